Source: an optimization exercise on an open RTL-to-GDS flow (aim: small area and a short achievable clock period). Production flows keep margins and buffers that such runs may drop. Function was checked by simulation only, so behaviour that the tests miss may differ from the original. The runs stand in the order in which they began. Some may have run side by side, so a run need not build on the results above it, and the first need not be the original design. Some runs may be left out. An edit can pass the tests and still lose a function that they never use. Power is estimated from default activity; no workload was simulated.

==> design.v <==
module Control(OPCode, Reg2Loc, Branch, UncondBranch, MemRead, MemToReg, ALUOP, MemWrite, ALUSrc, RegWrite);
input [10:0] OPCode;                         
output [1:0] ALUOP;                          
reg    [1:0] ALUOP;
output Reg2Loc;
output Branch;
output UncondBranch;
output MemRead;
output MemToReg;
output MemWrite;
output ALUSrc;
output RegWrite;
reg Reg2Loc, Branch, UncondBranch, MemRead, MemToReg, MemWrite, ALUSrc, RegWrite;
always @ (*)
begin
    Reg2Loc      =  1'b0;
    ALUSrc       =  1'b0;
    MemToReg     =  1'b0;
    RegWrite     =  1'b0;
    MemRead      =  1'b0;
    MemWrite     =  1'b0;
    Branch       =  1'b0;
    UncondBranch =  1'b0;
    ALUOP        =  2'b00;
    casez(OPCode)
        11'b11111000010:                     
            begin
                ALUSrc      =  1'b1;
                MemToReg    =  1'b1;
                RegWrite    =  1'b1;
                MemRead     =  1'b1;
                ALUOP       =  2'b00;
            end
        11'b11111000000:                     
            begin
                Reg2Loc     =  1'b1;
                ALUSrc      =  1'b1;
                MemWrite    =  1'b1;
                ALUOP       =  2'b00;
            end
        11'b10110100???:                     
            begin
                Reg2Loc     =  1'b1;
                Branch      =  1'b1;
                ALUOP       =  2'b01;
            end
        11'b000101?????:                     
            begin
                UncondBranch =  1'b1;
            end
        11'b10001011000,                     
        11'b11001011000,                     
        11'b10001010000,                     
        11'b10101010000:                     
            begin
                RegWrite    =  1'b1;
                ALUOP       =  2'b10;
            end
        11'b11010011011,                     
        11'b11010011010:                     
            begin
                ALUSrc      =  1'b1;
                RegWrite    =  1'b1;
                ALUOP       =  2'b10;
            end
        11'b1011001000?:                     
            begin
                ALUSrc      =  1'b1;
                RegWrite    =  1'b1;
                ALUOP       =  2'b11;
            end
        default: ;
    endcase
end
endmodule
module ALUControl(Operation, ALUOP, OPCode);
input [1:0] ALUOP;                           
input [10:0] OPCode;                         
output reg [3:0] Operation;                  
always @ (*)
begin
	Operation = 4'b0111;                     
	if (ALUOP == 2'b00)                      
		Operation =  4'b0010;
	if (ALUOP == 2'b01)                      
		Operation =  4'b0111;
	if (ALUOP == 2'b11)                      
		Operation =  4'b0001;
	if (ALUOP == 2'b10)                      
	begin
		if (OPCode == 11'b10001011000)       
			Operation =  4'b0010;
		if (OPCode == 11'b11001011000)       
			Operation =  4'b0110;
		if (OPCode == 11'b10001010000)       
			Operation =  4'b0000;
		if (OPCode == 11'b10101010000)       
			Operation =  4'b0001;
		if (OPCode == 11'b11010011011)       
			Operation =  4'b0011;
		if (OPCode == 11'b11010011010)       
			Operation =  4'b0100;
	end
end
endmodule
 module ALU(Out, R1, R2, Mode, Zero);
    localparam [3:0] OP_ADD   = 4'b0010;
    localparam [3:0] OP_SUB   = 4'b0110;
    localparam [3:0] OP_AND   = 4'b0000;
    localparam [3:0] OP_OR    = 4'b0001;
    localparam [3:0] OP_LSL   = 4'b0011;
    localparam [3:0] OP_LSR   = 4'b0100;
    localparam [3:0] OP_PassB = 4'b0111;
    input   [63:0] R1, R2;   
    input   [3:0] Mode;      
    output  [63:0] Out;      
    reg     [63:0] Out;
    output  wire Zero;
    always @(*)
        begin
        case(Mode)
            OP_AND:   Out = R1 & R2;
            OP_OR:    Out = R1 | R2;
            OP_ADD:   Out = R1 + R2;
            OP_LSL:   Out = R1 << R2;
            OP_LSR:   Out = R1 >> R2;
            OP_SUB:   Out = R1 - R2;
            OP_PassB: Out = R2;
            default:  Out = 64'b0;
        endcase
    end
    assign Zero = (Out == 64'b0);
endmodule
module SignExtend(Instruction, extended);
input [31:0] Instruction;
output reg [63:0] extended;
always @ (*)
begin
if (Instruction[31:26] == 6'b000101)                                      
	extended = {{38{Instruction[25]}}, Instruction[25:0]};
else if(Instruction[31:24] == 8'b10110100)                                
	extended = {{45{Instruction[23]}}, Instruction[23:5]};
else if(Instruction[31:21] == 11'b11111000010 || Instruction[31:21] == 11'b11111000000)    
	extended = {{55{Instruction[20]}}, Instruction[20:12]};
else if(Instruction[31:21] == 11'b11010011011 || Instruction[31:21] == 11'b11010011010)    
	extended = {{58{1'b0}}, Instruction[15:10]};
else if(Instruction[31:22] == 10'b1011001000)                             
	extended = {{52{1'b0}}, Instruction[21:10]};
else
	extended = {{32{Instruction[31]}},Instruction};
end
endmodule
module RegisterFile(R1, R2, WReg, Data, WE, Out1, Out2, Clk, Rst);
	input Clk;						 
	input Rst;
	input [4:0] R1, R2;				 
	input [4:0] WReg;				 
	input [63:0] Data;				 
	input WE;						 
	output [63:0] Out1, Out2;		 
	reg [63:0] registers [30:0]; 	 
	integer i;
	assign Out1 = (R1 == 5'b11111) ? 64'b0 : registers[R1];
	assign Out2 = (R2 == 5'b11111) ? 64'b0 : registers[R2];
	always @ (posedge Clk)
	begin
		if(Rst)
		begin
			for(i = 0; i < 31; i=i+1)
				registers[i] <= 64'b0;
		end
		else
		begin
			if(WE && WReg != 5'b11111)
				registers[WReg] <= Data;
		end
	end
endmodule
module ProgramCounter (NextPC, CurrentPC, SignExt, Branch, UncondBranch, ALUZero);
input [63:0] CurrentPC;
input [63:0] SignExt;
input Branch;
input UncondBranch;
input ALUZero;
output reg [63:0] NextPC;
always @ (*)
begin
    if (UncondBranch || (Branch && ALUZero))   
        NextPC = CurrentPC + (SignExt << 2);
    else
        NextPC = CurrentPC + 4;
end
endmodule
module SingleCycle(Clk, Rst, startPC, currentPC, instruction,
                   dMemAddr, dMemWData, dMemRead, dMemWrite, dMemRData);
   input Clk;
   input Rst;
   input [63:0] startPC;
   output [63:0] currentPC;
   input [31:0] instruction;
   output [63:0] dMemAddr;
   output [63:0] dMemWData;
   output dMemRead;
   output dMemWrite;
   input [63:0] dMemRData;
   wire [63:0] 	 nextPC;
   reg [63:0] 	 currentPC;
   wire [31:0] 	 currentInstruction;
   wire [10:0] 	 OPCode;
   wire [4:0] 	 rm,rn,rd;
   wire [5:0] 	 shamt;
   assign currentInstruction = instruction;
   assign {OPCode, rm, shamt, rn, rd} = currentInstruction;
   wire [63:0] 	 Out1;
   wire [63:0] 	 Out2;
   wire [63:0] 	 Data;
   wire [4:0]	 Rb;
   wire Reg2Loc, Branch, UncondBranch, MemRead, MemToReg, MemWrite, ALUSrc, RegWrite;
   wire [1:0] 	 ALUOP;
   wire [3:0] 	 Operation;
   wire [63:0] 	 ALUIn1, ALUIn2;
   wire [63:0] 	 OutALU;
   wire 	 Zero;
   wire [63:0]    signextended;
   ProgramCounter next(
      .NextPC(nextPC),
      .CurrentPC(currentPC),
      .SignExt(signextended),
      .Branch(Branch),
      .UncondBranch(UncondBranch),
      .ALUZero(Zero)
   );
   always @ (posedge Clk)
   begin
      if(Rst)
         currentPC <= startPC;
      else
         currentPC <= nextPC;
   end
   Control control(
      .OPCode(OPCode),
      .Reg2Loc(Reg2Loc),
      .Branch(Branch),
      .UncondBranch(UncondBranch),
      .MemRead(MemRead),
      .MemToReg(MemToReg),
      .ALUOP(ALUOP),
      .MemWrite(MemWrite),
      .ALUSrc(ALUSrc),
      .RegWrite(RegWrite)
   );
   assign Rb = Reg2Loc ? rd : rm;
   RegisterFile registers(
      .R1(rn),
      .R2(Rb),
      .WReg(rd),
      .Data(Data),
      .WE(RegWrite),
      .Out1(Out1),
      .Out2(Out2),
      .Clk(Clk),
      .Rst(Rst)
   );
   SignExtend SignExt(
      .Instruction(currentInstruction),
      .extended(signextended)
   );
   ALUControl ALUCont(
      .Operation(Operation),
      .ALUOP(ALUOP),
      .OPCode(OPCode)
   );
   assign ALUIn2 = ALUSrc ? signextended : Out2;
   assign ALUIn1 = Out1;
   ALU mainALU(
      .Out(OutALU),
      .R1(ALUIn1),
      .R2(ALUIn2),
      .Mode(Operation),
      .Zero(Zero)
   );
   assign dMemAddr  = OutALU;
   assign dMemWData = Out2;
   assign dMemRead  = MemRead;
   assign dMemWrite = MemWrite;
   assign Data = MemToReg == 1 ? dMemRData : OutALU;
endmodule
==> run.sh <==
#!/bin/bash
# synth_recipe.tcl (not shown) runs the flow's synth.tcl, then flattens the netlist and writes it again
# the make line also repeats each setting of config.mk as NAME=value (left out here)
make -C /OpenROAD-flow-scripts/flow DESIGN_CONFIG=/design/flow/config.mk WORK_HOME=/design/flow/orfs CLKGATE_MAP_FILE= SYNTH_SCRIPT=/design/flow/synth_recipe.tcl finish
==> config.mk <==
export PLATFORM = sky130hd
export DESIGN_NAME = SingleCycle
export DESIGN_NICKNAME = SingleCycle
export VERILOG_FILES = /design/flow/design.v
export SDC_FILE = /design/flow/constraint.sdc
export NUM_CORES = 4
export LEC_CHECK = 0
export CAP_MARGIN = 30
export CORE_MARGIN = 2
export CORE_UTILIZATION = 40
export PLACE_DENSITY = 0.6
export SETUP_SLACK_MARGIN = 0.3
export SLEW_MARGIN = 30
==> constraint.sdc <==
create_clock -name core_clock -period 18.0 [get_ports {Clk}]
set_input_delay 3.6000 -clock core_clock [delete_from_list [all_inputs] [get_ports {Clk}]]
set_output_delay 3.6000 -clock core_clock [all_outputs]
set_load 0.01 [all_outputs]
==> results of run 1 <==
power breakdown:
group          switching, mW  total, mW  internal [mW]
registers              0.136       5.76           5.63
clock network           2.12       4.98           2.86
logic                   4.31       6.40           2.09
total                   6.57       17.1           10.6
state kept, by name, indices dropped and copies added (netlist names):
signal               flops
currentPC               64
registers.registers   2048
critical path, delay by kind of cell:
kind / cells / cell delay [ns]
buffers and inverters: 15 / 2.68
XOR/XNOR: 2 / 0.33
AO/OA/AOI/OAI: 30 / 5.71
AND/OR/NAND/NOR: 20 / 5.26
adder cells (fa/ha/maj): 2 / 0.56
metal layers:
layer | vias up | GRT usage | part of all wire
li1 | 49250 | - | -
met1 | 61780 | 0.5089 | 0.34
met2 | 11780 | 0.5925 | 0.41
met3 | 3110 | 0.1754 | 0.16
met4 | 69 | 0.3172 | 0.092
met5 | - | 0 | 0.00072
worst max path at each step:
stage | startpoint | to | slack [ns]
after CTS | instruction[23] | currentPC[60] | 0.32
after global routing | instruction[24] | currentPC[63] | 0.20
after detailed placement | instruction[30] | currentPC[60] | -2.02
after global placement | instruction[30] | currentPC[60] | -1.98
final | instruction[24] | currentPC[59] | 0.62
after floorplan | instruction[24] | currentPC[63] | 0.34
final cells by class:
| type | count | share of cell area |
|---|---|---|
| diodes | 38 | 0.0005867 |
| clock buffers | 260 | 0.03581 |
| well taps | 4346 | 0.03355 |
| repair buffers | 2307 | 0.1244 |
| flip-flops and latches | 2112 | 0.3875 |
| multi-input cells | 9047 | 0.4025 |
| inverters | 194 | 0.004500 |
| clock inverters | 157 | 0.01120 |
cells in the final DEF, fill, tap and decap left out, drive strengths merged, types with 185 or more instances in the layout:
master         count
nor2            2492
edfxtp          2050
buf             1953
nand2           1452
mux2i            661
mux4             640
nand3            433
o21ai            418
a21oi            387
clkdlybuf4s50    347
clkbuf           264
inv              198
mux2             185
repair_timing:
item	4_1_cts	5_1_grt
endpoints found under the setup margin	30	16
setup buffers	13	22
pin swaps	12	52
gates resized for setup	41	118
gates cloned	1	4
logic make-up after synthesis:
family | share of synthesized area
AOI/OAI and AO/OA | 0.1125
xor gates and xnor gates | 0.01063
adders and majority gates | 0.01719
buffers and inverters | 0.04824
DFF | 0.4762
muxes | 0.1753
other | 0.00002844
and+or+nand+nor | 0.1599
==> metrics.md, run 1 <==
| Metric | Value |
|---|---|
| Cell mode on critical path | buf_4 |
| CTS tree | built |
| Ys Warns | 7 |
| Critical Path Slowest Stage Cell | or4b_4 |
| First-pass DRT Iterations | 7 |
| Netlist Area Pre-Place | 131900 µm² |
| Max-Cap Viols | 0 |
| TritonCTS buffer count | 226 |
| FF-to-FF path depth | 63 |
| Post-Syn Instances | 12510 |
| Most area-hungry cell type in the Yosys netlist | edfxtp_1 |
| # IOs | 356 |
| Syn avg cell area | 10.54 µm² |
| Combined area of the multi-input logic cells | 65230 µm² |
| Worst skew pair latency | 1.00 ns |
| FF-to-FF End | currentPC[59] |
| Area grow syn2layout | 22.91% |
| Initial core utilization | 0.4025 |
| Number of synthesized flops with an enable pin | 2050 |
| Root Buffer | clkbuf_16 |
| Rows | 210 |
| Worst Hold Path Cells | 2 |
| Unrepaired setup endpoints after global routing | no |
| Total GRT Usage | 0.4198 |
| Seq. cell area | 62800 µm² |
| Critical Path Fanout Max | 7 |
| Cell with the most instances after synthesis | nor2_1 |
| Post-synth top cells | 2489 x nor2_1, 2050 x edfxtp_1, 1451 x nand2_1 |
| Reg-to-reg startpoint | registers.registers[16][8] |
| Crit Path Class | in -> reg |
| Hold EP | currentPC[2] |
| Core area | 327700 µm² |
| Fin Setup TNS | 0 ns |
| Reg2reg setup slack | 5.20 ns |
| Worst Path Arrival | 18.24 ns |
| Layout Nets | 14180 |
| CP peak stage delay | 0.66 ns |
| Total gr overflow | 0 |
| VDD IR max | 0.09604 mV |
| Finish-stage setup viols | 0 |
| Tmin final | 17.38 ns |
| CTS clock-pin slew for the worst setup and hold paths | 0.06 ns |
| Die area | 334300 µm² |
| Pins over their slew limit | 0 |
| Clock Sinks | 2112 |
| Crit start category | input pin |
| Min-delay worst type | reg -> reg |
| Final hold vios | 0 |
| Global-route wire length before repair | 972.2 mm |
| Clk buf depth | 4 |
| P per Cell Area | 105.8 nW/µm² |
| Post-route non-filler standard cell count | 18460 |
| Post-CTS Hold Buffers | 0 |
| DP Area | 153200 µm² |
| Fin Clk Skew | 0.1427 ns |
| Wirelength, routed | 723.7 mm |
| Largest net degree at the start of global routing | 117 |
| Post-Place Worst Slack | -2.025 ns |
| Detailed Place HPWL | 503.4 mm |
| Setup ws final | 0.6214 ns |
| Final instance area | 162100 µm² |
| Total power | 17.14 mW |
| CP endpoint kind | flop |
| DRC | 0 |
| Peak Freq | 0.05754 GHz |
| Least-Margin Pin Slew | 1.154 ns |
| Number of global-route vias before repair | 117100 |
| Area fraction of the dominant cell type after synthesis | 0.4668 |
| Static Leak | 63.95 nW |
| Via Count | 126000 |
| Fillers | 29650 |
| Hold_ws | 0.6839 ns |
| Async SR Flop Fraction | 0 |
| Number of routed nets with antenna violations | 0 |
| Dpl cells | 17970 |
| Cell variety after synth | 120 |
| Routed len/inst | 39.20 µm |
| Critical path required time | 18.86 ns |
| Die Height | 578.2 µm |
| Ys flop type | edfxtp_1 |
| RePlAce Congestion | 1.096 |
| Max-slew headroom | 0.2085 |
| Synth area leaders | edfxtp_1 47%, mux4_2 11%, nor2_1 7.1% |
| Min-delay src | currentPC[2] |
| DIE WIDTH | 578.2 µm |
| Final Util | 0.4947 |
| FF+latch count, synth | 2112 |
| Vias per std cell | 6.825 |
| Share of cells above drive strength 1 | 0.2473 |
| Initial antenna violation count | 75 |
| Port-buffer cells | 355 |
| Sequential fraction of the synthesis area | 0.4762 |
| Final period util | 0.9655 |
| Status | finished clean |
| H-Tree Depth | 4 |
| Iter 0 DRT Violations | 23340 |
==> inputs of run 2 (changes only) <==
==> design.v (replaced) <==
module Control(OPCode, IsLDUR, IsSTUR, IsCBZ, IsB, RegWrite);
input  [10:0] OPCode;
output IsLDUR, IsSTUR, IsCBZ, IsB, RegWrite;
wire IsADD  = (OPCode == 11'b10001011000);
wire IsSUB  = (OPCode == 11'b11001011000);
wire IsAND  = (OPCode == 11'b10001010000);
wire IsORR  = (OPCode == 11'b10101010000);
wire IsLSL  = (OPCode == 11'b11010011011);
wire IsLSR  = (OPCode == 11'b11010011010);
wire IsORRI = (OPCode[10:1] == 10'b1011001000);
assign IsLDUR = (OPCode == 11'b11111000010);
assign IsSTUR = (OPCode == 11'b11111000000);
assign IsCBZ  = (OPCode[10:3] == 8'b10110100);
assign IsB    = (OPCode[10:5] == 6'b000101);
assign RegWrite = IsLDUR | IsADD | IsSUB | IsAND | IsORR | IsLSL | IsLSR | IsORRI;
endmodule
module ALUControl(Instr, SelMem, SelShift, SelOr, SelAnd, SelAdd, Sub, ShLeft, OrImm);
input  [31:0] Instr;
output SelMem, SelShift, SelOr, SelAnd, SelAdd, Sub, ShLeft, OrImm;
wire i30 = Instr[30], i29 = Instr[29], i28 = Instr[28], i27 = Instr[27], i24 = Instr[24];
assign SelMem   =  i28 &  i27;
assign SelShift =  i28 & ~i27 &  i30;
assign OrImm    =  i28 & ~i27 & ~i30;
assign SelOr    =  OrImm | (~i28 & ~i24 & i29);
assign SelAnd   = ~i28 & ~i24 & ~i29;
assign SelAdd   = ~i28 &  i24;
assign Sub      =  i30;
assign ShLeft   =  Instr[21];
endmodule
module ALU(Out, R1, R2, Instr, MemData, SelMem, SelShift, SelOr, SelAnd, SelAdd, Sub, ShLeft, OrImm);
input  [63:0] R1, R2, MemData;
input  [31:0] Instr;
input  SelMem, SelShift, SelOr, SelAnd, SelAdd, Sub, ShLeft, OrImm;
output [63:0] Out;
wire [63:0] b = R2 ^ {64{Sub}};
wire [63:0] sum;
BKAdd add(.A(R1), .B(b), .Ci(Sub), .S(sum));
wire [63:0] orb = OrImm ? {52'b0, Instr[21:10]} : R2;
function [63:0] rev;
	input [63:0] x;
	integer k;
	begin
		for (k = 0; k < 64; k = k + 1) rev[k] = x[63-k];
	end
endfunction
wire [63:0] shin  = ShLeft ? rev(R1) : R1;
wire [63:0] shout = shin >> Instr[15:10];
wire [63:0] shres = ShLeft ? rev(shout) : shout;
assign Out = ({64{SelMem}}   & MemData)
           | ({64{SelAdd}}   & sum)
           | ({64{SelAnd}}   & (R1 & R2))
           | ({64{SelOr}}    & (R1 | orb))
           | ({64{SelShift}} & shres);
endmodule
module BKAdd(A, B, Ci, S);
input  [63:0] A, B;
input  Ci;
output [63:0] S;
wire [63:0] g0 = A & B;
wire [63:0] p0 = A ^ B;
wire [63:0] g [0:12];
wire [63:0] p [0:12];
assign g[0] = {g0[63:1], g0[0] | (p0[0] & Ci)};
assign p[0] = p0;
genvar k, j;
generate
   for (k = 0; k < 6; k = k + 1) begin : up
      for (j = 0; j < 64; j = j + 1) begin : b
         if ((j % (1 << (k+1))) == ((1 << (k+1)) - 1)) begin
            assign g[k+1][j] = g[k][j] | (p[k][j] & g[k][j - (1 << k)]);
            assign p[k+1][j] = p[k][j] & p[k][j - (1 << k)];
         end else begin
            assign g[k+1][j] = g[k][j];
            assign p[k+1][j] = p[k][j];
         end
      end
   end
   for (k = 0; k < 5; k = k + 1) begin : dn
      for (j = 0; j < 64; j = j + 1) begin : b
         if ((j % (1 << (5-k))) == ((1 << (4-k)) - 1) && j >= (1 << (5-k))) begin
            assign g[7+k][j] = g[6+k][j] | (p[6+k][j] & g[6+k][j - (1 << (4-k))]);
            assign p[7+k][j] = p[6+k][j] & p[6+k][j - (1 << (4-k))];
         end else begin
            assign g[7+k][j] = g[6+k][j];
            assign p[7+k][j] = p[6+k][j];
         end
      end
   end
endgenerate
wire [63:0] c = {g[11][62:0], Ci};
assign S = p0 ^ c;
endmodule
module SignExtend(A, B, S);
parameter W = 64;
parameter N = 9;
localparam H = W - N;
input  [W-1:0] A;
input  [N-1:0] B;
output [W-1:0] S;
wire [N-1:0] lo;
wire c;
SkAdd #(.N(N)) low(.A(A[N-1:0]), .B(B), .Ci(1'b0), .S(lo), .Co(c));
wire s = B[N-1];
wire inc = c & ~s;
wire dec = ~c & s;
wire [H-1:0] hi = A[W-1:N];
wire [H-1:0] po, pz;
PrefixAnd #(.H(H)) pao(.X(hi),  .P(po));
PrefixAnd #(.H(H)) paz(.X(~hi), .P(pz));
wire [H-1:0] eo = {po[H-2:0], 1'b1};
wire [H-1:0] ez = {pz[H-2:0], 1'b1};
assign S = {hi ^ (({H{inc}} & eo) | ({H{dec}} & ez)), lo};
endmodule
module PrefixAnd(X, P);
parameter H = 55;
localparam L = 6;    
input  [H-1:0] X;
output [H-1:0] P;
wire [H-1:0] lv [0:L];
assign lv[0] = X;
genvar k, j;
generate
   for (k = 0; k < L; k = k + 1) begin : lvl
      for (j = 0; j < H; j = j + 1) begin : b
         if (((j >> k) & 1) == 1)
            assign lv[k+1][j] = lv[k][j] & lv[k][((j >> k) << k) - 1];
         else
            assign lv[k+1][j] = lv[k][j];
      end
   end
endgenerate
assign P = lv[L];
endmodule
module SkAdd(A, B, Ci, S, Co);
parameter N = 9;
localparam L = 6;    
input  [N-1:0] A, B;
input  Ci;
output [N-1:0] S;
output Co;
wire [N-1:0] p0 = A ^ B;
wire [N-1:0] g [0:L];
wire [N-1:0] p [0:L];
assign g[0] = {A[N-1:1] & B[N-1:1], (A[0] & B[0]) | (p0[0] & Ci)};
assign p[0] = p0;
genvar k, j;
generate
   for (k = 0; k < L; k = k + 1) begin : lvl
      for (j = 0; j < N; j = j + 1) begin : b
         if (((j >> k) & 1) == 1) begin
            assign g[k+1][j] = g[k][j] | (p[k][j] & g[k][((j >> k) << k) - 1]);
            assign p[k+1][j] = p[k][j] & p[k][((j >> k) << k) - 1];
         end else begin
            assign g[k+1][j] = g[k][j];
            assign p[k+1][j] = p[k][j];
         end
      end
   end
endgenerate
assign S  = p0 ^ {g[L][N-2:0], Ci};
assign Co = g[L][N-1];
endmodule
module RegisterFile(SelA, SelB, WE, Data, Out1, Out2, Clk, Rst);
	input Clk;
	input Rst;
	input [30:0] SelA, SelB;	 
	input [30:0] WE;		 
	input [63:0] Data;
	output reg [63:0] Out1, Out2;
	reg [64*31-1:0] rf;
	integer i;
	always @(*)
	begin
		Out1 = 64'b0;
		Out2 = 64'b0;
		for (i = 0; i < 31; i = i + 1)
		begin
			Out1 = Out1 | ({64{SelA[i]}} & rf[64*i +: 64]);
			Out2 = Out2 | ({64{SelB[i]}} & rf[64*i +: 64]);
		end
	end
	wire [63:0] wd = Data & {64{~Rst}};
	always @(posedge Clk)
	begin
		for (i = 0; i < 31; i = i + 1)
			if (Rst | WE[i])
				rf[64*i +: 64] <= wd;
	end
endmodule
module ProgramCounter (NextPC, CurrentPC, Instr, IsCBZ, IsB, Zero);
input  [63:0] CurrentPC;
input  [31:0] Instr;
input  IsCBZ, IsB, Zero;
output [63:0] NextPC;
wire [25:0] boff = IsB ? Instr[25:0] : {{7{Instr[23]}}, Instr[23:5]};
wire taken = IsB | (IsCBZ & Zero);
wire [25:0] off = taken ? boff : 26'd1;
wire [61:0] npc;
SignExtend #(.W(62), .N(26)) add(.A(CurrentPC[63:2]), .B(off), .S(npc));
assign NextPC = {npc, CurrentPC[1:0]};
endmodule
module SingleCycle(Clk, Rst, startPC, currentPC, instruction,
                   dMemAddr, dMemWData, dMemRead, dMemWrite, dMemRData);
   input Clk;
   input Rst;
   input [63:0] startPC;
   output [63:0] currentPC;
   input [31:0] instruction;
   output [63:0] dMemAddr;
   output [63:0] dMemWData;
   output dMemRead;
   output dMemWrite;
   input [63:0] dMemRData;
   reg [63:0] currentPC;
   wire [63:0] nextPC;
   wire [4:0] rd = instruction[4:0];
   wire [4:0] rn = instruction[9:5];
   wire [4:0] rm = instruction[20:16];
   wire IsLDUR, IsSTUR, IsCBZ, IsB, RegWrite;
   Control control(
      .OPCode(instruction[31:21]),
      .IsLDUR(IsLDUR), .IsSTUR(IsSTUR), .IsCBZ(IsCBZ), .IsB(IsB),
      .RegWrite(RegWrite)
   );
   wire SelMem, SelShift, SelOr, SelAnd, SelAdd, Sub, ShLeft, OrImm;
   ALUControl aluctl(
      .Instr(instruction),
      .SelMem(SelMem), .SelShift(SelShift), .SelOr(SelOr), .SelAnd(SelAnd),
      .SelAdd(SelAdd), .Sub(Sub), .ShLeft(ShLeft), .OrImm(OrImm)
   );
   wire [30:0] selA, selB, we;
   genvar r;
   generate
      for (r = 0; r < 31; r = r + 1) begin : dec
         assign selA[r] = (rn == r);
         assign selB[r] = instruction[28] ? (rd == r) : (rm == r);
         assign we[r]   = RegWrite & (rd == r);
      end
   endgenerate
   wire [63:0] Out1, Out2, Data;
   RegisterFile registers(
      .SelA(selA), .SelB(selB), .WE(we), .Data(Data),
      .Out1(Out1), .Out2(Out2), .Clk(Clk), .Rst(Rst)
   );
   ALU mainALU(
      .Out(Data), .R1(Out1), .R2(Out2), .Instr(instruction), .MemData(dMemRData),
      .SelMem(SelMem), .SelShift(SelShift), .SelOr(SelOr), .SelAnd(SelAnd),
      .SelAdd(SelAdd), .Sub(Sub), .ShLeft(ShLeft), .OrImm(OrImm)
   );
   SignExtend #(.W(64), .N(9)) addr(.A(Out1), .B(instruction[20:12]), .S(dMemAddr));
   wire Zero = ~|Out2;
   ProgramCounter next(
      .NextPC(nextPC), .CurrentPC(currentPC), .Instr(instruction),
      .IsCBZ(IsCBZ), .IsB(IsB), .Zero(Zero)
   );
   always @ (posedge Clk)
   begin
      if (Rst)
         currentPC <= startPC;
      else
         currentPC <= nextPC;
   end
   assign dMemWData = Out2;
   assign dMemRead  = IsLDUR;
   assign dMemWrite = IsSTUR;
endmodule
--- a/config.mk
+++ b/config.mk
@@ -9,5 +9,6 @@
 export CORE_MARGIN = 2
-export CORE_UTILIZATION = 40
-export PLACE_DENSITY = 0.6
-export SETUP_SLACK_MARGIN = 0.3
+export CORE_UTILIZATION = 55
+export PLACE_DENSITY = 0.7
+export SETUP_SLACK_MARGIN = 5
 export SLEW_MARGIN = 30
+export SYNTH_HIERARCHICAL = 1
==> metrics.md, run 2 <==
| Metric | Value |
|---|---|
| Port-buffer cells | 355 |
| Layout Nets | 8323 |
| Root Buffer | clkbuf_16 |
| Worst skew pair latency | 0.92 ns |
| Max FFs per register | 1984 |
| Wirelength, routed | 457.6 mm |
| Power Internal | 9.667 mW |
| # IOs | 356 |
| Tmin final | 13.02 ns |
| Total gr overflow | 0 |
| Cell mode on critical path | buf_4 |
| Clock power frac | 0.315 |
| Static Leak | 41.05 nW |
| Final period util | 0.7233 |
| Critical Path Fanout Max | 39 |
| Max-slew headroom | 0.2035 |
| Share of cells above drive strength 1 | 0.1597 |
| Sw frac | 0.3174 |
| Most common cell after layout, fill and taps aside | edfxtp_1 |
| Peak Freq | 0.07681 GHz |
| Status | finished clean |
| Clk buf depth | 3 |
| Fillers | 13630 |
| Ordered list of cells on the worst path | buf_2 > nand2b_4 > buf_4 > nor2_4 > buf_4 > a222oi_1 > nand3_1 > or4_1 > buf_4 > nand4_2 > nor4_1 > nand4_1 > nor2_1 > a22oi_2 > xnor2_1 > clkdlybuf4s50_1 |
| Initial antenna violation count | 49 |
| Via Count | 85690 |
| Routed met3 length | 81.44 mm |
| Hold_ws | 0.4849 ns |
| Sw Pwr | 4.495 mW |
| Number of global-route vias before repair | 80540 |
| CTS clock-pin slew for the worst setup and hold paths | 0.06 ns |
| Fin Clk Skew | 0.1234 ns |
| Number of routed nets with antenna violations | 0 |
| Critical path required time | 14.40 ns |
| Crit Path Class | in -> out |
| Worst Path Arrival | 9.42 ns |
| Min-delay worst type | reg -> reg |
| Netlist Area Pre-Place | 102900 µm² |
| Total power | 14.16 mW |
| Kind of cell adding the most delay to the critical path | simple AND/OR/NAND/NOR gates |
| Iter 0 DRT Violations | 17880 |
| M1 wire length | 148.9 mm |
| P per Cell Area | 120.5 nW/µm² |
| Final hold vios | 0 |
| Global-route wire length before repair | 623.4 mm |
| Initial core utilization | 0.5543 |
| H-Tree Depth | 4 |
| CP peak stage delay | 0.73 ns |
| Largest net degree at the start of global routing | 65 |
| Pins over their slew limit | 0 |
| Max-Cap Viols | 0 |
| Vias per std cell | 8.007 |
| Routed len/inst | 42.76 µm |
| First-pass DRT Iterations | 13 |
| Metal2 WL | 187.6 mm |
| Top flop regs | registers.rf (1984), currentPC (64) |
| Area grow syn2layout | 14.23% |
| Die area | 190600 µm² |
| Core area | 185600 µm² |
| Most frequent cells in the layout | 1984 x edfxtp_1, 1591 x a22oi_1, 353 x nand3_1 |
| TritonCTS buffer count | 201 |
| Least-Margin Pin Slew | 1.184 ns |
| Seq pwr share | 0.459 |
| Rows | 158 |
| RePlAce Congestion | 1.052 |
| Post-Syn Instances | 7745 |
| DR top layer | met5 |
| Critical Path Slowest Stage Cell | nor2_4 |
| Die Height | 436.5 µm |
| CP endpoint kind | output pin |
| Combinational Power Share | 0.226 |
| Ys Warns | 14 |
| Largest register by flop count | registers.rf |
| Unrepaired setup endpoints after global routing | no |
| Detailed Place HPWL | 292.6 mm |
| Total GRT Usage | 0.4641 |
| Crit start category | input pin |
| Fin Setup TNS | 0 ns |
| CTS tree | built |
| Syn avg cell area | 13.29 µm² |
| VDD IR max | 0.09046 mV |
| DRC | 0 |
| Bufs and invs on worst path | 5 |
| Finish-stage setup viols | 0 |
| DIE WIDTH | 436.5 µm |
| Clock Sinks | 2048 |
run 2: layer usage:
metal | global-route usage | vias to the layer above
met5 | 0.01411 | -
met4 | 0.3040 | 40
met3 | 0.2258 | 2117
met2 | 0.6554 | 8777
met1 | 0.5615 | 41860
li1 | - | 32900
run 2: final cells by class:
type,count,area [µm²],share of cell area
well taps,2480,3103,0.02640
repair buffers,703,6515,0.05543
flip-flops and latches,2048,60860,0.5177
diodes,23,57.56,0.0004896
inverters,232,870.8,0.007409
clock inverters,138,1702,0.01448
multi-input cells,4837,39230,0.3338
clock buffers,240,5207,0.04430
run 2: per-stage QoR:
stage	cells	util	instance area [µm²]	worst slack, ns
6_report	10700	0.6332	117500	4.981
5_1_grt	10680	0.6330	117500	5.011
4_1_cts	10670	0.6317	117300	5.035
3_5_place_dp	10270	0.5927	110000	3.280
3_3_place_gp	10260	0.5917	109800	3.391
2_1_floorplan	7745	-	102900	6.756
run 2: worst paths after layout:
path	from	endpoint	slack, ns	depth (start not counted)
worst max-delay path	instruction[8]	dMemAddr[59]	4.98	16
worst min-delay path	currentPC[1]	currentPC[1]	0.48	1
worst max register to register	registers.rf[931]	currentPC[30]	9.92	23
worst min register to register	currentPC[1]	currentPC[1]	0.48	1
run 2: power groups by stage:
| stage | combinational (mW) | clock (mW) | sequential, mW |
|---|---|---|---|
| global route | 3.23 | 4.61 | 6.55 |
| CTS | 3.00 | 4.45 | 6.47 |
| detailed placement | 2.97 | 0 | 6.57 |
| global placement | 2.92 | 0 | 6.53 |
| finish | 3.20 | 4.46 | 6.50 |
| floorplan | 1.53 | 0 | 6.48 |
run 2: timing repair:
action | CTS | global route
resized for setup | 49 | 14
pin swaps | 10 | 2
endpoints found under the setup margin | 57 | 49
setup buffers | 19 | 4
gates cloned | 3 | 0
hold buffers | 0 | 0
==> inputs of run 3 (changes only) <==
--- a/design.v
+++ b/design.v
@@ -38,2 +38,6 @@
 wire [63:0] orb = OrImm ? {52'b0, Instr[21:10]} : R2;
+wire [63:0] shout;
+ShiftUnit shu(.X(R1), .Sh(Instr[15:10]), .Left(ShLeft), .Y(shout));
+wire SelShL = SelShift &  ShLeft;
+wire SelShR = SelShift & ~ShLeft;
 function [63:0] rev;
@@ -45,5 +49,2 @@
 endfunction
-wire [63:0] shin  = ShLeft ? rev(R1) : R1;
-wire [63:0] shout = shin >> Instr[15:10];
-wire [63:0] shres = ShLeft ? rev(shout) : shout;
 assign Out = ({64{SelMem}}   & MemData)
@@ -52,3 +53,34 @@
            | ({64{SelOr}}    & (R1 | orb))
-           | ({64{SelShift}} & shres);
+           | ({64{SelShR}}   & shout)
+           | ({64{SelShL}}   & rev(shout));
+endmodule
+module ShiftUnit(X, Sh, Left, Y);
+input  [63:0] X;
+input  [5:0] Sh;
+input  Left;
+output [63:0] Y;
+wire [63:0] st [0:6];
+genvar k, i;
+generate
+	for (i = 0; i < 64; i = i + 1) begin : rv
+		assign st[0][i] = Left ? X[63-i] : X[i];
+	end
+	for (k = 0; k < 6; k = k + 1) begin : stg
+		for (i = 0; i < 64; i = i + 1) begin : b
+			if (i + (1 << k) < 64) begin : m
+				MUX2I u(.A0(st[k][i]), .A1(st[k][i + (1 << k)]), .S(Sh[k]), .Y(st[k+1][i]));
+			end else if (k % 2 == 0) begin : z0
+				assign st[k+1][i] = ~(~Sh[k] & st[k][i]);
+			end else begin : z1
+				assign st[k+1][i] = ~(Sh[k] | st[k][i]);
+			end
+		end
+	end
+endgenerate
+assign Y = st[6];
+endmodule
+module MUX2I(A0, A1, S, Y);
+input A0, A1, S;
+output Y;
+assign Y = ~(S ? A1 : A0);
 endmodule
@@ -58,8 +90,21 @@
 output [63:0] S;
-wire [63:0] g0 = A & B;
-wire [63:0] p0 = A ^ B;
-wire [63:0] g [0:12];
-wire [63:0] p [0:12];
-assign g[0] = {g0[63:1], g0[0] | (p0[0] & Ci)};
-assign p[0] = p0;
+wire [63:0] p;
+wire [64:0] c;
+genvar j;
+generate
+   for (j = 0; j < 64; j = j + 1) begin : px
+      XOR2 up(.A(A[j]), .B(B[j]), .Y(p[j]));
+      XOR2 us(.A(p[j]), .B(c[j]), .Y(S[j]));
+   end
+endgenerate
+BKCarry cy(.G(A & B), .P(p), .Ci(Ci), .C(c));
+endmodule
+module BKCarry(G, P, Ci, C);
+input  [63:0] G, P;
+input  Ci;
+output [64:0] C;
+wire [63:0] g [0:11];
+wire [63:0] p [0:11];
+assign g[0] = {G[63:1], G[0] | (P[0] & Ci)};
+assign p[0] = P;
 genvar k, j;
@@ -89,4 +134,3 @@
 endgenerate
-wire [63:0] c = {g[11][62:0], Ci};
-assign S = p0 ^ c;
+assign C = {g[11], Ci};
 endmodule
@@ -111,3 +155,11 @@
 wire [H-1:0] ez = {pz[H-2:0], 1'b1};
-assign S = {hi ^ (({H{inc}} & eo) | ({H{dec}} & ez)), lo};
+wire [H-1:0] t = ({H{inc}} & eo) | ({H{dec}} & ez);
+wire [H-1:0] sh;
+genvar x;
+generate
+   for (x = 0; x < H; x = x + 1) begin : hx
+      XOR2 u(.A(hi[x]), .B(t[x]), .Y(sh[x]));
+   end
+endgenerate
+assign S = {sh, lo};
 endmodule
@@ -124,4 +176,4 @@
       for (j = 0; j < H; j = j + 1) begin : b
-         if (((j >> k) & 1) == 1)
-            assign lv[k+1][j] = lv[k][j] & lv[k][((j >> k) << k) - 1];
+         if (j >= (1 << k))
+            assign lv[k+1][j] = lv[k][j] & lv[k][j - (1 << k)];
          else
@@ -135,3 +187,2 @@
 parameter N = 9;
-localparam L = 6;    
 input  [N-1:0] A, B;
@@ -140,7 +191,24 @@
 output Co;
-wire [N-1:0] p0 = A ^ B;
+wire [N-1:0] p;
+wire [N:0] c;
+genvar j;
+generate
+   for (j = 0; j < N; j = j + 1) begin : px
+      XOR2 up(.A(A[j]), .B(B[j]), .Y(p[j]));
+      XOR2 us(.A(p[j]), .B(c[j]), .Y(S[j]));
+   end
+endgenerate
+SkCarry #(.N(N)) cy(.G(A & B), .P(p), .Ci(Ci), .C(c));
+assign Co = c[N];
+endmodule
+module SkCarry(G, P, Ci, C);
+parameter N = 9;
+localparam L = 6;    
+input  [N-1:0] G, P;
+input  Ci;
+output [N:0] C;
 wire [N-1:0] g [0:L];
 wire [N-1:0] p [0:L];
-assign g[0] = {A[N-1:1] & B[N-1:1], (A[0] & B[0]) | (p0[0] & Ci)};
-assign p[0] = p0;
+assign g[0] = {G[N-1:1], G[0] | (P[0] & Ci)};
+assign p[0] = P;
 genvar k, j;
@@ -159,24 +227,1477 @@
 endgenerate
-assign S  = p0 ^ {g[L][N-2:0], Ci};
-assign Co = g[L][N-1];
+assign C = {g[L], Ci};
+endmodule
+module XOR2(A, B, Y);
+input A, B;
+output Y;
+assign Y = A ^ B;
+endmodule
+module AddrAdd(A, An, B, S);
+input  [63:0] A, An;
+input  [8:0] B;
+output [63:0] S;
+wire n1;
+NAND2 u2(.A(A[0]), .B(B[0]), .Y(n1));
+wire n3;
+NOR2 u4(.A(A[0]), .B(B[0]), .Y(n3));
+wire n5;
+NAND2 u6(.A(A[1]), .B(B[1]), .Y(n5));
+wire n7;
+NOR2 u8(.A(A[1]), .B(B[1]), .Y(n7));
+wire n9;
+NAND2 u10(.A(A[2]), .B(B[2]), .Y(n9));
+wire n11;
+NOR2 u12(.A(A[2]), .B(B[2]), .Y(n11));
+wire n13;
+NAND2 u14(.A(A[3]), .B(B[3]), .Y(n13));
+wire n15;
+NOR2 u16(.A(A[3]), .B(B[3]), .Y(n15));
+wire n17;
+NAND2 u18(.A(A[4]), .B(B[4]), .Y(n17));
+wire n19;
+NOR2 u20(.A(A[4]), .B(B[4]), .Y(n19));
+wire n21;
+NAND2 u22(.A(A[5]), .B(B[5]), .Y(n21));
+wire n23;
+NOR2 u24(.A(A[5]), .B(B[5]), .Y(n23));
+wire n25;
+NAND2 u26(.A(A[6]), .B(B[6]), .Y(n25));
+wire n27;
+NOR2 u28(.A(A[6]), .B(B[6]), .Y(n27));
+wire n29;
+NAND2 u30(.A(A[7]), .B(B[7]), .Y(n29));
+wire n31;
+NOR2 u32(.A(A[7]), .B(B[7]), .Y(n31));
+wire n33;
+NAND2 u34(.A(A[8]), .B(B[8]), .Y(n33));
+wire n35;
+NOR2 u36(.A(A[8]), .B(B[8]), .Y(n35));
+wire n37;
+OAI21 u38(.A1(n7), .A2(n1), .B1(n5), .Y(n37));
+wire n39;
+OAI21 u40(.A1(n15), .A2(n9), .B1(n13), .Y(n39));
+wire n41;
+NOR2 u42(.A(n15), .B(n11), .Y(n41));
+wire n43;
+OAI21 u44(.A1(n23), .A2(n17), .B1(n21), .Y(n43));
+wire n45;
+NOR2 u46(.A(n23), .B(n19), .Y(n45));
+wire n47;
+OAI21 u48(.A1(n31), .A2(n25), .B1(n29), .Y(n47));
+wire n49;
+NOR2 u50(.A(n31), .B(n27), .Y(n49));
+wire n51;
+INV u52(.A(n37), .Y(n51));
+wire n53;
+OAI21 u54(.A1(n11), .A2(n51), .B1(n9), .Y(n53));
+wire n55;
+AOI21 u56(.A1(n41), .A2(n37), .B1(n39), .Y(n55));
+wire n57;
+INV u58(.A(n43), .Y(n57));
+wire n59;
+OAI21 u60(.A1(n27), .A2(n57), .B1(n25), .Y(n59));
+wire n61;
+INV u62(.A(n45), .Y(n61));
+wire n63;
+NOR2 u64(.A(n27), .B(n61), .Y(n63));
+wire n65;
+AOI21 u66(.A1(n49), .A2(n43), .B1(n47), .Y(n65));
+wire n67;
+NAND2 u68(.A(n49), .B(n45), .Y(n67));
+wire n69;
+OAI21 u70(.A1(n19), .A2(n55), .B1(n17), .Y(n69));
+wire n71;
+INV u72(.A(n55), .Y(n71));
+wire n73;
+AOI21 u74(.A1(n45), .A2(n71), .B1(n43), .Y(n73));
+wire n75;
+AOI21 u76(.A1(n63), .A2(n71), .B1(n59), .Y(n75));
+wire n77;
+OAI21 u78(.A1(n67), .A2(n55), .B1(n65), .Y(n77));
+wire n79;
+INV u80(.A(n77), .Y(n79));
+wire n81;
+OAI21 u82(.A1(n35), .A2(n79), .B1(n33), .Y(n81));
+wire n83;
+XOR2 u84(.A(A[0]), .B(B[0]), .Y(n83));
+assign S[0] = n83;
+wire n85;
+XOR2 u86(.A(A[1]), .B(B[1]), .Y(n85));
+XNOR2 u87(.A(n85), .B(n1), .Y(S[1]));
+wire n88;
+XOR2 u89(.A(A[2]), .B(B[2]), .Y(n88));
+XOR2 u90(.A(n88), .B(n37), .Y(S[2]));
+wire n91;
+XOR2 u92(.A(A[3]), .B(B[3]), .Y(n91));
+XOR2 u93(.A(n91), .B(n53), .Y(S[3]));
+wire n94;
+XOR2 u95(.A(A[4]), .B(B[4]), .Y(n94));
+XNOR2 u96(.A(n94), .B(n55), .Y(S[4]));
+wire n97;
+XOR2 u98(.A(A[5]), .B(B[5]), .Y(n97));
+XOR2 u99(.A(n97), .B(n69), .Y(S[5]));
+wire n100;
+XOR2 u101(.A(A[6]), .B(B[6]), .Y(n100));
+XNOR2 u102(.A(n100), .B(n73), .Y(S[6]));
+wire n103;
+XOR2 u104(.A(A[7]), .B(B[7]), .Y(n103));
+XNOR2 u105(.A(n103), .B(n75), .Y(S[7]));
+wire n106;
+XOR2 u107(.A(A[8]), .B(B[8]), .Y(n106));
+XOR2 u108(.A(n106), .B(n77), .Y(S[8]));
+wire n109;
+INV u110(.A(B[8]), .Y(n109));
+wire n111;
+INV u112(.A(n81), .Y(n111));
+wire n113;
+NAND2 u114(.A(n81), .B(n109), .Y(n113));
+wire n115;
+NAND2 u116(.A(n111), .B(B[8]), .Y(n115));
+wire n117;
+INV u118(.A(n113), .Y(n117));
+wire n119;
+INV u120(.A(n115), .Y(n119));
+wire n121;
+NAND2 u122(.A(A[10]), .B(A[9]), .Y(n121));
+wire n123;
+NAND2 u124(.A(A[11]), .B(A[10]), .Y(n123));
+wire n125;
+NAND2 u126(.A(A[12]), .B(A[11]), .Y(n125));
+wire n127;
+NAND2 u128(.A(A[13]), .B(A[12]), .Y(n127));
+wire n129;
+NAND2 u130(.A(A[14]), .B(A[13]), .Y(n129));
+wire n131;
+NAND2 u132(.A(A[15]), .B(A[14]), .Y(n131));
+wire n133;
+NAND2 u134(.A(A[16]), .B(A[15]), .Y(n133));
+wire n135;
+NAND2 u136(.A(A[17]), .B(A[16]), .Y(n135));
+wire n137;
+NAND2 u138(.A(A[18]), .B(A[17]), .Y(n137));
+wire n139;
+NAND2 u140(.A(A[19]), .B(A[18]), .Y(n139));
+wire n141;
+NAND2 u142(.A(A[20]), .B(A[19]), .Y(n141));
+wire n143;
+NAND2 u144(.A(A[21]), .B(A[20]), .Y(n143));
+wire n145;
+NAND2 u146(.A(A[22]), .B(A[21]), .Y(n145));
+wire n147;
+NAND2 u148(.A(A[23]), .B(A[22]), .Y(n147));
+wire n149;
+NAND2 u150(.A(A[24]), .B(A[23]), .Y(n149));
+wire n151;
+NAND2 u152(.A(A[25]), .B(A[24]), .Y(n151));
+wire n153;
+NAND2 u154(.A(A[26]), .B(A[25]), .Y(n153));
+wire n155;
+NAND2 u156(.A(A[27]), .B(A[26]), .Y(n155));
+wire n157;
+NAND2 u158(.A(A[28]), .B(A[27]), .Y(n157));
+wire n159;
+NAND2 u160(.A(A[29]), .B(A[28]), .Y(n159));
+wire n161;
+NAND2 u162(.A(A[30]), .B(A[29]), .Y(n161));
+wire n163;
+NAND2 u164(.A(A[31]), .B(A[30]), .Y(n163));
+wire n165;
+NAND2 u166(.A(A[32]), .B(A[31]), .Y(n165));
+wire n167;
+NAND2 u168(.A(A[33]), .B(A[32]), .Y(n167));
+wire n169;
+NAND2 u170(.A(A[34]), .B(A[33]), .Y(n169));
+wire n171;
+NAND2 u172(.A(A[35]), .B(A[34]), .Y(n171));
+wire n173;
+NAND2 u174(.A(A[36]), .B(A[35]), .Y(n173));
+wire n175;
+NAND2 u176(.A(A[37]), .B(A[36]), .Y(n175));
+wire n177;
+NAND2 u178(.A(A[38]), .B(A[37]), .Y(n177));
+wire n179;
+NAND2 u180(.A(A[39]), .B(A[38]), .Y(n179));
+wire n181;
+NAND2 u182(.A(A[40]), .B(A[39]), .Y(n181));
+wire n183;
+NAND2 u184(.A(A[41]), .B(A[40]), .Y(n183));
+wire n185;
+NAND2 u186(.A(A[42]), .B(A[41]), .Y(n185));
+wire n187;
+NAND2 u188(.A(A[43]), .B(A[42]), .Y(n187));
+wire n189;
+NAND2 u190(.A(A[44]), .B(A[43]), .Y(n189));
+wire n191;
+NAND2 u192(.A(A[45]), .B(A[44]), .Y(n191));
+wire n193;
+NAND2 u194(.A(A[46]), .B(A[45]), .Y(n193));
+wire n195;
+NAND2 u196(.A(A[47]), .B(A[46]), .Y(n195));
+wire n197;
+NAND2 u198(.A(A[48]), .B(A[47]), .Y(n197));
+wire n199;
+NAND2 u200(.A(A[49]), .B(A[48]), .Y(n199));
+wire n201;
+NAND2 u202(.A(A[50]), .B(A[49]), .Y(n201));
+wire n203;
+NAND2 u204(.A(A[51]), .B(A[50]), .Y(n203));
+wire n205;
+NAND2 u206(.A(A[52]), .B(A[51]), .Y(n205));
+wire n207;
+NAND2 u208(.A(A[53]), .B(A[52]), .Y(n207));
+wire n209;
+NAND2 u210(.A(A[54]), .B(A[53]), .Y(n209));
+wire n211;
+NAND2 u212(.A(A[55]), .B(A[54]), .Y(n211));
+wire n213;
+NAND2 u214(.A(A[56]), .B(A[55]), .Y(n213));
+wire n215;
+NAND2 u216(.A(A[57]), .B(A[56]), .Y(n215));
+wire n217;
+NAND2 u218(.A(A[58]), .B(A[57]), .Y(n217));
+wire n219;
+NAND2 u220(.A(A[59]), .B(A[58]), .Y(n219));
+wire n221;
+NAND2 u222(.A(A[60]), .B(A[59]), .Y(n221));
+wire n223;
+NAND2 u224(.A(A[61]), .B(A[60]), .Y(n223));
+wire n225;
+NAND2 u226(.A(A[62]), .B(A[61]), .Y(n225));
+wire n227;
+INV u228(.A(A[9]), .Y(n227));
+wire n229;
+NOR2 u230(.A(n123), .B(n227), .Y(n229));
+wire n231;
+NOR2 u232(.A(n125), .B(n121), .Y(n231));
+wire n233;
+NOR2 u234(.A(n127), .B(n123), .Y(n233));
+wire n235;
+NOR2 u236(.A(n129), .B(n125), .Y(n235));
+wire n237;
+NOR2 u238(.A(n131), .B(n127), .Y(n237));
+wire n239;
+NOR2 u240(.A(n133), .B(n129), .Y(n239));
+wire n241;
+NOR2 u242(.A(n135), .B(n131), .Y(n241));
+wire n243;
+NOR2 u244(.A(n137), .B(n133), .Y(n243));
+wire n245;
+NOR2 u246(.A(n139), .B(n135), .Y(n245));
+wire n247;
+NOR2 u248(.A(n141), .B(n137), .Y(n247));
+wire n249;
+NOR2 u250(.A(n143), .B(n139), .Y(n249));
+wire n251;
+NOR2 u252(.A(n145), .B(n141), .Y(n251));
+wire n253;
+NOR2 u254(.A(n147), .B(n143), .Y(n253));
+wire n255;
+NOR2 u256(.A(n149), .B(n145), .Y(n255));
+wire n257;
+NOR2 u258(.A(n151), .B(n147), .Y(n257));
+wire n259;
+NOR2 u260(.A(n153), .B(n149), .Y(n259));
+wire n261;
+NOR2 u262(.A(n155), .B(n151), .Y(n261));
+wire n263;
+NOR2 u264(.A(n157), .B(n153), .Y(n263));
+wire n265;
+NOR2 u266(.A(n159), .B(n155), .Y(n265));
+wire n267;
+NOR2 u268(.A(n161), .B(n157), .Y(n267));
+wire n269;
+NOR2 u270(.A(n163), .B(n159), .Y(n269));
+wire n271;
+NOR2 u272(.A(n165), .B(n161), .Y(n271));
+wire n273;
+NOR2 u274(.A(n167), .B(n163), .Y(n273));
+wire n275;
+NOR2 u276(.A(n169), .B(n165), .Y(n275));
+wire n277;
+NOR2 u278(.A(n171), .B(n167), .Y(n277));
+wire n279;
+NOR2 u280(.A(n173), .B(n169), .Y(n279));
+wire n281;
+NOR2 u282(.A(n175), .B(n171), .Y(n281));
+wire n283;
+NOR2 u284(.A(n177), .B(n173), .Y(n283));
+wire n285;
+NOR2 u286(.A(n179), .B(n175), .Y(n285));
+wire n287;
+NOR2 u288(.A(n181), .B(n177), .Y(n287));
+wire n289;
+NOR2 u290(.A(n183), .B(n179), .Y(n289));
+wire n291;
+NOR2 u292(.A(n185), .B(n181), .Y(n291));
+wire n293;
+NOR2 u294(.A(n187), .B(n183), .Y(n293));
+wire n295;
+NOR2 u296(.A(n189), .B(n185), .Y(n295));
+wire n297;
+NOR2 u298(.A(n191), .B(n187), .Y(n297));
+wire n299;
+NOR2 u300(.A(n193), .B(n189), .Y(n299));
+wire n301;
+NOR2 u302(.A(n195), .B(n191), .Y(n301));
+wire n303;
+NOR2 u304(.A(n197), .B(n193), .Y(n303));
+wire n305;
+NOR2 u306(.A(n199), .B(n195), .Y(n305));
+wire n307;
+NOR2 u308(.A(n201), .B(n197), .Y(n307));
+wire n309;
+NOR2 u310(.A(n203), .B(n199), .Y(n309));
+wire n311;
+NOR2 u312(.A(n205), .B(n201), .Y(n311));
+wire n313;
+NOR2 u314(.A(n207), .B(n203), .Y(n313));
+wire n315;
+NOR2 u316(.A(n209), .B(n205), .Y(n315));
+wire n317;
+NOR2 u318(.A(n211), .B(n207), .Y(n317));
+wire n319;
+NOR2 u320(.A(n213), .B(n209), .Y(n319));
+wire n321;
+NOR2 u322(.A(n215), .B(n211), .Y(n321));
+wire n323;
+NOR2 u324(.A(n217), .B(n213), .Y(n323));
+wire n325;
+NOR2 u326(.A(n219), .B(n215), .Y(n325));
+wire n327;
+NOR2 u328(.A(n221), .B(n217), .Y(n327));
+wire n329;
+NOR2 u330(.A(n223), .B(n219), .Y(n329));
+wire n331;
+NOR2 u332(.A(n225), .B(n221), .Y(n331));
+wire n333;
+NAND2 u334(.A(n233), .B(A[9]), .Y(n333));
+wire n335;
+INV u336(.A(n121), .Y(n335));
+wire n337;
+NAND2 u338(.A(n235), .B(n335), .Y(n337));
+wire n339;
+NAND2 u340(.A(n237), .B(n229), .Y(n339));
+wire n341;
+NAND2 u342(.A(n239), .B(n231), .Y(n341));
+wire n343;
+NAND2 u344(.A(n241), .B(n233), .Y(n343));
+wire n345;
+NAND2 u346(.A(n243), .B(n235), .Y(n345));
+wire n347;
+NAND2 u348(.A(n245), .B(n237), .Y(n347));
+wire n349;
+NAND2 u350(.A(n247), .B(n239), .Y(n349));
+wire n351;
+NAND2 u352(.A(n249), .B(n241), .Y(n351));
+wire n353;
+NAND2 u354(.A(n251), .B(n243), .Y(n353));
+wire n355;
+NAND2 u356(.A(n253), .B(n245), .Y(n355));
+wire n357;
+NAND2 u358(.A(n255), .B(n247), .Y(n357));
+wire n359;
+NAND2 u360(.A(n257), .B(n249), .Y(n359));
+wire n361;
+NAND2 u362(.A(n259), .B(n251), .Y(n361));
+wire n363;
+NAND2 u364(.A(n261), .B(n253), .Y(n363));
+wire n365;
+NAND2 u366(.A(n263), .B(n255), .Y(n365));
+wire n367;
+NAND2 u368(.A(n265), .B(n257), .Y(n367));
+wire n369;
+NAND2 u370(.A(n267), .B(n259), .Y(n369));
+wire n371;
+NAND2 u372(.A(n269), .B(n261), .Y(n371));
+wire n373;
+NAND2 u374(.A(n271), .B(n263), .Y(n373));
+wire n375;
+NAND2 u376(.A(n273), .B(n265), .Y(n375));
+wire n377;
+NAND2 u378(.A(n275), .B(n267), .Y(n377));
+wire n379;
+NAND2 u380(.A(n277), .B(n269), .Y(n379));
+wire n381;
+NAND2 u382(.A(n279), .B(n271), .Y(n381));
+wire n383;
+NAND2 u384(.A(n281), .B(n273), .Y(n383));
+wire n385;
+NAND2 u386(.A(n283), .B(n275), .Y(n385));
+wire n387;
+NAND2 u388(.A(n285), .B(n277), .Y(n387));
+wire n389;
+NAND2 u390(.A(n287), .B(n279), .Y(n389));
+wire n391;
+NAND2 u392(.A(n289), .B(n281), .Y(n391));
+wire n393;
+NAND2 u394(.A(n291), .B(n283), .Y(n393));
+wire n395;
+NAND2 u396(.A(n293), .B(n285), .Y(n395));
+wire n397;
+NAND2 u398(.A(n295), .B(n287), .Y(n397));
+wire n399;
+NAND2 u400(.A(n297), .B(n289), .Y(n399));
+wire n401;
+NAND2 u402(.A(n299), .B(n291), .Y(n401));
+wire n403;
+NAND2 u404(.A(n301), .B(n293), .Y(n403));
+wire n405;
+NAND2 u406(.A(n303), .B(n295), .Y(n405));
+wire n407;
+NAND2 u408(.A(n305), .B(n297), .Y(n407));
+wire n409;
+NAND2 u410(.A(n307), .B(n299), .Y(n409));
+wire n411;
+NAND2 u412(.A(n309), .B(n301), .Y(n411));
+wire n413;
+NAND2 u414(.A(n311), .B(n303), .Y(n413));
+wire n415;
+NAND2 u416(.A(n313), .B(n305), .Y(n415));
+wire n417;
+NAND2 u418(.A(n315), .B(n307), .Y(n417));
+wire n419;
+NAND2 u420(.A(n317), .B(n309), .Y(n419));
+wire n421;
+NAND2 u422(.A(n319), .B(n311), .Y(n421));
+wire n423;
+NAND2 u424(.A(n321), .B(n313), .Y(n423));
+wire n425;
+NAND2 u426(.A(n323), .B(n315), .Y(n425));
+wire n427;
+NAND2 u428(.A(n325), .B(n317), .Y(n427));
+wire n429;
+NAND2 u430(.A(n327), .B(n319), .Y(n429));
+wire n431;
+NAND2 u432(.A(n329), .B(n321), .Y(n431));
+wire n433;
+NAND2 u434(.A(n331), .B(n323), .Y(n433));
+wire n435;
+NOR2 u436(.A(n343), .B(n227), .Y(n435));
+wire n437;
+NOR2 u438(.A(n345), .B(n121), .Y(n437));
+wire n439;
+INV u440(.A(n229), .Y(n439));
+wire n441;
+NOR2 u442(.A(n347), .B(n439), .Y(n441));
+wire n443;
+INV u444(.A(n231), .Y(n443));
+wire n445;
+NOR2 u446(.A(n349), .B(n443), .Y(n445));
+wire n447;
+NOR2 u448(.A(n351), .B(n333), .Y(n447));
+wire n449;
+NOR2 u450(.A(n353), .B(n337), .Y(n449));
+wire n451;
+NOR2 u452(.A(n355), .B(n339), .Y(n451));
+wire n453;
+NOR2 u454(.A(n357), .B(n341), .Y(n453));
+wire n455;
+NOR2 u456(.A(n359), .B(n343), .Y(n455));
+wire n457;
+NOR2 u458(.A(n361), .B(n345), .Y(n457));
+wire n459;
+NOR2 u460(.A(n363), .B(n347), .Y(n459));
+wire n461;
+NOR2 u462(.A(n365), .B(n349), .Y(n461));
+wire n463;
+NOR2 u464(.A(n367), .B(n351), .Y(n463));
+wire n465;
+NOR2 u466(.A(n369), .B(n353), .Y(n465));
+wire n467;
+NOR2 u468(.A(n371), .B(n355), .Y(n467));
+wire n469;
+NOR2 u470(.A(n373), .B(n357), .Y(n469));
+wire n471;
+NOR2 u472(.A(n375), .B(n359), .Y(n471));
+wire n473;
+NOR2 u474(.A(n377), .B(n361), .Y(n473));
+wire n475;
+NOR2 u476(.A(n379), .B(n363), .Y(n475));
+wire n477;
+NOR2 u478(.A(n381), .B(n365), .Y(n477));
+wire n479;
+NOR2 u480(.A(n383), .B(n367), .Y(n479));
+wire n481;
+NOR2 u482(.A(n385), .B(n369), .Y(n481));
+wire n483;
+NOR2 u484(.A(n387), .B(n371), .Y(n483));
+wire n485;
+NOR2 u486(.A(n389), .B(n373), .Y(n485));
+wire n487;
+NOR2 u488(.A(n391), .B(n375), .Y(n487));
+wire n489;
+NOR2 u490(.A(n393), .B(n377), .Y(n489));
+wire n491;
+NOR2 u492(.A(n395), .B(n379), .Y(n491));
+wire n493;
+NOR2 u494(.A(n397), .B(n381), .Y(n493));
+wire n495;
+NOR2 u496(.A(n399), .B(n383), .Y(n495));
+wire n497;
+NOR2 u498(.A(n401), .B(n385), .Y(n497));
+wire n499;
+NOR2 u500(.A(n403), .B(n387), .Y(n499));
+wire n501;
+NOR2 u502(.A(n405), .B(n389), .Y(n501));
+wire n503;
+NOR2 u504(.A(n407), .B(n391), .Y(n503));
+wire n505;
+NOR2 u506(.A(n409), .B(n393), .Y(n505));
+wire n507;
+NOR2 u508(.A(n411), .B(n395), .Y(n507));
+wire n509;
+NOR2 u510(.A(n413), .B(n397), .Y(n509));
+wire n511;
+NOR2 u512(.A(n415), .B(n399), .Y(n511));
+wire n513;
+NOR2 u514(.A(n417), .B(n401), .Y(n513));
+wire n515;
+NOR2 u516(.A(n419), .B(n403), .Y(n515));
+wire n517;
+NOR2 u518(.A(n421), .B(n405), .Y(n517));
+wire n519;
+NOR2 u520(.A(n423), .B(n407), .Y(n519));
+wire n521;
+NOR2 u522(.A(n425), .B(n409), .Y(n521));
+wire n523;
+NOR2 u524(.A(n427), .B(n411), .Y(n523));
+wire n525;
+NOR2 u526(.A(n429), .B(n413), .Y(n525));
+wire n527;
+NOR2 u528(.A(n431), .B(n415), .Y(n527));
+wire n529;
+NOR2 u530(.A(n433), .B(n417), .Y(n529));
+wire n531;
+NAND2 u532(.A(n455), .B(A[9]), .Y(n531));
+wire n533;
+NAND2 u534(.A(n457), .B(n335), .Y(n533));
+wire n535;
+NAND2 u536(.A(n459), .B(n229), .Y(n535));
+wire n537;
+NAND2 u538(.A(n461), .B(n231), .Y(n537));
+wire n539;
+INV u540(.A(n333), .Y(n539));
+wire n541;
+NAND2 u542(.A(n463), .B(n539), .Y(n541));
+wire n543;
+INV u544(.A(n337), .Y(n543));
+wire n545;
+NAND2 u546(.A(n465), .B(n543), .Y(n545));
+wire n547;
+INV u548(.A(n339), .Y(n547));
+wire n549;
+NAND2 u550(.A(n467), .B(n547), .Y(n549));
+wire n551;
+INV u552(.A(n341), .Y(n551));
+wire n553;
+NAND2 u554(.A(n469), .B(n551), .Y(n553));
+wire n555;
+NAND2 u556(.A(n471), .B(n435), .Y(n555));
+wire n557;
+NAND2 u558(.A(n473), .B(n437), .Y(n557));
+wire n559;
+NAND2 u560(.A(n475), .B(n441), .Y(n559));
+wire n561;
+NAND2 u562(.A(n477), .B(n445), .Y(n561));
+wire n563;
+NAND2 u564(.A(n479), .B(n447), .Y(n563));
+wire n565;
+NAND2 u566(.A(n481), .B(n449), .Y(n565));
+wire n567;
+NAND2 u568(.A(n483), .B(n451), .Y(n567));
+wire n569;
+NAND2 u570(.A(n485), .B(n453), .Y(n569));
+wire n571;
+NAND2 u572(.A(n487), .B(n455), .Y(n571));
+wire n573;
+NAND2 u574(.A(n489), .B(n457), .Y(n573));
+wire n575;
+NAND2 u576(.A(n491), .B(n459), .Y(n575));
+wire n577;
+NAND2 u578(.A(n493), .B(n461), .Y(n577));
+wire n579;
+NAND2 u580(.A(n495), .B(n463), .Y(n579));
+wire n581;
+NAND2 u582(.A(n497), .B(n465), .Y(n581));
+wire n583;
+NAND2 u584(.A(n499), .B(n467), .Y(n583));
+wire n585;
+NAND2 u586(.A(n501), .B(n469), .Y(n585));
+wire n587;
+NAND2 u588(.A(n503), .B(n471), .Y(n587));
+wire n589;
+NAND2 u590(.A(n505), .B(n473), .Y(n589));
+wire n591;
+NAND2 u592(.A(n507), .B(n475), .Y(n591));
+wire n593;
+NAND2 u594(.A(n509), .B(n477), .Y(n593));
+wire n595;
+NAND2 u596(.A(n511), .B(n479), .Y(n595));
+wire n597;
+NAND2 u598(.A(n513), .B(n481), .Y(n597));
+wire n599;
+NAND2 u600(.A(n515), .B(n483), .Y(n599));
+wire n601;
+NAND2 u602(.A(n517), .B(n485), .Y(n601));
+wire n603;
+NAND2 u604(.A(n519), .B(n487), .Y(n603));
+wire n605;
+NAND2 u606(.A(n521), .B(n489), .Y(n605));
+wire n607;
+NAND2 u608(.A(n523), .B(n491), .Y(n607));
+wire n609;
+NAND2 u610(.A(n525), .B(n493), .Y(n609));
+wire n611;
+NAND2 u612(.A(n527), .B(n495), .Y(n611));
+wire n613;
+NAND2 u614(.A(n529), .B(n497), .Y(n613));
+wire n615;
+NOR2 u616(.A(n571), .B(n227), .Y(n615));
+wire n617;
+NOR2 u618(.A(n573), .B(n121), .Y(n617));
+wire n619;
+NOR2 u620(.A(n575), .B(n439), .Y(n619));
+wire n621;
+NOR2 u622(.A(n577), .B(n443), .Y(n621));
+wire n623;
+NOR2 u624(.A(n579), .B(n333), .Y(n623));
+wire n625;
+NOR2 u626(.A(n581), .B(n337), .Y(n625));
+wire n627;
+NOR2 u628(.A(n583), .B(n339), .Y(n627));
+wire n629;
+NOR2 u630(.A(n585), .B(n341), .Y(n629));
+wire n631;
+INV u632(.A(n435), .Y(n631));
+wire n633;
+NOR2 u634(.A(n587), .B(n631), .Y(n633));
+wire n635;
+INV u636(.A(n437), .Y(n635));
+wire n637;
+NOR2 u638(.A(n589), .B(n635), .Y(n637));
+wire n639;
+INV u640(.A(n441), .Y(n639));
+wire n641;
+NOR2 u642(.A(n591), .B(n639), .Y(n641));
+wire n643;
+INV u644(.A(n445), .Y(n643));
+wire n645;
+NOR2 u646(.A(n593), .B(n643), .Y(n645));
+wire n647;
+INV u648(.A(n447), .Y(n647));
+wire n649;
+NOR2 u650(.A(n595), .B(n647), .Y(n649));
+wire n651;
+INV u652(.A(n449), .Y(n651));
+wire n653;
+NOR2 u654(.A(n597), .B(n651), .Y(n653));
+wire n655;
+INV u656(.A(n451), .Y(n655));
+wire n657;
+NOR2 u658(.A(n599), .B(n655), .Y(n657));
+wire n659;
+INV u660(.A(n453), .Y(n659));
+wire n661;
+NOR2 u662(.A(n601), .B(n659), .Y(n661));
+wire n663;
+NOR2 u664(.A(n603), .B(n531), .Y(n663));
+wire n665;
+NOR2 u666(.A(n605), .B(n533), .Y(n665));
+wire n667;
+NOR2 u668(.A(n607), .B(n535), .Y(n667));
+wire n669;
+NOR2 u670(.A(n609), .B(n537), .Y(n669));
+wire n671;
+NOR2 u672(.A(n611), .B(n541), .Y(n671));
+wire n673;
+NOR2 u674(.A(n613), .B(n545), .Y(n673));
+wire n675;
+NAND2 u676(.A(An[10]), .B(An[9]), .Y(n675));
+wire n677;
+NAND2 u678(.A(An[11]), .B(An[10]), .Y(n677));
+wire n679;
+NAND2 u680(.A(An[12]), .B(An[11]), .Y(n679));
+wire n681;
+NAND2 u682(.A(An[13]), .B(An[12]), .Y(n681));
+wire n683;
+NAND2 u684(.A(An[14]), .B(An[13]), .Y(n683));
+wire n685;
+NAND2 u686(.A(An[15]), .B(An[14]), .Y(n685));
+wire n687;
+NAND2 u688(.A(An[16]), .B(An[15]), .Y(n687));
+wire n689;
+NAND2 u690(.A(An[17]), .B(An[16]), .Y(n689));
+wire n691;
+NAND2 u692(.A(An[18]), .B(An[17]), .Y(n691));
+wire n693;
+NAND2 u694(.A(An[19]), .B(An[18]), .Y(n693));
+wire n695;
+NAND2 u696(.A(An[20]), .B(An[19]), .Y(n695));
+wire n697;
+NAND2 u698(.A(An[21]), .B(An[20]), .Y(n697));
+wire n699;
+NAND2 u700(.A(An[22]), .B(An[21]), .Y(n699));
+wire n701;
+NAND2 u702(.A(An[23]), .B(An[22]), .Y(n701));
+wire n703;
+NAND2 u704(.A(An[24]), .B(An[23]), .Y(n703));
+wire n705;
+NAND2 u706(.A(An[25]), .B(An[24]), .Y(n705));
+wire n707;
+NAND2 u708(.A(An[26]), .B(An[25]), .Y(n707));
+wire n709;
+NAND2 u710(.A(An[27]), .B(An[26]), .Y(n709));
+wire n711;
+NAND2 u712(.A(An[28]), .B(An[27]), .Y(n711));
+wire n713;
+NAND2 u714(.A(An[29]), .B(An[28]), .Y(n713));
+wire n715;
+NAND2 u716(.A(An[30]), .B(An[29]), .Y(n715));
+wire n717;
+NAND2 u718(.A(An[31]), .B(An[30]), .Y(n717));
+wire n719;
+NAND2 u720(.A(An[32]), .B(An[31]), .Y(n719));
+wire n721;
+NAND2 u722(.A(An[33]), .B(An[32]), .Y(n721));
+wire n723;
+NAND2 u724(.A(An[34]), .B(An[33]), .Y(n723));
+wire n725;
+NAND2 u726(.A(An[35]), .B(An[34]), .Y(n725));
+wire n727;
+NAND2 u728(.A(An[36]), .B(An[35]), .Y(n727));
+wire n729;
+NAND2 u730(.A(An[37]), .B(An[36]), .Y(n729));
+wire n731;
+NAND2 u732(.A(An[38]), .B(An[37]), .Y(n731));
+wire n733;
+NAND2 u734(.A(An[39]), .B(An[38]), .Y(n733));
+wire n735;
+NAND2 u736(.A(An[40]), .B(An[39]), .Y(n735));
+wire n737;
+NAND2 u738(.A(An[41]), .B(An[40]), .Y(n737));
+wire n739;
+NAND2 u740(.A(An[42]), .B(An[41]), .Y(n739));
+wire n741;
+NAND2 u742(.A(An[43]), .B(An[42]), .Y(n741));
+wire n743;
+NAND2 u744(.A(An[44]), .B(An[43]), .Y(n743));
+wire n745;
+NAND2 u746(.A(An[45]), .B(An[44]), .Y(n745));
+wire n747;
+NAND2 u748(.A(An[46]), .B(An[45]), .Y(n747));
+wire n749;
+NAND2 u750(.A(An[47]), .B(An[46]), .Y(n749));
+wire n751;
+NAND2 u752(.A(An[48]), .B(An[47]), .Y(n751));
+wire n753;
+NAND2 u754(.A(An[49]), .B(An[48]), .Y(n753));
+wire n755;
+NAND2 u756(.A(An[50]), .B(An[49]), .Y(n755));
+wire n757;
+NAND2 u758(.A(An[51]), .B(An[50]), .Y(n757));
+wire n759;
+NAND2 u760(.A(An[52]), .B(An[51]), .Y(n759));
+wire n761;
+NAND2 u762(.A(An[53]), .B(An[52]), .Y(n761));
+wire n763;
+NAND2 u764(.A(An[54]), .B(An[53]), .Y(n763));
+wire n765;
+NAND2 u766(.A(An[55]), .B(An[54]), .Y(n765));
+wire n767;
+NAND2 u768(.A(An[56]), .B(An[55]), .Y(n767));
+wire n769;
+NAND2 u770(.A(An[57]), .B(An[56]), .Y(n769));
+wire n771;
+NAND2 u772(.A(An[58]), .B(An[57]), .Y(n771));
+wire n773;
+NAND2 u774(.A(An[59]), .B(An[58]), .Y(n773));
+wire n775;
+NAND2 u776(.A(An[60]), .B(An[59]), .Y(n775));
+wire n777;
+NAND2 u778(.A(An[61]), .B(An[60]), .Y(n777));
+wire n779;
+NAND2 u780(.A(An[62]), .B(An[61]), .Y(n779));
+wire n781;
+INV u782(.A(An[9]), .Y(n781));
+wire n783;
+NOR2 u784(.A(n677), .B(n781), .Y(n783));
+wire n785;
+NOR2 u786(.A(n679), .B(n675), .Y(n785));
+wire n787;
+NOR2 u788(.A(n681), .B(n677), .Y(n787));
+wire n789;
+NOR2 u790(.A(n683), .B(n679), .Y(n789));
+wire n791;
+NOR2 u792(.A(n685), .B(n681), .Y(n791));
+wire n793;
+NOR2 u794(.A(n687), .B(n683), .Y(n793));
+wire n795;
+NOR2 u796(.A(n689), .B(n685), .Y(n795));
+wire n797;
+NOR2 u798(.A(n691), .B(n687), .Y(n797));
+wire n799;
+NOR2 u800(.A(n693), .B(n689), .Y(n799));
+wire n801;
+NOR2 u802(.A(n695), .B(n691), .Y(n801));
+wire n803;
+NOR2 u804(.A(n697), .B(n693), .Y(n803));
+wire n805;
+NOR2 u806(.A(n699), .B(n695), .Y(n805));
+wire n807;
+NOR2 u808(.A(n701), .B(n697), .Y(n807));
+wire n809;
+NOR2 u810(.A(n703), .B(n699), .Y(n809));
+wire n811;
+NOR2 u812(.A(n705), .B(n701), .Y(n811));
+wire n813;
+NOR2 u814(.A(n707), .B(n703), .Y(n813));
+wire n815;
+NOR2 u816(.A(n709), .B(n705), .Y(n815));
+wire n817;
+NOR2 u818(.A(n711), .B(n707), .Y(n817));
+wire n819;
+NOR2 u820(.A(n713), .B(n709), .Y(n819));
+wire n821;
+NOR2 u822(.A(n715), .B(n711), .Y(n821));
+wire n823;
+NOR2 u824(.A(n717), .B(n713), .Y(n823));
+wire n825;
+NOR2 u826(.A(n719), .B(n715), .Y(n825));
+wire n827;
+NOR2 u828(.A(n721), .B(n717), .Y(n827));
+wire n829;
+NOR2 u830(.A(n723), .B(n719), .Y(n829));
+wire n831;
+NOR2 u832(.A(n725), .B(n721), .Y(n831));
+wire n833;
+NOR2 u834(.A(n727), .B(n723), .Y(n833));
+wire n835;
+NOR2 u836(.A(n729), .B(n725), .Y(n835));
+wire n837;
+NOR2 u838(.A(n731), .B(n727), .Y(n837));
+wire n839;
+NOR2 u840(.A(n733), .B(n729), .Y(n839));
+wire n841;
+NOR2 u842(.A(n735), .B(n731), .Y(n841));
+wire n843;
+NOR2 u844(.A(n737), .B(n733), .Y(n843));
+wire n845;
+NOR2 u846(.A(n739), .B(n735), .Y(n845));
+wire n847;
+NOR2 u848(.A(n741), .B(n737), .Y(n847));
+wire n849;
+NOR2 u850(.A(n743), .B(n739), .Y(n849));
+wire n851;
+NOR2 u852(.A(n745), .B(n741), .Y(n851));
+wire n853;
+NOR2 u854(.A(n747), .B(n743), .Y(n853));
+wire n855;
+NOR2 u856(.A(n749), .B(n745), .Y(n855));
+wire n857;
+NOR2 u858(.A(n751), .B(n747), .Y(n857));
+wire n859;
+NOR2 u860(.A(n753), .B(n749), .Y(n859));
+wire n861;
+NOR2 u862(.A(n755), .B(n751), .Y(n861));
+wire n863;
+NOR2 u864(.A(n757), .B(n753), .Y(n863));
+wire n865;
+NOR2 u866(.A(n759), .B(n755), .Y(n865));
+wire n867;
+NOR2 u868(.A(n761), .B(n757), .Y(n867));
+wire n869;
+NOR2 u870(.A(n763), .B(n759), .Y(n869));
+wire n871;
+NOR2 u872(.A(n765), .B(n761), .Y(n871));
+wire n873;
+NOR2 u874(.A(n767), .B(n763), .Y(n873));
+wire n875;
+NOR2 u876(.A(n769), .B(n765), .Y(n875));
+wire n877;
+NOR2 u878(.A(n771), .B(n767), .Y(n877));
+wire n879;
+NOR2 u880(.A(n773), .B(n769), .Y(n879));
+wire n881;
+NOR2 u882(.A(n775), .B(n771), .Y(n881));
+wire n883;
+NOR2 u884(.A(n777), .B(n773), .Y(n883));
+wire n885;
+NOR2 u886(.A(n779), .B(n775), .Y(n885));
+wire n887;
+NAND2 u888(.A(n787), .B(An[9]), .Y(n887));
+wire n889;
+INV u890(.A(n675), .Y(n889));
+wire n891;
+NAND2 u892(.A(n789), .B(n889), .Y(n891));
+wire n893;
+NAND2 u894(.A(n791), .B(n783), .Y(n893));
+wire n895;
+NAND2 u896(.A(n793), .B(n785), .Y(n895));
+wire n897;
+NAND2 u898(.A(n795), .B(n787), .Y(n897));
+wire n899;
+NAND2 u900(.A(n797), .B(n789), .Y(n899));
+wire n901;
+NAND2 u902(.A(n799), .B(n791), .Y(n901));
+wire n903;
+NAND2 u904(.A(n801), .B(n793), .Y(n903));
+wire n905;
+NAND2 u906(.A(n803), .B(n795), .Y(n905));
+wire n907;
+NAND2 u908(.A(n805), .B(n797), .Y(n907));
+wire n909;
+NAND2 u910(.A(n807), .B(n799), .Y(n909));
+wire n911;
+NAND2 u912(.A(n809), .B(n801), .Y(n911));
+wire n913;
+NAND2 u914(.A(n811), .B(n803), .Y(n913));
+wire n915;
+NAND2 u916(.A(n813), .B(n805), .Y(n915));
+wire n917;
+NAND2 u918(.A(n815), .B(n807), .Y(n917));
+wire n919;
+NAND2 u920(.A(n817), .B(n809), .Y(n919));
+wire n921;
+NAND2 u922(.A(n819), .B(n811), .Y(n921));
+wire n923;
+NAND2 u924(.A(n821), .B(n813), .Y(n923));
+wire n925;
+NAND2 u926(.A(n823), .B(n815), .Y(n925));
+wire n927;
+NAND2 u928(.A(n825), .B(n817), .Y(n927));
+wire n929;
+NAND2 u930(.A(n827), .B(n819), .Y(n929));
+wire n931;
+NAND2 u932(.A(n829), .B(n821), .Y(n931));
+wire n933;
+NAND2 u934(.A(n831), .B(n823), .Y(n933));
+wire n935;
+NAND2 u936(.A(n833), .B(n825), .Y(n935));
+wire n937;
+NAND2 u938(.A(n835), .B(n827), .Y(n937));
+wire n939;
+NAND2 u940(.A(n837), .B(n829), .Y(n939));
+wire n941;
+NAND2 u942(.A(n839), .B(n831), .Y(n941));
+wire n943;
+NAND2 u944(.A(n841), .B(n833), .Y(n943));
+wire n945;
+NAND2 u946(.A(n843), .B(n835), .Y(n945));
+wire n947;
+NAND2 u948(.A(n845), .B(n837), .Y(n947));
+wire n949;
+NAND2 u950(.A(n847), .B(n839), .Y(n949));
+wire n951;
+NAND2 u952(.A(n849), .B(n841), .Y(n951));
+wire n953;
+NAND2 u954(.A(n851), .B(n843), .Y(n953));
+wire n955;
+NAND2 u956(.A(n853), .B(n845), .Y(n955));
+wire n957;
+NAND2 u958(.A(n855), .B(n847), .Y(n957));
+wire n959;
+NAND2 u960(.A(n857), .B(n849), .Y(n959));
+wire n961;
+NAND2 u962(.A(n859), .B(n851), .Y(n961));
+wire n963;
+NAND2 u964(.A(n861), .B(n853), .Y(n963));
+wire n965;
+NAND2 u966(.A(n863), .B(n855), .Y(n965));
+wire n967;
+NAND2 u968(.A(n865), .B(n857), .Y(n967));
+wire n969;
+NAND2 u970(.A(n867), .B(n859), .Y(n969));
+wire n971;
+NAND2 u972(.A(n869), .B(n861), .Y(n971));
+wire n973;
+NAND2 u974(.A(n871), .B(n863), .Y(n973));
+wire n975;
+NAND2 u976(.A(n873), .B(n865), .Y(n975));
+wire n977;
+NAND2 u978(.A(n875), .B(n867), .Y(n977));
+wire n979;
+NAND2 u980(.A(n877), .B(n869), .Y(n979));
+wire n981;
+NAND2 u982(.A(n879), .B(n871), .Y(n981));
+wire n983;
+NAND2 u984(.A(n881), .B(n873), .Y(n983));
+wire n985;
+NAND2 u986(.A(n883), .B(n875), .Y(n985));
+wire n987;
+NAND2 u988(.A(n885), .B(n877), .Y(n987));
+wire n989;
+NOR2 u990(.A(n897), .B(n781), .Y(n989));
+wire n991;
+NOR2 u992(.A(n899), .B(n675), .Y(n991));
+wire n993;
+INV u994(.A(n783), .Y(n993));
+wire n995;
+NOR2 u996(.A(n901), .B(n993), .Y(n995));
+wire n997;
+INV u998(.A(n785), .Y(n997));
+wire n999;
+NOR2 u1000(.A(n903), .B(n997), .Y(n999));
+wire n1001;
+NOR2 u1002(.A(n905), .B(n887), .Y(n1001));
+wire n1003;
+NOR2 u1004(.A(n907), .B(n891), .Y(n1003));
+wire n1005;
+NOR2 u1006(.A(n909), .B(n893), .Y(n1005));
+wire n1007;
+NOR2 u1008(.A(n911), .B(n895), .Y(n1007));
+wire n1009;
+NOR2 u1010(.A(n913), .B(n897), .Y(n1009));
+wire n1011;
+NOR2 u1012(.A(n915), .B(n899), .Y(n1011));
+wire n1013;
+NOR2 u1014(.A(n917), .B(n901), .Y(n1013));
+wire n1015;
+NOR2 u1016(.A(n919), .B(n903), .Y(n1015));
+wire n1017;
+NOR2 u1018(.A(n921), .B(n905), .Y(n1017));
+wire n1019;
+NOR2 u1020(.A(n923), .B(n907), .Y(n1019));
+wire n1021;
+NOR2 u1022(.A(n925), .B(n909), .Y(n1021));
+wire n1023;
+NOR2 u1024(.A(n927), .B(n911), .Y(n1023));
+wire n1025;
+NOR2 u1026(.A(n929), .B(n913), .Y(n1025));
+wire n1027;
+NOR2 u1028(.A(n931), .B(n915), .Y(n1027));
+wire n1029;
+NOR2 u1030(.A(n933), .B(n917), .Y(n1029));
+wire n1031;
+NOR2 u1032(.A(n935), .B(n919), .Y(n1031));
+wire n1033;
+NOR2 u1034(.A(n937), .B(n921), .Y(n1033));
+wire n1035;
+NOR2 u1036(.A(n939), .B(n923), .Y(n1035));
+wire n1037;
+NOR2 u1038(.A(n941), .B(n925), .Y(n1037));
+wire n1039;
+NOR2 u1040(.A(n943), .B(n927), .Y(n1039));
+wire n1041;
+NOR2 u1042(.A(n945), .B(n929), .Y(n1041));
+wire n1043;
+NOR2 u1044(.A(n947), .B(n931), .Y(n1043));
+wire n1045;
+NOR2 u1046(.A(n949), .B(n933), .Y(n1045));
+wire n1047;
+NOR2 u1048(.A(n951), .B(n935), .Y(n1047));
+wire n1049;
+NOR2 u1050(.A(n953), .B(n937), .Y(n1049));
+wire n1051;
+NOR2 u1052(.A(n955), .B(n939), .Y(n1051));
+wire n1053;
+NOR2 u1054(.A(n957), .B(n941), .Y(n1053));
+wire n1055;
+NOR2 u1056(.A(n959), .B(n943), .Y(n1055));
+wire n1057;
+NOR2 u1058(.A(n961), .B(n945), .Y(n1057));
+wire n1059;
+NOR2 u1060(.A(n963), .B(n947), .Y(n1059));
+wire n1061;
+NOR2 u1062(.A(n965), .B(n949), .Y(n1061));
+wire n1063;
+NOR2 u1064(.A(n967), .B(n951), .Y(n1063));
+wire n1065;
+NOR2 u1066(.A(n969), .B(n953), .Y(n1065));
+wire n1067;
+NOR2 u1068(.A(n971), .B(n955), .Y(n1067));
+wire n1069;
+NOR2 u1070(.A(n973), .B(n957), .Y(n1069));
+wire n1071;
+NOR2 u1072(.A(n975), .B(n959), .Y(n1071));
+wire n1073;
+NOR2 u1074(.A(n977), .B(n961), .Y(n1073));
+wire n1075;
+NOR2 u1076(.A(n979), .B(n963), .Y(n1075));
+wire n1077;
+NOR2 u1078(.A(n981), .B(n965), .Y(n1077));
+wire n1079;
+NOR2 u1080(.A(n983), .B(n967), .Y(n1079));
+wire n1081;
+NOR2 u1082(.A(n985), .B(n969), .Y(n1081));
+wire n1083;
+NOR2 u1084(.A(n987), .B(n971), .Y(n1083));
+wire n1085;
+NAND2 u1086(.A(n1009), .B(An[9]), .Y(n1085));
+wire n1087;
+NAND2 u1088(.A(n1011), .B(n889), .Y(n1087));
+wire n1089;
+NAND2 u1090(.A(n1013), .B(n783), .Y(n1089));
+wire n1091;
+NAND2 u1092(.A(n1015), .B(n785), .Y(n1091));
+wire n1093;
+INV u1094(.A(n887), .Y(n1093));
+wire n1095;
+NAND2 u1096(.A(n1017), .B(n1093), .Y(n1095));
+wire n1097;
+INV u1098(.A(n891), .Y(n1097));
+wire n1099;
+NAND2 u1100(.A(n1019), .B(n1097), .Y(n1099));
+wire n1101;
+INV u1102(.A(n893), .Y(n1101));
+wire n1103;
+NAND2 u1104(.A(n1021), .B(n1101), .Y(n1103));
+wire n1105;
+INV u1106(.A(n895), .Y(n1105));
+wire n1107;
+NAND2 u1108(.A(n1023), .B(n1105), .Y(n1107));
+wire n1109;
+NAND2 u1110(.A(n1025), .B(n989), .Y(n1109));
+wire n1111;
+NAND2 u1112(.A(n1027), .B(n991), .Y(n1111));
+wire n1113;
+NAND2 u1114(.A(n1029), .B(n995), .Y(n1113));
+wire n1115;
+NAND2 u1116(.A(n1031), .B(n999), .Y(n1115));
+wire n1117;
+NAND2 u1118(.A(n1033), .B(n1001), .Y(n1117));
+wire n1119;
+NAND2 u1120(.A(n1035), .B(n1003), .Y(n1119));
+wire n1121;
+NAND2 u1122(.A(n1037), .B(n1005), .Y(n1121));
+wire n1123;
+NAND2 u1124(.A(n1039), .B(n1007), .Y(n1123));
+wire n1125;
+NAND2 u1126(.A(n1041), .B(n1009), .Y(n1125));
+wire n1127;
+NAND2 u1128(.A(n1043), .B(n1011), .Y(n1127));
+wire n1129;
+NAND2 u1130(.A(n1045), .B(n1013), .Y(n1129));
+wire n1131;
+NAND2 u1132(.A(n1047), .B(n1015), .Y(n1131));
+wire n1133;
+NAND2 u1134(.A(n1049), .B(n1017), .Y(n1133));
+wire n1135;
+NAND2 u1136(.A(n1051), .B(n1019), .Y(n1135));
+wire n1137;
+NAND2 u1138(.A(n1053), .B(n1021), .Y(n1137));
+wire n1139;
+NAND2 u1140(.A(n1055), .B(n1023), .Y(n1139));
+wire n1141;
+NAND2 u1142(.A(n1057), .B(n1025), .Y(n1141));
+wire n1143;
+NAND2 u1144(.A(n1059), .B(n1027), .Y(n1143));
+wire n1145;
+NAND2 u1146(.A(n1061), .B(n1029), .Y(n1145));
+wire n1147;
+NAND2 u1148(.A(n1063), .B(n1031), .Y(n1147));
+wire n1149;
+NAND2 u1150(.A(n1065), .B(n1033), .Y(n1149));
+wire n1151;
+NAND2 u1152(.A(n1067), .B(n1035), .Y(n1151));
+wire n1153;
+NAND2 u1154(.A(n1069), .B(n1037), .Y(n1153));
+wire n1155;
+NAND2 u1156(.A(n1071), .B(n1039), .Y(n1155));
+wire n1157;
+NAND2 u1158(.A(n1073), .B(n1041), .Y(n1157));
+wire n1159;
+NAND2 u1160(.A(n1075), .B(n1043), .Y(n1159));
+wire n1161;
+NAND2 u1162(.A(n1077), .B(n1045), .Y(n1161));
+wire n1163;
+NAND2 u1164(.A(n1079), .B(n1047), .Y(n1163));
+wire n1165;
+NAND2 u1166(.A(n1081), .B(n1049), .Y(n1165));
+wire n1167;
+NAND2 u1168(.A(n1083), .B(n1051), .Y(n1167));
+wire n1169;
+NOR2 u1170(.A(n1125), .B(n781), .Y(n1169));
+wire n1171;
+NOR2 u1172(.A(n1127), .B(n675), .Y(n1171));
+wire n1173;
+NOR2 u1174(.A(n1129), .B(n993), .Y(n1173));
+wire n1175;
+NOR2 u1176(.A(n1131), .B(n997), .Y(n1175));
+wire n1177;
+NOR2 u1178(.A(n1133), .B(n887), .Y(n1177));
+wire n1179;
+NOR2 u1180(.A(n1135), .B(n891), .Y(n1179));
+wire n1181;
+NOR2 u1182(.A(n1137), .B(n893), .Y(n1181));
+wire n1183;
+NOR2 u1184(.A(n1139), .B(n895), .Y(n1183));
+wire n1185;
+INV u1186(.A(n989), .Y(n1185));
+wire n1187;
+NOR2 u1188(.A(n1141), .B(n1185), .Y(n1187));
+wire n1189;
+INV u1190(.A(n991), .Y(n1189));
+wire n1191;
+NOR2 u1192(.A(n1143), .B(n1189), .Y(n1191));
+wire n1193;
+INV u1194(.A(n995), .Y(n1193));
+wire n1195;
+NOR2 u1196(.A(n1145), .B(n1193), .Y(n1195));
+wire n1197;
+INV u1198(.A(n999), .Y(n1197));
+wire n1199;
+NOR2 u1200(.A(n1147), .B(n1197), .Y(n1199));
+wire n1201;
+INV u1202(.A(n1001), .Y(n1201));
+wire n1203;
+NOR2 u1204(.A(n1149), .B(n1201), .Y(n1203));
+wire n1205;
+INV u1206(.A(n1003), .Y(n1205));
+wire n1207;
+NOR2 u1208(.A(n1151), .B(n1205), .Y(n1207));
+wire n1209;
+INV u1210(.A(n1005), .Y(n1209));
+wire n1211;
+NOR2 u1212(.A(n1153), .B(n1209), .Y(n1211));
+wire n1213;
+INV u1214(.A(n1007), .Y(n1213));
+wire n1215;
+NOR2 u1216(.A(n1155), .B(n1213), .Y(n1215));
+wire n1217;
+NOR2 u1218(.A(n1157), .B(n1085), .Y(n1217));
+wire n1219;
+NOR2 u1220(.A(n1159), .B(n1087), .Y(n1219));
+wire n1221;
+NOR2 u1222(.A(n1161), .B(n1089), .Y(n1221));
+wire n1223;
+NOR2 u1224(.A(n1163), .B(n1091), .Y(n1223));
+wire n1225;
+NOR2 u1226(.A(n1165), .B(n1095), .Y(n1225));
+wire n1227;
+NOR2 u1228(.A(n1167), .B(n1099), .Y(n1227));
+wire n1229;
+NAND2 u1230(.A(n113), .B(n115), .Y(n1229));
+XOR2 u1231(.A(A[9]), .B(n1229), .Y(S[9]));
+wire n1232;
+AOI22 u1233(.A1(n117), .A2(A[9]), .B1(n119), .B2(An[9]), .Y(n1232));
+XNOR2 u1234(.A(A[10]), .B(n1232), .Y(S[10]));
+wire n1235;
+OAI22 u1236(.A1(n113), .A2(n121), .B1(n115), .B2(n675), .Y(n1235));
+XOR2 u1237(.A(A[11]), .B(n1235), .Y(S[11]));
+wire n1238;
+AOI22 u1239(.A1(n117), .A2(n229), .B1(n119), .B2(n783), .Y(n1238));
+XNOR2 u1240(.A(A[12]), .B(n1238), .Y(S[12]));
+wire n1241;
+AOI22 u1242(.A1(n117), .A2(n231), .B1(n119), .B2(n785), .Y(n1241));
+XNOR2 u1243(.A(A[13]), .B(n1241), .Y(S[13]));
+wire n1244;
+OAI22 u1245(.A1(n113), .A2(n333), .B1(n115), .B2(n887), .Y(n1244));
+XOR2 u1246(.A(A[14]), .B(n1244), .Y(S[14]));
+wire n1247;
+OAI22 u1248(.A1(n113), .A2(n337), .B1(n115), .B2(n891), .Y(n1247));
+XOR2 u1249(.A(A[15]), .B(n1247), .Y(S[15]));
+wire n1250;
+OAI22 u1251(.A1(n113), .A2(n339), .B1(n115), .B2(n893), .Y(n1250));
+XOR2 u1252(.A(A[16]), .B(n1250), .Y(S[16]));
+wire n1253;
+OAI22 u1254(.A1(n113), .A2(n341), .B1(n115), .B2(n895), .Y(n1253));
+XOR2 u1255(.A(A[17]), .B(n1253), .Y(S[17]));
+wire n1256;
+AOI22 u1257(.A1(n117), .A2(n435), .B1(n119), .B2(n989), .Y(n1256));
+XNOR2 u1258(.A(A[18]), .B(n1256), .Y(S[18]));
+wire n1259;
+AOI22 u1260(.A1(n117), .A2(n437), .B1(n119), .B2(n991), .Y(n1259));
+XNOR2 u1261(.A(A[19]), .B(n1259), .Y(S[19]));
+wire n1262;
+AOI22 u1263(.A1(n117), .A2(n441), .B1(n119), .B2(n995), .Y(n1262));
+XNOR2 u1264(.A(A[20]), .B(n1262), .Y(S[20]));
+wire n1265;
+AOI22 u1266(.A1(n117), .A2(n445), .B1(n119), .B2(n999), .Y(n1265));
+XNOR2 u1267(.A(A[21]), .B(n1265), .Y(S[21]));
+wire n1268;
+AOI22 u1269(.A1(n117), .A2(n447), .B1(n119), .B2(n1001), .Y(n1268));
+XNOR2 u1270(.A(A[22]), .B(n1268), .Y(S[22]));
+wire n1271;
+AOI22 u1272(.A1(n117), .A2(n449), .B1(n119), .B2(n1003), .Y(n1271));
+XNOR2 u1273(.A(A[23]), .B(n1271), .Y(S[23]));
+wire n1274;
+AOI22 u1275(.A1(n117), .A2(n451), .B1(n119), .B2(n1005), .Y(n1274));
+XNOR2 u1276(.A(A[24]), .B(n1274), .Y(S[24]));
+wire n1277;
+AOI22 u1278(.A1(n117), .A2(n453), .B1(n119), .B2(n1007), .Y(n1277));
+XNOR2 u1279(.A(A[25]), .B(n1277), .Y(S[25]));
+wire n1280;
+OAI22 u1281(.A1(n113), .A2(n531), .B1(n115), .B2(n1085), .Y(n1280));
+XOR2 u1282(.A(A[26]), .B(n1280), .Y(S[26]));
+wire n1283;
+OAI22 u1284(.A1(n113), .A2(n533), .B1(n115), .B2(n1087), .Y(n1283));
+XOR2 u1285(.A(A[27]), .B(n1283), .Y(S[27]));
+wire n1286;
+OAI22 u1287(.A1(n113), .A2(n535), .B1(n115), .B2(n1089), .Y(n1286));
+XOR2 u1288(.A(A[28]), .B(n1286), .Y(S[28]));
+wire n1289;
+OAI22 u1290(.A1(n113), .A2(n537), .B1(n115), .B2(n1091), .Y(n1289));
+XOR2 u1291(.A(A[29]), .B(n1289), .Y(S[29]));
+wire n1292;
+OAI22 u1293(.A1(n113), .A2(n541), .B1(n115), .B2(n1095), .Y(n1292));
+XOR2 u1294(.A(A[30]), .B(n1292), .Y(S[30]));
+wire n1295;
+OAI22 u1296(.A1(n113), .A2(n545), .B1(n115), .B2(n1099), .Y(n1295));
+XOR2 u1297(.A(A[31]), .B(n1295), .Y(S[31]));
+wire n1298;
+OAI22 u1299(.A1(n113), .A2(n549), .B1(n115), .B2(n1103), .Y(n1298));
+XOR2 u1300(.A(A[32]), .B(n1298), .Y(S[32]));
+wire n1301;
+OAI22 u1302(.A1(n113), .A2(n553), .B1(n115), .B2(n1107), .Y(n1301));
+XOR2 u1303(.A(A[33]), .B(n1301), .Y(S[33]));
+wire n1304;
+OAI22 u1305(.A1(n113), .A2(n555), .B1(n115), .B2(n1109), .Y(n1304));
+XOR2 u1306(.A(A[34]), .B(n1304), .Y(S[34]));
+wire n1307;
+OAI22 u1308(.A1(n113), .A2(n557), .B1(n115), .B2(n1111), .Y(n1307));
+XOR2 u1309(.A(A[35]), .B(n1307), .Y(S[35]));
+wire n1310;
+OAI22 u1311(.A1(n113), .A2(n559), .B1(n115), .B2(n1113), .Y(n1310));
+XOR2 u1312(.A(A[36]), .B(n1310), .Y(S[36]));
+wire n1313;
+OAI22 u1314(.A1(n113), .A2(n561), .B1(n115), .B2(n1115), .Y(n1313));
+XOR2 u1315(.A(A[37]), .B(n1313), .Y(S[37]));
+wire n1316;
+OAI22 u1317(.A1(n113), .A2(n563), .B1(n115), .B2(n1117), .Y(n1316));
+XOR2 u1318(.A(A[38]), .B(n1316), .Y(S[38]));
+wire n1319;
+OAI22 u1320(.A1(n113), .A2(n565), .B1(n115), .B2(n1119), .Y(n1319));
+XOR2 u1321(.A(A[39]), .B(n1319), .Y(S[39]));
+wire n1322;
+OAI22 u1323(.A1(n113), .A2(n567), .B1(n115), .B2(n1121), .Y(n1322));
+XOR2 u1324(.A(A[40]), .B(n1322), .Y(S[40]));
+wire n1325;
+OAI22 u1326(.A1(n113), .A2(n569), .B1(n115), .B2(n1123), .Y(n1325));
+XOR2 u1327(.A(A[41]), .B(n1325), .Y(S[41]));
+wire n1328;
+AOI22 u1329(.A1(n117), .A2(n615), .B1(n119), .B2(n1169), .Y(n1328));
+XNOR2 u1330(.A(A[42]), .B(n1328), .Y(S[42]));
+wire n1331;
+AOI22 u1332(.A1(n117), .A2(n617), .B1(n119), .B2(n1171), .Y(n1331));
+XNOR2 u1333(.A(A[43]), .B(n1331), .Y(S[43]));
+wire n1334;
+AOI22 u1335(.A1(n117), .A2(n619), .B1(n119), .B2(n1173), .Y(n1334));
+XNOR2 u1336(.A(A[44]), .B(n1334), .Y(S[44]));
+wire n1337;
+AOI22 u1338(.A1(n117), .A2(n621), .B1(n119), .B2(n1175), .Y(n1337));
+XNOR2 u1339(.A(A[45]), .B(n1337), .Y(S[45]));
+wire n1340;
+AOI22 u1341(.A1(n117), .A2(n623), .B1(n119), .B2(n1177), .Y(n1340));
+XNOR2 u1342(.A(A[46]), .B(n1340), .Y(S[46]));
+wire n1343;
+AOI22 u1344(.A1(n117), .A2(n625), .B1(n119), .B2(n1179), .Y(n1343));
+XNOR2 u1345(.A(A[47]), .B(n1343), .Y(S[47]));
+wire n1346;
+AOI22 u1347(.A1(n117), .A2(n627), .B1(n119), .B2(n1181), .Y(n1346));
+XNOR2 u1348(.A(A[48]), .B(n1346), .Y(S[48]));
+wire n1349;
+AOI22 u1350(.A1(n117), .A2(n629), .B1(n119), .B2(n1183), .Y(n1349));
+XNOR2 u1351(.A(A[49]), .B(n1349), .Y(S[49]));
+wire n1352;
+AOI22 u1353(.A1(n117), .A2(n633), .B1(n119), .B2(n1187), .Y(n1352));
+XNOR2 u1354(.A(A[50]), .B(n1352), .Y(S[50]));
+wire n1355;
+AOI22 u1356(.A1(n117), .A2(n637), .B1(n119), .B2(n1191), .Y(n1355));
+XNOR2 u1357(.A(A[51]), .B(n1355), .Y(S[51]));
+wire n1358;
+AOI22 u1359(.A1(n117), .A2(n641), .B1(n119), .B2(n1195), .Y(n1358));
+XNOR2 u1360(.A(A[52]), .B(n1358), .Y(S[52]));
+wire n1361;
+AOI22 u1362(.A1(n117), .A2(n645), .B1(n119), .B2(n1199), .Y(n1361));
+XNOR2 u1363(.A(A[53]), .B(n1361), .Y(S[53]));
+wire n1364;
+AOI22 u1365(.A1(n117), .A2(n649), .B1(n119), .B2(n1203), .Y(n1364));
+XNOR2 u1366(.A(A[54]), .B(n1364), .Y(S[54]));
+wire n1367;
+AOI22 u1368(.A1(n117), .A2(n653), .B1(n119), .B2(n1207), .Y(n1367));
+XNOR2 u1369(.A(A[55]), .B(n1367), .Y(S[55]));
+wire n1370;
+AOI22 u1371(.A1(n117), .A2(n657), .B1(n119), .B2(n1211), .Y(n1370));
+XNOR2 u1372(.A(A[56]), .B(n1370), .Y(S[56]));
+wire n1373;
+AOI22 u1374(.A1(n117), .A2(n661), .B1(n119), .B2(n1215), .Y(n1373));
+XNOR2 u1375(.A(A[57]), .B(n1373), .Y(S[57]));
+wire n1376;
+AOI22 u1377(.A1(n117), .A2(n663), .B1(n119), .B2(n1217), .Y(n1376));
+XNOR2 u1378(.A(A[58]), .B(n1376), .Y(S[58]));
+wire n1379;
+AOI22 u1380(.A1(n117), .A2(n665), .B1(n119), .B2(n1219), .Y(n1379));
+XNOR2 u1381(.A(A[59]), .B(n1379), .Y(S[59]));
+wire n1382;
+AOI22 u1383(.A1(n117), .A2(n667), .B1(n119), .B2(n1221), .Y(n1382));
+XNOR2 u1384(.A(A[60]), .B(n1382), .Y(S[60]));
+wire n1385;
+AOI22 u1386(.A1(n117), .A2(n669), .B1(n119), .B2(n1223), .Y(n1385));
+XNOR2 u1387(.A(A[61]), .B(n1385), .Y(S[61]));
+wire n1388;
+AOI22 u1389(.A1(n117), .A2(n671), .B1(n119), .B2(n1225), .Y(n1388));
+XNOR2 u1390(.A(A[62]), .B(n1388), .Y(S[62]));
+wire n1391;
+AOI22 u1392(.A1(n117), .A2(n673), .B1(n119), .B2(n1227), .Y(n1391));
+XNOR2 u1393(.A(A[63]), .B(n1391), .Y(S[63]));
 endmodule
-module RegisterFile(SelA, SelB, WE, Data, Out1, Out2, Clk, Rst);
+module INV(A, Y);
+input A;
+output Y;
+assign Y = ~A;
+endmodule
+module NAND2(A, B, Y);
+input A, B;
+output Y;
+assign Y = ~(A & B);
+endmodule
+module NOR2(A, B, Y);
+input A, B;
+output Y;
+assign Y = ~(A | B);
+endmodule
+module XNOR2(A, B, Y);
+input A, B;
+output Y;
+assign Y = ~(A ^ B);
+endmodule
+module AOI21(A1, A2, B1, Y);
+input A1, A2, B1;
+output Y;
+assign Y = ~((A1 & A2) | B1);
+endmodule
+module OAI21(A1, A2, B1, Y);
+input A1, A2, B1;
+output Y;
+assign Y = ~((A1 | A2) & B1);
+endmodule
+module AOI22(A1, A2, B1, B2, Y);
+input A1, A2, B1, B2;
+output Y;
+assign Y = ~((A1 & A2) | (B1 & B2));
+endmodule
+module OAI22(A1, A2, B1, B2, Y);
+input A1, A2, B1, B2;
+output Y;
+assign Y = ~((A1 | A2) & (B1 | B2));
+endmodule
+module RegisterFile(SelA, SelB, WE, Data, Out1, Out1A, Out1An, Out2, Clk, Rst);
 	input Clk;
 	input Rst;
-	input [30:0] SelA, SelB;	 
+	input [4*31-1:0] SelA;	 
+	input [2*31-1:0] SelB;	 
 	input [30:0] WE;		 
 	input [63:0] Data;
-	output reg [63:0] Out1, Out2;
+	output [63:0] Out1, Out1A, Out1An, Out2;	 
 	reg [64*31-1:0] rf;
 	integer i;
-	always @(*)
-	begin
-		Out1 = 64'b0;
-		Out2 = 64'b0;
-		for (i = 0; i < 31; i = i + 1)
-		begin
-			Out1 = Out1 | ({64{SelA[i]}} & rf[64*i +: 64]);
-			Out2 = Out2 | ({64{SelB[i]}} & rf[64*i +: 64]);
+	genvar b, r;
+	generate
+		for (b = 0; b < 64; b = b + 1) begin : col
+			wire [30:0] d;
+			for (r = 0; r < 31; r = r + 1) begin : row
+				assign d[r] = rf[64*r + b];
+			end
+			wire [10:0] ya, yb;
+			wire [2:0] za, zb;
+			ReadAOI ra(.D(d), .S(SelA[(b / 16) * 31 +: 31]), .Y(ya));
+			ReadAOI rb(.D(d), .S(SelB[(b / 32) * 31 +: 31]), .Y(yb));
+			NAND11P na(.A(ya), .Z(za));
+			NAND11P nb(.A(yb), .Z(zb));
+			OR3 oa(.A(za), .Y(Out1[b]));
+			OR3 ob(.A(za), .Y(Out1A[b]));
+			NOR3 obn(.A(za), .Y(Out1An[b]));
+			OR3 o2(.A(zb), .Y(Out2[b]));
 		end
-	end
+	endgenerate
 	wire [63:0] wd = Data & {64{~Rst}};
@@ -189,2 +1710,34 @@
 endmodule
+module ReadAOI(D, S, Y);
+	input [30:0] D, S;
+	output [10:0] Y;
+	genvar i;
+	generate
+		for (i = 0; i < 10; i = i + 1) begin : g
+			AOI222 u(.A(D[3*i]), .B(S[3*i]), .C(D[3*i+1]), .D(S[3*i+1]),
+			         .E(D[3*i+2]), .F(S[3*i+2]), .Y(Y[i]));
+		end
+	endgenerate
+	assign Y[10] = ~(D[30] & S[30]);
+endmodule
+module NAND11P(A, Z);
+	input [10:0] A;
+	output [2:0] Z;
+	assign Z = {~&A[10:8], ~&A[7:4], ~&A[3:0]};
+endmodule
+module NOR3(A, Y);
+	input [2:0] A;
+	output Y;
+	assign Y = ~|A;
+endmodule
+module OR3(A, Y);
+	input [2:0] A;
+	output Y;
+	assign Y = |A;
+endmodule
+module AOI222(A, B, C, D, E, F, Y);
+	input A, B, C, D, E, F;
+	output Y;
+	assign Y = ~((A & B) | (C & D) | (E & F));
+endmodule
 module ProgramCounter (NextPC, CurrentPC, Instr, IsCBZ, IsB, Zero);
@@ -230,8 +1783,14 @@
    );
-   wire [30:0] selA, selB, we;
+   wire [4*31-1:0] selA;
+   wire [2*31-1:0] selB;
+   wire [30:0] we;
    genvar r;
    generate
-      for (r = 0; r < 31; r = r + 1) begin : dec
-         assign selA[r] = (rn == r);
-         assign selB[r] = instruction[28] ? (rd == r) : (rm == r);
+      for (r = 0; r < 4; r = r + 1) begin : deca
+         Dec5 d(.A(rn), .Y(selA[31*r +: 31]));
+      end
+      for (r = 0; r < 2; r = r + 1) begin : decb
+         DecB d(.Rd(rd), .Rm(rm), .UseRd(instruction[28]), .Y(selB[31*r +: 31]));
+      end
+      for (r = 0; r < 31; r = r + 1) begin : decw
          assign we[r]   = RegWrite & (rd == r);
@@ -239,6 +1798,6 @@
    endgenerate
-   wire [63:0] Out1, Out2, Data;
+   wire [63:0] Out1, Out1A, Out1An, Out2, Data;
    RegisterFile registers(
       .SelA(selA), .SelB(selB), .WE(we), .Data(Data),
-      .Out1(Out1), .Out2(Out2), .Clk(Clk), .Rst(Rst)
+      .Out1(Out1), .Out1A(Out1A), .Out1An(Out1An), .Out2(Out2), .Clk(Clk), .Rst(Rst)
    );
@@ -249,3 +1808,3 @@
    );
-   SignExtend #(.W(64), .N(9)) addr(.A(Out1), .B(instruction[20:12]), .S(dMemAddr));
+   AddrAdd addr(.A(Out1A), .An(Out1An), .B(instruction[20:12]), .S(dMemAddr));
    wire Zero = ~|Out2;
@@ -266 +1825,17 @@
 endmodule
+module Dec5(A, Y);
+   input [4:0] A;
+   output [30:0] Y;
+   genvar r;
+   generate
+      for (r = 0; r < 31; r = r + 1) begin : d
+         assign Y[r] = (A == r);
+      end
+   endgenerate
+endmodule
+module DecB(Rd, Rm, UseRd, Y);
+   input [4:0] Rd, Rm;
+   input UseRd;
+   output [30:0] Y;
+   Dec5 d(.A(UseRd ? Rd : Rm), .Y(Y));
+endmodule
==> flow/run.sh (new file) <==
#!/bin/bash
# Own flow: the standard layout (standard.sh: unchanged synthesis and
# steps, the standard flow's SDC and clock period) with two changes to how the layout is
# optimised:
#  - timing repair aims for a larger setup margin, so it keeps improving the
#    paths past the design's clock period;
#  - the port buffers are buf_2 instead of the delay cell buffer_ports picks
#    by default (every port still gets its buffer).
# The make output goes to layout.log; ORFS keeps each step's log under orfs/logs.
set -euo pipefail
cd "$(dirname "$0")/.."
MARGIN=${OWN_SETUP_MARGIN:-8}
sed -e "s/SETUP_SLACK_MARGIN=[^ ]*/SETUP_SLACK_MARGIN=${MARGIN}/" \
    -e "s/CLKGATE_MAP_FILE= /CLKGATE_MAP_FILE= 'BUFFER_PORTS_ARGS=-buffer_cell sky130_fd_sc_hd__buf_2' /" \
    standard.sh > own_standard.sh
grep -q "SETUP_SLACK_MARGIN=${MARGIN}" own_standard.sh
grep -q "BUFFER_PORTS_ARGS" own_standard.sh
bash own_standard.sh finish > layout.log 2>&1
test -s out/final.def
==> standard.sh (new file) <==
#!/bin/bash
# synth_recipe.tcl (not shown) runs the flow's synth.tcl, then flattens the netlist and writes it again
# the make line also repeats each setting of config.mk as NAME=value (left out here)
make -C /OpenROAD-flow-scripts/flow DESIGN_CONFIG=/design/flow/config.mk WORK_HOME=/design/flow/orfs CLKGATE_MAP_FILE= SYNTH_SCRIPT=/design/flow/synth_recipe.tcl "${@:-finish}"
--- a/config.mk
+++ b/config.mk
@@ -10,2 +10,3 @@
 export CORE_UTILIZATION = 55
+export CTS_BUF_LIST = sky130_fd_sc_hd__clkbuf_8
 export PLACE_DENSITY = 0.7
@@ -14 +15,2 @@
 export SYNTH_HIERARCHICAL = 1
+export TNS_END_PERCENT = 0
removed: run.sh
==> metrics.md, run 3 <==
| Metric | Value |
|---|---|
| Core area | 180200 µm² |
| P per Cell Area | 118.8 nW/µm² |
| Detailed Place HPWL | 280.4 mm |
| Cell mode on critical path | buf_4 |
| Hold EP | currentPC[0] |
| Post-CTS Hold Buffers | 0 |
| CP endpoint kind | output pin |
| Kind of cell adding the most delay to the critical path | simple AND/OR/NAND/NOR gates |
| Status | finished clean |
| Min-delay worst type | reg -> reg |
| Via Count | 86410 |
| Critical path required time | 14.40 ns |
| CTS tree | built |
| Fin Clk Skew | 0.06894 ns |
| Ys Warns | 13 |
| Initial antenna violation count | 24 |
| Critical Path Stages | 19 |
| Bufs and invs on worst path | 7 |
| Critical Path Fanout Max | 18 |
| Unrepaired setup endpoints after global routing | yes |
| DRC | 0 |
| Total gr overflow | 0 |
| Iter 0 DRT Violations | 25280 |
| Fillers | 13180 |
| Total power | 13.74 mW |
| Share of cells above drive strength 1 | 0.2229 |
| Finish-stage setup viols | 0 |
| CP peak stage delay | 0.36 ns |
| FF-to-FF End | currentPC[61] |
| Min-delay src | currentPC[0] |
| Vias per std cell | 7.940 |
| TritonCTS buffer count | 346 |
| Reg2reg setup slack | 10.77 ns |
| Most common cell after layout, fill and taps aside | edfxtp_1 |
| Rows | 156 |
| Final hold vios | 0 |
| Layout Nets | 8416 |
| Static Leak | 42.44 nW |
| Largest net degree at the start of global routing | 86 |
| Initial core utilization | 0.5518 |
| VDD IR max | 0.06836 mV |
| Critical Path Slowest Stage Cell | nor2_2 |
| Global-route wire length before repair | 591.1 mm |
| Max FFs per register | 1984 |
| Most frequent cells in the layout | 1984 x edfxtp_1, 1280 x a222oi_1, 572 x nand2_1 |
| Port-buffer cells | 355 |
| Number of global-route vias before repair | 80430 |
| RePlAce Congestion | 1.081 |
| # IOs | 356 |
| Wirelength, routed | 431.0 mm |
| DIE WIDTH | 429.1 µm |
| Tmin final | 11.33 ns |
| Total GRT Usage | 0.4501 |
| H-Tree Depth | 5 |
| Netlist Area Pre-Place | 99400 µm² |
| Die Height | 429.1 µm |
| Die area | 184200 µm² |
| Reg-to-reg startpoint | registers.rf[774] |
| Crit start category | input pin |
| First-pass DRT Iterations | 21 |
| Number of routed nets with antenna violations | 0 |
| Max-slew headroom | 0.3061 |
| CTS clock-pin slew for the worst setup and hold paths | 0.06 ns |
| Area grow syn2layout | 16.36% |
| Worst skew pair latency | 1.17 ns |
| Worst Path Arrival | 7.73 ns |
| Crit Path Class | in -> out |
| Least-Margin Pin Slew | 1.039 ns |
| Clock Sinks | 2048 |
| Max-Cap Viols | 0 |
| Root Buffer | clkbuf_8 |
| Largest register by flop count | registers.rf |
| Peak Freq | 0.08825 GHz |
| Routed len/inst | 39.60 µm |
| Syn avg cell area | 13.60 µm² |
| Post-Syn Instances | 7311 |
| Ordered list of cells on the worst path | buf_12 > or2_4 > buf_4 > nor2_4 > buf_12 > buf_4 > buf_4 > a222oi_1 > nand4_1 > buf_4 > or3_4 > nand2_1 > nor2_2 > nand2_1 > nor2_1 > nand2_1 > o22ai_1 > xor2_1 > buf_2 |
| Fin Setup TNS | 0 ns |
| Final period util | 0.6295 |
| Clk buf depth | 4 |
| Worst Hold Path Cells | 1 |
| Pins over their slew limit | 0 |
| Top flop regs | registers.rf (1984), currentPC (64) |
| FF-to-FF path depth | 20 |
==> run 3: cell types whose count changed in the layout (fill, tap and decap cells not counted), moves of 202 or more <==
| cell | previous run | this run |
|---|---|---|
| nor2_1 | 159 | 363 |
| nand2_1 | 201 | 572 |
| clkbuf_8 | 1 | 357 |
| mux2i_1 | 77 | 323 |
| buf_2 | 6 | 339 |
| a22oi_1 | 1591 | 64 |
| a222oi_1 | 141 | 1280 |
| xor2_1 | 93 | 300 |
| clkbuf_16 | 202 | 0 |
| clkdlybuf4s50_1 | 342 | 0 |
==> run 3: layout make-up <==
class / count / area [µm²] / area share
multi-input cells: 5026 / 39730 / 0.3435
diodes: 26 / 65.06 / 0.0005625
well taps: 2370 / 2965 / 0.02564
clock inverters: 227 / 1184 / 0.01023
clock buffers: 357 / 4913 / 0.04248
flip-flops and latches: 2048 / 60860 / 0.5262
repair buffers: 727 / 5552 / 0.04800
inverters: 103 / 397.9 / 0.003440
==> run 3: how the worst max path moves through the flow <==
| stage | start | slack [ns] | endpoint |
|---|---|---|---|
| floorplan | instruction[6] | 7.59 | dMemAddr[10] |
| global placement | instruction[6] | 4.90 | dMemAddr[56] |
| detailed placement | instruction[6] | 5.10 | dMemAddr[22] |
| CTS | instruction[8] | 7.05 | dMemAddr[52] |
| global route | instruction[8] | 6.66 | dMemAddr[11] |
| finish | instruction[7] | 6.67 | dMemAddr[41] |
==> run 3: per-stage QoR <==
step	area, µm²	instances	hold WS (ns)	setup slack, ns	utilization
2_1_floorplan	99750	7312	0.6146	7.586	-
3_3_place_gp	105600	10080	0.4624	4.905	0.5862
3_5_place_dp	106000	10090	0.4646	5.105	0.5886
4_1_cts	115200	10840	0.4790	7.051	0.6396
5_1_grt	115600	10860	0.4895	6.663	0.6418
6_report	115700	10880	0.4772	6.669	0.6420
==> run 3: power breakdown <==
part	leakage (nW)	switching [mW]	total (mW)	internal [mW]
Clock	3.47	1.90	3.87	1.97
Combinational	18.1	2.33	3.28	0.956
Sequential	20.9	0.396	6.59	6.19
Total	42.4	4.63	13.7	9.11
==> run 3: routing by layer <==
metal  track usage  up-vias  part of all wire  wire length (µm)
met5             0        -           0.00024               103
met4        0.3415       14             0.094             40650
met3        0.1750     1968              0.18             76400
met2        0.6201     9621              0.40            173800
met1        0.5707    41100              0.32            140000
li1              -    33710                 -                 -
==> run 3: repair_timing <==
item                                    in CTS  in global routing
cloned                                       9                  0
endpoints found under the hold margin        0                  0
endpoints found under the setup margin     196                723
buffers inserted                           161                 18
gates resized for setup                    212                 26
pin swaps                                  102                 20
==> inputs of run 4 (changes only) <==
--- a/design.v
+++ b/design.v
@@ -34,6 +34,6 @@
 output [63:0] Out;
-wire [63:0] b = R2 ^ {64{Sub}};
-wire [63:0] sum;
-BKAdd add(.A(R1), .B(b), .Ci(Sub), .S(sum));
 wire [63:0] orb = OrImm ? {52'b0, Instr[21:10]} : R2;
+wire [63:0] b = orb ^ {64{Sub}};
+wire [63:0] sum, g, p;
+BKAdd add(.A(R1), .B(b), .Ci(Sub), .S(sum), .G(g), .P(p));
 wire [63:0] shout;
@@ -51,4 +51,4 @@
            | ({64{SelAdd}}   & sum)
-           | ({64{SelAnd}}   & (R1 & R2))
-           | ({64{SelOr}}    & (R1 | orb))
+           | ({64{SelAnd}}   & g)
+           | ({64{SelOr}}    & (g | p))
            | ({64{SelShR}}   & shout)
@@ -86,3 +86,3 @@
 endmodule
-module BKAdd(A, B, Ci, S);
+module BKAdd(A, B, Ci, S, G, P);
 input  [63:0] A, B;
@@ -90,3 +90,6 @@
 output [63:0] S;
+output [63:0] G, P;	 
 wire [63:0] p;
+assign G = A & B;
+assign P = p;
 wire [64:0] c;
@@ -99,3 +102,3 @@
 endgenerate
-BKCarry cy(.G(A & B), .P(p), .Ci(Ci), .C(c));
+BKCarry cy(.G(G), .P(p), .Ci(Ci), .C(c));
 endmodule
--- a/flow/run.sh
+++ b/flow/run.sh
@@ -6,3 +6,3 @@
 #    paths past the design's clock period;
-#  - the port buffers are buf_2 instead of the delay cell buffer_ports picks
+#  - the port buffers are buf_1 instead of the delay cell buffer_ports picks
 #    by default (every port still gets its buffer).
@@ -13,3 +13,3 @@
 sed -e "s/SETUP_SLACK_MARGIN=[^ ]*/SETUP_SLACK_MARGIN=${MARGIN}/" \
-    -e "s/CLKGATE_MAP_FILE= /CLKGATE_MAP_FILE= 'BUFFER_PORTS_ARGS=-buffer_cell sky130_fd_sc_hd__buf_2' /" \
+    -e "s/CLKGATE_MAP_FILE= /CLKGATE_MAP_FILE= 'BUFFER_PORTS_ARGS=-buffer_cell sky130_fd_sc_hd__buf_1' /" \
     standard.sh > own_standard.sh
--- a/config.mk
+++ b/config.mk
@@ -10,3 +10,5 @@
 export CORE_UTILIZATION = 55
-export CTS_BUF_LIST = sky130_fd_sc_hd__clkbuf_8
+export CTS_BUF_LIST = sky130_fd_sc_hd__clkbuf_16
+export CTS_CLUSTER_DIAMETER = 85
+export CTS_CLUSTER_SIZE = 22
 export PLACE_DENSITY = 0.7
==> metrics.md, run 4 <==
| Metric | Value |
|---|---|
| Largest register by flop count | registers.rf |
| Unrepaired setup endpoints after global routing | yes |
| DIE WIDTH | 428.3 µm |
| Fin Clk Skew | 0.03854 ns |
| Critical path required time | 14.40 ns |
| Most frequent cells in the layout | 1984 x edfxtp_1, 1281 x a222oi_1, 495 x nand2_1 |
| Critical Path Slowest Stage Cell | or3_4 |
| Status | finished clean |
| VDD IR max | 0.09692 mV |
| Die Height | 428.3 µm |
| Port-buffer cells | 355 |
| Post-CTS Hold Buffers | 0 |
| Total power | 13.10 mW |
| Finish-stage setup viols | 0 |
| Share of cells above drive strength 1 | 0.1827 |
| Root Buffer | clkbuf_16 |
| Die area | 183400 µm² |
| Rows | 155 |
| Total GRT Usage | 0.4780 |
| Worst skew pair latency | 0.86 ns |
| Worst Path Arrival | 7.67 ns |
| DRC | 0 |
| CP endpoint kind | output pin |
| Final period util | 0.6260 |
| # IOs | 356 |
| Max-Cap Viols | 0 |
| Fillers | 13070 |
| Min-delay worst type | reg -> reg |
| Max-slew headroom | 0.2301 |
| Initial core utilization | 0.5543 |
| Global-route wire length before repair | 619.1 mm |
| Area grow syn2layout | 15.51% |
| Pins over their slew limit | 0 |
| Largest net degree at the start of global routing | 77 |
| Vias per std cell | 8.220 |
| Ys Warns | 13 |
| Crit start category | input pin |
| P per Cell Area | 114.6 nW/µm² |
| Number of routed nets with antenna violations | 0 |
| Clk buf depth | 3 |
| CP peak stage delay | 0.48 ns |
| Total gr overflow | 0 |
| Initial antenna violation count | 32 |
| Top flop regs | registers.rf (1984), currentPC (64) |
| Iter 0 DRT Violations | 26060 |
| Least-Margin Pin Slew | 1.155 ns |
| Tmin final | 11.27 ns |
| Layout Nets | 8338 |
| RePlAce Congestion | 1.073 |
| Number of global-route vias before repair | 80280 |
| Crit Path Class | in -> out |
| Core area | 178600 µm² |
| Peak Freq | 0.08875 GHz |
| Detailed Place HPWL | 288.1 mm |
| Final Util | 0.6402 |
| Routed len/inst | 43.12 µm |
| Static Leak | 40.71 nW |
| Critical Path Fanout Max | 17 |
| Fin Setup TNS | 0 ns |
| Ordered list of cells on the worst path | clkbuf_8 > nand3b_1 > buf_6 > nor2_4 > buf_12 > buf_12 > a222oi_1 > nand4_1 > or3_4 > nor2_4 > nor2_4 > a21oi_4 > o21ai_4 > inv_2 > o21ai_4 > buf_12 > clkinvlp_4 > nand2_8 > buf_4 > o22ai_4 > xor2_4 > buf_6 |
| Max FFs per register | 1984 |
| Clock Sinks | 2048 |
| CTS clock-pin slew for the worst setup and hold paths | 0.08 ns |
| Syn avg cell area | 13.67 µm² |
| First-pass DRT Iterations | 22 |
| Most common cell after layout, fill and taps aside | edfxtp_1 |
| Via Count | 87050 |
| H-Tree Depth | 3 |
| TritonCTS buffer count | 117 |
| Wirelength, routed | 456.7 mm |
| Final hold vios | 0 |
| CTS tree | built |
| Post-Syn Instances | 7241 |
| Netlist Area Pre-Place | 99000 µm² |
[run 4: what timing repair did]
action                                  4_1_cts  5_1_grt
endpoints found under the setup margin      606     1314
resized for setup                           271       37
gates cloned                                 28        1
setup buffers                               329       50
pin swaps                                   178       66
[run 4: final timing paths]
check,from,to,slack (ns),depth (start not counted)
max,instruction[5],dMemAddr[16],6.73,22
min reg2reg,currentPC[1],currentPC[1],0.49,1
max reg2reg,registers.rf[1173],currentPC[49],10.97,21
min,currentPC[1],currentPC[1],0.49,1
[run 4: metal layers]
layer  up-vias  share of wire  wire [µm]  track usage
met5         -         0.0011        484      0.01249
met4        44           0.10      46390       0.3722
met3      2254           0.19      85160       0.2085
met2      9923           0.40     182000       0.6597
met1     41540           0.31     142600       0.5850
li1      33290              -          -            -
[run 4: power breakdown]
group | switching [mW] | internal, mW | total (mW)
sequential | 0.432 | 6.26 | 6.69
clock | 1.65 | 1.25 | 2.90
combinational | 2.52 | 0.992 | 3.51
total | 4.60 | 8.50 | 13.1
[run 4: through the flow]
stage	worst slack (ns)	instance area (µm²)	hold WS, ns	std cells
floorplan	7.586	99340	0.6146	7242
global placement	4.611	104900	0.4687	9997
detailed placement	4.867	105300	0.4724	10000
CTS	7.099	113700	0.4912	10530
global route	6.854	114300	0.5084	10590
finish	6.733	114400	0.4866	10590
[run 4: area by class of cell]
cell class,instances,area (µm²),share of cell area
inverter,110,424.2,0.003709
tap,2355,2947,0.02577
sequential,2048,60860,0.5322
multi-input combinational,4959,39530,0.3457
clock buffer,118,2953,0.02582
antenna,9,22.52,0.0001970
timing repair buffer,938,7061,0.06174
clock inverter,53,559.3,0.004891
[run 4: worst max-delay path: cells and delay by family]
family,cells,cell delay [ns]
and+or+nand+nor,7,1.24
buffers and inverters,9,1.44
xor gates and xnor gates,1,0.39
AOI/OAI and AO/OA,5,0.97
==> inputs of run 5 (changes only) <==
--- a/config.mk
+++ b/config.mk
@@ -9,3 +9,3 @@
 export CORE_MARGIN = 2
-export CORE_UTILIZATION = 55
+export CORE_UTILIZATION = 60
 export CTS_BUF_LIST = sky130_fd_sc_hd__clkbuf_16
@@ -13,3 +13,3 @@
 export CTS_CLUSTER_SIZE = 22
-export PLACE_DENSITY = 0.7
+export PLACE_DENSITY = 0.74
 export SETUP_SLACK_MARGIN = 5
==> metrics.md, run 5 <==
| Metric | Value |
|---|---|
| Status | finished clean |
| Sw Pwr | 4.297 mW |
| Critical Path Slowest Stage Cell | or3_1 |
| Critical path required time | 14.40 ns |
| Ordered list of cells on the worst path | buf_6 > or3b_4 > nor2_4 > a222oi_1 > nand4_1 > or3_1 > nand2_1 > nor2_1 > nand2_1 > nor2_1 > nand2_1 > nor2_1 > a22oi_2 > xnor2_1 > buf_1 |
| Clock Sinks | 2048 |
| Least-Margin Pin Slew | 1.087 ns |
| TritonCTS buffer count | 108 |
| Sw frac | 0.3401 |
| CTS tree | built |
| Die area | 168300 µm² |
| Number of global-route vias before repair | 77280 |
| Area grow syn2layout | 13.10% |
| Die Height | 410.2 µm |
| Crit Path Class | in -> out |
| Initial core utilization | 0.6021 |
| Top flop regs | registers.rf (1984), currentPC (64) |
| Crit path launch | instruction[8] |
| Clk buf depth | 3 |
| Netlist Area Pre-Place | 99000 µm² |
| Seq pwr share | 0.529 |
| Finish-stage setup viols | 0 |
| Reg2reg setup slack | 10.88 ns |
| Largest register by flop count | registers.rf |
| Share of cells above drive strength 1 | 0.1579 |
| Post-CTS Hold Buffers | 0 |
| Vias per std cell | 8.281 |
| VDD IR max | 0.08766 mV |
| Pins over their slew limit | 0 |
| Detailed Place HPWL | 272.1 mm |
| Via Count | 85180 |
| Hold_ws | 0.4897 ns |
| DRC | 0 |
| RePlAce Congestion | 1.081 |
| Post-route non-filler standard cell count | 10290 |
| Layout Nets | 8183 |
| Tmin final | 11.18 ns |
| Syn avg cell area | 13.67 µm² |
| Max-slew headroom | 0.2546 |
| Final instance area | 112000 µm² |
| Static Leak | 39.79 nW |
| Most common cell after layout, fill and taps aside | edfxtp_1 |
| Fin Clk Skew | 0.05479 ns |
| Worst Path Arrival | 7.58 ns |
| Wirelength, routed | 418.5 mm |
| Ys Warns | 13 |
| Clock power frac | 0.210 |
| Rows | 149 |
| Final hold vios | 0 |
| Power Internal | 8.339 mW |
| CTS clock-pin slew for the worst setup and hold paths | 0.09 ns |
| Worst skew pair latency | 0.83 ns |
| Critical Path Fanout Max | 17 |
| CP endpoint kind | output pin |
| Number of routed nets with antenna violations | 0 |
| Unrepaired setup endpoints after global routing | yes |
| Bufs and invs on worst path | 2 |
| Min-delay worst type | reg -> reg |
| First-pass DRT Iterations | 17 |
| CP peak stage delay | 0.57 ns |
| Post-Syn Instances | 7241 |
| Crit start category | input pin |
| Routed len/inst | 40.68 µm |
| Setup ws final | 6.818 ns |
| Root Buffer | clkbuf_16 |
| Port-buffer cells | 355 |
| Max-Cap Viols | 0 |
| Post-Place Worst Slack | 4.966 ns |
| Most frequent cells in the layout | 1984 x edfxtp_1, 1281 x a222oi_1, 503 x nand2_1 |
| Reg-to-reg startpoint | registers.rf[791] |
| P per Cell Area | 112.9 nW/µm² |
| Total gr overflow | 0 |
| DP Area | 104800 µm² |
| Largest net degree at the start of global routing | 77 |
| DIE WIDTH | 410.2 µm |
| Peak Freq | 0.08943 GHz |
| Iter 0 DRT Violations | 26140 |
| Core area | 164400 µm² |
| Initial antenna violation count | 26 |
| Max FFs per register | 1984 |
| Total GRT Usage | 0.4778 |
| Kind of cell adding the most delay to the critical path | simple AND/OR/NAND/NOR gates |
| Final period util | 0.6212 |
| Fin Setup TNS | 0 ns |
| Min-delay src | currentPC[1] |
| Combinational Power Share | 0.262 |
| Global-route wire length before repair | 571.9 mm |
| H-Tree Depth | 3 |
| Dpl cells | 9819 |
| # IOs | 356 |
-- run 5: area by class of cell --
class,count,area [µm²]
timing repair inverter,2,15.01
clock inverter,57,350.3
tap,2189,2739
timing repair buffer,797,5752
antenna,21,52.55
clock buffer,110,2753
multi-input combinational,4952,39030
inverter,110,424.2
fill,11600,52460
sequential,2048,60860
-- run 5: path summary, 6_finish.rpt --
| check | endpoint | cells past startpoint |
|---|---|---|
| min reg2reg | currentPC[1] | 1 |
| min | currentPC[1] | 1 |
| max | dMemAddr[42] | 15 |
| max reg2reg | currentPC[63] | 22 |
-- run 5: power groups by stage --
stage                     clock, mW  sequential (mW)  combinational [mW]
final                          2.65             6.68                3.31
after floorplan                   0             6.63                1.71
after global placement            0             6.70                2.87
after CTS                      2.63             6.64                3.07
after global routing           2.78             6.73                3.38
after detailed placement          0             6.74                2.93
-- run 5: layer usage --
metal	part of all wire	vias to the layer above	track usage
li1	-	33000	-
met1	0.33	40550	0.6400
met2	0.39	9800	0.6394
met3	0.20	1798	0.2055
met4	0.080	28	0.2904
met5	0.00055	-	0.007759
-- run 5: timing repair --
action,in CTS,in global routing
pin swaps,106,62
setup buffers,207,56
gates cloned,12,2
setup endpoints to repair,1499,1373
resized for setup,147,83
-- run 5: stage by stage --
step,util,total power [mW]
floorplan,-,8.344
global placement,0.6351,9.568
detailed placement,0.6375,9.678
CTS,0.6746,12.34
global route,0.6807,12.89
finish,0.6810,12.64
==> inputs of run 6 (changes only) <==
==> run.sh (new file) <==
#!/bin/bash
# synth_recipe.tcl (not shown) runs the flow's synth.tcl, then flattens the netlist and writes it again
# the make line also repeats each setting of config.mk as NAME=value (left out here)
make -C /OpenROAD-flow-scripts/flow DESIGN_CONFIG=/design/flow/config.mk WORK_HOME=/design/flow/orfs CLKGATE_MAP_FILE= SYNTH_SCRIPT=/design/flow/synth_recipe.tcl finish
--- a/config.mk
+++ b/config.mk
@@ -9,3 +9,3 @@
 export CORE_MARGIN = 2
-export CORE_UTILIZATION = 60
+export CORE_UTILIZATION = 55
 export CTS_BUF_LIST = sky130_fd_sc_hd__clkbuf_16
@@ -13,3 +13,3 @@
 export CTS_CLUSTER_SIZE = 22
-export PLACE_DENSITY = 0.74
+export PLACE_DENSITY = 0.7
 export SETUP_SLACK_MARGIN = 5
removed: flow/run.sh
removed: standard.sh
==> metrics.md, run 6 <==
| Metric | Value |
|---|---|
| Root Buffer | clkbuf_16 |
| Min-delay worst type | reg -> reg |
| Crit start category | input pin |
| Combined area of the multi-input logic cells | 37980 µm² |
| Status | finished clean |
| First-pass DRT Iterations | 17 |
| Pins over their slew limit | 0 |
| P per Cell Area | 116.7 nW/µm² |
| Final period util | 0.7228 |
| Most common cell after layout, fill and taps aside | edfxtp_1 |
| RePlAce Congestion | 1.062 |
| # IOs | 356 |
| Top flop regs | registers.rf (1984), currentPC (64) |
| H-Tree Depth | 3 |
| Reg-to-reg startpoint | registers.rf[589] |
| Met3 Use GR | 0.1564 |
| Fin Clk Skew | 0.06408 ns |
| Detailed Place HPWL | 291.9 mm |
| Crit Path Class | in -> out |
| Rows | 155 |
| DIE WIDTH | 428.3 µm |
| Critical Path Fanout Max | 33 |
| TritonCTS buffer count | 116 |
| Least-Margin Pin Slew | 1.170 ns |
| Via Count | 83140 |
| Syn avg cell area | 13.67 µm² |
| Total gr overflow | 0 |
| Reg2reg setup slack | 10.51 ns |
| FF-to-FF path depth | 21 |
| Finish-stage setup viols | 0 |
| Initial antenna violation count | 24 |
| Fin Setup TNS | 0 ns |
| Total GRT Usage | 0.4579 |
| VDD IR max | 0.1004 mV |
| Max-Cap Viols | 0 |
| Largest register by flop count | registers.rf |
| Ys Warns | 13 |
| Area grow syn2layout | 12.07% |
| Number of global-route vias before repair | 76950 |
| Final instance area | 111000 µm² |
| Core area | 178600 µm² |
| Worst Hold Path Cells | 1 |
| Total power | 12.95 mW |
| CP endpoint kind | output pin |
| Unrepaired setup endpoints after global routing | no |
| Seq. cell area | 60860 µm² |
| Wirelength, routed | 436.9 mm |
| Critical path required time | 14.40 ns |
| Die area | 183400 µm² |
| Die Height | 428.3 µm |
| Largest net degree at the start of global routing | 71 |
| Dpl cells | 10030 |
| Worst skew pair latency | 0.84 ns |
| Crit path launch | instruction[9] |
| Clock Sinks | 2048 |
| Post-route non-filler standard cell count | 10210 |
| Fillers | 13570 |
| Min-delay src | currentPC[1] |
| Netlist Area Pre-Place | 99000 µm² |
| Post-Syn Instances | 7241 |
| Clk buf depth | 3 |
| Initial core utilization | 0.5543 |
| Static Leak | 39.08 nW |
| Busiest grt layer | met2 |
| Port-buffer cells | 355 |
| Worst Path Arrival | 9.41 ns |
| Final hold vios | 0 |
| Share of cells above drive strength 1 | 0.1169 |
| Max-slew headroom | 0.2190 |
| Global-route wire length before repair | 593.1 mm |
| Routed len/inst | 42.78 µm |
| Iter 0 DRT Violations | 23930 |
| Tmin final | 13.01 ns |
| CTS clock-pin slew for the worst setup and hold paths | 0.08 ns |
| Max FFs per register | 1984 |
| DP Area | 107200 µm² |
| Most frequent cells in the layout | 1984 x edfxtp_1, 1281 x a222oi_1, 512 x nand2_1 |
| Met2 usage | 0.6574 |
| Post-CTS Hold Buffers | 0 |
| Layout Nets | 7964 |
| Number of routed nets with antenna violations | 0 |
| CTS tree | built |
| DRC | 0 |
| Peak Freq | 0.07686 GHz |
| Vias per std cell | 8.141 |
| Met1 Track Usage GR | 0.5899 |
-- run 6: changes by cell type in the layout (fill, tap and decap cells not counted), moves of 33 or more --
cell / before / now
buf_1: 315 / 0
buf_12: 70 / 1
buf_4: 362 / 225
clkdlybuf4s50_1: 0 / 341
nor2_1: 421 / 486
nor2_4: 124 / 77
or3_1: 176 / 209
or3_4: 34 / 1
-- run 6: timing repair --
action                     in CTS  in global routing
buffers inserted                0                  0
setup endpoints to repair      55                 35
resized for setup               9                  8
gates cloned                    0                  0
-- run 6: path summary, 6_finish.rpt --
kind	end
hold / removal	currentPC[1]
hold reg to reg	currentPC[1]
setup reg to reg	currentPC[63]
setup / recovery	dMemAddr[13]
-- run 6: routing by layer --
metal	part of all wire	up-vias
met5	0.00034	-
met4	0.084	16
met3	0.17	1661
met2	0.42	8728
met1	0.33	40220
li1	-	32520
-- run 6: power by group --
| part | total [mW] | internal (mW) | switching [mW] |
|---|---|---|---|
| Combinational | 3.44 | 1.01 | 2.43 |
| Sequential | 6.67 | 6.26 | 0.407 |
| Clock | 2.85 | 1.22 | 1.62 |
-- run 6: final cells by class --
cell class | instances | area share
Clock inverter | 43 | 0.004567
Tap cell | 2355 | 0.02656
Antenna cell | 16 | 0.0003609
Sequential cell | 2048 | 0.5485
Multi-Input combinational cell | 4943 | 0.3423
Inverter | 110 | 0.003812
Clock buffer | 117 | 0.02639
Timing Repair Buffer | 581 | 0.04753
-- run 6: per-stage QoR --
step                      worst slack [ns]  utilization  hold WS [ns]
after floorplan                      6.678            -        0.6146
after global placement               3.227       0.5988        0.4659
after detailed placement             3.913       0.6002        0.4780
after CTS                            5.009       0.6196        0.4982
after global routing                 5.030       0.6210        0.5199
final                                4.989       0.6212        0.4941
-- run 6: worst max-delay path, cell delays in order --
cell	delay, ns
buf_2	0.50
nand2b_1	0.39
nor2_1	0.09
buf_4	0.24
a222oi_1	0.39
nand4_1	0.23
or3_1	0.54
nor2_1	0.13
o21ai_1	0.12
a21oi_2	0.34
o21ai_1	0.19
inv_1	0.22
o21ai_4	0.19
nand2_1	0.12
buf_4	0.46
inv_6	0.33
a22oi_2	0.43
xnor2_4	0.23
clkdlybuf4s50_1	0.62
==> inputs of run 7 (changes only) <==
==> flow/run.sh (new file) <==
#!/bin/bash
# Own flow: the standard layout (standard.sh: unchanged synthesis and
# steps, the standard flow's SDC and clock period) with two changes to how the layout is
# optimised:
#  - timing repair aims for a larger setup margin, so it keeps improving the
#    paths past the design's clock period;
#  - the port buffers are buf_1 instead of the delay cell buffer_ports picks
#    by default (every port still gets its buffer).
# The make output goes to layout.log; ORFS keeps each step's log under orfs/logs.
set -euo pipefail
cd "$(dirname "$0")/.."
MARGIN=${OWN_SETUP_MARGIN:-8}
sed -e "s/SETUP_SLACK_MARGIN=[^ ]*/SETUP_SLACK_MARGIN=${MARGIN}/" \
    -e "s/CLKGATE_MAP_FILE= /CLKGATE_MAP_FILE= 'BUFFER_PORTS_ARGS=-buffer_cell sky130_fd_sc_hd__buf_1' /" \
    standard.sh > own_standard.sh
grep -q "SETUP_SLACK_MARGIN=${MARGIN}" own_standard.sh
grep -q "BUFFER_PORTS_ARGS" own_standard.sh
bash own_standard.sh finish > layout.log 2>&1
test -s out/final.def
==> standard.sh (new file) <==
#!/bin/bash
# synth_recipe.tcl (not shown) runs the flow's synth.tcl, then flattens the netlist and writes it again
# the make line also repeats each setting of config.mk as NAME=value (left out here)
make -C /OpenROAD-flow-scripts/flow DESIGN_CONFIG=/design/flow/config.mk WORK_HOME=/design/flow/orfs CLKGATE_MAP_FILE= SYNTH_SCRIPT=/design/flow/synth_recipe.tcl "${@:-finish}"
--- a/config.mk
+++ b/config.mk
@@ -7,5 +7,5 @@
 export LEC_CHECK = 0
-export CAP_MARGIN = 30
+export CAP_MARGIN = 20
 export CORE_MARGIN = 2
-export CORE_UTILIZATION = 55
+export CORE_UTILIZATION = 58
 export CTS_BUF_LIST = sky130_fd_sc_hd__clkbuf_16
@@ -13,5 +13,5 @@
 export CTS_CLUSTER_SIZE = 22
-export PLACE_DENSITY = 0.7
+export PLACE_DENSITY = 0.72
 export SETUP_SLACK_MARGIN = 5
-export SLEW_MARGIN = 30
+export SLEW_MARGIN = 20
 export SYNTH_HIERARCHICAL = 1
removed: run.sh
==> metrics.md, run 7 <==
| Metric | Value |
|---|---|
| Worst skew pair latency | 0.84 ns |
| Tmin final | 11.23 ns |
| Final period util | 0.6236 |
| Largest net degree at the start of global routing | 78 |
| Post-Syn Instances | 7241 |
| Pins over their slew limit | 0 |
| First-pass DRT Iterations | 28 |
| Rows | 151 |
| CTS clock-pin slew for the worst setup and hold paths | 0.08 ns |
| Crit Path Class | in -> out |
| Initial antenna violation count | 28 |
| Die Height | 417.1 µm |
| Crit start category | input pin |
| CP endpoint kind | output pin |
| Number of routed nets with antenna violations | 0 |
| Ys Warns | 13 |
| Total GRT Usage | 0.4961 |
| H-Tree Depth | 3 |
| Worst Path Arrival | 7.63 ns |
| Ordered list of cells on the worst path | clkbuf_16 > or3b_4 > nor2_4 > a222oi_1 > nand4_1 > or3_1 > nand2_2 > nor2_1 > nand2_1 > nor2_1 > inv_1 > nor2_1 > a22oi_2 > xnor2_1 > buf_1 |
| CTS tree | built |
| RePlAce Congestion | 1.134 |
| Critical path required time | 14.40 ns |
| Cell mode on critical path | nor2_1 |
| Number of global-route vias before repair | 79490 |
| Share of cells above drive strength 1 | 0.1758 |
| Total gr overflow | 0 |
| Critical Path Slowest Stage Cell | nor2_4 |
| Max-slew headroom | 0.1426 |
| Finish-stage setup viols | 0 |
| Peak Freq | 0.08908 GHz |
| VDD IR max | 0.1046 mV |
| Most common cell after layout, fill and taps aside | edfxtp_1 |
| Initial core utilization | 0.5842 |
| Area grow syn2layout | 14.72% |
| Final hold vios | 0 |
| Critical Path Fanout Max | 17 |
| Die area | 174000 µm² |
| Post-CTS Hold Buffers | 0 |
| TritonCTS buffer count | 113 |
| CP peak stage delay | 0.52 ns |
| DRC | 0 |
| Static Leak | 40.34 nW |
| Fin Clk Skew | 0.04754 ns |
| Most frequent cells in the layout | 1984 x edfxtp_1, 1281 x a222oi_1, 500 x nand2_1 |
| Port-buffer cells | 355 |
| Root Buffer | clkbuf_16 |
| Top flop regs | registers.rf (1984), currentPC (64) |
| P per Cell Area | 114.3 nW/µm² |
| Min-delay worst type | reg -> reg |
| Iter 0 DRT Violations | 26740 |
| Max-Cap Viols | 0 |
| Fin Setup TNS | 0 ns |
| Routed len/inst | 43.04 µm |
| Core area | 169500 µm² |
| Least-Margin Pin Slew | 1.250 ns |
| Detailed Place HPWL | 286.7 mm |
| Total power | 12.98 mW |
| Netlist Area Pre-Place | 99000 µm² |
| Largest register by flop count | registers.rf |
| Syn avg cell area | 13.67 µm² |
| Max FFs per register | 1984 |
| Clk buf depth | 3 |
| Unrepaired setup endpoints after global routing | yes |
| Via Count | 86430 |
| Wirelength, routed | 447.9 mm |
| Status | finished clean |
| DIE WIDTH | 417.1 µm |
| Vias per std cell | 8.305 |
| # IOs | 356 |
| Layout Nets | 8287 |
| Global-route wire length before repair | 605.2 mm |
| Clock Sinks | 2048 |
[run 7: metrics by stage]
step	cell area, µm²	hold slack (ns)	utilization	setup WS [ns]	std cells
finish	113600	0.4857	0.6702	6.774	10410
CTS	112600	0.4874	0.6644	7.065	10330
floorplan	99340	0.6146	-	7.586	7242
detailed placement	104800	0.4684	0.6182	4.292	9858
global route	113500	0.5033	0.6699	6.870	10390
global placement	104700	0.4642	0.6179	4.536	9857
[run 7: cell type report]
type / instances / area [µm²]
Timing Repair Buffer: 895 / 6585
Inverter: 110 / 424.2
Timing Repair inverter: 2 / 15.01
Antenna cell: 21 / 52.55
Sequential cell: 2048 / 60860
Multi-Input combinational cell: 4953 / 39520
Clock inverter: 43 / 434.2
Clock buffer: 116 / 2903
Fill cell: 12070 / 55900
Tap cell: 2218 / 2775
[run 7: worst paths after layout]
path	slack [ns]	endpoint	start	cells past startpoint
worst max-delay path	6.77	dMemAddr[56]	instruction[6]	15
worst min-delay path	0.49	currentPC[1]	currentPC[1]	1
worst max register to register	10.93	currentPC[62]	registers.rf[596]	22
worst min register to register	0.49	currentPC[1]	currentPC[1]	1
[run 7: per-layer routing]
layer,up-vias,global-route usage,wire length [µm]
li1,33200,-,-
met1,41140,0.6096,140400
met2,9846,0.6924,181100
met3,2211,0.2151,82320
met4,30,0.3668,43710
met5,-,0.01389,352
[run 7: power breakdown]
| part | total, mW | switching, mW | internal [mW] |
|---|---|---|---|
| Combinational | 3.49 | 2.51 | 0.972 |
| Clock | 2.80 | 1.60 | 1.20 |
| Sequential | 6.69 | 0.430 | 6.26 |
| Total | 13.0 | 4.54 | 8.44 |
[run 7: what timing repair did]
item	in CTS	in global routing
setup endpoints to repair	1264	1595
gates cloned	23	0
gates resized for setup	269	52
buffers inserted	285	60
pin swaps	122	53
[run 7: critical path, delay by kind of cell]
family	cells	cell delay (ns)
xor+xnor	1	0.17
buf+inv	3	0.45
compound gates	2	0.37
simple gates	9	3.00

## port drivers added, routing unchanged
The results above use ideal ports. As a check the final layouts listed here were re-extracted and re-timed, cells and wires unchanged.
Step 1: set_driving_cell puts a clkbuf_16 on Clk and a buf_2 on each other input, an assumption about the parent block.
Step 2 also shifts input and output timing later by t, the mid clock arrival at the registers, as if the neighbouring blocks saw the same clock.
a / b / c = no drivers / after step 1 / after step 2; a / b = the first two.
run	t, ns	setup slack, ns	worst setup path after step 2	clock arrival spread, ns
run 1	1.033	0.621 / 0.674 / -0.356	input to register	0.143 / 0.142
run 2	0.949	4.981 / 4.952 / 4.192	input to register	0.124 / 0.124
run 3	1.223	6.669 / 6.458 / 5.659	input to register	0.069 / 0.068
run 4	0.923	6.733 / 6.399 / 6.095	input to register	0.038 / 0.039
run 5	0.903	6.818 / 6.532 / 6.096	input to register	0.055 / 0.055
run 6	0.909	4.989 / 4.946 / 4.625	input to register	0.065 / 0.064
run 7	0.918	6.774 / 6.331 / 6.087	input to register	0.047 / 0.047
With both steps, setup timing fails in run 1, where it was met with ideal ports. For run 3, which loses most, drivers alone change the setup slack by -0.211 ns; drivers and shift together by -1.010 ns.
